What follows belongs to an exercise in optimizing a design on an open flow for a short achievable clock period and few clock cycles; a production flow would make more cautious choices. Function was checked by simulation only, so behaviour that the tests miss may differ from the original. The runs stand in the order in which they began. Some may have run side by side, so a run need not build on the results above it, and the first need not be the original design. Not every run is shown, and edits may drop behaviour that the tests do not exercise. No activity file was given, so power comes from the tool's default toggle rates.

==> flow/design.v <==
module adder #(parameter WIDTH = 32) (
    input       [WIDTH-1:0] a, b,
    output      [WIDTH-1:0] sum
);
assign sum = a + b;
endmodule
module mux2 #(parameter WIDTH = 32) (
    input       [WIDTH-1:0] d0, d1,
    input       sel,
    output      [WIDTH-1:0] y
);
assign y = sel ? d1 : d0;
endmodule
module mux4 #(parameter WIDTH = 32) (
    input       [WIDTH-1:0] d0, d1, d2, d3,
    input       [1:0] sel,
    output      [WIDTH-1:0] y
);
assign y = (sel == 2'b00) ? d0 :
           (sel == 2'b01) ? d1 :
           (sel == 2'b10) ? d2 :
                            d3;
endmodule
module reset_ff #(parameter WIDTH = 32) (
    input       clk, rst,
    input       [WIDTH-1:0] d,
    output reg  [WIDTH-1:0] q,
    input       StallD
);
always @(posedge clk or posedge rst) begin
    if (rst) q <= 0;
    else if(!StallD)    q <= d;
end
endmodule
module imm_extend (
    input  [31:7]     instr,
    input  [ 2:0]     immsrc,
    output reg [31:0] immext
);
always @(*) begin
case (immsrc)
    3'b000: immext = {{20{instr[31]}}, instr[31:20]};
    3'b001: immext = {{20{instr[31]}}, instr[31:25], instr[11:7]};
    3'b010: immext = {{20{instr[31]}}, instr[7], instr[30:25], instr[11:8], 1'b0};
    3'b011: immext = {{12{instr[31]}}, instr[19:12], instr[20], instr[30:21], 1'b0};
    3'b100: immext = { {instr[31:12]}, 12'b0};
    3'b101: immext = {{instr[31:12]}, 12'b0};
    default:immext = 32'b0; 
endcase    
end
endmodule
module main_decoder (
    input  [6:0] op,
	 input  [2:0] funct3,
    output [1:0] ResultSrc,
    output       MemWrite, Branch, ALUSrc,
    output       RegWrite, Jump,jalr,
    output [2:0] ImmSrc,
    output [1:0] ALUOp
);
reg [12:0] controls;
always @(*) begin
    casez (op)
        7'b0000011: controls = 13'b1_000_1_0_01_00_0_0_0;  
        7'b0100011: controls = 13'b0_001_1_1_00_00_0_0_0;  
        7'b0110011: controls = 13'b1_000_0_0_00_10_0_0_0;  
        7'b1100011: controls = 13'b0_010_0_0_00_01_0_0_1;  
        7'b0010011: controls = 13'b1_000_1_0_00_10_0_0_0;  
		7'b0010111: controls = 13'b1_100_1_0_11_00_0_0_0;   
        7'b0110111: controls = 13'b1_101_1_0_11_00_0_0_0;   
		7'b1100111: controls = 13'b1_000_1_0_10_00_1_1_0;   
        7'b1101111: controls = 13'b1_011_0_0_10_00_1_0_0;  
        default:    controls = 13'b0_000_0_0_00_00_0_0_0;  
    endcase
end
assign {RegWrite, ImmSrc, ALUSrc, MemWrite, ResultSrc, ALUOp, Jump,jalr,Branch} = controls;
endmodule
module alu_decoder (
    input            opb5,
    input [2:0]      funct3,
    input            funct7b5,
    input [1:0]      ALUOp,
    output reg [2:0] ALUControl
);
always @(*) begin
    case (ALUOp)
        2'b00: ALUControl = 3'b000;              
        2'b01: ALUControl = 3'b001;              
        2'b10: begin case (funct3)  
                3'b000: begin
                    if   (funct7b5 & opb5) ALUControl = 3'b001;  
                    else                   ALUControl = 3'b000;  
                end
                3'b001:  ALUControl = 3'b100; 
                3'b010:  ALUControl = 3'b101;  
				3'b011:  ALUControl = 3'b101;  
                3'b100:  ALUControl = 3'b111; 
				3'b101:  ALUControl = 3'b110;  
                3'b110:  ALUControl = 3'b011;  
                3'b111:  ALUControl = 3'b010;  
                default: ALUControl = 3'b000;  
            endcase
            end
        default: ALUControl = 3'b000;
    endcase
end
endmodule
module controller (
    input [6:0]  op,
    input [2:0]  funct3,
    input        funct7b5,
    output       [1:0] ResultSrc,
    output       MemWrite,
    output       ALUSrc,
    output       RegWrite, Jump, jalr,Branch,
    output [2:0] ImmSrc,
    output [2:0] ALUControl
);
wire [1:0] ALUOp;
main_decoder    md (op, funct3,ResultSrc, MemWrite, Branch,
                    ALUSrc, RegWrite, Jump,jalr, ImmSrc, ALUOp);
alu_decoder     ad (op[5], funct3, funct7b5, ALUOp, ALUControl);
endmodule
module alu #(parameter WIDTH = 32) (
    input [WIDTH-1:0] a, b,
    input [2:0] ALUControl,
    output reg [WIDTH-1:0] Result,
    output Zero,
    input funct7b6, funct3_bit
);
always @(*) begin
    case(ALUControl)
        3'b000: Result = a + b;  
        3'b001: Result = a - b;  
        3'b010: Result = a & b;  
        3'b011: Result = a | b;  
        3'b100: Result = a << b[4:0];  
        3'b101: begin case (funct3_bit)
            1'b0: Result = ($signed(a) < $signed(b)) ? 1 : 0;  
            1'b1: Result = (a < b) ? 1 : 0;  
                endcase
                end
        3'b110: begin
            if(funct7b6) Result = $signed(a) >>> b[4:0];  
            else Result = a >> b[4:0];  
        end
        3'b111: Result = a ^ b;  
        default: Result = 32'b0;
    endcase
end
assign Zero = (Result == 0)?1:0;
endmodule
module branching_unit (
    input [31:0] a, b,
    input Zero,
    input [2:0] funct3,
    output reg Takebranch
);
    always @(*) begin
        case(funct3)
		  3'b000: Takebranch =Zero; 
		  3'b001: Takebranch =!Zero; 
		  3'b101: Takebranch =!($signed(a) < $signed(b)); 
		  3'b111: Takebranch =!(a < b); 
		  3'b100: Takebranch =($signed(a) < $signed(b)); 
		  3'b110: Takebranch =(a < b); 
          default:Takebranch = 0;
        endcase
    end
endmodule
module hazard_unit (
    input rst,RegWriteM,RegWriteW,
    input [4:0]RdM,RdW,
    input [4:0] rs1_addr_E,rs2_addr_E,
    output [1:0] ForwardAE,ForwardBE,
    input [1:0] ResultSrcE,
    input [4:0] Rs1D,Rs2D,RdE,
    output StallF,StallD,FlushE,
    input PCSrcE,
    output FlushD
);
wire lwstall;
assign ForwardAE = (rst==1'b1)? 2'b00 : 
                   ((RegWriteM ==1'b1) && (RdM != 5'b00000) && (RdM == rs1_addr_E)) ? 2'b10 : 
                   ((RegWriteW ==1'b1) && (RdW != 5'b00000) && (RdW == rs1_addr_E)) ? 2'b01 : 2'b00;
assign ForwardBE = (rst==1'b1)? 2'b00 : 
                   ((RegWriteM ==1'b1) && (RdM != 5'b00000) && (RdM == rs2_addr_E)) ? 2'b10 : 
                   ((RegWriteW ==1'b1) && (RdW != 5'b00000) && (RdW == rs2_addr_E)) ? 2'b01 : 2'b00;
assign lwstall = (ResultSrcE ==2'b01) & ((Rs1D == RdE) | (Rs2D == RdE));
assign StallF = lwstall;
assign StallD = lwstall;
assign FlushE = lwstall | PCSrcE;
assign FlushD = PCSrcE;
endmodule
module reg_file #(parameter DATA_WIDTH = 32) (
    input       clk,
    input       wr_en,
    input       [4:0] rd_addr1, rd_addr2, wr_addr,
    input       [DATA_WIDTH-1:0] wr_data,
    output      [DATA_WIDTH-1:0] rd_data1, rd_data2
);
reg [DATA_WIDTH-1:0] reg_file_arr [0:31];
always @(posedge clk) begin
    if (wr_en) reg_file_arr[wr_addr] <= wr_data;
end
assign rd_data1 = ( rd_addr1 == 0 ) ? 0 :
                  ( wr_en && (wr_addr == rd_addr1) ) ? wr_data : reg_file_arr[rd_addr1];
assign rd_data2 = ( rd_addr2 == 0 ) ? 0 :
                  ( wr_en && (wr_addr == rd_addr2) ) ? wr_data : reg_file_arr[rd_addr2];
endmodule
module data_mem #(
    parameter DATA_WIDTH = 32,ADDR_WIDTH = 32
) (
    input wr_en,
    input [2:0] funct3,
    input [ADDR_WIDTH-1:0] wr_addr,
    input [DATA_WIDTH-1:0] wr_data,
    output reg [DATA_WIDTH-1:0] rd_data_mem,
    output [ADDR_WIDTH-1:0] mem_addr,
    output reg [DATA_WIDTH-1:0] mem_wdata,
    output reg [3:0] mem_wmask,
    input [DATA_WIDTH-1:0] mem_rdata
);
wire [1:0] off = wr_addr[1:0];
wire [7:0] rbyte = (off == 2'd0) ? mem_rdata[7:0] :
                   (off == 2'd1) ? mem_rdata[15:8] :
                   (off == 2'd2) ? mem_rdata[23:16] : mem_rdata[31:24];
wire [15:0] rhalf = off[1] ? mem_rdata[31:16] : mem_rdata[15:0];
assign mem_addr = wr_addr;
always @(*) begin
    mem_wdata = wr_data;
    mem_wmask = 4'b0000;
    if (wr_en) begin
        case (funct3)
            3'b000: begin
                mem_wdata = {4{wr_data[7:0]}};
                mem_wmask = 4'b0001 << off;
            end
            3'b001: begin
                mem_wdata = {2{wr_data[15:0]}};
                mem_wmask = off[1] ? 4'b1100 : 4'b0011;
            end
            3'b010: begin
                mem_wdata = wr_data;
                mem_wmask = 4'b1111;
            end
            default: ;
        endcase
    end
end
always @(*) begin
    case (funct3)
        3'b000:rd_data_mem = {{24{rbyte[7]}},rbyte};
        3'b001:rd_data_mem = {{16{rhalf[15]}},rhalf};
        3'b010:rd_data_mem = mem_rdata;
        3'b100:rd_data_mem = {24'b0,rbyte};
        3'b101:rd_data_mem = {16'b0,rhalf};
        default:rd_data_mem = 32'b0;
    endcase
end
endmodule
module fetch_cycle (
    input clk,rst,PCSrcE,
    input [31:0] PCTragetE,
    output [31:0] InstrD,PCD,PCPlus4D,
    input StallF,StallD,FlushD,
    output [31:0] imem_addr,
    input  [31:0] imem_rdata
);
wire [31:0] PC_F,PCF,PCPlus4F,InstrF;
reg [31:0] InstrF_reg,PCF_reg,PCPlus4F_reg;
mux2 pcmux(PCPlus4F,PCTragetE,PCSrcE,PC_F);
reset_ff PC(clk,rst,PC_F,PCF,StallD);
assign imem_addr = PCF;
assign InstrF = imem_rdata;
adder pcadder(PCF,32'h4,PCPlus4F);
always @(posedge clk or posedge rst) begin
    if(rst==1'b1)begin
        InstrF_reg<=32'h0;
        PCF_reg<=32'h0;
        PCPlus4F_reg<=32'h0;
    end
    else if(FlushD)begin
        InstrF_reg<=32'h0;
        PCF_reg<=32'h0;
        PCPlus4F_reg<=32'h0;
    end
    else if(!StallF) begin
        InstrF_reg<=InstrF;
        PCF_reg<=PCF;
        PCPlus4F_reg<=PCPlus4F;
    end
end
assign InstrD=(rst==1'b1)?32'h0:InstrF_reg;
assign PCD=(rst==1'b1)?32'h0:PCF_reg;
assign PCPlus4D=(rst==1'b1)?32'h0:PCPlus4F_reg;
endmodule
module decode_cycle (
   input clk,rst,
   input [31:0] InstrD,PCD,PCPlus4D,
   input [31:0] RD1_D,RD2_D,
   output [31:0] RD1_E,RD2_E,ImmExtE,PCE,PCPlus4E,InstrE,
   output [4:0] RdE,
   output RegWriteE,MemWriteE,JumpE,jalrE,BranchE,ALUSrcE,
   output [2:0] ALUControlE,
   output [1:0] ResultSrcE,
   output [4:0] rs1,rs2,
   output [4:0] rs1_addr_E,rs2_addr_E,
   output [4:0] Rs1D,Rs2D,
   input FlushE,
   output luauE
);
wire [2:0] ImmSrcD;
wire [1:0] ResultSrcD;
wire [31:0] ImmExtD;
wire RegWriteD,MemWriteD,JumpD,jalrD,BranchD,ALUSrcD;
wire [2:0] ALUControlD;
wire [2:0] funct3;
wire funct7b5,luaumux;
wire [6:0] op;
wire [31:0] PC_jmp;
reg [31:0] RD1_D_r,RD2_D_r,PCD_r,PCPlus4D_r,ImmExtD_r,InstrD_r;
reg RegWriteD_r,MemWriteD_r,JumpD_r,jalrD_r,BranchD_r,ALUSrcD_r,luau_r;
reg [2:0] ALUControlD_r;
reg [1:0] ResultSrcD_r;
reg [4:0] RD_D_r;
reg [4:0] rs1_addr_E_r,rs2_addr_E_r;
controller c(op,funct3,funct7b5,ResultSrcD,MemWriteD,ALUSrcD,RegWriteD,JumpD,jalrD,BranchD,ImmSrcD,ALUControlD);
imm_extend imm( InstrD[31:7], ImmSrcD,ImmExtD);
assign Rs1D = InstrD[19:15];
assign Rs2D = InstrD[24:20];
assign funct3 = InstrD[14:12];
assign funct7b5 = InstrD[30];
assign op = InstrD[6:0];
assign rs1 = InstrD[19:15];
assign rs2 = InstrD[24:20];
assign luaumux = InstrD[5];
always @(posedge clk or posedge rst) begin
    if(rst) begin
        RD1_D_r <= 0;
        RD2_D_r <= 0;
        RD_D_r <= 0;
        PCD_r <= 0;
        PCPlus4D_r <= 0;
        ImmExtD_r <= 0;
        RegWriteD_r <= 0;
        MemWriteD_r <= 0;
        JumpD_r <= 0;
        jalrD_r <= 0;
        BranchD_r <= 0;
        ALUSrcD_r <= 0;
        ResultSrcD_r <= 0;
        ALUControlD_r <= 0;
        InstrD_r <= 0;
        rs1_addr_E_r <= 0;
        rs2_addr_E_r <= 0;
        luau_r <= 0;
    end
       else if( FlushE) begin
        RD1_D_r <= 0;
        RD2_D_r <= 0;
        RD_D_r <= 0;
        PCD_r <= 0;
        PCPlus4D_r <= 0;
        ImmExtD_r <= 0;
        RegWriteD_r <= 0;
        MemWriteD_r <= 0;
        JumpD_r <= 0;
        jalrD_r <= 0;
        BranchD_r <= 0;
        ALUSrcD_r <= 0;
        ResultSrcD_r <= 0;
        ALUControlD_r <= 0;
        InstrD_r <= 0;
        rs1_addr_E_r <= 0;
        rs2_addr_E_r <= 0;
        luau_r <= 0;
    end
    else begin
        RD1_D_r <= RD1_D;
        RD2_D_r <= RD2_D;
        RD_D_r <= InstrD[11:7];
        PCD_r <= PCD;
        PCPlus4D_r <= PCPlus4D;
        ImmExtD_r <= ImmExtD;
        RegWriteD_r <= RegWriteD;
        MemWriteD_r <= MemWriteD;
        JumpD_r <= JumpD;
        jalrD_r <= jalrD;
        BranchD_r <= BranchD;
        ALUSrcD_r <= ALUSrcD;
        ResultSrcD_r <= ResultSrcD;
        ALUControlD_r <= ALUControlD;
        InstrD_r <= InstrD;
        rs1_addr_E_r <= rs1;
        rs2_addr_E_r <= rs2;
        luau_r <= luaumux;
    end
end
assign RD1_E = RD1_D_r;
assign RD2_E = RD2_D_r;
assign ImmExtE = ImmExtD_r;
assign PCE = PCD_r;
assign PCPlus4E = PCPlus4D_r;
assign RdE = RD_D_r;
assign RegWriteE = RegWriteD_r;
assign MemWriteE = MemWriteD_r;
assign JumpE = JumpD_r;
assign jalrE = jalrD_r;
assign BranchE = BranchD_r;
assign ALUSrcE = ALUSrcD_r;
assign ALUControlE = ALUControlD_r;
assign ResultSrcE = ResultSrcD_r;
assign InstrE = InstrD_r;
assign rs1_addr_E = rs1_addr_E_r;
assign rs2_addr_E = rs2_addr_E_r;
assign luauE = luau_r;
endmodule
module execute_cycle (
    input clk,rst,
    input [31:0] InstrE,RD1_E,RD2_E,PCE,ImmExtE,PCPlus4E,
    input [4:0] RdE,
    input  RegWriteE,MemWriteE,JumpE,Jalr,BranchE,ALUSrcE,
    input [2:0] ALUControlE,
    input [1:0] ResultSrcE,
    output [31:0] PCTargetE,WriteDataM,ALUResultM,PCPlus4M,InstrM,
    output [4:0] RdM,
    output RegWriteM,MemWriteM,
    output [1:0] ResultSrcM,
    output PCSrcE,
    input [1:0] ForwardAE,ForwardBE,
    input [31:0] ResultW,
    input luauE,
    output [31:0] AuLu_ResultM
);
wire [31:0] ForwardM;
wire [31:0] SrcBE,SrcBE_F;
wire Takebranch,Zero;
wire [31:0] ALUResultE;
wire [31:0] SrcAE,auipcadderout,AuLu_ResultE,PCTargetE_w;
reg [31:0] ALUResultE_r,WriteDataE_r,PCPlus4E_r,InstrE_r,AuLu_ResultE_r;
reg [4:0] RdE_r;
reg RegWriteE_r,MemWriteE_r;
reg [1:0] ResultSrcE_r;
mux2 srcmux(SrcBE,ImmExtE,ALUSrcE,SrcBE_F);
alu alu_main(SrcAE,SrcBE_F,ALUControlE,ALUResultE,Zero,InstrE[30],InstrE[12]);
branching_unit bu(SrcAE,SrcBE_F,Zero,InstrE[14:12],Takebranch);
adder pctarget(PCE,ImmExtE,PCTargetE_w);
adder auipcadder(PCE,ImmExtE,auipcadderout);
mux2 auipcluimux(auipcadderout,ImmExtE,luauE,AuLu_ResultE);
mux4 fwdmux_m(ALUResultM,ALUResultM,PCPlus4M,AuLu_ResultM,ResultSrcM,ForwardM);
mux4 forwarda(RD1_E,ResultW,ForwardM,32'b0,ForwardAE,SrcAE);
mux4 forwardb(RD2_E,ResultW,ForwardM,32'b0,ForwardBE,SrcBE);
mux2 jalrmux(PCTargetE_w,{ALUResultE[31:1],1'b0},Jalr,PCTargetE);
assign PCSrcE = (Takebranch & BranchE) | JumpE;
always @(posedge clk or posedge rst) begin
    if(rst==1'b1) begin
        ALUResultE_r <= 0;
        WriteDataE_r <= 0;
        PCPlus4E_r <= 0;
        RdE_r <= 0;
        RegWriteE_r <= 0;
        MemWriteE_r <= 0;
        ResultSrcE_r <= 0;
        InstrE_r <= 0;
        AuLu_ResultE_r <= 0;
    end
    else begin
        ALUResultE_r <= ALUResultE;
        WriteDataE_r <= SrcBE;
        PCPlus4E_r <= PCPlus4E;
        RdE_r <= RdE;
        RegWriteE_r <= RegWriteE;
        MemWriteE_r <= MemWriteE;
        ResultSrcE_r <= ResultSrcE;
        InstrE_r <= InstrE;
        AuLu_ResultE_r <= AuLu_ResultE;
    end
end
assign ALUResultM = ALUResultE_r;
assign PCPlus4M = PCPlus4E_r;
assign WriteDataM = WriteDataE_r;
assign RdM = RdE_r;
assign RegWriteM = RegWriteE_r;
assign MemWriteM = MemWriteE_r;
assign ResultSrcM = ResultSrcE_r;
assign InstrM = InstrE_r;
assign AuLu_ResultM = AuLu_ResultE_r;
endmodule
module memory_cycle (
    input clk,rst,RegWriteM,MemWriteM,
    input [1:0] ResultSrcM,
    input [31:0] WriteDataM,ALUResultM,PCPlus4M,InstrM,
    input [4:0] RdM,
    output RegWriteW,
    output [1:0] ResultSrcW,
    output [31:0] ReadDataW,ALUResultW,PCPlus4W,
    output [4:0] RdW,
    input [31:0] AuLu_ResultM,
    output [31:0] AuLu_ResultW,
    output [31:0] dmem_addr,
    output [31:0] dmem_wdata,
    output [3:0]  dmem_wmask,
    input  [31:0] dmem_rdata
    );
wire [31:0] ReadDataM;
reg [31:0] ReadDataW_r,ALUResultW_r,PCPlus4W_r,AuLu_ResultW_r;
reg [4:0] RdW_r;
reg RegWriteW_r;
reg [1:0] ResultSrcW_r;
data_mem dm(MemWriteM,InstrM[14:12],ALUResultM,WriteDataM,ReadDataM,dmem_addr,dmem_wdata,dmem_wmask,dmem_rdata);
always @(posedge clk or posedge rst) begin
    if(rst==1'b1)begin
        ReadDataW_r <= 32'b0;
        ALUResultW_r <= 32'b0;
        PCPlus4W_r <= 32'b0;
        RdW_r <= 5'b0;
        RegWriteW_r <= 1'b0;
        ResultSrcW_r <= 2'b00;
        AuLu_ResultW_r <= 32'b0;
    end
    else begin
        ReadDataW_r <= ReadDataM;
        ALUResultW_r <= ALUResultM;
        PCPlus4W_r <= PCPlus4M;
        RdW_r <= RdM;
        RegWriteW_r <= RegWriteM;
        ResultSrcW_r <= ResultSrcM;
        AuLu_ResultW_r <= AuLu_ResultM;
    end
end
assign ReadDataW = ReadDataW_r;
assign ALUResultW = ALUResultW_r;
assign PCPlus4W = PCPlus4W_r;
assign RdW = RdW_r;
assign RegWriteW = RegWriteW_r;
assign ResultSrcW = ResultSrcW_r;
assign AuLu_ResultW = AuLu_ResultW_r;
endmodule
module writeback_cycle (
   input clk,rst,
    input [1:0] ResultSrcW,
    input [31:0] ReadDataW,ALUResultW,PCPlus4W,
    output [31:0] ResultW,
    input [31:0] AuLu_ResultW
);
mux4 resultmux(ALUResultW,ReadDataW,PCPlus4W,AuLu_ResultW,ResultSrcW,ResultW);
endmodule
module riscv_top (
    input clk,rst,
    output [31:0] imem_addr,
    input  [31:0] imem_rdata,
    output [31:0] dmem_addr,
    output [31:0] dmem_wdata,
    output [3:0]  dmem_wmask,
    input  [31:0] dmem_rdata
);
wire [31:0] PCTargetE;
wire PCSrcE,Jalr;
wire  [31:0] InstrD,PCD,PCPlus4D,InstrE;
wire  [31:0] PCE,PCPlus4E,ImmExtE,RD1_E,RD2_E;
wire [4:0] RdE;
wire RegWriteE,MemWriteE,JumpE,BranchE,ALUSrcE;
wire [2:0] ALUControlE;
wire [1:0] ResultSrcE;
wire RegWriteM,MemWriteM;
wire [1:0] ResultSrcM;
wire [31:0] WriteDataM,ALUResultM,PCPlus4M,InstrM;
wire [4:0] RdM;
wire [4:0] Rd;
wire [1:0] ResultSrcW;
wire [31:0] ReadDataW,ALUResultW,PCPlus4W;
wire RegWriteW;
wire [4:0] RdW;
wire [31:0] ResultW,AuLu_ResultM,AuLu_ResultW;
wire [4:0] rs1,rs2;
wire RegWrite;
wire [31:0] RD1_D,RD2_D;
wire [4:0] rs1_addr_E,rs2_addr_E,Rs1D,Rs2D;
wire [1:0] ForwardAE,ForwardBE;
wire StallF,StallD,FlushE,FlushD,luauE;
fetch_cycle fc(clk,rst,PCSrcE,PCTargetE,InstrD,PCD,PCPlus4D,StallF,StallD,FlushD,imem_addr,imem_rdata);
decode_cycle dc(clk,rst,InstrD,PCD,PCPlus4D,RD1_D,RD2_D,RD1_E,RD2_E,ImmExtE,PCE,PCPlus4E,InstrE,RdE,RegWriteE,MemWriteE,JumpE,Jalr,BranchE,ALUSrcE,ALUControlE,ResultSrcE,rs1,rs2,rs1_addr_E,rs2_addr_E,Rs1D,Rs2D,FlushE,luauE);
reg_file r1(clk,RegWriteW,rs1,rs2,RdW,ResultW,RD1_D,RD2_D);
execute_cycle ec(clk,rst,InstrE,RD1_E,RD2_E,PCE,ImmExtE,PCPlus4E,RdE,RegWriteE,MemWriteE,JumpE,Jalr,BranchE,ALUSrcE,ALUControlE,ResultSrcE,PCTargetE,WriteDataM,ALUResultM,PCPlus4M,InstrM,RdM,RegWriteM,MemWriteM,ResultSrcM,PCSrcE,ForwardAE,ForwardBE,ResultW,luauE,AuLu_ResultM);
memory_cycle mc(clk,rst,RegWriteM,MemWriteM,ResultSrcM,WriteDataM,ALUResultM,PCPlus4M,InstrM,RdM,RegWriteW,ResultSrcW,ReadDataW,ALUResultW,PCPlus4W,RdW,AuLu_ResultM,AuLu_ResultW,dmem_addr,dmem_wdata,dmem_wmask,dmem_rdata);
writeback_cycle wc(clk,rst,ResultSrcW,ReadDataW,ALUResultW,PCPlus4W,ResultW,AuLu_ResultW);
hazard_unit hu(rst,RegWriteM,RegWriteW,RdM,RdW,rs1_addr_E,rs2_addr_E,ForwardAE,ForwardBE,ResultSrcE,Rs1D,Rs2D,RdE,StallF,StallD,FlushE,PCSrcE,FlushD);
endmodule
==> flow/run.sh <==
#!/bin/bash
# synth_recipe.tcl (not shown) runs the flow's synth.tcl, then flattens the netlist and writes it again
# the make line also repeats each setting of config.mk as NAME=value (left out here)
make -C /OpenROAD-flow-scripts/flow DESIGN_CONFIG=/design/flow/config.mk WORK_HOME=/design/flow/orfs CLKGATE_MAP_FILE= SYNTH_SCRIPT=/design/flow/synth_recipe.tcl finish
==> flow/config.mk <==
export PLATFORM = sky130hd
export DESIGN_NAME = riscv_top
export DESIGN_NICKNAME = riscv_top
export VERILOG_FILES = /design/flow/design.v
export SDC_FILE = /design/flow/constraint.sdc
export NUM_CORES = 4
export LEC_CHECK = 0
export CAP_MARGIN = 20
export CORE_MARGIN = 2
export CORE_UTILIZATION = 40
export PLACE_DENSITY = 0.6
export SLEW_MARGIN = 20
==> flow/constraint.sdc <==
create_clock -name core_clock -period 10.0 [get_ports {clk}]
set_input_delay 2.0000 -clock core_clock [delete_from_list [all_inputs] [get_ports {clk}]]
set_output_delay 2.0000 -clock core_clock [all_outputs]
set_load 0.01 [all_outputs]
==> metrics.cfg, run 1 <==
[drt]
vias_per_cell=6.60
postRouteAntennaNets=0
wl_um=349000
via_count=67100
drt-initial-drc-count=10500
dr_wl_met2_um=152000
wl_per_cell_um=34.4
dr.max_layer_used=met5
first_pass_iters=10
m1WireLength_um=138000
drc_errors=0
met3_length_um=37600

[yosys]
synth_async_sr_flop_share_pct=36.6
synth_cell_types=94
synthTopCellsByArea=edfxtp_1, dfrtp_1, mux4_2
yosysWarnings=12
netlist_area_sq_um=82800
ys.flop_type=edfxtp_1
synth_cells=7241
yosys.area.top_type_share_pct=37.2
synth_edf_count=1024
yosysSeqAreaShare_pct=55.0
synth.largest_area_cell=edfxtp_1
synth-seq-cells=1615
syn_avg_cell_area_sq_um=11.4

[clock_network]
clkSlewWorstSetupHoldPaths_ns=0.06
cts_made_buffers=175
cts_sinks=1615
cts_resized=0
post_cts_buffers=0
cts_root_buffer=clkbuf_16
holdBufCountCts=0
clockBufferDepth=3
cts_tree=yes
clk_latency_ns=0.87
h-tree-depth=4

[die]
coreArea_sq_um=205000
initial_core_util_pct=40.3
fp.dieH_um=459
die_x_um=459
io_pins=166
die_area_sq_um=211000
num_rows=166

[sta]
worst_slew_pin_slew_ns=1.25
max_slew_margin_pct=16.7
final.setup.tns_ns=0
maxSlewViolCount=0
finalHoldViolations=0
setup_viol=0
min_period_ns=9.50
fin_crit_sh_pct=95.0
fmax_mhz=105
skew_ns=0.0604
rsz0062_at_grt=false

[hold_path]
hold_depth=0
hp-class=flop to flop

[critical_path]
start_kind=input pin
reg2reg_to=dc.PCD_r[5]
ff2ff_path_depth=30
crit_arrival_ns=10.26
worstSetupPathType=input pin to flop
r2r_slack_ns=0.62
cpPeakStageDelay_ns=0.63
crit_top_cell=buf_4
cp-startpoint=rst
cp-end-kind=flop
crit_fanout=28
cp_slowest_cell=or4_1
worstReg2RegStart=ec.RdE_r[1]
cp-endpoint=dc.PCD_r[5]
required_ns=10.76

[global_route]
grt_pass1_vias=63000
grt_pass1_wl_um=487000
antenna_found_initial=20
grtUsageTotal_pct=32.4
grt_max_degree=186
grt.overflow.total=0

[placed_design]
hpwlAfterDp_um=231000
postPlaceCellArea_sq_um=88600
dp.cells=9830
io_buffers=165
gp_congestion=1.07

[pwr]
worst_ir_drop_vdd_mv=0.196
leakage_nw=34.9
p_per_area_nw_per_um2=221

[final_layout]
drive_gt1_share_pct=14.3
final_common_cell=edfxtp_1
regMostFlops=r1.reg_file_arr
final_util_pct=46.2
fin_nets=7519
largest_reg_flops=1024
area_growth_pct=14.4
layoutNonFillerInstCount=10200
layout_common_cells=edfxtp_1, nand2_1, dfrtp_1
design_area_sq_um=94700

[flow_run]
maxCapViolations=0

[outcome]
outcome=complete, no violations

## how the worst min path moves through the flow
stage / from / end / slack, ns
5_1_grt: dc.PCPlus4D_r[20] / ec.PCPlus4E_r[20] / 0.35
3_5_place_dp: dc.PCPlus4D_r[20] / ec.PCPlus4E_r[20] / 0.34
2_1_floorplan: dc.MemWriteD_r / ec.MemWriteE_r / 0.33
3_3_place_gp: dc.PCPlus4D_r[16] / ec.PCPlus4E_r[16] / 0.33
4_1_cts: dc.PCPlus4D_r[22] / ec.PCPlus4E_r[22] / 0.35
6_report: dc.PCPlus4D_r[22] / ec.PCPlus4E_r[22] / 0.34
## layer usage
metal,global-route usage (%),vias up
li1,-,27800
met1,44.2,33900
met2,48.0,4480
met3,7.01,870
met4,17.6,16
met5,0,-
## synth_stat cells (40+ instances only)
| cell | n |
|---|---|
| nor3_1 | 81 |
| o21ai_0 | 456 |
| a221oi_1 | 83 |
| o22ai_1 | 111 |
| o211ai_1 | 61 |
| ha_1 | 131 |
| o2111ai_1 | 41 |
| nand2_1 | 946 |
| clkbuf_1 | 459 |
| mux2i_1 | 372 |
| and3_1 | 45 |
| edfxtp_1 | 1024 |
| and2_1 | 75 |
| xnor2_1 | 78 |
| nand3_1 | 190 |
| a22oi_1 | 83 |
| nand4_1 | 45 |
| a32oi_1 | 75 |
| nand2b_1 | 40 |
| inv_1 | 145 |
| nor2_1 | 484 |
| a21oi_1 | 388 |
| dfrtp_1 | 591 |
| mux4_2 | 190 |
| a211oi_1 | 102 |
| mux2_2 | 165 |
| a222oi_1 | 118 |
| buf_1 | 77 |
| a311oi_1 | 115 |
## stage by stage
step                      hold slack [ns]  setup WS, ns  power (mW)
after global placement              0.334       -0.0945        14.1
after detailed placement            0.336       -0.0930        14.1
after CTS                           0.346         0.745        20.8
after floorplan                     0.331         0.269        11.3
final                               0.339         0.496        20.9
after global routing                0.352         0.173        21.5
## logic make-up after synthesis
logic type / Yosys count / synth area share, %
xor gates and xnor gates: 108 / 1.14
and+or+nand+nor: 2022 / 10.7
adders and majority gates: 134 / 2.05
buffers and inverters: 743 / 3.55
AOI/OAI and AO/OA: 1892 / 15.7
muxes: 727 / 11.9
DFF: 1615 / 55.0
## worst max-delay path, delay by kind of cell
family	cells	cell delay [ns]
adders and majority gates	1	0.38
muxes	1	0.33
buffers and inverters	7	1.37
AOI/OAI and AO/OA	10	2.47
and+or+nand+nor	13	3.67
## final cells by class
type	instances	area, sq um
repair buffers	493	4360
well taps	2688	3360
diodes	7	17.5
fillers	18500	110000
flip-flops and latches	1615	45600
multi-input cells	4883	34800
clock inverters	104	1290
inverters	151	576
clock buffers	217	4750
## report_power, final
group | internal (mW) | total, mW | switching [mW]
logic | 1.63 | 5.26 | 3.63
clock network | 3.93 | 6.78 | 2.86
registers | 8.28 | 8.90 | 0.626
Testbench counts, summed over its fixed seeds: cycles 81,726.
==> inputs of run 2 (changes only) <==
==> flow/design.v (replaced) <==
module add32 (
    input  [31:0] a, b,
    output [31:0] s
);
assign s = a + b;
endmodule
module sub33 (
    input  [31:0] a, b,
    output [32:0] d
);
assign d = {1'b0, a} - {1'b0, b};
endmodule
module eq32 (
    input  [31:0] a, b,
    output        eq
);
assign eq = (a == b);
endmodule
module br_check (
    input  [31:0] a_e, b_e, res_m,
    input  [3:0]  sel_eq, sel_ltu, sel_lts,
    input         inv,
    input         jalr, pred, fa, sq,
    input  [31:0] ptgt,
    output        redir
);
wire [32:0] d0 = {1'b0, a_e}   - {1'b0, b_e};
wire [32:0] d1 = {1'b0, a_e}   - {1'b0, res_m};
wire [32:0] d2 = {1'b0, res_m} - {1'b0, b_e};
wire lts0 = d0[32] ^ a_e[31]   ^ b_e[31];
wire lts1 = d1[32] ^ a_e[31]   ^ res_m[31];
wire lts2 = d2[32] ^ res_m[31] ^ b_e[31];
wire cond = (sel_eq[0]  & (a_e == b_e)) | (sel_eq[1] & (a_e == res_m)) |
            (sel_eq[2]  & (res_m == b_e)) | sel_eq[3] |
            (sel_ltu[0] & d0[32]) | (sel_ltu[1] & d1[32]) | (sel_ltu[2] & d2[32]) |
            (sel_lts[0] & lts0)   | (sel_lts[1] & lts1)   | (sel_lts[2] & lts2);
wire [31:0] a  = fa ? res_m : a_e;
wire [31:0] t  = {ptgt[31:1], a[0] ^ b_e[0]};
wire [31:0] x  = a ^ b_e ^ t;
wire [31:0] c  = {((a[30:0] & b_e[30:0]) | ((a[30:0] | b_e[30:0]) & ~t[30:0])), 1'b0};
wire jt_ok = (x == c);
assign redir = ~sq & ((cond ^ inv) | (jalr & ~(pred & jt_ok)));
endmodule
module mux2_32 (
    input  [31:0] a, b,
    input         s,
    output [31:0] y
);
assign y = s ? b : a;
endmodule
module riscv_top (
    input clk, rst,
    output [31:0] imem_addr,
    input  [31:0] imem_rdata,
    output [31:0] dmem_addr,
    output [31:0] dmem_wdata,
    output [3:0]  dmem_wmask,
    input  [31:0] dmem_rdata
);
localparam BI = 5;               
localparam BN = 1 << BI;
localparam TW = 5;               
wire        luse;                
wire        d_redir, e_redir;
wire [31:0] d_tgt, e_tgt;
reg  [31:0] pc_f;
assign imem_addr = pc_f;
reg  [BN-1:0] btb_v;
reg  [TW-1:0] btb_tag [0:BN-1];
reg  [9:0]    btb_tgt [0:BN-1];
reg  [1:0]    btb_ctr [0:BN-1];
wire [BI-1:0] f_idx   = pc_f[BI+1:2];
wire          f_hit   = btb_v[f_idx] & (btb_tag[f_idx] == pc_f[BI+TW+1:BI+2]);
wire [1:0]    f_ctr   = btb_ctr[f_idx];
wire [31:0]   f_ptgt  = {pc_f[31:12], btb_tgt[f_idx], 2'b00};
wire          f_taken = f_hit & f_ctr[1];
wire [31:0]   pc_f4   = pc_f + 32'd4;
wire [31:0] npc_d = d_redir ? d_tgt :
                    f_taken ? f_ptgt : pc_f4;
wire [31:0] npc;
mux2_32 u_npc (.a(npc_d), .b(e_tgt), .s(e_redir), .y(npc));
always @(posedge clk or posedge rst)
    if (rst) pc_f <= 32'd0;
    else     pc_f <= npc;
reg eq_q, dq_q;
always @(posedge clk or posedge rst)
    if (rst) begin eq_q <= 1'b0; dq_q <= 1'b0; end
    else     begin eq_q <= e_redir; dq_q <= d_redir; end
reg         v_d;
reg  [31:0] ir_d, pc_d, pc4_d, ptgt_d;
reg         fhit_d, ftaken_d;
reg  [1:0]  fctr_d;
always @(posedge clk or posedge rst)
    if (rst) v_d <= 1'b0;
    else     v_d <= 1'b1;
always @(posedge clk) begin
    ir_d     <= imem_rdata;
    pc_d     <= pc_f;
    pc4_d    <= pc_f4;
    ptgt_d   <= f_ptgt;
    fhit_d   <= f_hit;
    ftaken_d <= f_taken;
    fctr_d   <= f_ctr;
end
wire       vd   = v_d & ~eq_q & ~dq_q;
wire [6:0] op   = ir_d[6:0];
wire [4:0] rd   = ir_d[11:7];
wire [4:0] rs1  = ir_d[19:15];
wire [4:0] rs2  = ir_d[24:20];
wire [2:0] f3   = ir_d[14:12];
wire       f7b5 = ir_d[30];
wire is_lui   = op == 7'b0110111;
wire is_auipc = op == 7'b0010111;
wire is_jal   = op == 7'b1101111;
wire is_jalr  = op == 7'b1100111;
wire is_br    = op == 7'b1100011;
wire is_ld    = op == 7'b0000011;
wire is_st    = op == 7'b0100011;
wire is_opi   = op == 7'b0010011;
wire is_op    = op == 7'b0110011;
wire wr_d    = (is_lui | is_auipc | is_jal | is_jalr | is_ld | is_opi | is_op) & (rd != 5'd0);
wire use1_d  = is_jalr | is_br | is_ld | is_st | is_opi | is_op;
wire use2_d  = is_br | is_st | is_op;
wire alusrc  = ~(is_br | is_op);    
wire [31:0] imm_i = {{20{ir_d[31]}}, ir_d[31:20]};
wire [31:0] imm_s = {{20{ir_d[31]}}, ir_d[31:25], ir_d[11:7]};
wire [31:0] imm_b = {{20{ir_d[31]}}, ir_d[7], ir_d[30:25], ir_d[11:8], 1'b0};
wire [31:0] imm_u = {ir_d[31:12], 12'b0};
wire [31:0] imm_j = {{12{ir_d[31]}}, ir_d[19:12], ir_d[20], ir_d[30:21], 1'b0};
wire [31:0] imm_d = is_st ? imm_s : (is_lui | is_auipc) ? imm_u : imm_i;
reg         v_e, we_e, ld_e;
reg  [4:0]  rd_e;
wire        we_ev = we_e & ~eq_q;
wire        ld_ev = ld_e & ~eq_q;
reg         we_m, ld_m;
reg  [4:0]  rd_m;
reg  [31:0] res_m;
reg         we_w;
reg  [4:0]  rd_w;
reg  [31:0] res_w;
wire [31:0] ldv;                 
reg  [31:0] rf [1:31];
always @(posedge clk)
    if (we_w) rf[rd_w] <= res_w;
wire [31:0] res_mv = ld_m ? ldv : res_m;
wire m1 = we_m & (rd_m == rs1);
wire w1 = we_w & (rd_w == rs1);
wire m2 = we_m & (rd_m == rs2);
wire w2 = we_w & (rd_w == rs2);
wire [31:0] rf1 = (rs1 == 5'd0) ? 32'd0 : m1 ? res_mv : w1 ? res_w : rf[rs1];
wire [31:0] rf2 = (rs2 == 5'd0) ? 32'd0 : m2 ? res_mv : w2 ? res_w : rf[rs2];
assign luse = vd & ld_ev & ((use1_d & rs1 == rd_e) | (use2_d & rs2 == rd_e));
wire fa = use1_d & we_ev & (rd_e == rs1);
wire fs = use2_d & we_ev & (rd_e == rs2);
wire fb = fs & ~alusrc;
wire d_taken = is_jal | (is_br & (fhit_d ? fctr_d[1] : ir_d[31])) | (is_jalr & ftaken_d);
wire [31:0] tgt_b, tgt_j;
add32 u_tgt_b (.a(pc_d), .b(imm_b), .s(tgt_b));
add32 u_tgt_j (.a(pc_d), .b(imm_j), .s(tgt_j));
wire [31:0] d_btgt = ({32{is_jal}} & tgt_j) | ({32{~is_jal}} & tgt_b);
wire [31:0] bx = pc_d ^ imm_b ^ ptgt_d;
wire [31:0] bc = {((pc_d[30:0] & imm_b[30:0]) | ((pc_d[30:0] | imm_b[30:0]) & ~ptgt_d[30:0])), 1'b0};
wire [31:0] jx = pc_d ^ imm_j ^ ptgt_d;
wire [31:0] jc = {((pc_d[30:0] & imm_j[30:0]) | ((pc_d[30:0] | imm_j[30:0]) & ~ptgt_d[30:0])), 1'b0};
wire d_tgt_ok = (is_jal & (jx == jc)) | (~is_jal & (bx == bc));
assign d_redir = vd & (luse | (d_taken != ftaken_d) | (d_taken & ~is_jalr & ~d_tgt_ok));
assign d_tgt   = ({32{luse}} & pc_d) | ({32{~luse & d_taken}} & d_btgt) | ({32{~luse & ~d_taken}} & pc4_d);
wire [9:0] aop_d;
assign aop_d[0] = ((is_op | is_opi) & f3 == 3'b000 & ~(is_op & f7b5)) | is_ld | is_st | is_lui | is_auipc;  
assign aop_d[1] = is_op & f3 == 3'b000 & f7b5;              
assign aop_d[2] = (is_op | is_opi) & f3 == 3'b111;          
assign aop_d[3] = (is_op | is_opi) & f3 == 3'b110;          
assign aop_d[4] = (is_op | is_opi) & f3 == 3'b100;          
assign aop_d[5] = (is_op | is_opi) & f3 == 3'b001;          
assign aop_d[6] = (is_op | is_opi) & f3 == 3'b101;          
assign aop_d[7] = (is_op | is_opi) & f3 == 3'b010;          
assign aop_d[8] = (is_op | is_opi) & f3 == 3'b011;          
assign aop_d[9] = is_jal | is_jalr;                         
wire [31:0] a_d = is_auipc ? pc_d : is_lui ? 32'd0 : rf1;
wire [31:0] b_d = alusrc ? imm_d : rf2;
wire [3:0] psel_d = {fa & fb, fa & ~fb, ~fa & fb, ~fa & ~fb};
reg  [31:0] a_e, b_e, s_e, btgt_e, alt_e, link_e, pc_e, ptgt_e;
reg         fa_e, fb_e, fs_e;
reg  [3:0]  psel, psum, pdif;
reg  [3:0]  bs_eq, bs_ltu, bs_lts;
reg         br_inv;
reg  [9:0]  aop_e;
reg         sra_e;
reg  [2:0]  f3_e;
reg         br_e, jal_e, jalr_e, st_e, pred_e, fhit_e;
reg  [1:0]  fctr_e;
always @(posedge clk or posedge rst)
    if (rst) begin
        v_e <= 1'b0; we_e <= 1'b0; ld_e <= 1'b0; st_e <= 1'b0;
        br_e <= 1'b0; jal_e <= 1'b0; jalr_e <= 1'b0;
    end else if (~vd | luse) begin
        v_e <= 1'b0; we_e <= 1'b0; ld_e <= 1'b0; st_e <= 1'b0;
        br_e <= 1'b0; jal_e <= 1'b0; jalr_e <= 1'b0;
    end else begin
        v_e <= 1'b1; we_e <= wr_d; ld_e <= is_ld; st_e <= is_st;
        br_e <= is_br; jal_e <= is_jal; jalr_e <= is_jalr;
    end
always @(posedge clk) begin
    a_e    <= a_d;
    b_e    <= b_d;
    s_e    <= rf2;
    btgt_e <= d_btgt;
    alt_e  <= d_taken ? pc4_d : d_btgt;
    link_e <= pc4_d;
    pc_e   <= pc_d;
    ptgt_e <= ptgt_d;
    fa_e   <= fa;
    fb_e   <= fb;
    fs_e   <= fs;
    psel   <= psel_d;
    psum   <= psel_d & {4{aop_d[0]}};
    bs_eq  <= psel_d & {4{vd & ~luse & is_br & ~f3[2]}};
    bs_ltu <= psel_d & {4{vd & ~luse & is_br & f3[2] & f3[1]}};
    bs_lts <= psel_d & {4{vd & ~luse & is_br & f3[2] & ~f3[1]}};
    br_inv <= (vd & ~luse & is_br) & (f3[0] ^ d_taken);
    pdif   <= psel_d & {4{aop_d[1]}};
    aop_e  <= aop_d;
    sra_e  <= f7b5;
    f3_e   <= f3;
    rd_e   <= rd;
    pred_e <= d_taken;
    fhit_e <= fhit_d;
    fctr_e <= fctr_d;
end
wire br_ev   = br_e & ~eq_q;
wire jal_ev  = jal_e & ~eq_q;
wire jalr_ev = jalr_e & ~eq_q;
wire st_ev   = st_e & ~eq_q;
wire [31:0] A = fa_e ? res_m : a_e;
wire [31:0] B = fb_e ? res_m : b_e;
wire [31:0] S = fs_e ? res_m : s_e;
wire [31:0] asrc [0:2];
wire [31:0] bsrc [0:2];
assign asrc[0] = a_e;   assign bsrc[0] = b_e;
assign asrc[1] = a_e;   assign bsrc[1] = res_m;
assign asrc[2] = res_m; assign bsrc[2] = b_e;
wire [3:0]  p_eq, p_ltu, p_lts;
wire [31:0] p_sum [0:3];
wire [31:0] p_dif [0:3];
genvar gi;
generate
    for (gi = 0; gi < 3; gi = gi + 1) begin : g_p
        wire [32:0] d;
        sub33 u_sub (.a(asrc[gi]), .b(bsrc[gi]), .d(d));
        add32 u_add (.a(asrc[gi]), .b(bsrc[gi]), .s(p_sum[gi]));
        eq32  u_eq  (.a(asrc[gi]), .b(bsrc[gi]), .eq(p_eq[gi]));
        assign p_dif[gi] = d[31:0];
        assign p_ltu[gi] = d[32];
        assign p_lts[gi] = (asrc[gi][31] != bsrc[gi][31]) ? asrc[gi][31] : d[32];
    end
endgenerate
assign p_sum[3] = {res_m[30:0], 1'b0};
assign p_dif[3] = 32'd0;
assign p_eq[3]  = 1'b1;
assign p_ltu[3] = 1'b0;
assign p_lts[3] = 1'b0;
wire eq   = |(psel & p_eq);
wire lt_u = |(psel & p_ltu);
wire lt_s = |(psel & p_lts);
wire [31:0] sum = fa_e ? p_sum[2] : p_sum[0];
wire [31:0] arith = ({32{psum[0]}} & p_sum[0]) | ({32{psum[1]}} & p_sum[1])
                  | ({32{psum[2]}} & p_sum[2]) | ({32{psum[3]}} & p_sum[3])
                  | ({32{pdif[0]}} & p_dif[0]) | ({32{pdif[1]}} & p_dif[1])
                  | ({32{pdif[2]}} & p_dif[2]) | ({32{pdif[3]}} & p_dif[3]);
wire [31:0] shl0 = a_e << B[4:0];
wire [31:0] shl1 = res_m << B[4:0];
wire [31:0] shr0 = $signed({sra_e & a_e[31], a_e}) >>> B[4:0];
wire [31:0] shr1 = $signed({sra_e & res_m[31], res_m}) >>> B[4:0];
wire [31:0] shl  = fa_e ? shl1 : shl0;
wire [31:0] shr  = fa_e ? shr1 : shr0;
wire [31:0] res_e = arith
                  | ({32{aop_e[2]}} & (A & B))
                  | ({32{aop_e[3]}} & (A | B))
                  | ({32{aop_e[4]}} & (A ^ B))
                  | ({32{aop_e[5]}} & shl)
                  | ({32{aop_e[6]}} & shr)
                  | {31'd0, (aop_e[7] & lt_s) | (aop_e[8] & lt_u)}
                  | ({32{aop_e[9]}} & link_e);
wire cond  = f3_e[2] ? (f3_e[1] ? lt_u : lt_s) : eq;
wire taken = cond ^ f3_e[0];
br_check u_brc (.a_e(a_e), .b_e(b_e), .res_m(res_m), .sel_eq(bs_eq), .sel_ltu(bs_ltu),
                .sel_lts(bs_lts), .inv(br_inv), .jalr(jalr_e), .pred(pred_e), .fa(fa_e),
                .sq(eq_q), .ptgt(ptgt_e), .redir(e_redir));
assign e_tgt   = jalr_e ? {sum[31:1], 1'b0} : alt_e;
wire [BI-1:0] e_idx = pc_e[BI+1:2];
wire btb_alloc = jal_ev | jalr_ev | (br_ev & taken);
wire btb_dec   = br_ev & ~taken & fhit_e;
wire [1:0] ctr_new = (jal_e | jalr_e) ? 2'b11 :
                     taken ? (fhit_e ? (fctr_e == 2'b11 ? 2'b11 : fctr_e + 2'b01) : 2'b10) :
                             (fctr_e == 2'b00 ? 2'b00 : fctr_e - 2'b01);
reg           u_alloc, u_dec;
reg  [BI-1:0] u_idx;
reg  [TW-1:0] u_tag;
reg  [9:0]    u_tgt;
reg  [1:0]    u_ctr;
always @(posedge clk or posedge rst)
    if (rst) begin u_alloc <= 1'b0; u_dec <= 1'b0; end
    else     begin u_alloc <= btb_alloc; u_dec <= btb_dec; end
always @(posedge clk) begin
    u_idx <= e_idx;
    u_tag <= pc_e[BI+TW+1:BI+2];
    u_tgt <= jalr_e ? sum[11:2] : btgt_e[11:2];
    u_ctr <= ctr_new;
end
always @(posedge clk or posedge rst)
    if (rst) btb_v <= {BN{1'b0}};
    else if (u_alloc) btb_v[u_idx] <= 1'b1;
always @(posedge clk) begin
    if (u_alloc) begin
        btb_tag[u_idx] <= u_tag;
        btb_tgt[u_idx] <= u_tgt;
    end
    if (u_alloc | u_dec) btb_ctr[u_idx] <= u_ctr;
end
wire [31:0] wdata_e = f3_e[1] ? S : f3_e[0] ? {2{S[15:0]}} : {4{S[7:0]}};
wire [3:0]  wmask_e = f3_e[1] ? 4'b1111 :
                      f3_e[0] ? (sum[1] ? 4'b1100 : 4'b0011) :
                                (4'b0001 << sum[1:0]);
reg  [31:0] addr_m, wdata_m;
reg  [3:0]  wmask_m;
reg  [2:0]  f3_m;
always @(posedge clk or posedge rst)
    if (rst) begin
        wmask_m <= 4'b0; we_m <= 1'b0; ld_m <= 1'b0;
    end else begin
        wmask_m <= st_ev ? wmask_e : 4'b0;
        we_m    <= we_ev;
        ld_m    <= ld_ev;
    end
always @(posedge clk) begin
    addr_m  <= sum;
    wdata_m <= wdata_e;
    res_m   <= res_e;
    rd_m    <= rd_e;
    f3_m    <= f3_e;
end
assign dmem_addr  = addr_m;
assign dmem_wdata = wdata_m;
assign dmem_wmask = wmask_m;
wire [1:0]  off   = addr_m[1:0];
wire [7:0]  lbyte = off[1] ? (off[0] ? dmem_rdata[31:24] : dmem_rdata[23:16])
                           : (off[0] ? dmem_rdata[15:8]  : dmem_rdata[7:0]);
wire [15:0] lhalf = off[1] ? dmem_rdata[31:16] : dmem_rdata[15:0];
assign ldv = f3_m[1] ? dmem_rdata :
             f3_m[0] ? {{16{lhalf[15] & ~f3_m[2]}}, lhalf} :
                       {{24{lbyte[7] & ~f3_m[2]}}, lbyte};
always @(posedge clk or posedge rst)
    if (rst) we_w <= 1'b0;
    else     we_w <= we_m;
always @(posedge clk) begin
    res_w <= res_mv;
    rd_w  <= rd_m;
end
endmodule
==> flow/flow/run.sh (new file) <==
#!/bin/bash
set -uo pipefail
bash standard.sh SETUP_SLACK_MARGIN=7 finish > standard_flow.log 2>&1
==> flow/standard.sh (new file) <==
#!/bin/bash
# synth_recipe.tcl (not shown) runs the flow's synth.tcl, then flattens the netlist and writes it again
# the make line also repeats each setting of config.mk as NAME=value (left out here)
make -C /OpenROAD-flow-scripts/flow DESIGN_CONFIG=/design/flow/config.mk WORK_HOME=/design/flow/orfs CLKGATE_MAP_FILE= SYNTH_SCRIPT=/design/flow/synth_recipe.tcl "${@:-finish}"
--- a/flow/config.mk
+++ b/flow/config.mk
@@ -10,3 +10,5 @@
 export CORE_UTILIZATION = 40
 export PLACE_DENSITY = 0.6
 export SLEW_MARGIN = 20
+export SYNTH_HIERARCHICAL = 1
+export SYNTH_MINIMUM_KEEP_SIZE = 0
removed: flow/run.sh
==> run 2 against run 1 <==
Against the previous run: still clean; sequential share of layout area fell by 8.1 points; global-route usage rose by 0.42 points; critical path depth fell by 20; clock-buffer cell count rose by 90; routed wire length rose by 46%; hold slack got worse by 0.020 ns; power rose by 45%; setup slack improved by 5.5 ns; critical path type is now flop to flop; largest cell class is now multi-input combinational cells.
==> metrics.cfg, run 2 <==
[outcome]
outcome=complete, no violations

[drt]
drt-initial-drc-count=13500
via_count=93200
wl_um=509000
postRouteAntennaNets=0
wl_per_cell_um=35.5
vias_per_cell=6.51
first_pass_iters=9
drc_errors=0

[yosys]
synth_cells=9322
netlist_area_sq_um=117000
syn_avg_cell_area_sq_um=12.5
yosysWarnings=7

[clock_network]
cts_root_buffer=clkbuf_16
cts_tree=yes
clk_latency_ns=0.94
cts_made_buffers=232
clkSlewWorstSetupHoldPaths_ns=0.07
clockBufferDepth=4
holdBufCountCts=0
h-tree-depth=4
cts_sinks=2145

[placed_design]
dp.cells=13100
place_ws_ns=4.38
hpwlAfterDp_um=309000
io_buffers=165
postPlaceCellArea_sq_um=124000
gp_congestion=1.03

[global_route]
grtUsageTotal_pct=32.8
grt_pass1_vias=88000
grt_pass1_wl_um=685000
antenna_found_initial=30
grt_max_degree=68
grt.overflow.total=0

[sta]
finalHoldViolations=0
min_period_ns=4.02
fin_crit_sh_pct=40.2
max_slew_margin_pct=18.7
setup_viol=0
final.setup.tns_ns=0
skew_ns=0.106
maxSlewViolCount=0
fmax_mhz=249
rsz0062_at_grt=true
worst_slew_pin_slew_ns=1.18
holdWs_ns=0.319
worst_slack_ns=5.98

[final_layout]
regMostFlops=rf
area_growth_pct=26.8
design_area_sq_um=148000
multi_input_area_sq_um=61200
final_common_cell=edfxtp_1
layout_common_cells=edfxtp_1, buf_4, nor2_1
layoutNonFillerInstCount=14300
largest_reg_flops=992
regArea_sq_um=59300
drive_gt1_share_pct=34.4
final_util_pct=50.9
fin_nets=10800
num-fill-cells=24600
largestRegisters=rf x992, btb_tgt x320, btb_tag x160

[critical_path]
ff2ff_path_depth=12
reg2reg_to=res_m[17]
crit_arrival_ns=4.75
cp_slowest_cell=a222oi_1
crit_fanout=5
start_kind=flop
worstSetupPathType=flop to flop
required_ns=10.73
r2r_slack_ns=5.98
cp-end-kind=flop
path_cells=buf_12 > ha_4 > nand4_1 > buf_4 > nor2_2 > o311ai_2 > a21boi_2 > mux2i_1 > and3_1 > a222oi_1 > o211ai_1 > or3_4
cpPeakStageDelay_ns=0.93
cp-startpoint=res_m[5]
worstReg2RegStart=res_m[5]
cp-endpoint=res_m[17]

[hold_path]
hp-class=flop to flop
hold_depth=0

[die]
die_x_um=544
io_pins=166
num_rows=198
fp.dieH_um=544
die_area_sq_um=296000
initial_core_util_pct=40.2
coreArea_sq_um=291000

[pwr]
p_total_mw=30.4
leakage_nw=54.8
worst_ir_drop_vdd_mv=0.189
p_per_area_nw_per_um2=205

[flow_run]
maxCapViolations=0

## run 2: power by group
group          switching [mW]  internal [mW]  leakage (nW)  total [mW]
clock                    3.72           4.98          3.68        8.70
combinational            5.83           4.33          31.4        10.2
sequential               1.04           10.4          19.7        11.5
## run 2: final cells by class
class                      instances  area share, %
clock inverter                   109          0.767
tap                             3900           3.29
timing repair buffer            1209           9.19
antenna                           24         0.0405
sequential                      2145           40.0
multi-input combinational       6227           41.3
inverter                         399           1.05
timing repair inverter             1        0.00338
clock buffer                     307           4.30
## run 2: how the worst min path moves through the flow
stage	startpoint	end	slack, ns
after global placement	pc_e[5]	u_idx[3]	0.31
after CTS	pc4_d[7]	link_e[7]	0.32
after floorplan	fctr_d[0]	fctr_e[0]	0.31
final	pc4_d[7]	link_e[7]	0.32
after detailed placement	pc_e[9]	u_tag[2]	0.31
after global routing	pc_e[4]	u_idx[2]	0.33
## run 2: timing repair
item | in CTS | in global routing
pin swaps | 222 | 248
setup buffers | 463 | 265
gates resized for setup | 1523 | 714
gates cloned | 62 | 32
setup endpoints to repair | 805 | 409
## run 2: critical path, delay by kind of cell (launching register included)
family	cells	cell delay, ns
compound gates	4	1.64
mux	1	0.11
flops	1	0.37
simple gates	4	1.04
buf+inv	2	0.35
fa+ha+maj	1	0.28
## run 2: metal layers
metal | vias to the layer above | global-route usage [%] | share of wire, %
met3 | 1684 | 7.94 | 12
met2 | 6670 | 48.6 | 43
li1 | 37700 | - | -
met5 | - | 0 | 0.026
met4 | 18 | 22.1 | 8.5
met1 | 47100 | 42.5 | 37
Testbench counts for the RTL of run 2, summed over its fixed seeds: cycles 66,585.
==> inputs of run 3 (changes only) <==
==> flow/design.v (replaced) <==
module mux2_32 (
    input  [31:0] a, b,
    input         s,
    output [31:0] y
);
assign y = s ? b : a;
endmodule
module alu_e (
    input  [31:0] a_e, b_e, s_e, res_m, link,
    input         fa, fb, fs,
    input  [3:0]  psum, pdif, psel,
    input  [7:0]  aop,
    input         sra,
    input  [1:0]  f3,            
    output [31:0] res,
    output [31:0] addr,          
    output [31:0] wdata,
    output [3:0]  wmask          
);
wire [31:0] A = fa ? res_m : a_e;
wire [31:0] B = fb ? res_m : b_e;
wire [31:0] S = fs ? res_m : s_e;
wire [31:0] s0 = a_e + b_e;
wire [31:0] s1 = a_e + res_m;
wire [31:0] s2 = res_m + b_e;
wire [31:0] s3 = {res_m[30:0], 1'b0};
wire [32:0] d0 = {1'b0, a_e}   - {1'b0, b_e};
wire [32:0] d1 = {1'b0, a_e}   - {1'b0, res_m};
wire [32:0] d2 = {1'b0, res_m} - {1'b0, b_e};
wire ltu = (psel[0] & d0[32]) | (psel[1] & d1[32]) | (psel[2] & d2[32]);
wire lts = (psel[0] & (d0[32] ^ a_e[31] ^ b_e[31])) |
           (psel[1] & (d1[32] ^ a_e[31] ^ res_m[31])) |
           (psel[2] & (d2[32] ^ res_m[31] ^ b_e[31]));
wire [31:0] shl0 = a_e << B[4:0];
wire [31:0] shl1 = res_m << B[4:0];
wire [31:0] shr0 = $signed({sra & a_e[31], a_e}) >>> B[4:0];
wire [31:0] shr1 = $signed({sra & res_m[31], res_m}) >>> B[4:0];
wire [31:0] shl  = fa ? shl1 : shl0;
wire [31:0] shr  = fa ? shr1 : shr0;
assign res = ({32{psum[0]}} & s0) | ({32{psum[1]}} & s1)
           | ({32{psum[2]}} & s2) | ({32{psum[3]}} & s3)
           | ({32{pdif[0]}} & d0[31:0]) | ({32{pdif[1]}} & d1[31:0])
           | ({32{pdif[2]}} & d2[31:0])
           | ({32{aop[0]}} & (A & B))
           | ({32{aop[1]}} & (A | B))
           | ({32{aop[2]}} & (A ^ B))
           | ({32{aop[3]}} & shl)
           | ({32{aop[4]}} & shr)
           | {31'd0, (aop[5] & lts) | (aop[6] & ltu)}
           | ({32{aop[7]}} & link);
assign addr  = fa ? s2 : s0;
assign wdata = f3[1] ? S : f3[0] ? {2{S[15:0]}} : {4{S[7:0]}};
assign wmask = f3[1] ? 4'b1111 :
               f3[0] ? (addr[1] ? 4'b1100 : 4'b0011) :
                       (4'b0001 << addr[1:0]);
endmodule
module br_check (
    input  [31:0] a_e, b_e, res_m,
    input  [3:0]  sel_eq, sel_ltu, sel_lts,
    input         inv, f3_0,
    input         jalr, pred, fa, sq,
    input  [31:0] ptgt,
    output        redir,
    output        taken
);
wire [32:0] d0 = {1'b0, a_e}   - {1'b0, b_e};
wire [32:0] d1 = {1'b0, a_e}   - {1'b0, res_m};
wire [32:0] d2 = {1'b0, res_m} - {1'b0, b_e};
wire lts0 = d0[32] ^ a_e[31]   ^ b_e[31];
wire lts1 = d1[32] ^ a_e[31]   ^ res_m[31];
wire lts2 = d2[32] ^ res_m[31] ^ b_e[31];
wire cond = (sel_eq[0]  & (a_e == b_e)) | (sel_eq[1] & (a_e == res_m)) |
            (sel_eq[2]  & (res_m == b_e)) | sel_eq[3] |
            (sel_ltu[0] & d0[32]) | (sel_ltu[1] & d1[32]) | (sel_ltu[2] & d2[32]) |
            (sel_lts[0] & lts0)   | (sel_lts[1] & lts1)   | (sel_lts[2] & lts2);
wire [31:0] a  = fa ? res_m : a_e;
wire [31:0] t  = {ptgt[31:1], a[0] ^ b_e[0]};
wire [31:0] x  = a ^ b_e ^ t;
wire [31:0] c  = {((a[30:0] & b_e[30:0]) | ((a[30:0] | b_e[30:0]) & ~t[30:0])), 1'b0};
wire jt_ok = (x == c);
assign redir = ~sq & ((cond ^ inv) | (jalr & ~(pred & jt_ok)));
assign taken = cond ^ f3_0;
endmodule
module dec_redirect (
    input  [31:0] ir, pc, pc4, ptgt,
    input         fhit, ftaken,
    input  [1:0]  fctr,
    input         valid, luse,
    output        taken,
    output [31:0] btgt,         
    output        redir,
    output [31:0] tgt
);
wire [6:0] op = ir[6:0];
wire is_jal  = op == 7'b1101111;
wire is_jalr = op == 7'b1100111;
wire is_br   = op == 7'b1100011;
wire [31:0] imm_b = {{20{ir[31]}}, ir[7], ir[30:25], ir[11:8], 1'b0};
wire [31:0] imm_j = {{12{ir[31]}}, ir[19:12], ir[20], ir[30:21], 1'b0};
assign taken = is_jal | (is_br & (fhit ? fctr[1] : ir[31])) | (is_jalr & ftaken);
wire [31:0] tgt_b = pc + imm_b;
wire [31:0] tgt_j = pc + imm_j;
assign btgt = ({32{is_jal}} & tgt_j) | ({32{~is_jal}} & tgt_b);
wire [31:0] bx = pc ^ imm_b ^ ptgt;
wire [31:0] bc = {((pc[30:0] & imm_b[30:0]) | ((pc[30:0] | imm_b[30:0]) & ~ptgt[30:0])), 1'b0};
wire [31:0] jx = pc ^ imm_j ^ ptgt;
wire [31:0] jc = {((pc[30:0] & imm_j[30:0]) | ((pc[30:0] | imm_j[30:0]) & ~ptgt[30:0])), 1'b0};
wire tgt_ok = (is_jal & (jx == jc)) | (~is_jal & (bx == bc));
assign redir = valid & (luse | (taken != ftaken) | (taken & ~is_jalr & ~tgt_ok));
assign tgt   = ({32{luse}} & pc) | ({32{~luse & taken}} & btgt) | ({32{~luse & ~taken}} & pc4);
endmodule
module riscv_top (
    input clk, rst,
    output [31:0] imem_addr,
    input  [31:0] imem_rdata,
    output [31:0] dmem_addr,
    output [31:0] dmem_wdata,
    output [3:0]  dmem_wmask,
    input  [31:0] dmem_rdata
);
localparam BI = 5;               
localparam BN = 1 << BI;
localparam TW = 5;               
wire        luse;                
wire        d_redir, e_redir;
wire [31:0] d_tgt, e_tgt;
reg  [31:0] pc_f;
assign imem_addr = pc_f;
reg  [BN-1:0] btb_v;
reg  [TW-1:0] btb_tag [0:BN-1];
reg  [9:0]    btb_tgt [0:BN-1];
reg  [1:0]    btb_ctr [0:BN-1];
wire [BI-1:0] f_idx   = pc_f[BI+1:2];
wire          f_hit   = btb_v[f_idx] & (btb_tag[f_idx] == pc_f[BI+TW+1:BI+2]);
wire [1:0]    f_ctr   = btb_ctr[f_idx];
wire [31:0]   f_ptgt  = {pc_f[31:12], btb_tgt[f_idx], 2'b00};
wire          f_taken = f_hit & f_ctr[1];
wire [31:0]   pc_f4   = pc_f + 32'd4;
wire [31:0] npc_f = f_taken ? f_ptgt : pc_f4;
wire [31:0] npc_d, npc;
mux2_32 u_npc_d (.a(npc_f), .b(d_tgt), .s(d_redir), .y(npc_d));
mux2_32 u_npc_e (.a(npc_d), .b(e_tgt), .s(e_redir), .y(npc));
always @(posedge clk or posedge rst)
    if (rst) pc_f <= 32'd0;
    else     pc_f <= npc;
reg eq_q, dq_q;
always @(posedge clk or posedge rst)
    if (rst) begin eq_q <= 1'b0; dq_q <= 1'b0; end
    else     begin eq_q <= e_redir; dq_q <= d_redir; end
reg         v_d;
reg  [31:0] ir_d, pc_d, pc4_d, ptgt_d;
reg         fhit_d, ftaken_d;
reg  [1:0]  fctr_d;
always @(posedge clk or posedge rst)
    if (rst) v_d <= 1'b0;
    else     v_d <= 1'b1;
always @(posedge clk) begin
    ir_d     <= imem_rdata;
    pc_d     <= pc_f;
    pc4_d    <= pc_f4;
    ptgt_d   <= f_ptgt;
    fhit_d   <= f_hit;
    ftaken_d <= f_taken;
    fctr_d   <= f_ctr;
end
wire       vd   = v_d & ~eq_q & ~dq_q;
wire [6:0] op   = ir_d[6:0];
wire [4:0] rd   = ir_d[11:7];
wire [4:0] rs1  = ir_d[19:15];
wire [4:0] rs2  = ir_d[24:20];
wire [2:0] f3   = ir_d[14:12];
wire       f7b5 = ir_d[30];
wire is_lui   = op == 7'b0110111;
wire is_auipc = op == 7'b0010111;
wire is_jal   = op == 7'b1101111;
wire is_jalr  = op == 7'b1100111;
wire is_br    = op == 7'b1100011;
wire is_ld    = op == 7'b0000011;
wire is_st    = op == 7'b0100011;
wire is_opi   = op == 7'b0010011;
wire is_op    = op == 7'b0110011;
wire wr_d    = (is_lui | is_auipc | is_jal | is_jalr | is_ld | is_opi | is_op) & (rd != 5'd0);
wire use1_d  = is_jalr | is_br | is_ld | is_st | is_opi | is_op;
wire use2_d  = is_br | is_st | is_op;
wire alusrc  = ~(is_br | is_op);    
wire [31:0] imm_i = {{20{ir_d[31]}}, ir_d[31:20]};
wire [31:0] imm_s = {{20{ir_d[31]}}, ir_d[31:25], ir_d[11:7]};
wire [31:0] imm_u = {ir_d[31:12], 12'b0};
wire [31:0] imm_d = is_st ? imm_s : (is_lui | is_auipc) ? imm_u : imm_i;
reg         we_e, ld_e;
reg  [4:0]  rd_e;
wire        we_ev = we_e & ~eq_q;
wire        ld_ev = ld_e & ~eq_q;
reg         we_m, ld_m;
reg  [4:0]  rd_m;
reg  [31:0] res_m;
reg         we_w;
reg  [4:0]  rd_w;
reg  [31:0] res_w;
wire [31:0] ldv;                 
reg  [31:0] rf [1:31];
always @(posedge clk)
    if (we_w) rf[rd_w] <= res_w;
wire [31:0] res_mv = ld_m ? ldv : res_m;
wire m1 = we_m & (rd_m == rs1);
wire w1 = we_w & (rd_w == rs1);
wire m2 = we_m & (rd_m == rs2);
wire w2 = we_w & (rd_w == rs2);
wire [31:0] rf1 = (rs1 == 5'd0) ? 32'd0 : m1 ? res_mv : w1 ? res_w : rf[rs1];
wire [31:0] rf2 = (rs2 == 5'd0) ? 32'd0 : m2 ? res_mv : w2 ? res_w : rf[rs2];
assign luse = vd & ld_ev & ((use1_d & rs1 == rd_e) | (use2_d & rs2 == rd_e));
wire fa = use1_d & we_ev & (rd_e == rs1);
wire fs = use2_d & we_ev & (rd_e == rs2);
wire fb = fs & ~alusrc;
wire        d_taken;
wire [31:0] d_btgt;
dec_redirect u_dred (.ir(ir_d), .pc(pc_d), .pc4(pc4_d), .ptgt(ptgt_d), .fhit(fhit_d),
                     .ftaken(ftaken_d), .fctr(fctr_d), .valid(vd), .luse(luse),
                     .taken(d_taken), .btgt(d_btgt), .redir(d_redir), .tgt(d_tgt));
wire is_add = ((is_op | is_opi) & f3 == 3'b000 & ~(is_op & f7b5)) | is_ld | is_st | is_lui | is_auipc;
wire is_sub = is_op & f3 == 3'b000 & f7b5;
wire [7:0] aop_d;
assign aop_d[0] = (is_op | is_opi) & f3 == 3'b111;          
assign aop_d[1] = (is_op | is_opi) & f3 == 3'b110;          
assign aop_d[2] = (is_op | is_opi) & f3 == 3'b100;          
assign aop_d[3] = (is_op | is_opi) & f3 == 3'b001;          
assign aop_d[4] = (is_op | is_opi) & f3 == 3'b101;          
assign aop_d[5] = (is_op | is_opi) & f3 == 3'b010;          
assign aop_d[6] = (is_op | is_opi) & f3 == 3'b011;          
assign aop_d[7] = is_jal | is_jalr;                         
wire [31:0] a_d = is_auipc ? pc_d : is_lui ? 32'd0 : rf1;
wire [31:0] b_d = alusrc ? imm_d : rf2;
wire [3:0] psel_d = {fa & fb, fa & ~fb, ~fa & fb, ~fa & ~fb};
wire       br_d   = vd & ~luse & is_br;
reg  [31:0] a_e, b_e, s_e, btgt_e, alt_e, link_e, pc_e, ptgt_e;
reg         fa_e, fb_e, fs_e;
reg  [3:0]  psel, psum, pdif;
reg  [3:0]  bs_eq, bs_ltu, bs_lts;
reg         br_inv;
reg  [7:0]  aop_e;
reg         sra_e;
reg  [2:0]  f3_e;
reg         br_e, jal_e, jalr_e, st_e, pred_e, fhit_e;
reg  [1:0]  fctr_e;
always @(posedge clk or posedge rst)
    if (rst) begin
        we_e <= 1'b0; ld_e <= 1'b0; st_e <= 1'b0;
        br_e <= 1'b0; jal_e <= 1'b0; jalr_e <= 1'b0;
    end else if (~vd | luse) begin
        we_e <= 1'b0; ld_e <= 1'b0; st_e <= 1'b0;
        br_e <= 1'b0; jal_e <= 1'b0; jalr_e <= 1'b0;
    end else begin
        we_e <= wr_d; ld_e <= is_ld; st_e <= is_st;
        br_e <= is_br; jal_e <= is_jal; jalr_e <= is_jalr;
    end
always @(posedge clk) begin
    a_e    <= a_d;
    b_e    <= b_d;
    s_e    <= rf2;
    btgt_e <= d_btgt;
    alt_e  <= d_taken ? pc4_d : d_btgt;
    link_e <= pc4_d;
    pc_e   <= pc_d;
    ptgt_e <= ptgt_d;
    fa_e   <= fa;
    fb_e   <= fb;
    fs_e   <= fs;
    psel   <= psel_d;
    psum   <= psel_d & {4{is_add}};
    pdif   <= psel_d & {4{is_sub}};
    bs_eq  <= psel_d & {4{br_d & ~f3[2]}};
    bs_ltu <= psel_d & {4{br_d & f3[2] & f3[1]}};
    bs_lts <= psel_d & {4{br_d & f3[2] & ~f3[1]}};
    br_inv <= br_d & (f3[0] ^ d_taken);
    aop_e  <= aop_d;
    sra_e  <= f7b5;
    f3_e   <= f3;
    rd_e   <= rd;
    pred_e <= d_taken;
    fhit_e <= fhit_d;
    fctr_e <= fctr_d;
end
wire br_ev   = br_e & ~eq_q;
wire jal_ev  = jal_e & ~eq_q;
wire jalr_ev = jalr_e & ~eq_q;
wire st_ev   = st_e & ~eq_q;
wire [31:0] res_e, sum, wdata_e;
wire [3:0]  wmask_e;
alu_e u_alu (.a_e(a_e), .b_e(b_e), .s_e(s_e), .res_m(res_m), .link(link_e),
             .fa(fa_e), .fb(fb_e), .fs(fs_e), .psum(psum), .pdif(pdif), .psel(psel),
             .aop(aop_e), .sra(sra_e), .f3(f3_e[1:0]),
             .res(res_e), .addr(sum), .wdata(wdata_e), .wmask(wmask_e));
wire taken;
br_check u_brc (.a_e(a_e), .b_e(b_e), .res_m(res_m), .sel_eq(bs_eq), .sel_ltu(bs_ltu),
                .sel_lts(bs_lts), .inv(br_inv), .f3_0(f3_e[0]), .jalr(jalr_e), .pred(pred_e),
                .fa(fa_e), .sq(eq_q), .ptgt(ptgt_e), .redir(e_redir), .taken(taken));
assign e_tgt = jalr_e ? {sum[31:1], 1'b0} : alt_e;
wire [BI-1:0] e_idx = pc_e[BI+1:2];
wire btb_alloc = jal_ev | jalr_ev | (br_ev & taken);
wire btb_dec   = br_ev & ~taken & fhit_e;
wire [1:0] ctr_new = (jal_e | jalr_e) ? 2'b11 :
                     taken ? (fhit_e ? (fctr_e == 2'b11 ? 2'b11 : fctr_e + 2'b01) : 2'b10) :
                             (fctr_e == 2'b00 ? 2'b00 : fctr_e - 2'b01);
reg           u_alloc, u_dec;
reg  [BI-1:0] u_idx;
reg  [TW-1:0] u_tag;
reg  [9:0]    u_tgt;
reg  [1:0]    u_ctr;
always @(posedge clk or posedge rst)
    if (rst) begin u_alloc <= 1'b0; u_dec <= 1'b0; end
    else     begin u_alloc <= btb_alloc; u_dec <= btb_dec; end
always @(posedge clk) begin
    u_idx <= e_idx;
    u_tag <= pc_e[BI+TW+1:BI+2];
    u_tgt <= jalr_e ? sum[11:2] : btgt_e[11:2];
    u_ctr <= ctr_new;
end
always @(posedge clk or posedge rst)
    if (rst) btb_v <= {BN{1'b0}};
    else if (u_alloc) btb_v[u_idx] <= 1'b1;
always @(posedge clk) begin
    if (u_alloc) begin
        btb_tag[u_idx] <= u_tag;
        btb_tgt[u_idx] <= u_tgt;
    end
    if (u_alloc | u_dec) btb_ctr[u_idx] <= u_ctr;
end
reg  [31:0] addr_m, wdata_m;
reg  [3:0]  wmask_m;
reg  [2:0]  f3_m;
always @(posedge clk or posedge rst)
    if (rst) begin
        wmask_m <= 4'b0; we_m <= 1'b0; ld_m <= 1'b0;
    end else begin
        wmask_m <= st_ev ? wmask_e : 4'b0;
        we_m    <= we_ev;
        ld_m    <= ld_ev;
    end
always @(posedge clk) begin
    addr_m  <= sum;
    wdata_m <= wdata_e;
    res_m   <= res_e;
    rd_m    <= rd_e;
    f3_m    <= f3_e;
end
assign dmem_addr  = addr_m;
assign dmem_wdata = wdata_m;
assign dmem_wmask = wmask_m;
wire [1:0]  off   = addr_m[1:0];
wire [7:0]  lbyte = off[1] ? (off[0] ? dmem_rdata[31:24] : dmem_rdata[23:16])
                           : (off[0] ? dmem_rdata[15:8]  : dmem_rdata[7:0]);
wire [15:0] lhalf = off[1] ? dmem_rdata[31:16] : dmem_rdata[15:0];
assign ldv = f3_m[1] ? dmem_rdata :
             f3_m[0] ? {{16{lhalf[15] & ~f3_m[2]}}, lhalf} :
                       {{24{lbyte[7] & ~f3_m[2]}}, lbyte};
always @(posedge clk or posedge rst)
    if (rst) we_w <= 1'b0;
    else     we_w <= we_m;
always @(posedge clk) begin
    res_w <= res_mv;
    rd_w  <= rd_m;
end
endmodule
==> run 3 against run 2 <==
Against the previous run: critical path depth rose by 3; sequential share of layout area rose by 0.34 points; global-route usage fell by 1.8 points; largest power group is now combinational cells.
==> metrics.cfg, run 3 <==
[outcome]
outcome=complete, no violations

[sta]
rsz0062_at_grt=true
worst_slack_ns=5.81
max_slew_margin_pct=11.5
maxSlewViolCount=0
fin_crit_sh_pct=41.9
min_period_ns=4.19
setup_viol=0
finalHoldViolations=0
skew_ns=0.0964
worst_slew_pin_slew_ns=1.33
final.setup.tns_ns=0
fmax_mhz=239

[global_route]
grt_pass1_vias=84900
antenna_found_initial=33
grt.overflow.total=0
grt_pass1_wl_um=649000
grtUsageTotal_pct=31.0
grt_max_degree=66

[final_layout]
fin_nets=10500
design_area_sq_um=147000
drive_gt1_share_pct=35.1
num-fill-cells=24100
regMostFlops=rf
final_common_cell=edfxtp_1
largestRegisters=rf x992, btb_tgt x320, btb_tag x160
area_growth_pct=27.0
layout_common_cells=edfxtp_1, buf_4, mux4_2
largest_reg_flops=992
multi_input_area_sq_um=59500
regArea_sq_um=59200

[drt]
postRouteAntennaNets=0
dr.max_layer_used=met5
first_pass_iters=8
wl_per_cell_um=34.3
met3_length_um=50700
m1WireLength_um=180000
vias_per_cell=6.39
drc_errors=0
wl_um=476000
drt-initial-drc-count=12500
dr_wl_met2_um=209000
via_count=88700

[critical_path]
start_kind=flop
crit_arrival_ns=4.95
crit_fanout=4
required_ns=10.76
worstSetupPathType=flop to flop
cp-end-kind=flop

[die]
initial_core_util_pct=40.2
die_area_sq_um=293000
coreArea_sq_um=288000
io_pins=166
num_rows=197
fp.dieH_um=541
die_x_um=541

[clock_network]
clkSlewWorstSetupHoldPaths_ns=0.06
holdBufCountCts=0
clk_latency_ns=0.95
clockBufferDepth=4
cts_sinks=2144
h-tree-depth=4
cts_root_buffer=clkbuf_16
cts_tree=yes
cts_made_buffers=231

[yosys]
yosysWarnings=7
netlist_area_sq_um=116000
synth_cells=9115
syn_avg_cell_area_sq_um=12.7

[pwr]
worst_ir_drop_vdd_mv=0.186
leakage_nw=53.4
p_per_area_nw_per_um2=228
p_total_mw=33.5

[placed_design]
gp_congestion=0.995
place_ws_ns=4.23
postPlaceCellArea_sq_um=122000
hpwlAfterDp_um=294000
io_buffers=165

[flow_run]
maxCapViolations=0

[hold_path]
hp-class=flop to flop

==> run 3: report_power, final <==
part / switching (mW) / internal [mW]
logic: 7.34 / 5.14
registers: 1.26 / 10.9
clock network: 3.74 / 5.14
==> run 3: worst max-delay path, cell delays in order, from the launching register on <==
cell	delay, ns
dfxtp_2	0.32
buf_6	0.13
inv_4	0.04
ha_4	0.25
nand4_1	0.20
nor4_4	0.51
o31a_1	0.33
nor3_2	0.06
or4_1	0.51
a2111o_1	0.48
xnor2_2	0.19
a21oi_4	0.17
buf_12	0.19
buf_16	0.14
buf_12	0.13
mux2_4	0.30
==> run 3: final cells by class <==
cell class	count	area share, %
Tap cell	3781	3.23
Timing Repair Buffer	1149	9.25
Clock inverter	153	1.08
Antenna cell	22	0.0375
Sequential cell	2144	40.4
Multi-Input combinational cell	5882	40.6
Clock buffer	269	4.19
Inverter	489	1.30
==> run 3: repair_timing <==
| action | in CTS | in global routing |
|---|---|---|
| pin swaps | 265 | 210 |
| gates cloned | 62 | 27 |
| setup endpoints to repair | 651 | 475 |
| setup buffers | 461 | 185 |
| gates resized for setup | 2010 | 486 |
==> run 3: routing by layer <==
layer / track usage, % / vias up
met5: 0 / -
met4: 19.8 / 14
met3: 6.74 / 1355
met2: 46.8 / 5787
met1: 40.4 / 45000
li1: - / 36500
==> run 3: final timing paths <==
kind                       startpoint       end  slack, ns  cells past startpoint
min reg2reg                   pc_e[9]  u_tag[2]       0.30                      0
max reg2reg                   b_e[28]   pc_f[1]       5.81                     15
max                           b_e[28]   pc_f[1]       5.81                     15
min in group asynchronous         rst  pc_f[31]       1.61                      3
max in group asynchronous         rst      ld_m       7.20                      4
min                           pc_e[9]  u_tag[2]       0.30                      0
==> run 3: per-stage QoR <==
step                      util [%]  hold slack [ns]  std cells
after CTS                     49.3            0.294      13700
after global placement        42.4            0.314      12700
after global routing          51.0            0.288      13900
final                         51.0            0.302      13900
after floorplan                  -            0.310       9117
after detailed placement      42.4            0.312      12700
Testbench counts for the RTL of run 3, summed over its fixed seeds: cycles 66,585.
==> inputs of run 4 (changes only) <==
--- a/flow/design.v
+++ b/flow/design.v
@@ -61,6 +61,7 @@
     input         jalr, pred, fa, sq,
     input  [31:0] ptgt,
     output        redir,
+    output        jmis,
     output        taken
 );
 wire [32:0] d0 = {1'b0, a_e}   - {1'b0, b_e};
@@ -78,11 +79,15 @@
 wire [31:0] x  = a ^ b_e ^ t;
 wire [31:0] c  = {((a[30:0] & b_e[30:0]) | ((a[30:0] | b_e[30:0]) & ~t[30:0])), 1'b0};
 wire jt_ok = (x == c);
-assign redir = ~sq & ((cond ^ inv) | (jalr & ~(pred & jt_ok)));
+assign redir = ~sq & (cond ^ inv);
+assign jmis  = ~sq & jalr & ~(pred & jt_ok);
 assign taken = cond ^ f3_0;
 endmodule
 module dec_redirect (
-    input  [31:0] ir, pc, pc4, ptgt,
+    input  [31:0] ir, pc, pc4,
+    input  [9:0]  ptgt,
+    input  [19:0] pu_p1, pu_m1,
+    input  [11:0] pv_p1, pv_m1,
     input         fhit, ftaken,
     input  [1:0]  fctr,
     input         valid, luse,
@@ -95,17 +100,22 @@
 wire is_jal  = op == 7'b1101111;
 wire is_jalr = op == 7'b1100111;
 wire is_br   = op == 7'b1100011;
-wire [31:0] imm_b = {{20{ir[31]}}, ir[7], ir[30:25], ir[11:8], 1'b0};
-wire [31:0] imm_j = {{12{ir[31]}}, ir[19:12], ir[20], ir[30:21], 1'b0};
-assign taken = is_jal | (is_br & (fhit ? fctr[1] : ir[31])) | (is_jalr & ftaken);
-wire [31:0] tgt_b = pc + imm_b;
-wire [31:0] tgt_j = pc + imm_j;
+wire s = ir[31];
+assign taken = is_jal | (is_br & (fhit ? fctr[1] : s)) | (is_jalr & ftaken);
+wire [12:0] lb = {1'b0, pc[11:0]} + {1'b0, ir[7], ir[30:25], ir[11:8], 1'b0};
+wire [19:0] ub = (lb[12] == s) ? pc[31:12] : (lb[12] ? pu_p1 : pu_m1);
+wire [31:0] tgt_b = {ub, lb[11:0]};
+wire [12:0] lj = {1'b0, pc[11:0]} + {1'b0, ir[20], ir[30:21], 1'b0};
+wire [8:0]  mj0 = {1'b0, pc[19:12]} + {1'b0, ir[19:12]};
+wire [8:0]  mj1 = {1'b0, pc[19:12]} + {1'b0, ir[19:12]} + 9'd1;
+wire [8:0]  mj  = lj[12] ? mj1 : mj0;
+wire [11:0] uj = (mj[8] == s) ? pc[31:20] : (mj[8] ? pv_p1 : pv_m1);
+wire [31:0] tgt_j = {uj, mj[7:0], lj[11:0]};
 assign btgt = ({32{is_jal}} & tgt_j) | ({32{~is_jal}} & tgt_b);
-wire [31:0] bx = pc ^ imm_b ^ ptgt;
-wire [31:0] bc = {((pc[30:0] & imm_b[30:0]) | ((pc[30:0] | imm_b[30:0]) & ~ptgt[30:0])), 1'b0};
-wire [31:0] jx = pc ^ imm_j ^ ptgt;
-wire [31:0] jc = {((pc[30:0] & imm_j[30:0]) | ((pc[30:0] | imm_j[30:0]) & ~ptgt[30:0])), 1'b0};
-wire tgt_ok = (is_jal & (jx == jc)) | (~is_jal & (bx == bc));
+wire ok_b = (lb[12] == s) & (lb[11:2] == ptgt) & (lb[1:0] == 2'b00);
+wire ok_j = (lj[12] ? (s & (ir[19:12] == 8'hff)) : (~s & (ir[19:12] == 8'h00))) &
+            (lj[11:2] == ptgt) & (lj[1:0] == 2'b00);
+wire tgt_ok = (is_jal & ok_j) | (~is_jal & ok_b);
 assign redir = valid & (luse | (taken != ftaken) | (taken & ~is_jalr & ~tgt_ok));
 assign tgt   = ({32{luse}} & pc) | ({32{~luse & taken}} & btgt) | ({32{~luse & ~taken}} & pc4);
 endmodule
@@ -122,8 +132,8 @@
 localparam BN = 1 << BI;
 localparam TW = 5;               
 wire        luse;                
-wire        d_redir, e_redir;
-wire [31:0] d_tgt, e_tgt;
+wire        d_redir;
+wire [31:0] d_tgt;
 reg  [31:0] pc_f;
 assign imem_addr = pc_f;
 reg  [BN-1:0] btb_v;
@@ -136,19 +146,27 @@
 wire [31:0]   f_ptgt  = {pc_f[31:12], btb_tgt[f_idx], 2'b00};
 wire          f_taken = f_hit & f_ctr[1];
 wire [31:0]   pc_f4   = pc_f + 32'd4;
-wire [31:0] npc_f = f_taken ? f_ptgt : pc_f4;
-wire [31:0] npc_d, npc;
-mux2_32 u_npc_d (.a(npc_f), .b(d_tgt), .s(d_redir), .y(npc_d));
-mux2_32 u_npc_e (.a(npc_d), .b(e_tgt), .s(e_redir), .y(npc));
+reg         mq, mq_q;            
+reg         mq_jalr;             
+reg  [31:0] alt_m;               
+reg  [31:0] addr_m;
+wire [31:0] npc_m = mq ? (mq_jalr ? {addr_m[31:1], 1'b0} : alt_m) : pc_f4;
+wire [31:0] npc_f, npc;
+mux2_32 u_npc_f (.a(npc_m), .b(f_ptgt), .s(f_taken & ~mq), .y(npc_f));
+mux2_32 u_npc_d (.a(npc_f), .b(d_tgt), .s(d_redir), .y(npc));
 always @(posedge clk or posedge rst)
     if (rst) pc_f <= 32'd0;
     else     pc_f <= npc;
-reg eq_q, dq_q;
+reg  dq_q;
+wire bmis, jmis;
 always @(posedge clk or posedge rst)
-    if (rst) begin eq_q <= 1'b0; dq_q <= 1'b0; end
-    else     begin eq_q <= e_redir; dq_q <= d_redir; end
+    if (rst) begin dq_q <= 1'b0; mq <= 1'b0; mq_q <= 1'b0; end
+    else     begin dq_q <= d_redir; mq <= bmis | jmis; mq_q <= mq; end
+wire sq_e = mq;
 reg         v_d;
 reg  [31:0] ir_d, pc_d, pc4_d, ptgt_d;
+reg  [19:0] pu_p1_d, pu_m1_d;
+reg  [11:0] pv_p1_d, pv_m1_d;
 reg         fhit_d, ftaken_d;
 reg  [1:0]  fctr_d;
 always @(posedge clk or posedge rst)
@@ -158,12 +176,16 @@
     ir_d     <= imem_rdata;
     pc_d     <= pc_f;
     pc4_d    <= pc_f4;
+    pu_p1_d  <= pc_f[31:12] + 20'd1;
+    pu_m1_d  <= pc_f[31:12] - 20'd1;
+    pv_p1_d  <= pc_f[31:20] + 12'd1;
+    pv_m1_d  <= pc_f[31:20] - 12'd1;
     ptgt_d   <= f_ptgt;
     fhit_d   <= f_hit;
     ftaken_d <= f_taken;
     fctr_d   <= f_ctr;
 end
-wire       vd   = v_d & ~eq_q & ~dq_q;
+wire       vd   = v_d & ~dq_q & ~mq & ~mq_q;
 wire [6:0] op   = ir_d[6:0];
 wire [4:0] rd   = ir_d[11:7];
 wire [4:0] rs1  = ir_d[19:15];
@@ -189,8 +211,8 @@
 wire [31:0] imm_d = is_st ? imm_s : (is_lui | is_auipc) ? imm_u : imm_i;
 reg         we_e, ld_e;
 reg  [4:0]  rd_e;
-wire        we_ev = we_e & ~eq_q;
-wire        ld_ev = ld_e & ~eq_q;
+wire        we_ev = we_e & ~sq_e;
+wire        ld_ev = ld_e & ~sq_e;
 reg         we_m, ld_m;
 reg  [4:0]  rd_m;
 reg  [31:0] res_m;
@@ -214,7 +236,8 @@
 wire fb = fs & ~alusrc;
 wire        d_taken;
 wire [31:0] d_btgt;
-dec_redirect u_dred (.ir(ir_d), .pc(pc_d), .pc4(pc4_d), .ptgt(ptgt_d), .fhit(fhit_d),
+dec_redirect u_dred (.ir(ir_d), .pc(pc_d), .pc4(pc4_d), .ptgt(ptgt_d[11:2]),
+                     .pu_p1(pu_p1_d), .pu_m1(pu_m1_d), .pv_p1(pv_p1_d), .pv_m1(pv_m1_d), .fhit(fhit_d),
                      .ftaken(ftaken_d), .fctr(fctr_d), .valid(vd), .luse(luse),
                      .taken(d_taken), .btgt(d_btgt), .redir(d_redir), .tgt(d_tgt));
 wire is_add = ((is_op | is_opi) & f3 == 3'b000 & ~(is_op & f7b5)) | is_ld | is_st | is_lui | is_auipc;
@@ -253,6 +276,15 @@
         we_e <= wr_d; ld_e <= is_ld; st_e <= is_st;
         br_e <= is_br; jal_e <= is_jal; jalr_e <= is_jalr;
     end
+always @(posedge clk or posedge rst)
+    if (rst) begin
+        bs_eq <= 4'd0; bs_ltu <= 4'd0; bs_lts <= 4'd0; br_inv <= 1'b0;
+    end else begin
+        bs_eq  <= psel_d & {4{br_d & ~f3[2]}};
+        bs_ltu <= psel_d & {4{br_d & f3[2] & f3[1]}};
+        bs_lts <= psel_d & {4{br_d & f3[2] & ~f3[1]}};
+        br_inv <= br_d & (f3[0] ^ d_taken);
+    end
 always @(posedge clk) begin
     a_e    <= a_d;
     b_e    <= b_d;
@@ -268,10 +300,6 @@
     psel   <= psel_d;
     psum   <= psel_d & {4{is_add}};
     pdif   <= psel_d & {4{is_sub}};
-    bs_eq  <= psel_d & {4{br_d & ~f3[2]}};
-    bs_ltu <= psel_d & {4{br_d & f3[2] & f3[1]}};
-    bs_lts <= psel_d & {4{br_d & f3[2] & ~f3[1]}};
-    br_inv <= br_d & (f3[0] ^ d_taken);
     aop_e  <= aop_d;
     sra_e  <= f7b5;
     f3_e   <= f3;
@@ -280,10 +308,10 @@
     fhit_e <= fhit_d;
     fctr_e <= fctr_d;
 end
-wire br_ev   = br_e & ~eq_q;
-wire jal_ev  = jal_e & ~eq_q;
-wire jalr_ev = jalr_e & ~eq_q;
-wire st_ev   = st_e & ~eq_q;
+wire br_ev   = br_e & ~sq_e;
+wire jal_ev  = jal_e & ~sq_e;
+wire jalr_ev = jalr_e & ~sq_e;
+wire st_ev   = st_e & ~sq_e;
 wire [31:0] res_e, sum, wdata_e;
 wire [3:0]  wmask_e;
 alu_e u_alu (.a_e(a_e), .b_e(b_e), .s_e(s_e), .res_m(res_m), .link(link_e),
@@ -293,39 +321,46 @@
 wire taken;
 br_check u_brc (.a_e(a_e), .b_e(b_e), .res_m(res_m), .sel_eq(bs_eq), .sel_ltu(bs_ltu),
                 .sel_lts(bs_lts), .inv(br_inv), .f3_0(f3_e[0]), .jalr(jalr_e), .pred(pred_e),
-                .fa(fa_e), .sq(eq_q), .ptgt(ptgt_e), .redir(e_redir), .taken(taken));
-assign e_tgt = jalr_e ? {sum[31:1], 1'b0} : alt_e;
-wire [BI-1:0] e_idx = pc_e[BI+1:2];
-wire btb_alloc = jal_ev | jalr_ev | (br_ev & taken);
-wire btb_dec   = br_ev & ~taken & fhit_e;
-wire [1:0] ctr_new = (jal_e | jalr_e) ? 2'b11 :
-                     taken ? (fhit_e ? (fctr_e == 2'b11 ? 2'b11 : fctr_e + 2'b01) : 2'b10) :
-                             (fctr_e == 2'b00 ? 2'b00 : fctr_e - 2'b01);
-reg           u_alloc, u_dec;
+                .fa(fa_e), .sq(sq_e), .ptgt(ptgt_e), .redir(bmis), .jmis(jmis),
+                .taken(taken));
+always @(posedge clk) begin
+    alt_m   <= alt_e;
+    mq_jalr <= jalr_e;
+end
+reg           u_br, u_jump, u_jalr, u_taken, u_hit;
+reg  [1:0]    u_fctr;
 reg  [BI-1:0] u_idx;
 reg  [TW-1:0] u_tag;
-reg  [9:0]    u_tgt;
-reg  [1:0]    u_ctr;
+reg  [9:0]    u_btgt, u_jtgt;
 always @(posedge clk or posedge rst)
-    if (rst) begin u_alloc <= 1'b0; u_dec <= 1'b0; end
-    else     begin u_alloc <= btb_alloc; u_dec <= btb_dec; end
+    if (rst) begin u_br <= 1'b0; u_jump <= 1'b0; end
+    else     begin u_br <= br_ev; u_jump <= jal_ev | jalr_ev; end
 always @(posedge clk) begin
-    u_idx <= e_idx;
-    u_tag <= pc_e[BI+TW+1:BI+2];
-    u_tgt <= jalr_e ? sum[11:2] : btgt_e[11:2];
-    u_ctr <= ctr_new;
+    u_jalr  <= jalr_e;
+    u_taken <= taken;
+    u_hit   <= fhit_e;
+    u_fctr  <= fctr_e;
+    u_idx   <= pc_e[BI+1:2];
+    u_tag   <= pc_e[BI+TW+1:BI+2];
+    u_btgt  <= btgt_e[11:2];
+    u_jtgt  <= sum[11:2];
 end
+wire u_alloc = u_jump | (u_br & u_taken);
+wire u_dec   = u_br & ~u_taken & u_hit;
+wire [1:0] u_ctr = u_jump ? 2'b11 :
+                   u_taken ? (u_hit ? (u_fctr == 2'b11 ? 2'b11 : u_fctr + 2'b01) : 2'b10) :
+                             (u_fctr == 2'b00 ? 2'b00 : u_fctr - 2'b01);
 always @(posedge clk or posedge rst)
     if (rst) btb_v <= {BN{1'b0}};
     else if (u_alloc) btb_v[u_idx] <= 1'b1;
 always @(posedge clk) begin
     if (u_alloc) begin
         btb_tag[u_idx] <= u_tag;
-        btb_tgt[u_idx] <= u_tgt;
+        btb_tgt[u_idx] <= u_jalr ? u_jtgt : u_btgt;
     end
     if (u_alloc | u_dec) btb_ctr[u_idx] <= u_ctr;
 end
-reg  [31:0] addr_m, wdata_m;
+reg  [31:0] wdata_m;
 reg  [3:0]  wmask_m;
 reg  [2:0]  f3_m;
 always @(posedge clk or posedge rst)
--- a/flow/config.mk
+++ b/flow/config.mk
@@ -7,8 +7,8 @@
 export LEC_CHECK = 0
 export CAP_MARGIN = 20
 export CORE_MARGIN = 2
-export CORE_UTILIZATION = 40
-export PLACE_DENSITY = 0.6
+export CORE_UTILIZATION = 35
+export PLACE_DENSITY = 0.45
 export SLEW_MARGIN = 20
 export SYNTH_HIERARCHICAL = 1
 export SYNTH_MINIMUM_KEEP_SIZE = 0
==> run 4 against run 3 <==
Against the previous run: power grew 8.9%; global-route usage fell by 1.3 points; sequential share of layout area increased by 0.88 points; final area grew 1.4%; die area up 15%; largest power group unchanged; utilization shrank 6.0 points; sequential cell count increased by 98; hold slack gained 0.013 ns; setup slack better by 0.49 ns; fmax rose by 13%; cell count up 5.5%; clock power up about 10%.
==> metrics.cfg, run 4 <==
[outcome]
outcome=complete, no violations

[sta]
skew_ns=0.0599
setup_viol=0
final.setup.tns_ns=0
worst_slew_pin_slew_ns=1.18
max_slew_margin_pct=20.9
min_period_ns=3.70
fmax_mhz=270
rsz0062_at_grt=true
finalHoldViolations=0
fin_crit_sh_pct=37.0
maxSlewViolCount=0

[die]
coreArea_sq_um=330000
die_x_um=580
die_area_sq_um=337000
fp.dieH_um=580
num_rows=211
initial_core_util_pct=35.2
io_pins=166

[clock_network]
cts_sinks=2242
holdBufCountCts=0
cts_root_buffer=clkbuf_16
clockBufferDepth=4
cts_made_buffers=271
clkSlewWorstSetupHoldPaths_ns=0.06
h-tree-depth=5
cts_tree=yes
clk_latency_ns=0.90

[critical_path]
cp-end-kind=primary output
required_ns=8.00
r2r_slack_ns=6.31
start_kind=flop
crit_arrival_ns=1.70
worstSetupPathType=flop to primary output
crit_fanout=4

[drt]
wl_um=519000
drc_errors=0
wl_per_cell_um=35.5
postRouteAntennaNets=0
vias_per_cell=5.99
via_count=87800
drt-initial-drc-count=9272
first_pass_iters=9

[yosys]
syn_avg_cell_area_sq_um=12.6
yosysWarnings=7
netlist_area_sq_um=116000
synth_cells=9225

[final_layout]
largest_reg_flops=992
area_growth_pct=28.0
num-fill-cells=29800
drive_gt1_share_pct=33.9
design_area_sq_um=149000
layout_common_cells=edfxtp_1, buf_4, nand2_1
fin_nets=10500
largestRegisters=rf x992, btb_tgt x320, btb_tag x160
regMostFlops=rf
final_common_cell=edfxtp_1

[global_route]
gr-max-usage-layer=met2
use_met2_pct=48.3
grt_max_degree=70
use_met1_pct=38.6
antenna_found_initial=40
use_met3_pct=4.70
grtUsageTotal_pct=29.7
grt.overflow.total=0
grt_pass1_wl_um=706000
grt_pass1_vias=86300

[placed_design]
hpwlAfterDp_um=329000
gp_congestion=0.956
postPlaceCellArea_sq_um=124000
io_buffers=165

[pwr]
p_per_area_nw_per_um2=245
leakage_nw=53.7
worst_ir_drop_vdd_mv=0.145

[hold_path]
hp-class=flop to flop

[flow_run]
maxCapViolations=0

## run 4: power by group
group	leakage, nW	switching [mW]	total [mW]	internal, mW
Combinational	29.2	8.01	13.6	5.60
Sequential	20.3	1.51	13.1	11.6
Clock	4.24	4.06	9.80	5.74
Total	53.7	13.6	36.5	22.9
## run 4: path summary, 6_finish.rpt
| check | startpoint | to | depth (start not counted) |
|---|---|---|---|
| worst min register to register | alt_e[10] | alt_m[10] | 0 |
| min in group asynchronous | rst | btb_v[4] | 3 |
| worst max register to register | pc_f[4] | pc_f[30] | 15 |
| max in group asynchronous | rst | pc_f[14] | 4 |
| worst min-delay path | alt_e[10] | alt_m[10] | 0 |
| worst max-delay path | pc_f[3] | imem_addr[3] | 2 |
## run 4: cell type report
type	instances	area, sq um	share of cell area (%)
flip-flops and latches	2242	61300	41.2
multi-input cells	5972	58300	39.2
repair buffers	1187	13500	9.05
clock buffers	352	7470	5.02
well taps	4366	5460	3.67
inverters	378	1480	0.996
clock inverters	131	1190	0.798
diodes	18	45.0	0.0303
## run 4: critical path, stage by stage (launching register included)
cell	delay (ns)
dfrtp_4	0.52
buf_16	0.16
buf_6	0.12
## run 4: per-stage QoR
step / worst slack [ns] / hold WS (ns) / instances / utilization, % / power [mW]
2_1_floorplan: 6.38 / 0.310 / 9227 / - / 18.7
3_3_place_gp: 4.73 / 0.310 / 13400 / 37.4 / 23.3
3_5_place_dp: 4.75 / 0.312 / 13400 / 37.4 / 23.3
4_1_cts: 6.24 / 0.318 / 14400 / 43.9 / 35.8
5_1_grt: 6.27 / 0.324 / 14600 / 45.0 / 37.7
6_report: 6.30 / 0.315 / 14600 / 45.0 / 36.5
## run 4: metal layers
layer | share of wire, % | wire length, um
met1 | 41 | 210000
met2 | 47 | 242000
met3 | 6.8 | 35100
met4 | 6.0 | 31200
met5 | 0.021 | 107
## run 4: repair_timing
action / 4_1_cts / 5_1_grt
setup buffers: 470 / 185
pin swaps: 255 / 248
endpoints found under the setup margin: 567 / 347
cloned: 65 / 13
resized for setup: 2017 / 428
Testbench counts for the RTL of run 4, summed over its fixed seeds: cycles 68,954.
==> inputs of run 5 (changes only) <==
--- a/flow/design.v
+++ b/flow/design.v
@@ -31,10 +31,10 @@
 wire lts = (psel[0] & (d0[32] ^ a_e[31] ^ b_e[31])) |
            (psel[1] & (d1[32] ^ a_e[31] ^ res_m[31])) |
            (psel[2] & (d2[32] ^ res_m[31] ^ b_e[31]));
-wire [31:0] shl0 = a_e << B[4:0];
-wire [31:0] shl1 = res_m << B[4:0];
-wire [31:0] shr0 = $signed({sra & a_e[31], a_e}) >>> B[4:0];
-wire [31:0] shr1 = $signed({sra & res_m[31], res_m}) >>> B[4:0];
+wire [31:0] shl0 = a_e << b_e[4:0];
+wire [31:0] shl1 = res_m << b_e[4:0];
+wire [31:0] shr0 = $signed({sra & a_e[31], a_e}) >>> b_e[4:0];
+wire [31:0] shr1 = $signed({sra & res_m[31], res_m}) >>> b_e[4:0];
 wire [31:0] shl  = fa ? shl1 : shl0;
 wire [31:0] shr  = fa ? shr1 : shr0;
 assign res = ({32{psum[0]}} & s0) | ({32{psum[1]}} & s1)
@@ -101,6 +101,9 @@
 wire is_jalr = op == 7'b1100111;
 wire is_br   = op == 7'b1100011;
 wire s = ir[31];
+function sum_is (input [12:0] a, input [12:0] b, input [12:0] t);
+    sum_is = ((a ^ b ^ t) == {((a[11:0] & b[11:0]) | ((a[11:0] | b[11:0]) & ~t[11:0])), 1'b0});
+endfunction
 assign taken = is_jal | (is_br & (fhit ? fctr[1] : s)) | (is_jalr & ftaken);
 wire [12:0] lb = {1'b0, pc[11:0]} + {1'b0, ir[7], ir[30:25], ir[11:8], 1'b0};
 wire [19:0] ub = (lb[12] == s) ? pc[31:12] : (lb[12] ? pu_p1 : pu_m1);
@@ -112,9 +115,12 @@
 wire [11:0] uj = (mj[8] == s) ? pc[31:20] : (mj[8] ? pv_p1 : pv_m1);
 wire [31:0] tgt_j = {uj, mj[7:0], lj[11:0]};
 assign btgt = ({32{is_jal}} & tgt_j) | ({32{~is_jal}} & tgt_b);
-wire ok_b = (lb[12] == s) & (lb[11:2] == ptgt) & (lb[1:0] == 2'b00);
-wire ok_j = (lj[12] ? (s & (ir[19:12] == 8'hff)) : (~s & (ir[19:12] == 8'h00))) &
-            (lj[11:2] == ptgt) & (lj[1:0] == 2'b00);
+wire [12:0] pa = {1'b0, pc[11:0]};
+wire [12:0] ob = {1'b0, ir[7], ir[30:25], ir[11:8], 1'b0};
+wire [12:0] oj = {1'b0, ir[20], ir[30:21], 1'b0};
+wire ok_b = sum_is(pa, ob, {s, ptgt, 2'b00});
+wire ok_j = (sum_is(pa, oj, {1'b1, ptgt, 2'b00}) & s & (ir[19:12] == 8'hff)) |
+            (sum_is(pa, oj, {1'b0, ptgt, 2'b00}) & ~s & (ir[19:12] == 8'h00));
 wire tgt_ok = (is_jal & ok_j) | (~is_jal & ok_b);
 assign redir = valid & (luse | (taken != ftaken) | (taken & ~is_jalr & ~tgt_ok));
 assign tgt   = ({32{luse}} & pc) | ({32{~luse & taken}} & btgt) | ({32{~luse & ~taken}} & pc4);
@@ -140,10 +146,24 @@
 reg  [TW-1:0] btb_tag [0:BN-1];
 reg  [9:0]    btb_tgt [0:BN-1];
 reg  [1:0]    btb_ctr [0:BN-1];
-wire [BI-1:0] f_idx   = pc_f[BI+1:2];
-wire          f_hit   = btb_v[f_idx] & (btb_tag[f_idx] == pc_f[BI+TW+1:BI+2]);
-wire [1:0]    f_ctr   = btb_ctr[f_idx];
-wire [31:0]   f_ptgt  = {pc_f[31:12], btb_tgt[f_idx], 2'b00};
+reg  [BN-1:0] foh;
+reg  [TW-1:0] r_tag;
+reg  [9:0]    r_tgt;
+reg  [1:0]    r_ctr;
+reg           r_v;
+integer bi;
+always @(*) begin
+    r_tag = {TW{1'b0}}; r_tgt = 10'd0; r_ctr = 2'd0; r_v = 1'b0;
+    for (bi = 0; bi < BN; bi = bi + 1) begin
+        r_tag = r_tag | ({TW{foh[bi]}} & btb_tag[bi]);
+        r_tgt = r_tgt | ({10{foh[bi]}} & btb_tgt[bi]);
+        r_ctr = r_ctr | ({2{foh[bi]}} & btb_ctr[bi]);
+        r_v   = r_v   | (foh[bi] & btb_v[bi]);
+    end
+end
+wire          f_hit   = r_v & (r_tag == pc_f[BI+TW+1:BI+2]);
+wire [1:0]    f_ctr   = r_ctr;
+wire [31:0]   f_ptgt  = {pc_f[31:12], r_tgt, 2'b00};
 wire          f_taken = f_hit & f_ctr[1];
 wire [31:0]   pc_f4   = pc_f + 32'd4;
 reg         mq, mq_q;            
@@ -157,6 +177,16 @@
 always @(posedge clk or posedge rst)
     if (rst) pc_f <= 32'd0;
     else     pc_f <= npc;
+function [BN-1:0] onehot (input [BI-1:0] x);
+    onehot = {{(BN-1){1'b0}}, 1'b1} << x;
+endfunction
+wire [BN-1:0] foh_m = mq ? onehot(mq_jalr ? addr_m[BI+1:2] : alt_m[BI+1:2])
+                         : {foh[BN-2:0], foh[BN-1]};
+wire [BN-1:0] foh_f = (f_taken & ~mq) ? onehot(r_tgt[BI-1:0]) : foh_m;
+wire [BN-1:0] foh_n = d_redir ? onehot(d_tgt[BI+1:2]) : foh_f;
+always @(posedge clk or posedge rst)
+    if (rst) foh <= {{(BN-1){1'b0}}, 1'b1};
+    else     foh <= foh_n;
 reg  dq_q;
 wire bmis, jmis;
 always @(posedge clk or posedge rst)
@@ -230,7 +260,9 @@
 wire w2 = we_w & (rd_w == rs2);
 wire [31:0] rf1 = (rs1 == 5'd0) ? 32'd0 : m1 ? res_mv : w1 ? res_w : rf[rs1];
 wire [31:0] rf2 = (rs2 == 5'd0) ? 32'd0 : m2 ? res_mv : w2 ? res_w : rf[rs2];
-assign luse = vd & ld_ev & ((use1_d & rs1 == rd_e) | (use2_d & rs2 == rd_e));
+wire sh_d = is_op & (f3 == 3'b001 | f3 == 3'b101);
+assign luse = vd & ((ld_ev & ((use1_d & rs1 == rd_e) | (use2_d & rs2 == rd_e))) |
+                    (sh_d & we_ev & rs2 == rd_e));
 wire fa = use1_d & we_ev & (rd_e == rs1);
 wire fs = use2_d & we_ev & (rd_e == rs2);
 wire fb = fs & ~alusrc;
==> run 5 against run 4 <==
Against the previous run: register-to-register slack improved by 0.08 ns; utilization increased by 0.090 points; sequential share of layout area decreased by 0.45 points; sequential power decreased by 4%; synthesized cell count increased by 3.2%; clock-buffer cell count increased by 24; still clean; fmax increased by 2.5%; synthesized area increased by 2.1%.
==> metrics.cfg, run 5 <==
[outcome]
outcome=complete, no violations

[critical_path]
critical-path-top-delay-family=flip-flops
start_kind=flop
cp-end-kind=primary output
worstSetupPathType=flop to primary output
critPathBufInv=1
crit_arrival_ns=1.61
crit_fanout=2
cpPeakStageDelay_ns=0.56
path_cells=buf_6
cp_slowest_cell=dfrtp_4
required_ns=8.00

[die]
fp.dieH_um=586
die_x_um=586
io_pins=166
coreArea_sq_um=337000
die_area_sq_um=344000
initial_core_util_pct=35.2
num_rows=213

[clock_network]
h-tree-depth=5
cts_root_buffer=clkbuf_16
cts_sinks=2274
clk_latency_ns=0.93
cts_tree=yes
clkSlewWorstSetupHoldPaths_ns=0.06
cts_made_buffers=273
clockBufferDepth=4
holdBufCountCts=0

[drt]
wl_um=573000
first_pass_iters=7
drc_errors=0
drt-initial-drc-count=11000
vias_per_cell=6.14
postRouteAntennaNets=0
via_count=93000
wl_per_cell_um=37.9

[global_route]
grt_pass1_wl_um=767000
grt.overflow.total=0
antenna_found_initial=41
grt_max_degree=113
grt_pass1_vias=90200
grtUsageTotal_pct=32.3

[sta]
min_period_ns=3.61
worst_slack_ns=6.39
finalHoldViolations=0
maxSlewViolCount=0
setup_viol=0
holdWs_ns=0.307
final.setup.tns_ns=0
rsz0062_at_grt=true
worst_slew_pin_slew_ns=1.23
skew_ns=0.0516
fmax_mhz=277
max_slew_margin_pct=18.0
fin_crit_sh_pct=36.1

[pwr]
leakage_nw=55.0
p_int_mw=22.5
worst_ir_drop_vdd_mv=0.129
combPwrFrac_pct=36.1
switching_power_mw=13.1
clkPwrFrac_pct=28.4
power_frac_seq_pct=35.5
p_per_area_nw_per_um2=234
switching_share_pct=36.9
p_total_mw=35.6

[final_layout]
layout_common_cells=edfxtp_1, buf_4, nor2_1
largest_reg_flops=992
multi_input_area_sq_um=59500
final_util_pct=45.1
final_common_cell=edfxtp_1
regArea_sq_um=62000
area_growth_pct=28.1
fin_nets=10900
largestRegisters=rf x992, btb_tgt x320, btb_tag x160
num-fill-cells=30600
drive_gt1_share_pct=33.7
regMostFlops=rf

[yosys]
syn_avg_cell_area_sq_um=12.5
synth_cells=9523
yosysWarnings=8
netlist_area_sq_um=119000

[hold_path]
hp-class=flop to flop

[placed_design]
place_ws_ns=4.77
io_buffers=165
gp_congestion=1.01
hpwlAfterDp_um=354000

[flow_run]
maxCapViolations=0

-- run 5: power by group through the flow --
stage	sequential, mW	combinational [mW]	clock (mW)
after detailed placement	13.0	9.22	0
after global placement	13.0	9.19	0
after global routing	12.7	13.3	10.6
after floorplan	12.3	5.35	0
after CTS	12.6	11.8	10.2
final	12.6	12.8	10.1
-- run 5: worst paths after layout --
path	start	to	slack [ns]	depth (start not counted)
worst max-delay path	pc_f[11]	imem_addr[11]	6.39	1
worst max register to register	b_e[3]	res_m[25]	6.39	9
worst min-delay path	fctr_e[0]	u_fctr[0]	0.31	0
worst min register to register	fctr_e[0]	u_fctr[0]	0.31	0
min in group asynchronous	rst	pc_f[28]	1.51	2
max in group asynchronous	rst	mq	7.16	3
-- run 5: per-stage QoR --
stage                     cells  area, sq um
final                     15100       152000
after global routing      15100       152000
after detailed placement  13900       127000
after CTS                 14900       148000
after floorplan            9525       120000
after global placement    13800       127000
-- run 5: area by class of cell --
class	instances	area share, %
timing repair inverter	3	0.0214
clock inverter	111	0.767
sequential	2274	40.8
timing repair buffer	1244	9.19
antenna	23	0.0379
clock buffer	376	5.11
tap	4515	3.72
inverter	429	1.21
multi-input combinational	6157	39.2
-- run 5: layer usage --
| metal | global-route usage, % | vias to the layer above | share of wire [%] |
|---|---|---|---|
| met5 | 0 | - | 0.013 |
| met4 | 18.7 | 12 | 7.0 |
| met3 | 6.28 | 1271 | 8.5 |
| met2 | 50.8 | 5046 | 45 |
| met1 | 41.7 | 48300 | 39 |
| li1 | - | 38300 | - |
-- run 5: timing repair --
action / in CTS / in global routing
setup endpoints to repair: 675 / 332
setup buffers: 502 / 200
pin swaps: 279 / 232
gates cloned: 48 / 20
hold endpoints to repair: 0 / 0
resized for setup: 2026 / 461
Testbench counts for the RTL of run 5, summed over its fixed seeds: cycles 69,050.
==> inputs of run 6 (changes only) <==
--- a/flow/design.v
+++ b/flow/design.v
@@ -11,6 +11,8 @@
     input  [3:0]  psum, pdif, psel,
     input  [7:0]  aop,
     input         sra,
+    input  [3:0]  sa1, sa2,      
+    input         sa4,           
     input  [1:0]  f3,            
     output [31:0] res,
     output [31:0] addr,          
@@ -31,10 +33,30 @@
 wire lts = (psel[0] & (d0[32] ^ a_e[31] ^ b_e[31])) |
            (psel[1] & (d1[32] ^ a_e[31] ^ res_m[31])) |
            (psel[2] & (d2[32] ^ res_m[31] ^ b_e[31]));
-wire [31:0] shl0 = a_e << b_e[4:0];
-wire [31:0] shl1 = res_m << b_e[4:0];
-wire [31:0] shr0 = $signed({sra & a_e[31], a_e}) >>> b_e[4:0];
-wire [31:0] shr1 = $signed({sra & res_m[31], res_m}) >>> b_e[4:0];
+function [31:0] sh_l (input [31:0] x, input [3:0] s1, input [3:0] s2, input s4);
+    reg [31:0] y, z;
+    begin
+        y = ({32{s1[0]}} & x) | ({32{s1[1]}} & {x[30:0], 1'b0}) |
+            ({32{s1[2]}} & {x[29:0], 2'b0}) | ({32{s1[3]}} & {x[28:0], 3'b0});
+        z = ({32{s2[0]}} & y) | ({32{s2[1]}} & {y[27:0], 4'b0}) |
+            ({32{s2[2]}} & {y[23:0], 8'b0}) | ({32{s2[3]}} & {y[19:0], 12'b0});
+        sh_l = s4 ? {z[15:0], 16'b0} : z;
+    end
+endfunction
+function [31:0] sh_r (input [31:0] x, input f, input [3:0] s1, input [3:0] s2, input s4);
+    reg [31:0] y, z;
+    begin
+        y = ({32{s1[0]}} & x) | ({32{s1[1]}} & {f, x[31:1]}) |
+            ({32{s1[2]}} & {{2{f}}, x[31:2]}) | ({32{s1[3]}} & {{3{f}}, x[31:3]});
+        z = ({32{s2[0]}} & y) | ({32{s2[1]}} & {{4{f}}, y[31:4]}) |
+            ({32{s2[2]}} & {{8{f}}, y[31:8]}) | ({32{s2[3]}} & {{12{f}}, y[31:12]});
+        sh_r = s4 ? {{16{f}}, z[31:16]} : z;
+    end
+endfunction
+wire [31:0] shl0 = sh_l(a_e, sa1, sa2, sa4);
+wire [31:0] shl1 = sh_l(res_m, sa1, sa2, sa4);
+wire [31:0] shr0 = sh_r(a_e, sra & a_e[31], sa1, sa2, sa4);
+wire [31:0] shr1 = sh_r(res_m, sra & res_m[31], sa1, sa2, sa4);
 wire [31:0] shl  = fa ? shl1 : shl0;
 wire [31:0] shr  = fa ? shr1 : shr0;
 assign res = ({32{psum[0]}} & s0) | ({32{psum[1]}} & s1)
@@ -294,6 +316,7 @@
 reg         br_inv;
 reg  [7:0]  aop_e;
 reg         sra_e;
+reg  [3:0]  sa1_e, sa2_e;
 reg  [2:0]  f3_e;
 reg         br_e, jal_e, jalr_e, st_e, pred_e, fhit_e;
 reg  [1:0]  fctr_e;
@@ -334,6 +357,8 @@
     pdif   <= psel_d & {4{is_sub}};
     aop_e  <= aop_d;
     sra_e  <= f7b5;
+    sa1_e  <= 4'b0001 << b_d[1:0];
+    sa2_e  <= 4'b0001 << b_d[3:2];
     f3_e   <= f3;
     rd_e   <= rd;
     pred_e <= d_taken;
@@ -348,7 +373,7 @@
 wire [3:0]  wmask_e;
 alu_e u_alu (.a_e(a_e), .b_e(b_e), .s_e(s_e), .res_m(res_m), .link(link_e),
              .fa(fa_e), .fb(fb_e), .fs(fs_e), .psum(psum), .pdif(pdif), .psel(psel),
-             .aop(aop_e), .sra(sra_e), .f3(f3_e[1:0]),
+             .aop(aop_e), .sra(sra_e), .sa1(sa1_e), .sa2(sa2_e), .sa4(b_e[4]), .f3(f3_e[1:0]),
              .res(res_e), .addr(sum), .wdata(wdata_e), .wmask(wmask_e));
 wire taken;
 br_check u_brc (.a_e(a_e), .b_e(b_e), .res_m(res_m), .sel_eq(bs_eq), .sel_ltu(bs_ltu),
--- a/flow/config.mk
+++ b/flow/config.mk
@@ -7,8 +7,10 @@
 export LEC_CHECK = 0
 export CAP_MARGIN = 20
 export CORE_MARGIN = 2
-export CORE_UTILIZATION = 35
-export PLACE_DENSITY = 0.45
+export CORE_UTILIZATION = 45
+export CTS_CLUSTER_DIAMETER = 100
+export CTS_CLUSTER_SIZE = 30
+export PLACE_DENSITY = 0.55
 export SLEW_MARGIN = 20
 export SYNTH_HIERARCHICAL = 1
 export SYNTH_MINIMUM_KEEP_SIZE = 0
==> run 6 against run 5 <==
Against the previous run: utilization up 9.8 points; hold slack worse by 0.0025 ns; global-route usage up 7.5 points; non-clock buffer count down 9; sequential power about the same; final area down 4.1%; cell count down 6.6%; still clean on timing, DRC and antenna; setup slack worse by 0.081 ns.
==> metrics.cfg, run 6 <==
[clock_network]
cts_sinks=2282
clkSlewWorstSetupHoldPaths_ns=0.12
cts_made_buffers=102
cts_root_buffer=clkbuf_16
h-tree-depth=3
clk_latency_ns=0.86
cts_tree=yes
clockBufferDepth=3

[final_layout]
drive_gt1_share_pct=31.2
fin_nets=11000
regMostFlops=rf
area_growth_pct=21.4
largestRegisters=rf x992, btb_tgt x320, btb_tag x160
final_util_pct=55.0
design_area_sq_um=146000
layout_common_cells=edfxtp_1, nand2_1, buf_4
largest_reg_flops=992
num-fill-cells=22000
final_common_cell=edfxtp_1
layoutNonFillerInstCount=14100

[drt]
drc_errors=0
wl_um=562000
wl_per_cell_um=39.7
postRouteAntennaNets=0
vias_per_cell=6.86
first_pass_iters=10
drt-initial-drc-count=14500
via_count=97000

[global_route]
grt.overflow.total=0
antenna_found_initial=44
grtUsageTotal_pct=39.9
grt_max_degree=92
grt_pass1_wl_um=752000
grt_pass1_vias=91900

[critical_path]
crit_arrival_ns=4.42
cp-end-kind=flop
path_cells=inv_4 > ha_4 > inv_2 > fa_2 > a21o_1 > a221oi_4 > o31a_1 > o41ai_4 > nand3_1 > a311o_2 > nand2_2 > xnor2_1 > a22o_1 > a211o_1
cp_slowest_cell=o41ai_4
critPathBufInv=2
cpPeakStageDelay_ns=0.66
crit_fanout=4
start_kind=flop
worst-path-stages=14
r2r_slack_ns=6.31
reg2reg_to=res_m[0]
required_ns=10.73
critical-path-top-delay-family=compound AO/OA/AOI/OAI gates
ff2ff_path_depth=14
worstReg2RegStart=a_e[0]
worstSetupPathType=flop to flop
cp-startpoint=a_e[0]

[yosys]
netlist_area_sq_um=120000
synth_cells=9873
syn_avg_cell_area_sq_um=12.2
yosysWarnings=9

[sta]
min_period_ns=3.69
skew_ns=0.0651
max_slew_margin_pct=18.1
fmax_mhz=271
setup_viol=0
worst_slew_pin_slew_ns=1.19
finalHoldViolations=0
maxSlewViolCount=0
final.setup.tns_ns=0
rsz0062_at_grt=true
fin_crit_sh_pct=36.9
holdWs_ns=0.305
worst_slack_ns=6.31

[placed_design]
hpwlAfterDp_um=350000
postPlaceCellArea_sq_um=127000
io_buffers=165
gp_congestion=1.02
place_ws_ns=4.69
dp.cells=13100

[pwr]
combPwrFrac_pct=41.2
switching_share_pct=40.0
p_per_area_nw_per_um2=214
p_int_mw=18.7
switching_power_mw=12.5
power_frac_seq_pct=41.2
worst_ir_drop_vdd_mv=0.155
p_total_mw=31.2
leakage_nw=52.2
clkPwrFrac_pct=17.5

[die]
initial_core_util_pct=45.3
die_area_sq_um=271000
die_x_um=521
io_pins=166
num_rows=189
fp.dieH_um=521
coreArea_sq_um=265000

[hold_path]
hp-start=alt_e[13]
hold_depth=0
hp-class=flop to flop
min_to=alt_m[13]

[flow_run]
maxCapViolations=0

[outcome]
outcome=complete, no violations

## run 6: worst register-to-register path, cell delays in order (launching register included)
cell and delay [ns]:
dfxtp_4 0.43, inv_4 0.07, ha_4 0.16, inv_2 0.05, fa_2 0.21, a21o_1 0.19
a221oi_4 0.09, o31a_1 0.37, o41ai_4 0.66, nand3_1 0.15, a311o_2 0.53, nand2_2 0.12
xnor2_1 0.09, a22o_1 0.18, a211o_1 0.28
## run 6: worst max path at each step
stage / to / slack [ns]
after floorplan: br_e / 6.45
after global placement: a_e[8] / 4.73
after detailed placement: a_e[8] / 4.69
after CTS: res_m[0] / 6.31
after global routing: res_m[0] / 6.24
final: res_m[0] / 6.31
## run 6: power groups by stage
stage | combinational (mW) | clock, mW | sequential, mW
final | 12.9 | 5.47 | 12.9
after global routing | 13.3 | 5.77 | 12.9
after CTS | 11.7 | 5.49 | 12.8
after detailed placement | 9.21 | 0 | 13.3
after global placement | 9.16 | 0 | 13.3
after floorplan | 5.85 | 0 | 12.4
## run 6: layer usage
layer	track usage, %	up-vias	part of all wire (%)
met5	0.176	-	0.031
met3	9.67	1489	11
met4	24.2	18	7.6
met1	51.4	49700	37
met2	60.8	6617	44
li1	-	39200	-
## run 6: final cells by class
type	instances	area (sq um)	area share (%)
repair buffers	1235	13700	9.40
well taps	3533	4420	3.03
clock buffers	134	2740	1.88
multi-input cells	6456	60200	41.3
repair inverters	3	23.8	0.0163
clock inverters	50	713	0.489
diodes	24	60.1	0.0412
flip-flops and latches	2282	62200	42.7
inverters	423	1740	1.20
## run 6: what timing repair did
action,in CTS,in global routing
hold buffers,0,0
setup endpoints to repair,418,429
cloned,48,15
buffers inserted,498,223
resized for setup,1944,393
pin swaps,225,220
Testbench counts for the RTL of run 6, summed over its fixed seeds: cycles 69,050.
==> inputs of run 7 (changes only) <==
--- a/flow/design.v
+++ b/flow/design.v
@@ -11,8 +11,6 @@
     input  [3:0]  psum, pdif, psel,
     input  [7:0]  aop,
     input         sra,
-    input  [3:0]  sa1, sa2,      
-    input         sa4,           
     input  [1:0]  f3,            
     output [31:0] res,
     output [31:0] addr,          
@@ -33,30 +31,10 @@
 wire lts = (psel[0] & (d0[32] ^ a_e[31] ^ b_e[31])) |
            (psel[1] & (d1[32] ^ a_e[31] ^ res_m[31])) |
            (psel[2] & (d2[32] ^ res_m[31] ^ b_e[31]));
-function [31:0] sh_l (input [31:0] x, input [3:0] s1, input [3:0] s2, input s4);
-    reg [31:0] y, z;
-    begin
-        y = ({32{s1[0]}} & x) | ({32{s1[1]}} & {x[30:0], 1'b0}) |
-            ({32{s1[2]}} & {x[29:0], 2'b0}) | ({32{s1[3]}} & {x[28:0], 3'b0});
-        z = ({32{s2[0]}} & y) | ({32{s2[1]}} & {y[27:0], 4'b0}) |
-            ({32{s2[2]}} & {y[23:0], 8'b0}) | ({32{s2[3]}} & {y[19:0], 12'b0});
-        sh_l = s4 ? {z[15:0], 16'b0} : z;
-    end
-endfunction
-function [31:0] sh_r (input [31:0] x, input f, input [3:0] s1, input [3:0] s2, input s4);
-    reg [31:0] y, z;
-    begin
-        y = ({32{s1[0]}} & x) | ({32{s1[1]}} & {f, x[31:1]}) |
-            ({32{s1[2]}} & {{2{f}}, x[31:2]}) | ({32{s1[3]}} & {{3{f}}, x[31:3]});
-        z = ({32{s2[0]}} & y) | ({32{s2[1]}} & {{4{f}}, y[31:4]}) |
-            ({32{s2[2]}} & {{8{f}}, y[31:8]}) | ({32{s2[3]}} & {{12{f}}, y[31:12]});
-        sh_r = s4 ? {{16{f}}, z[31:16]} : z;
-    end
-endfunction
-wire [31:0] shl0 = sh_l(a_e, sa1, sa2, sa4);
-wire [31:0] shl1 = sh_l(res_m, sa1, sa2, sa4);
-wire [31:0] shr0 = sh_r(a_e, sra & a_e[31], sa1, sa2, sa4);
-wire [31:0] shr1 = sh_r(res_m, sra & res_m[31], sa1, sa2, sa4);
+wire [31:0] shl0 = a_e << b_e[4:0];
+wire [31:0] shl1 = res_m << b_e[4:0];
+wire [31:0] shr0 = $signed({sra & a_e[31], a_e}) >>> b_e[4:0];
+wire [31:0] shr1 = $signed({sra & res_m[31], res_m}) >>> b_e[4:0];
 wire [31:0] shl  = fa ? shl1 : shl0;
 wire [31:0] shr  = fa ? shr1 : shr0;
 assign res = ({32{psum[0]}} & s0) | ({32{psum[1]}} & s1)
@@ -192,23 +170,30 @@
 reg         mq_jalr;             
 reg  [31:0] alt_m;               
 reg  [31:0] addr_m;
-wire [31:0] npc_m = mq ? (mq_jalr ? {addr_m[31:1], 1'b0} : alt_m) : pc_f4;
+reg  first;                      
+reg  rst_q;                      
+always @(posedge clk or posedge rst)
+    if (rst) first <= 1'b1;
+    else     first <= 1'b0;
+always @(posedge clk)
+    rst_q <= rst;
+wire clr = rst | (first & ~rst_q);
+wire [31:0] npc_m = clr ? 32'd0 : mq ? (mq_jalr ? {addr_m[31:1], 1'b0} : alt_m) : pc_f4;
 wire [31:0] npc_f, npc;
-mux2_32 u_npc_f (.a(npc_m), .b(f_ptgt), .s(f_taken & ~mq), .y(npc_f));
+mux2_32 u_npc_f (.a(npc_m), .b(f_ptgt), .s(f_taken & ~mq & ~clr), .y(npc_f));
 mux2_32 u_npc_d (.a(npc_f), .b(d_tgt), .s(d_redir), .y(npc));
-always @(posedge clk or posedge rst)
-    if (rst) pc_f <= 32'd0;
-    else     pc_f <= npc;
+always @(posedge clk)
+    pc_f <= npc;
 function [BN-1:0] onehot (input [BI-1:0] x);
     onehot = {{(BN-1){1'b0}}, 1'b1} << x;
 endfunction
-wire [BN-1:0] foh_m = mq ? onehot(mq_jalr ? addr_m[BI+1:2] : alt_m[BI+1:2])
+wire [BN-1:0] foh_m = clr ? {{(BN-1){1'b0}}, 1'b1} :
+                      mq ? onehot(mq_jalr ? addr_m[BI+1:2] : alt_m[BI+1:2])
                          : {foh[BN-2:0], foh[BN-1]};
-wire [BN-1:0] foh_f = (f_taken & ~mq) ? onehot(r_tgt[BI-1:0]) : foh_m;
+wire [BN-1:0] foh_f = (f_taken & ~mq & ~clr) ? onehot(r_tgt[BI-1:0]) : foh_m;
 wire [BN-1:0] foh_n = d_redir ? onehot(d_tgt[BI+1:2]) : foh_f;
-always @(posedge clk or posedge rst)
-    if (rst) foh <= {{(BN-1){1'b0}}, 1'b1};
-    else     foh <= foh_n;
+always @(posedge clk)
+    foh <= foh_n;
 reg  dq_q;
 wire bmis, jmis;
 always @(posedge clk or posedge rst)
@@ -223,7 +208,7 @@
 reg  [1:0]  fctr_d;
 always @(posedge clk or posedge rst)
     if (rst) v_d <= 1'b0;
-    else     v_d <= 1'b1;
+    else     v_d <= ~clr;
 always @(posedge clk) begin
     ir_d     <= imem_rdata;
     pc_d     <= pc_f;
@@ -316,7 +301,6 @@
 reg         br_inv;
 reg  [7:0]  aop_e;
 reg         sra_e;
-reg  [3:0]  sa1_e, sa2_e;
 reg  [2:0]  f3_e;
 reg         br_e, jal_e, jalr_e, st_e, pred_e, fhit_e;
 reg  [1:0]  fctr_e;
@@ -357,8 +341,6 @@
     pdif   <= psel_d & {4{is_sub}};
     aop_e  <= aop_d;
     sra_e  <= f7b5;
-    sa1_e  <= 4'b0001 << b_d[1:0];
-    sa2_e  <= 4'b0001 << b_d[3:2];
     f3_e   <= f3;
     rd_e   <= rd;
     pred_e <= d_taken;
@@ -373,7 +355,7 @@
 wire [3:0]  wmask_e;
 alu_e u_alu (.a_e(a_e), .b_e(b_e), .s_e(s_e), .res_m(res_m), .link(link_e),
              .fa(fa_e), .fb(fb_e), .fs(fs_e), .psum(psum), .pdif(pdif), .psel(psel),
-             .aop(aop_e), .sra(sra_e), .sa1(sa1_e), .sa2(sa2_e), .sa4(b_e[4]), .f3(f3_e[1:0]),
+             .aop(aop_e), .sra(sra_e), .f3(f3_e[1:0]),
              .res(res_e), .addr(sum), .wdata(wdata_e), .wmask(wmask_e));
 wire taken;
 br_check u_brc (.a_e(a_e), .b_e(b_e), .res_m(res_m), .sel_eq(bs_eq), .sel_ltu(bs_ltu),
--- a/flow/config.mk
+++ b/flow/config.mk
@@ -8,8 +8,6 @@
 export CAP_MARGIN = 20
 export CORE_MARGIN = 2
 export CORE_UTILIZATION = 45
-export CTS_CLUSTER_DIAMETER = 100
-export CTS_CLUSTER_SIZE = 30
 export PLACE_DENSITY = 0.55
 export SLEW_MARGIN = 20
 export SYNTH_HIERARCHICAL = 1
==> run 7 against run 6 <==
Against the previous run: register-to-register slack got worse by 0.11 ns; largest cell class unchanged; critical endpoint is now res_m[30]; cell count decreased by 1.1%; clock-buffer cell count increased by 158.
==> metrics.cfg, run 7 <==
[final_layout]
layoutNonFillerInstCount=14000
regMostFlops=rf
fin_nets=10800
drive_gt1_share_pct=33.6
layout_common_cells=edfxtp_1, buf_4, mux4_2
largestRegisters=rf x992, btb_tgt x320, btb_tag x160
largest_reg_flops=992
area_growth_pct=26.2
final_common_cell=edfxtp_1
num-fill-cells=21100

[drt]
vias_per_cell=6.70
postRouteAntennaNets=0
via_count=93700
wl_um=529000
first_pass_iters=7
wl_per_cell_um=37.8
drc_errors=0
drt-initial-drc-count=12600

[die]
num_rows=188
initial_core_util_pct=45.1
coreArea_sq_um=262000
die_x_um=516
fp.dieH_um=516
die_area_sq_um=267000
io_pins=166

[yosys]
netlist_area_sq_um=118000
synth_cells=9448
syn_avg_cell_area_sq_um=12.5
yosysWarnings=8

[pwr]
leakage_nw=53.9
worst_ir_drop_vdd_mv=0.186
p_per_area_nw_per_um2=188

[critical_path]
crit_top_cell=o211ai_1
start_kind=flop
crit_fanout=2
worstSetupPathType=flop to flop
critPathBufInv=2
cpPeakStageDelay_ns=0.42
cp-end-kind=flop
cp_slowest_cell=o211ai_1
path_cells=inv_4 > ha_4 > inv_2 > fa_2 > a21o_1 > a221oi_4 > a21oi_2 > o211ai_1 > o211ai_1 > a211oi_2 > xor2_1 > nor2_1 > nor4b_2 > o2111ai_1
crit_arrival_ns=4.53
required_ns=10.72
critical-path-top-delay-family=compound AO/OA/AOI/OAI gates

[sta]
setup_viol=0
max_slew_margin_pct=9.46
maxSlewViolCount=0
final.setup.tns_ns=0
min_period_ns=3.80
skew_ns=0.149
fin_crit_sh_pct=38.0
worst_slew_pin_slew_ns=1.36
fmax_mhz=263
rsz0062_at_grt=true
finalHoldViolations=0

[flow_run]
maxCapViolations=0

[clock_network]
clk_latency_ns=1.00
clkSlewWorstSetupHoldPaths_ns=0.06
cts_sinks=2276
cts_root_buffer=clkbuf_16
cts_tree=yes
cts_made_buffers=248
holdBufCountCts=0
h-tree-depth=4
clockBufferDepth=4

[global_route]
grt_pass1_wl_um=716000
grt.overflow.total=0
grtUsageTotal_pct=38.5
antenna_found_initial=46
grt_max_degree=66
grt_pass1_vias=89900

[placed_design]
io_buffers=165
hpwlAfterDp_um=324000
gp_congestion=1.01
dp.cells=12700

[outcome]
outcome=complete, no violations

[hold_path]
hp-class=flop to flop

## run 7: changes by cell type in the layout (fill, tap and decap cells not counted), sizes merged, moves of 45 or more
cell	delta
clkbuf	+164
mux4	+55
nand4	-98
clkinv	+62
dfxtp	+57
buf	-46
nor2	+53
a222oi	-58
mux2i	+61
a21oi	-70
dfrtp	-63
a22oi	-45
nand2	-293
## run 7: path summary, 6_finish.rpt
check                               start  slack (ns)  depth (start not counted)         to
worst min register to register  alt_e[16]        0.29                          0  alt_m[16]
min in group asynchronous             rst        1.55                          4  bs_lts[2]
worst max-delay path               a_e[0]        6.20                         14  res_m[30]
max in group asynchronous             rst        7.70                          4       ld_m
worst min-delay path            alt_e[16]        0.29                          0  alt_m[16]
worst max register to register     a_e[0]        6.20                         14  res_m[30]
## run 7: layer usage
layer / GRT usage [%] / share of wire, % / up-vias
li1: - / - / 38000
met1: 48.5 / 37 / 47900
met2: 58.7 / 45 / 6275
met3: 9.98 / 11 / 1520
met4: 25.8 / 7.7 / 20
met5: 0 / 0.028 / -
## run 7: repair_timing
action | 4_1_cts | 5_1_grt
cloned | 64 | 19
pin swaps | 308 | 215
setup buffers | 471 | 202
endpoints found under the setup margin | 479 | 456
resized for setup | 1846 | 428
## run 7: through the flow
step	area [sq um]	util, %	power (mW)	hold WS, ns	setup slack (ns)
finish	149000	56.9	28.0	0.292	6.20
global route	149000	56.9	28.6	0.287	6.18
CTS	145000	55.3	27.4	0.278	6.30
detailed placement	125000	47.7	16.5	0.312	4.26
global placement	125000	47.7	16.4	0.310	4.26
floorplan	119000	-	14.2	0.310	5.99
## run 7: layout make-up
cell class	count	area [sq um]	share of cell area, %
Clock buffer	292	6650	4.46
Tap cell	3515	4400	2.95
Sequential cell	2276	61800	41.5
Antenna cell	31	77.6	0.0520
Timing Repair inverter	3	25.0	0.0168
Inverter	430	1710	1.15
Clock inverter	160	2050	1.37
Multi-Input combinational cell	6075	58700	39.3
Timing Repair Buffer	1201	13700	9.19
## run 7: where the power goes
group	total, mW	internal [mW]	switching (mW)
combinational	7.03	2.75	4.28
clock	9.89	5.85	4.04
sequential	11.0	10.6	0.462
Testbench counts for the RTL of run 7, summed over its fixed seeds: cycles 69,050.
==> inputs of run 8 (changes only) <==
--- a/flow/design.v
+++ b/flow/design.v
@@ -11,6 +11,8 @@
     input  [3:0]  psum, pdif, psel,
     input  [7:0]  aop,
     input         sra,
+    input  [3:0]  sa1, sa2,      
+    input         sa4,           
     input  [1:0]  f3,            
     output [31:0] res,
     output [31:0] addr,          
@@ -31,10 +33,30 @@
 wire lts = (psel[0] & (d0[32] ^ a_e[31] ^ b_e[31])) |
            (psel[1] & (d1[32] ^ a_e[31] ^ res_m[31])) |
            (psel[2] & (d2[32] ^ res_m[31] ^ b_e[31]));
-wire [31:0] shl0 = a_e << b_e[4:0];
-wire [31:0] shl1 = res_m << b_e[4:0];
-wire [31:0] shr0 = $signed({sra & a_e[31], a_e}) >>> b_e[4:0];
-wire [31:0] shr1 = $signed({sra & res_m[31], res_m}) >>> b_e[4:0];
+function [31:0] sh_l (input [31:0] x, input [3:0] s1, input [3:0] s2, input s4);
+    reg [31:0] y, z;
+    begin
+        y = ({32{s1[0]}} & x) | ({32{s1[1]}} & {x[30:0], 1'b0}) |
+            ({32{s1[2]}} & {x[29:0], 2'b0}) | ({32{s1[3]}} & {x[28:0], 3'b0});
+        z = ({32{s2[0]}} & y) | ({32{s2[1]}} & {y[27:0], 4'b0}) |
+            ({32{s2[2]}} & {y[23:0], 8'b0}) | ({32{s2[3]}} & {y[19:0], 12'b0});
+        sh_l = s4 ? {z[15:0], 16'b0} : z;
+    end
+endfunction
+function [31:0] sh_r (input [31:0] x, input f, input [3:0] s1, input [3:0] s2, input s4);
+    reg [31:0] y, z;
+    begin
+        y = ({32{s1[0]}} & x) | ({32{s1[1]}} & {f, x[31:1]}) |
+            ({32{s1[2]}} & {{2{f}}, x[31:2]}) | ({32{s1[3]}} & {{3{f}}, x[31:3]});
+        z = ({32{s2[0]}} & y) | ({32{s2[1]}} & {{4{f}}, y[31:4]}) |
+            ({32{s2[2]}} & {{8{f}}, y[31:8]}) | ({32{s2[3]}} & {{12{f}}, y[31:12]});
+        sh_r = s4 ? {{16{f}}, z[31:16]} : z;
+    end
+endfunction
+wire [31:0] shl0 = sh_l(a_e, sa1, sa2, sa4);
+wire [31:0] shl1 = sh_l(res_m, sa1, sa2, sa4);
+wire [31:0] shr0 = sh_r(a_e, sra & a_e[31], sa1, sa2, sa4);
+wire [31:0] shr1 = sh_r(res_m, sra & res_m[31], sa1, sa2, sa4);
 wire [31:0] shl  = fa ? shl1 : shl0;
 wire [31:0] shr  = fa ? shr1 : shr0;
 assign res = ({32{psum[0]}} & s0) | ({32{psum[1]}} & s1)
@@ -301,6 +323,7 @@
 reg         br_inv;
 reg  [7:0]  aop_e;
 reg         sra_e;
+reg  [3:0]  sa1_e, sa2_e;
 reg  [2:0]  f3_e;
 reg         br_e, jal_e, jalr_e, st_e, pred_e, fhit_e;
 reg  [1:0]  fctr_e;
@@ -341,6 +364,8 @@
     pdif   <= psel_d & {4{is_sub}};
     aop_e  <= aop_d;
     sra_e  <= f7b5;
+    sa1_e  <= 4'b0001 << b_d[1:0];
+    sa2_e  <= 4'b0001 << b_d[3:2];
     f3_e   <= f3;
     rd_e   <= rd;
     pred_e <= d_taken;
@@ -355,7 +380,7 @@
 wire [3:0]  wmask_e;
 alu_e u_alu (.a_e(a_e), .b_e(b_e), .s_e(s_e), .res_m(res_m), .link(link_e),
              .fa(fa_e), .fb(fb_e), .fs(fs_e), .psum(psum), .pdif(pdif), .psel(psel),
-             .aop(aop_e), .sra(sra_e), .f3(f3_e[1:0]),
+             .aop(aop_e), .sra(sra_e), .sa1(sa1_e), .sa2(sa2_e), .sa4(b_e[4]), .f3(f3_e[1:0]),
              .res(res_e), .addr(sum), .wdata(wdata_e), .wmask(wmask_e));
 wire taken;
 br_check u_brc (.a_e(a_e), .b_e(b_e), .res_m(res_m), .sel_eq(bs_eq), .sel_ltu(bs_ltu),
==> run 8 against run 7 <==
Against the previous run: largest cell class unchanged; synthesized cell count rose by 3.8%; final area increased by 1.9%; setup slack gained 0.0040 ns; critical path depth grew 1; sequential share of layout area fell by 0.64 points; sequential power about the same; non-clock buffer count rose by 157; die area is 1.0% higher; global-route usage is 2.1 points higher.
==> metrics.cfg, run 8 <==
[outcome]
outcome=complete, no violations

[sta]
maxSlewViolCount=0
worst_slew_pin_slew_ns=1.38
fmax_mhz=263
min_period_ns=3.80
fin_crit_sh_pct=38.0
setup_viol=0
finalHoldViolations=0
max_slew_margin_pct=8.00
skew_ns=0.0946
rsz0062_at_grt=true
final.setup.tns_ns=0

[drt]
drt-initial-drc-count=14300
wl_per_cell_um=39.4
first_pass_iters=9
vias_per_cell=6.78
wl_um=570000
drc_errors=0
postRouteAntennaNets=0
via_count=98200

[yosys]
syn_avg_cell_area_sq_um=12.2
netlist_area_sq_um=119000
yosysWarnings=9
synth_cells=9805

[die]
io_pins=166
num_rows=189
fp.dieH_um=519
coreArea_sq_um=264000
initial_core_util_pct=45.1
die_area_sq_um=269000
die_x_um=519

[critical_path]
worstSetupPathType=flop to flop
crit_arrival_ns=4.60
crit_fanout=4
required_ns=10.80
cp-end-kind=flop
start_kind=flop

[pwr]
leakage_nw=55.3
worst_ir_drop_vdd_mv=0.244
p_per_area_nw_per_um2=187

[clock_network]
cts_sinks=2284
clockBufferDepth=4
cts_root_buffer=clkbuf_16
clkSlewWorstSetupHoldPaths_ns=0.06
clk_latency_ns=0.98
h-tree-depth=4
cts_made_buffers=241
cts_tree=yes

[global_route]
antenna_found_initial=55
grt_pass1_wl_um=765000
use_met1_pct=52.5
gr-max-usage-layer=met2
grt_max_degree=79
use_met3_pct=9.16
grt_pass1_vias=93200
grtUsageTotal_pct=40.7
use_met2_pct=61.2
grt.overflow.total=0

[final_layout]
fin_nets=11200
regMostFlops=rf
final_common_cell=edfxtp_1
num-fill-cells=21700
drive_gt1_share_pct=33.7
largestRegisters=rf x992, btb_tgt x320, btb_tag x160
multi_input_area_sq_um=60700
largest_reg_flops=992
regArea_sq_um=62000
layoutNonFillerInstCount=14500
layout_common_cells=edfxtp_1, buf_4, nand2_1
area_growth_pct=27.3

[placed_design]
gp_congestion=1.02
io_buffers=165
dp.cells=13100
hpwlAfterDp_um=352000

[flow_run]
maxCapViolations=0

[hold_path]
hp-class=flop to flop

[run 8: metal layers]
metal	vias to the layer above	part of all wire [%]
met5	-	0.013
met4	12	8.4
met3	1647	11
met2	6632	44
met1	50200	37
li1	39700	-
[run 8: area by class of cell]
class	instances	area share [%]
Antenna cell	35	0.0577
Clock buffer	337	4.46
Clock inverter	113	0.806
Inverter	417	1.11
Multi-Input combinational cell	6392	40.0
Sequential cell	2284	40.8
Tap cell	3533	2.91
Timing Repair Buffer	1358	9.87
Timing Repair inverter	1	0.00494
[run 8: where the power goes]
part	internal [mW]	total, mW	switching, mW
combinational	3.13	7.96	4.83
sequential	10.6	11.2	0.572
clock	5.22	9.23	4.01
total	19.0	28.4	9.42
[run 8: path summary, 6_finish.rpt]
path	startpoint	endpoint	slack [ns]	cells past startpoint
max	a_e[0]	res_m[16]	6.20	15
min	alt_e[10]	alt_m[10]	0.31	0
max reg2reg	a_e[0]	res_m[16]	6.20	15
min reg2reg	alt_e[10]	alt_m[10]	0.31	0
max in group asynchronous	rst	wmask_m[2]	7.68	3
min in group asynchronous	rst	v_d	1.06	2
[run 8: metrics by stage]
step | util (%) | cell area [sq um] | hold WS [ns] | power (mW) | worst slack (ns)
global placement | 47.5 | 126000 | 0.310 | 17.0 | 3.99
global route | 57.4 | 152000 | 0.311 | 29.1 | 6.17
floorplan | - | 120000 | 0.310 | 14.5 | 5.83
finish | 57.5 | 152000 | 0.307 | 28.4 | 6.20
detailed placement | 47.6 | 126000 | 0.312 | 17.1 | 3.95
CTS | 55.5 | 147000 | 0.304 | 27.7 | 6.24
[run 8: repair_timing]
action	in CTS	in global routing
hold buffers	0	0
pin swaps	287	264
cloned	51	21
setup endpoints to repair	460	420
buffers inserted	594	225
resized for setup	2040	515
[run 8: worst max-delay path, cell delays in order (launching register included)]
cell	delay [ns]
dfxtp_4	0.43
ha_4	0.16
inv_2	0.04
fa_2	0.42
o21ba_4	0.22
a2111o_1	0.43
a31oi_4	0.21
buf_12	0.15
a211oi_4	0.06
o21bai_1	0.19
a21oi_2	0.09
a221o_1	0.35
a221oi_2	0.32
buf_4	0.24
o21ai_2	0.06
a221o_1	0.27
Testbench counts for the RTL of run 8, summed over its fixed seeds: cycles 69,050.
==> inputs of run 9 (changes only) <==
--- a/flow/design.v
+++ b/flow/design.v
@@ -8,7 +8,8 @@
 module alu_e (
     input  [31:0] a_e, b_e, s_e, res_m, link,
     input         fa, fb, fs,
-    input  [3:0]  psum, pdif, psel,
+    input  [3:0]  psum, pdif,
+    input         ltu, lts,      
     input  [7:0]  aop,
     input         sra,
     input  [3:0]  sa1, sa2,      
@@ -29,10 +30,6 @@
 wire [32:0] d0 = {1'b0, a_e}   - {1'b0, b_e};
 wire [32:0] d1 = {1'b0, a_e}   - {1'b0, res_m};
 wire [32:0] d2 = {1'b0, res_m} - {1'b0, b_e};
-wire ltu = (psel[0] & d0[32]) | (psel[1] & d1[32]) | (psel[2] & d2[32]);
-wire lts = (psel[0] & (d0[32] ^ a_e[31] ^ b_e[31])) |
-           (psel[1] & (d1[32] ^ a_e[31] ^ res_m[31])) |
-           (psel[2] & (d2[32] ^ res_m[31] ^ b_e[31]));
 function [31:0] sh_l (input [31:0] x, input [3:0] s1, input [3:0] s2, input s4);
     reg [31:0] y, z;
     begin
@@ -76,6 +73,19 @@
                f3[0] ? (addr[1] ? 4'b1100 : 4'b0011) :
                        (4'b0001 << addr[1:0]);
 endmodule
+module set_lt (
+    input  [31:0] a_e, b_e, res_m,
+    input  [3:0]  psel,
+    output        ltu, lts
+);
+wire [32:0] d0 = {1'b0, a_e}   - {1'b0, b_e};
+wire [32:0] d1 = {1'b0, a_e}   - {1'b0, res_m};
+wire [32:0] d2 = {1'b0, res_m} - {1'b0, b_e};
+assign ltu = (psel[0] & d0[32]) | (psel[1] & d1[32]) | (psel[2] & d2[32]);
+assign lts = (psel[0] & (d0[32] ^ a_e[31] ^ b_e[31])) |
+             (psel[1] & (d1[32] ^ a_e[31] ^ res_m[31])) |
+             (psel[2] & (d2[32] ^ res_m[31] ^ b_e[31]));
+endmodule
 module br_check (
     input  [31:0] a_e, b_e, res_m,
     input  [3:0]  sel_eq, sel_ltu, sel_lts,
@@ -377,9 +387,11 @@
 wire jalr_ev = jalr_e & ~sq_e;
 wire st_ev   = st_e & ~sq_e;
 wire [31:0] res_e, sum, wdata_e;
+wire        slt_u, slt_s;
+set_lt u_slt (.a_e(a_e), .b_e(b_e), .res_m(res_m), .psel(psel), .ltu(slt_u), .lts(slt_s));
 wire [3:0]  wmask_e;
 alu_e u_alu (.a_e(a_e), .b_e(b_e), .s_e(s_e), .res_m(res_m), .link(link_e),
-             .fa(fa_e), .fb(fb_e), .fs(fs_e), .psum(psum), .pdif(pdif), .psel(psel),
+             .fa(fa_e), .fb(fb_e), .fs(fs_e), .psum(psum), .pdif(pdif), .ltu(slt_u), .lts(slt_s),
              .aop(aop_e), .sra(sra_e), .sa1(sa1_e), .sa2(sa2_e), .sa4(b_e[4]), .f3(f3_e[1:0]),
              .res(res_e), .addr(sum), .wdata(wdata_e), .wmask(wmask_e));
 wire taken;
==> run 9 against run 8 <==
Against the previous run: register-to-register slack improved by 0.06 ns; routed wire length rose by 1.9%; global-route usage fell by 0.32 points; final area is 1.6% higher; critical path type unchanged; highest routed layer unchanged.
==> metrics.cfg, run 9 <==
[hold_path]
hp-class=flop to flop
min_to=u_idx[3]
hp-start=pc_e[5]
hold_depth=0

[clock_network]
cts_made_buffers=262
cts_tree=yes
holdBufCountCts=0
h-tree-depth=5
clockBufferDepth=4
clk_latency_ns=0.92
cts_sinks=2284
cts_root_buffer=clkbuf_16
clkSlewWorstSetupHoldPaths_ns=0.06

[global_route]
use_met1_pct=50.3
use_met3_pct=9.79
use_met2_pct=61.1
grtUsageTotal_pct=40.4
grt_max_degree=72
grt_pass1_wl_um=780000
gr-max-usage-layer=met2
antenna_found_initial=36
grt_pass1_vias=96100
grt.overflow.total=0

[final_layout]
largest_reg_flops=992
regMostFlops=rf
final_common_cell=edfxtp_1
area_growth_pct=26.2
final_util_pct=57.0
design_area_sq_um=154000
largestRegisters=rf x992, btb_tgt x320, btb_tag x160
fin_nets=11700
drive_gt1_share_pct=31.6
layout_common_cells=edfxtp_1, nand2_1, buf_4

[pwr]
leakage_nw=56.6
p_per_area_nw_per_um2=190
power_frac_seq_pct=38.1
switching_share_pct=33.9
switching_power_mw=9.96
worst_ir_drop_vdd_mv=0.142
combPwrFrac_pct=29.1
p_total_mw=29.4
p_int_mw=19.4
clkPwrFrac_pct=32.8

[sta]
fmax_mhz=267
maxSlewViolCount=0
max_slew_margin_pct=13.8
rsz0062_at_grt=true
setup_viol=0
final.setup.tns_ns=0
worst_slew_pin_slew_ns=1.29
skew_ns=0.0706
finalHoldViolations=0
fin_crit_sh_pct=37.4
min_period_ns=3.74

[critical_path]
path_cells=buf_4 > inv_1 > ha_1 > nor4_1 > a2111oi_4 > o41ai_4 > or4_1 > o311ai_1 > nor4bb_4
r2r_slack_ns=6.26
ff2ff_path_depth=9
reg2reg_to=addr_m[31]
cpPeakStageDelay_ns=0.76
crit_fanout=8
start_kind=flop
cp-end-kind=flop
required_ns=10.73
cp_slowest_cell=nor4_1
worstReg2RegStart=b_e[24]
worstSetupPathType=flop to flop
crit_arrival_ns=4.48

[yosys]
yosysWarnings=9
synth_cells=10200
syn_avg_cell_area_sq_um=12.0
netlist_area_sq_um=122000

[outcome]
outcome=complete, no violations

[die]
num_rows=191
initial_core_util_pct=45.2
die_area_sq_um=276000
die_x_um=525
fp.dieH_um=525
io_pins=166
coreArea_sq_um=271000

[placed_design]
io_buffers=165
gp_congestion=1.03
postPlaceCellArea_sq_um=129000
hpwlAfterDp_um=346000

[drt]
first_pass_iters=9
vias_per_cell=6.78
drc_errors=0
via_count=101000
wl_per_cell_um=38.9
drt-initial-drc-count=14700
postRouteAntennaNets=0
wl_um=581000

[flow_run]
maxCapViolations=0

-- run 9: layer usage --
metal  wire length, um  up-vias  share of wire, %
li1                  -    41100                 -
met2            255000     6955                44
met3             63600     1868                11
met1            210000    51300                36
met4             52200       12               9.0
met5                70        -             0.012
-- run 9: worst max-delay path: cells and delay by family (launching register included) --
kind	cells	cell delay (ns)
simple gates	3	1.59
compound gates	3	0.71
flops	1	0.31
fa+ha+maj	1	0.44
buf+inv	2	0.47
-- run 9: area by class of cell --
| cell class | count | area (sq um) |
|---|---|---|
| fill | 22200 | 116000 |
| sequential | 2284 | 62100 |
| multi-input combinational | 6736 | 62500 |
| clock inverter | 138 | 1330 |
| inverter | 493 | 1960 |
| tap | 3570 | 4470 |
| clock buffer | 335 | 7060 |
| timing repair buffer | 1328 | 14800 |
| timing repair inverter | 1 | 8.76 |
| antenna | 35 | 87.6 |
-- run 9: worst max-delay path by stage --
| stage | to | cells after the start | startpoint | slack (ns) |
|---|---|---|---|---|
| floorplan | pc_f[10] | 9 | rst | 5.58 |
| global placement | pc_f[8] | 9 | rst | 3.46 |
| detailed placement | pc_f[10] | 9 | rst | 3.44 |
| CTS | res_m[0] | 16 | res_m[19] | 6.24 |
| global route | addr_m[31] | 9 | b_e[24] | 6.25 |
| finish | addr_m[31] | 9 | b_e[24] | 6.26 |
-- run 9: per-stage QoR --
step,setup slack (ns),std cells,hold slack [ns]
2_1_floorplan,5.58,10200,0.310
3_3_place_gp,3.46,13500,0.310
3_5_place_dp,3.44,13500,0.312
4_1_cts,6.24,14700,0.305
5_1_grt,6.25,14900,0.315
6_report,6.26,14900,0.301
-- run 9: repair_timing --
action	in CTS	in global routing
gates resized for setup	1952	464
pin swaps	278	249
buffers inserted	627	180
cloned	55	23
setup endpoints to repair	519	509
-- run 9: power groups by stage --
| stage | Sequential, mW | Combinational (mW) | Clock [mW] |
|---|---|---|---|
| global route | 11.2 | 8.80 | 10.0 |
| floorplan | 11.2 | 3.52 | 0 |
| finish | 11.2 | 8.55 | 9.63 |
| detailed placement | 11.5 | 5.87 | 0 |
| global placement | 11.5 | 5.83 | 0 |
| CTS | 11.2 | 7.77 | 9.67 |
Testbench counts for the RTL of run 9, summed over its fixed seeds: cycles 69,050.
==> inputs of run 10 (changes only) <==
--- a/flow/config.mk
+++ b/flow/config.mk
@@ -7,8 +7,8 @@
 export LEC_CHECK = 0
 export CAP_MARGIN = 20
 export CORE_MARGIN = 2
-export CORE_UTILIZATION = 45
-export PLACE_DENSITY = 0.55
+export CORE_UTILIZATION = 35
+export PLACE_DENSITY = 0.45
 export SLEW_MARGIN = 20
 export SYNTH_HIERARCHICAL = 1
 export SYNTH_MINIMUM_KEEP_SIZE = 0
==> run 10 against run 9 <==
Against the previous run: utilization fell by 11 points; power is 3.3% higher; clock-buffer cell count grew 16; via count is 0.42% lower; routed wire length rose by 5.0%; still clean; final area up 3.5%; critical path depth is 5 higher; setup slack improved by 0.12 ns.
==> metrics.cfg, run 10 <==
[outcome]
outcome=complete, no violations

[sta]
min_period_ns=3.62
finalHoldViolations=0
fmax_mhz=276
final.setup.tns_ns=0
rsz0062_at_grt=true
worst_slew_pin_slew_ns=1.25
maxSlewViolCount=0
setup_viol=0
fin_crit_sh_pct=36.2
holdWs_ns=0.309
max_slew_margin_pct=15.9
skew_ns=0.0560

[final_layout]
final_util_pct=45.8
largestRegisters=rf x992, btb_tgt x320, btb_tag x160
fin_nets=11900
regMostFlops=rf
area_growth_pct=30.6
drive_gt1_share_pct=34.1
layout_common_cells=edfxtp_1, buf_4, nand2_1
largest_reg_flops=992
final_common_cell=edfxtp_1

[drt]
wl_um=609000
dr_wl_met2_um=271000
m1WireLength_um=241000
drt-initial-drc-count=13400
wl_per_cell_um=37.8
vias_per_cell=6.25
postRouteAntennaNets=0
via_count=101000
met3_length_um=54900
dr.max_layer_used=met5
first_pass_iters=8
drc_errors=0

[clock_network]
cts_made_buffers=275
clkSlewWorstSetupHoldPaths_ns=0.06
clk_latency_ns=0.92
h-tree-depth=5
clockBufferDepth=4
cts_tree=yes
cts_root_buffer=clkbuf_16
holdBufCountCts=0
cts_sinks=2284

[critical_path]
cp-end-kind=flop
start_kind=flop
crit_top_cell=o211ai_1
crit_fanout=14
crit_arrival_ns=4.38
critPathBufInv=3
path_cells=buf_12 > buf_4 > nand2_1 > o21a_1 > ha_2 > inv_2 > a222oi_1 > o211ai_1 > a21oi_1 > o211ai_1 > a31oi_2 > o221ai_2 > a211oi_2 > o221ai_1
worstSetupPathType=flop to flop
required_ns=10.76
cpPeakStageDelay_ns=0.93
critical-path-top-delay-family=compound AO/OA/AOI/OAI gates
cp_slowest_cell=a222oi_1

[global_route]
grt.overflow.total=0
antenna_found_initial=41
grtUsageTotal_pct=32.9
grt_max_degree=73
grt_pass1_wl_um=813000
grt_pass1_vias=97300

[yosys]
syn_avg_cell_area_sq_um=12.0
netlist_area_sq_um=122000
synth_cells=10200
yosysWarnings=9

[hold_path]
hp-class=flop to flop

[die]
initial_core_util_pct=35.1
io_pins=166
die_x_um=595
die_area_sq_um=354000
coreArea_sq_um=349000
fp.dieH_um=595
num_rows=217

[placed_design]
hpwlAfterDp_um=366000
gp_congestion=0.941
io_buffers=165

[pwr]
worst_ir_drop_vdd_mv=0.129
leakage_nw=58.2
p_per_area_nw_per_um2=190

[flow_run]
maxCapViolations=0

run 10: cell types whose count changed in the layout (fill, tap and decap cells not counted), moves of 18 or more:
cell and delta:
buf_12 +86, buf_4 +65, buf_6 +26, clkbuf_16 +23
dfxtp_1 -24, dfxtp_2 +22, ha_4 +21, nor2_1 -18
run 10: path summary, 6_finish.rpt:
check	cells after the start	from	slack (ns)	to
setup / recovery	14	res_m[25]	6.38	res_m[25]
hold / removal	0	alt_e[3]	0.31	alt_m[3]
setup reg to reg	14	res_m[25]	6.38	res_m[25]
hold reg to reg	0	alt_e[3]	0.31	alt_m[3]
max in group asynchronous	4	rst	7.52	ld_m
min in group asynchronous	2	rst	1.33	btb_v[8]
run 10: what timing repair did:
action	in CTS	in global routing
setup buffers	681	291
pin swaps	349	281
resized for setup	2221	514
endpoints found under the setup margin	483	421
cloned	49	29
run 10: per-stage QoR:
stage | cells | setup WS (ns) | cell area (sq um) | total power [mW]
3_5_place_dp | 14600 | 2.48 | 130000 | 17.4
3_3_place_gp | 14600 | 2.50 | 130000 | 17.4
6_report | 16100 | 6.38 | 160000 | 30.3
5_1_grt | 16100 | 6.36 | 160000 | 31.1
2_1_floorplan | 10200 | 5.58 | 123000 | 14.7
4_1_cts | 15800 | 6.43 | 154000 | 29.6
run 10: layout make-up:
cell class	instances	area [sq um]
timing repair inverter	2	13.8
multi-input combinational	6738	63700
antenna	26	65.1
clock buffer	351	7530
tap	4599	5750
clock inverter	142	1420
sequential	2284	62100
inverter	493	1990
timing repair buffer	1498	17100
fill	31500	189000
run 10: metal layers:
layer / vias up / track usage [%]
li1: 41500 / -
met1: 52100 / 43.2
met2: 5798 / 50.7
met3: 1421 / 6.36
met4: 6 / 18.8
met5: - / 0
run 10: power by group:
part | internal, mW | switching (mW) | total (mW)
Sequential | 10.7 | 0.547 | 11.2
Clock | 5.92 | 4.27 | 10.2
Combinational | 3.61 | 5.33 | 8.95
Total | 20.2 | 10.2 | 30.3

[what the ideal ports hide]
How much do the figures lean on ideal ports? The routed layouts below were timed once more, with nothing changed but the port constraints. Step 1 assumes that a clkbuf_16 drives the clock port and a buf_2 every other input. Step 2 moves the port delays by t, midway between the first and last clock arrival at a register: inputs arrive t later, outputs are due t later. That takes back most of the time a late clock gives input paths. a / b / c = no drivers / after step 1 / after step 2; a / b = the first two.
run | shift t [ns] | slack for setup (ns) | hold slack, ns | clock arrival spread, ns | slew at the worst register clock pin (ns)
run 1 | 0.932 | 0.496 / 0.446 / -0.486 | 0.339 / 0.339 / 0.339 | 0.066 / 0.066 | 0.07 / 0.07
run 2 | 0.998 | 5.985 / 5.985 / 5.969 | 0.319 / 0.319 / 0.319 | 0.113 / 0.113 | 0.09 / 0.09
run 3 | 0.998 | 5.809 / 5.809 / 5.809 | 0.302 / 0.302 / 0.302 | 0.103 / 0.103 | 0.08 / 0.08
run 4 | 0.970 | 6.302 / 6.202 / 5.858 | 0.315 / 0.315 / 0.315 | 0.063 / 0.063 | 0.07 / 0.07
run 5 | 1.010 | 6.392 / 6.276 / 5.751 | 0.307 / 0.307 / 0.307 | 0.062 / 0.061 | 0.07 / 0.07
run 6 | 0.928 | 6.311 / 6.311 / 5.991 | 0.305 / 0.305 / 0.305 | 0.071 / 0.071 | 0.12 / 0.12
run 7 | 1.006 | 6.196 / 6.196 / 5.820 | 0.292 / 0.292 / 0.292 | 0.150 / 0.150 | 0.07 / 0.07
run 8 | 1.046 | 6.200 / 6.200 / 5.806 | 0.307 / 0.307 / 0.307 | 0.108 / 0.108 | 0.09 / 0.09
run 9 | 0.993 | 6.257 / 6.257 / 5.819 | 0.301 / 0.301 / 0.301 | 0.071 / 0.072 | 0.07 / 0.07
run 10 | 1.002 | 6.381 / 6.381 / 5.762 | 0.309 / 0.309 / 0.309 | 0.065 / 0.065 | 0.07 / 0.07
With both steps, setup timing fails in run 1, where it was met with ideal ports. For run 1, which loses most, drivers alone change the setup slack by -0.050 ns; drivers and shift together by -0.982 ns.
